This design comes from an exercise in tuning for small area, a short achievable clock period and few clock cycles per item on the open sky130 flow, not from production work. RTL that was checked went through simulation tests only; none was proved equivalent to the original. The runs stand in the order in which they began. Some may have run side by side, so a run need not build on the results above it, and the first need not be the original design. The series may have gaps, and a smaller design here may also do less where the tests do not look. Only the layout flow was run in runs 11, 14, 15, 17, 18, 20, 21 and 24; the RTL was not checked for function there. No activity file was given, so power comes from the tool's default toggle rates.

`flow/config.mk`:
```
export PLATFORM = sky130hd
export DESIGN_NAME = divider
export DESIGN_NICKNAME = divider
export VERILOG_FILES = /design/flow/design.v
export SDC_FILE = /design/flow/constraint.sdc
export NUM_CORES = 4
export LEC_CHECK = 0
export CAP_MARGIN = 20
export CORE_MARGIN = 2
export CORE_UTILIZATION = 40
export SLEW_MARGIN = 20
```
`flow/constraint.sdc`:
```
create_clock -name core_clock -period 5.0 [get_ports {clk}]
set_input_delay 1.0000 -clock core_clock [delete_from_list [all_inputs] [get_ports {clk}]]
set_output_delay 1.0000 -clock core_clock [all_outputs]
set_load 0.01 [all_outputs]
```
`flow/design.v`:
```
module divider #(
    parameter WIDTH = 32
)(
    input  logic                   clk,
    input  logic                   rst_n,
    input  logic                   start,
    input  logic [WIDTH-1:0]       dividend,
    input  logic [WIDTH-1:0]       divisor,
    output logic [WIDTH-1:0]       quotient,
    output logic [WIDTH-1:0]       remainder,
    output logic                   done
);
    typedef enum logic [1:0] {
        IDLE = 2'd0,
        BUSY = 2'd1,
        DONE = 2'd2
    } state_e;
    state_e current_state, next_state;
    logic [WIDTH-1:0] dividend_reg, divisor_reg, quotient_reg, remainder_reg;
    logic [5:0] count;  
    logic [WIDTH:0] partial;
    assign partial = {remainder_reg, dividend_reg[WIDTH-1]} - {1'b0, divisor_reg};
    always_ff @(posedge clk or negedge rst_n) begin
        if (!rst_n)
            current_state <= IDLE;
        else
            current_state <= next_state;
    end
    always_comb begin
        next_state = current_state;
        case (current_state)
            IDLE: if (start) next_state = BUSY;
            BUSY: if (count == WIDTH) next_state = DONE;
            DONE: next_state = IDLE;
        endcase
    end
    always_ff @(posedge clk or negedge rst_n) begin
        if (!rst_n) begin
            dividend_reg <= '0;
            divisor_reg  <= '0;
            quotient_reg <= '0;
            remainder_reg<= '0;
            count        <= '0;
            done         <= 1'b0;
        end else begin
            case (current_state)
                IDLE: begin
                    done <= 1'b0;
                    if (start) begin
                        dividend_reg <= dividend;
                        divisor_reg  <= divisor;
                        quotient_reg <= '0;
                        remainder_reg<= '0;
                        count        <= '0;
                    end
                end
                BUSY: begin
                    if (count != WIDTH) begin
                        dividend_reg <= {dividend_reg[WIDTH-2:0], 1'b0};
                        if (partial[WIDTH]) begin
                            remainder_reg <= {remainder_reg[WIDTH-2:0], dividend_reg[WIDTH-1]};
                            quotient_reg  <= {quotient_reg[WIDTH-2:0], 1'b0};
                        end else begin
                            remainder_reg <= partial[WIDTH-1:0];
                            quotient_reg  <= {quotient_reg[WIDTH-2:0], 1'b1};
                        end
                    end
                    count <= count + 1;
                end
                DONE: begin
                    done <= 1'b1;
                end
            endcase
        end
    end
    assign quotient  = quotient_reg;
    assign remainder = remainder_reg;
endmodule
```
`flow/run.sh`:
```
#!/bin/bash
# synth_recipe.tcl (not shown) runs the flow's synth.tcl, then flattens the netlist and writes it again
# the make line also repeats each setting of config.mk as NAME=value (left out here)
make -C /OpenROAD-flow-scripts/flow DESIGN_CONFIG=/design/flow/config.mk WORK_HOME=/design/flow/orfs CLKGATE_MAP_FILE= SYNTH_SCRIPT=/design/flow/synth_recipe.tcl finish
```
==> results of run 1 <==
power breakdown:
part	total [mW]	switching, mW	internal [mW]
Sequential	1.71	0.242	1.47
Clock	1.38	0.487	0.897
Combinational	2.95	1.65	1.29
metrics by stage:
step	std cells	setup slack [ns]
after floorplan	746	2.225
final	1108	1.440
after CTS	1108	1.441
after global placement	1077	1.584
after global routing	1108	1.129
after detailed placement	1077	1.469
synth_stat cells, drive strengths merged, types with 3 or more instances:
library cell | n | area (sq um)
a21oi | 36 | 180.2
nor3 | 3 | 26.28
a21o | 14 | 105.1
nor2 | 22 | 82.58
o21bai | 3 | 22.52
a22o | 35 | 306.5
a31oi | 6 | 37.54
a32oi | 4 | 35.03
mux2 | 32 | 360.4
o21ai | 79 | 399.1
buf | 21 | 135.1
dfrtp | 137 | 3428
o221ai | 4 | 35.03
o21a | 9 | 67.56
mux2i | 58 | 580.6
nand2 | 91 | 354.1
inv | 46 | 172.7
o211ai | 5 | 42.54
xor2 | 10 | 87.58
ha | 38 | 475.5
a31o | 3 | 26.28
and3 | 4 | 30.03
nand3 | 11 | 55.05
nand2b | 3 | 18.77
xnor2 | 19 | 166.4
clkbuf | 18 | 68.81
cell usage in the layout (no fill, tap or decap), drive strengths merged, types with 5 or more instances in the layout:
master	count
dfrtp	137
clkdlybuf4s50	130
nand2	91
o21ai	79
mux2i	58
inv	48
ha	38
a21oi	36
a22o	35
mux2	32
nor2	22
clkbuf	20
xnor2	19
a21o	14
nand3	11
xor2	10
o21a	9
a31oi	6
buf	6
bufinv	5
o211ai	5
layer usage:
layer	GRT usage, %	part of all wire, %	vias up
met5	0	0	-
met4	6.421	1.5	0
met3	4.016	4.1	20
met2	29.56	47	141
met1	24.50	48	2838
li1	-	-	2888
tightest hold or removal path, delay by kind of cell (launching register included):
family	cells	cell delay [ns]
simple gates	1	0.05
compound gates	1	0.06
flops	1	0.34
cells by family after synthesis:
logic type / share of synthesized area [%]
and+or+nand+nor: 8.608
buffers and inverters: 4.954
adders and majority gates: 6.518
AOI/OAI and AO/OA: 19.11
muxes: 12.38
xor gates and xnor gates: 3.341
DFF: 45.10
worst paths after layout:
check | slack [ns] | endpoint | depth (start not counted) | startpoint
hold reg to reg | 0.48 | dividend_reg[21]$_DFFE_PN0P_ | 2 | dividend_reg[21]$_DFFE_PN0P_
setup reg to reg | 1.44 | remainder_reg[31]$_DFFE_PN0P_ | 13 | dividend_reg[31]$_DFFE_PN0P_
max in group asynchronous | 3.26 | quotient_reg[9]$_DFFE_PN0P_ | 2 | rst_n
min in group asynchronous | 0.66 | quotient_reg[30]$_DFFE_PN0P_ | 1 | rst_n
setup / recovery | 1.44 | remainder_reg[31]$_DFFE_PN0P_ | 13 | dividend_reg[31]$_DFFE_PN0P_
hold / removal | 0.48 | dividend_reg[21]$_DFFE_PN0P_ | 2 | dividend_reg[21]$_DFFE_PN0P_
final cells by class:
type / count / area, sq um
multi-input cells: 524 / 3810
repair buffers: 136 / 1350
flip-flops and latches: 137 / 3428
fillers: 1639 / 9011
well taps: 234 / 292.8
clock inverters: 11 / 193.9
clock buffers: 20 / 446.7
inverters: 46 / 172.7
==> flow_summary.yaml, run 1 <==
status:
  status: "finished clean"
synth:
  syn_area_sq_um: 7602
  synth-async-reset-ratio_pct: 100.0
  ys_ff_latch: 137
  synth_nets: 852
  netlist_instances: 746
  synth-edff-count: 0
  syn_avg_cell_area_sq_um: 10.19
  ys_warn_count: 1
  synth_ff_type: "dfrtp_1"
  ys_types: 65
  yosysSeqAreaShare_pct: 45.10
floorplan:
  fp-row-count: 50
  fp.dieW_um: 141.9
  initial_core_util_pct: 40.64
  core-area_sq_um: 18710
  die_h_um: 141.9
  die_area_sq_um: 20120
  io_pins: 132
critical_path:
  worstPathCellList: "inv_1 > ha_1 > inv_1 > fa_1 > a211oi_2 > o211a_1 > o21ai_1 > o311ai_2 > a22oi_2 > mux2i_1 > nand2_2 > o21ai_0 > a22oi_1"
  crit_buf_inv: 2
  worst_setup_path_end_kind: "register"
  critPathSlowestCell: "nand2_2"
  path_max_fanout: 30
  start_kind: "register"
  critPathMaxStageDelay_ns: 0.56
  cpMostUsedCell: "inv_1"
  critPathArrivalTime_ns: 3.82
  cp_data_required_time_ns: 5.26
  cp_top_family: "compound AO/OA/AOI/OAI gates"
  crit_type: "register to register"
timing:
  slew_violations: 0
  relSlewSlack_pct: 37.53
  fin_crit_sh_pct: 71.20
  rsz0062_at_grt: "no"
  tightest_slew_ns: 0.9371
  max_freq_mhz: 280.9
  setup_viol: 0
  finalHoldViolCount: 0
  skew_ns: 0.008502
  min_period_ns: 3.560
  finalSetupTns_ns: 0
  holdWs_ns: 0.4799
grt:
  grt_max_degree: 100
  grt_overflow: 0
  grt_pass1_wl_um: 29550
  grt_usage_pct: 18.34
  antenna_found_initial: 0
  grt_pass1_vias: 6008
detailed_routing:
  num_vias: 5887
  wl_per_cell_um: 16.10
  ant_nets: 0
  post-route-drc-count: 0
  wirelength_um: 17840
  via_per_inst: 5.313
  dr.pass1.iters: 5
  drt_iter0_markers: 289
final_layout:
  n_antenna_cell: 0
  syn_to_final_growth_pct: 27.52
  nNetsFinal: 968
  postLayoutCellArea_sq_um: 9694
  postLayoutCoreUtil_pct: 51.83
  drive_above_1_share_pct: 9.840
clock_network:
  cts_sinks: 137
  post_cts_resized: 0
  cts_buffer_depth: 2
  tritoncts: "built"
  postCtsSetupBuffers: 0
  h-tree-depth: 4
  cts_made_buffers: 17
  clock_latency_ns: 0.43
  clk_pin_slew_ns: 0.06
  cts_root_buf: "clkbuf_16"
  cts_hold_buf: 0
power_and_ir_drop:
  finalPower_mw: 6.044
  vdd_drop_max_v: 0.0002896
  power_leakage_nw: 4.438
  powerDensity_nw_per_um2: 623.4
placed_design:
  port_buffers: 131
  gp_congestion: 0.8742
  dpl.hpwl_um: 12380
  postPlaceCellArea_sq_um: 9054
min_path:
  holdCritPathClass: "register to register"
run:
  maxCapViolations: 0
Testbench counts, summed over its fixed seeds: cycles 44,800, items 1,280.
==> inputs of run 2 (changes only) <==
==> flow/design.v (replaced) <==
module divider #(
    parameter WIDTH = 32
)(
    input  logic                   clk,
    input  logic                   rst_n,
    input  logic                   start,
    input  logic [WIDTH-1:0]       dividend,
    input  logic [WIDTH-1:0]       divisor,
    output logic [WIDTH-1:0]       quotient,
    output logic [WIDTH-1:0]       remainder,
    output logic                   done
);
    logic        busy;
    logic [4:0]  cnt;           
    logic [31:0] rem_reg;       
    logic [31:0] dq_reg;        
    logic [31:0] dsr_reg;       
    logic [4:0] msb;
    always_comb begin
        msb = 5'd0;
        for (int i = 1; i < 32; i++)
            if (divisor[i]) msb = i[4:0];
    end
    logic [4:0]  skip;
    assign skip = {msb[4:2], 2'b00};
    logic [63:0] pre;
    assign pre = {32'd0, dividend} << skip;
    logic [32:0] partial;
    assign partial = {rem_reg, dq_reg[31]} - {1'b0, dsr_reg};
    always_ff @(posedge clk or negedge rst_n) begin
        if (!rst_n) begin
            busy <= 1'b0;
            done <= 1'b0;
        end else begin
            done <= busy && cnt == 5'd0;
            if (start)
                busy <= 1'b1;
            else if (cnt == 5'd0)
                busy <= 1'b0;
        end
    end
    always_ff @(posedge clk) begin
        if (start) begin
            rem_reg <= pre[63:32];
            dq_reg  <= pre[31:0];
            dsr_reg <= divisor;
            cnt     <= ~skip;
        end else if (busy) begin
            cnt    <= cnt - 5'd1;
            dq_reg <= {dq_reg[30:0], ~partial[32]};
            rem_reg <= partial[32] ? {rem_reg[30:0], dq_reg[31]} : partial[31:0];
        end
    end
    assign quotient  = dq_reg;
    assign remainder = rem_reg;
endmodule
==> run 2 against run 1 <==
Critical path type is now input pin to register. Final cell count is 6.5% lower. Combinational power fell by 25%. Largest cell class unchanged. Clock skew up 0.0023 ns. Utilization up 0.43 points. Register-to-register slack worse by 0.46 ns. Synthesized cell count is 8.2% lower. Global-route usage is 5.5 points higher. Critical path depth down 3.
==> flow_summary.yaml, run 2 <==
status:
  status: "finished clean"
floorplan:
  die_area_sq_um: 18140
  core-area_sq_um: 16640
  fp-row-count: 47
  fp.dieW_um: 134.7
  io_pins: 132
  initial_core_util_pct: 41.04
  die_h_um: 134.7
timing:
  setup_viol: 0
  min_period_ns: 4.064
  finalSetupTns_ns: 0
  skew_ns: 0.01077
  max_freq_mhz: 246.1
  rsz0062_at_grt: "no"
  slew_violations: 0
  relSlewSlack_pct: 33.95
  tightest_slew_ns: 0.9908
  fin_crit_sh_pct: 81.27
  finalHoldViolCount: 0
clock_network:
  tritoncts: "built"
  clock_latency_ns: 0.36
  cts_root_buf: "clkbuf_16"
  clk_pin_slew_ns: 0.08
  cts_buffer_depth: 2
  cts_made_buffers: 9
  h-tree-depth: 3
  post_cts_resized: 0
  postCtsSetupBuffers: 0
  cts_hold_buf: 0
  cts_sinks: 103
power_and_ir_drop:
  powerDensity_nw_per_um2: 491.9
  finalPower_mw: 4.278
  power_leakage_nw: 3.724
  vdd_drop_max_v: 0.0002237
synth:
  syn_avg_cell_area_sq_um: 9.971
  syn_area_sq_um: 6830
  yosysSeqAreaShare_pct: 45.14
  yosys.area.top_type_share_pct: 44.40
  synth-async-reset-ratio_pct: 1.942
  ys_ff_latch: 103
  yosys-top-cells-count: "edfxtp_1, nand2_1, a21oi_1, mux2i_1, nor2_1"
  synth.largest_area_cell: "edfxtp_1"
  synth_nets: 787
  synthTopCellsByArea: "edfxtp_1, mux2i_1, ha_1"
  yosys.cell_count.top_type: "edfxtp_1"
  synth_ff_type: "edfxtp_1"
  ys_types: 60
  ys_warn_count: 1
  netlist_instances: 685
  synth-edff-count: 101
critical_path:
  start_kind: "input pin"
  crit_type: "input pin to register"
  critPathMaxStageDelay_ns: 0.73
  worst_setup_path_end_kind: "register"
  r2r_setup_slack_ns: 0.98
  worstPathCellList: "clkdlybuf4s50_1 > nor4_1 > a21boi_0 > o21ai_4 > buf_12 > mux2i_1 > nor2_1 > a21oi_1 > o21ai_0 > mux2_2"
  cp_data_required_time_ns: 5.11
  critPathArrivalTime_ns: 4.18
  critPathSlowestCell: "nor4_1"
  path_max_fanout: 33
final_layout:
  nNetsFinal: 913
  nFillCells: 1531
  syn_to_final_growth_pct: 27.33
  regArea_sq_um: 3083
  mostFrequentLayoutCell: "clkdlybuf4s50_1"
  multi_input_comb_area_sq_um: 3453
  final_cell_mix: "clkdlybuf4s50_1, edfxtp_1, nand2_1"
  drive_above_1_share_pct: 5.637
  n_antenna_cell: 0
detailed_routing:
  ant_nets: 0
  dr.pass1.iters: 5
  drt_iter0_markers: 403
  via_per_inst: 5.808
  wirelength_um: 21660
  wl_per_cell_um: 20.91
  num_vias: 6017
  post-route-drc-count: 0
run:
  maxCapViolations: 0
placed_design:
  gp_congestion: 0.8852
  dpl.hpwl_um: 16260
  port_buffers: 131
min_path:
  holdCritPathClass: "register to register"
grt:
  grt_max_degree: 84
  grt_pass1_vias: 6028
  antenna_found_initial: 0
  grt_pass1_wl_um: 33360
  grt_usage_pct: 23.84
  grt_overflow: 0
==> run 2: cell types whose count changed after synthesis, sizes merged, moves of 26 or more <==
cell	before	now
dfrtp	137	2
edfxtp	0	101
o21ai	79	44
nor2	22	52
mux2	32	4
a22o	35	9
==> run 2: kinds of logic (layout without fill, tap and decap cells) <==
kind of cell	Yosys count	after routing	share of synthesized area [%]
DFF	103	103	45.14
AOI/OAI and AO/OA	201	201	19.49
adders and majority gates	35	35	6.521
buffers and inverters	76	207	4.506
muxes	57	57	8.426
and+or+nand+nor	185	185	12.33
xor gates and xnor gates	28	28	3.590
==> run 2: routing by layer <==
metal,routed length [um],track usage [%],vias up
met5,0,0,-
met4,324,5.731,0
met3,1292,4.617,27
met2,10190,38.44,233
met1,9854,33.21,2938
li1,-,-,2819
==> run 2: path summary, 6_finish.rpt <==
| check | from | end | depth (start not counted) |
|---|---|---|---|
| min in group asynchronous | rst_n | busy$_DFFE_PN0P_ | 1 |
| max | divisor[16] | dq_reg[27]$_DFFE_PP_ | 10 |
| min | busy$_DFFE_PN0P_ | busy$_DFFE_PN0P_ | 2 |
| max in group asynchronous | rst_n | done$_DFF_PN0_ | 1 |
| min reg2reg | busy$_DFFE_PN0P_ | busy$_DFFE_PN0P_ | 2 |
| max reg2reg | dq_reg[31]$_DFFE_PP_ | rem_reg[17]$_DFFE_PP_ | 13 |
==> run 2: report_power, final <==
| part | internal [mW] | switching [mW] | total, mW |
|---|---|---|---|
| combinational | 0.999 | 1.20 | 2.20 |
| sequential | 1.18 | 0.175 | 1.35 |
| clock | 0.353 | 0.367 | 0.720 |
| total | 2.53 | 1.75 | 4.28 |
==> run 2: area by class of cell <==
class	count	share of cell area (%)
timing repair buffer	145	16.37
inverter	46	2.000
clock inverter	7	0.7193
multi-input combinational	506	39.71
clock buffer	9	2.590
sequential	103	35.45
tap	220	3.165
==> run 2: through the flow <==
stage | cell area [sq um] | instances | hold WS [ns] | setup WS, ns | util (%)
after global placement | 8409 | 1020 | 0.4584 | 0.6778 | 50.53
after CTS | 8697 | 1036 | 0.4870 | 0.9152 | 52.26
after floorplan | 6830 | 685 | 0.4465 | 1.490 | -
final | 8697 | 1036 | 0.4827 | 0.9364 | 52.26
after global routing | 8697 | 1036 | 0.5277 | 0.7058 | 52.26
after detailed placement | 8409 | 1020 | 0.4686 | 0.6403 | 50.53
==> run 2: critical path: cells and delay by family <==
kind                   cells  cell delay (ns)
buffers and inverters      2             0.68
and+or+nand+nor            2             0.80
muxes                      2             0.62
AOI/OAI and AO/OA          4             1.05
Testbench counts for the RTL of run 2, summed over its fixed seeds: cycles 25,488, items 1,280.
==> inputs of run 3 (changes only) <==
--- a/flow/config.mk
+++ b/flow/config.mk
@@ -7,2 +7,3 @@
 export LEC_CHECK = 0
+export ABC_CLOCK_PERIOD_IN_PS = 3000
 export CAP_MARGIN = 20
==> run 3 against run 2 <==
Via count unchanged. Area after synthesis unchanged. Register-to-register slack about the same. Still clean. First-iteration DRC count unchanged. Critical path type unchanged. Setup slack unchanged. Die area unchanged. Cell area unchanged. Combinational power about the same. Final cell count unchanged.
==> flow_summary.yaml, run 3 <==
status:
  status: "finished clean"
synth:
  synth.largest_area_cell: "edfxtp_1"
  synth_ff_type: "edfxtp_1"
  synth_nets: 787
  syn_avg_cell_area_sq_um: 9.971
  ys_types: 60
  synthTopCellsByArea: "edfxtp_1, mux2i_1, ha_1"
  synth-edff-count: 101
  yosys.cell_count.top_type: "edfxtp_1"
  synth-adder-area-share_pct: 6.521
  yosys.area.top_type_share_pct: 44.40
  ys_warn_count: 1
  syn_area_sq_um: 6830
  synthSimpleGateAreaFrac_pct: 12.33
  synth-async-reset-ratio_pct: 1.942
  netlist_instances: 685
  synth_compound_area_share_pct: 19.49
  yosysSeqAreaShare_pct: 45.14
  yosys-top-cells-count: "edfxtp_1, nand2_1, a21oi_1, mux2i_1, nor2_1"
  synth_top_family_by_area: "compound AO/OA/AOI/OAI gates"
  muxShareOfSynthArea_pct: 8.426
  ys_ff_latch: 103
  synth_xor_area_share_pct: 3.590
timing:
  setup_viol: 0
  skew_ns: 0.01077
  slew_violations: 0
  finalHoldViolCount: 0
  tightest_slew_ns: 0.9908
  fin_crit_sh_pct: 81.27
  finalSetupTns_ns: 0
  min_period_ns: 4.064
  rsz0062_at_grt: "no"
  setup_slack_ns: 0.9364
  relSlewSlack_pct: 33.95
  max_freq_mhz: 246.1
critical_path:
  crit_type: "input pin to register"
  worstPathCellList: "clkdlybuf4s50_1 > nor4_1 > a21boi_0 > o21ai_4 > buf_12 > mux2i_1 > nor2_1 > a21oi_1 > o21ai_0 > mux2_2"
  critPathMaxStageDelay_ns: 0.73
  path_max_fanout: 33
  ff2ff_path_depth: 13
  cp_top_family: "compound AO/OA/AOI/OAI gates"
  critPathArrivalTime_ns: 4.18
  cp.depth: 10
  r2r_setup_slack_ns: 0.98
  start_kind: "input pin"
  critPathSlowestCell: "nor4_1"
  crit_buf_inv: 2
  reg2reg_to: "rem_reg[17]$_DFFE_PP_"
  worst_setup_path_end_kind: "register"
  r2r_start: "dq_reg[31]$_DFFE_PP_"
  cp_data_required_time_ns: 5.11
clock_network:
  postCtsSetupBuffers: 0
  cts_buffer_depth: 2
  cts_sinks: 103
  h-tree-depth: 3
  cts_hold_buf: 0
  cts_root_buf: "clkbuf_16"
  clock_latency_ns: 0.36
  cts_made_buffers: 9
  post_cts_resized: 0
  clk_pin_slew_ns: 0.08
  tritoncts: "built"
floorplan:
  die_area_sq_um: 18140
  fp-row-count: 47
  core-area_sq_um: 16640
  die_h_um: 134.7
  initial_core_util_pct: 41.04
  fp.dieW_um: 134.7
  io_pins: 132
placed_design:
  pre_cts_ws_ns: 0.6403
  gp_congestion: 0.8852
  port_buffers: 131
  dpl.hpwl_um: 16260
final_layout:
  nNetsFinal: 913
  mostFrequentLayoutCell: "clkdlybuf4s50_1"
  syn_to_final_growth_pct: 27.33
  final_cell_mix: "clkdlybuf4s50_1, edfxtp_1, nand2_1"
  drive_above_1_share_pct: 5.637
  n_antenna_cell: 0
detailed_routing:
  num_vias: 6017
  via_per_inst: 5.808
  ant_nets: 0
  post-route-drc-count: 0
  wirelength_um: 21660
  dr.pass1.iters: 5
  wl_per_cell_um: 20.91
  drt_iter0_markers: 403
grt:
  grt_max_degree: 84
  antenna_found_initial: 0
  grt_overflow: 0
  grt_usage_pct: 23.84
  grt_pass1_vias: 6028
  grt_pass1_wl_um: 33360
run:
  maxCapViolations: 0
power_and_ir_drop:
  power_leakage_nw: 3.724
  powerDensity_nw_per_um2: 491.9
  vdd_drop_max_v: 0.0002237
min_path:
  hold_start: "busy$_DFFE_PN0P_"
  holdCritPathClass: "register to register"
  min_path_cells: 2
  min_to: "busy$_DFFE_PN0P_"
[run 3: cell counts in the layout (fill, tap and decap cells not counted)]
Identical to the previous run, type by type.
[run 3: logic make-up (layout without fill, tap and decap cells)]
| group | count (synthesis) | count (layout) |
|---|---|---|
| AND/OR/NAND/NOR | 185 | 185 |
| AO/OA/AOI/OAI | 201 | 201 |
| XOR/XNOR | 28 | 28 |
| flip-flops | 103 | 103 |
| buffers and inverters | 76 | 207 |
| adder cells (fa/ha/maj) | 35 | 35 |
| multiplexers | 57 | 57 |
[run 3: through the flow]
stage	instances	total power, mW	instance area (sq um)	hold WS, ns	util (%)
finish	1036	4.278	8697	0.4827	52.26
CTS	1036	4.275	8697	0.4870	52.26
floorplan	685	2.776	6830	0.4465	-
global route	1036	4.546	8697	0.5277	52.26
detailed placement	1020	3.542	8409	0.4686	50.53
global placement	1020	3.509	8409	0.4584	50.53
[run 3: per-layer routing]
| layer | part of all wire [%] | routed length [um] | GRT usage, % |
|---|---|---|---|
| met5 | 0 | 0 | 0 |
| met4 | 1.5 | 324 | 5.731 |
| met2 | 47 | 10190 | 38.44 |
| met1 | 45 | 9854 | 33.21 |
| met3 | 6.0 | 1292 | 4.617 |
[run 3: worst max-delay path by stage]
stage	startpoint	endpoint	slack, ns
finish	divisor[16]	dq_reg[27]$_DFFE_PP_	0.94
global route	dq_reg[31]$_DFFE_PP_	rem_reg[17]$_DFFE_PP_	0.71
CTS	dq_reg[31]$_DFFE_PP_	rem_reg[17]$_DFFE_PP_	0.92
detailed placement	divisor[17]	dq_reg[27]$_DFFE_PP_	0.64
global placement	divisor[15]	dq_reg[27]$_DFFE_PP_	0.68
floorplan	start	cnt[0]$_SDFFCE_PP1P_	1.49
[run 3: worst reg2reg max path, cell delays in order, from the launching register on]
cell	delay, ns
edfxtp_1	0.39
inv_1	0.06
ha_1	0.21
fa_1	0.38
nor2b_1	0.19
o211ai_1	0.15
a211oi_1	0.42
o211ai_2	0.19
a21oi_1	0.37
o21a_1	0.24
o311a_4	0.40
clkinv_2	0.33
nand2_1	0.30
o21ai_0	0.14
[run 3: where the power goes]
group | leakage [nW] | internal, mW | switching (mW)
Clock | 0.145 | 0.353 | 0.367
Combinational | 2.46 | 0.999 | 1.20
Sequential | 1.12 | 1.18 | 0.175
[run 3: cell type report]
class                      count  area (sq um)
clock inverter                 7         62.56
clock buffer                   9         225.2
inverter                      46         173.9
fill                        1531          7945
sequential                   103          3083
timing repair buffer         145          1424
multi-input combinational    506          3453
tap                          220         275.3
==> inputs of run 4 (changes only) <==
--- a/flow/design.v
+++ b/flow/design.v
@@ -13,3 +13,3 @@
     logic        busy;
-    logic [4:0]  cnt;           
+    logic [3:0]  cnt;           
     logic [31:0] rem_reg;       
@@ -27,4 +27,22 @@
     assign pre = {32'd0, dividend} << skip;
-    logic [32:0] partial;
-    assign partial = {rem_reg, dq_reg[31]} - {1'b0, dsr_reg};
+    logic [33:0] w;
+    logic [34:0] d1, d2, d3;
+    assign w  = {rem_reg, dq_reg[31:30]};
+    assign d1 = {1'b0, w} - {3'b0, dsr_reg};
+    assign d2 = {1'b0, w} - {2'b0, dsr_reg, 1'b0};
+    logic [34:0] a3, nd, n2d, s3, cy3;
+    assign a3  = {1'b0, w};
+    assign nd  = ~{3'b0, dsr_reg};
+    assign n2d = ~{2'b0, dsr_reg, 1'b0};
+    assign s3  = a3 ^ nd ^ n2d;
+    assign cy3 = (a3 & nd) | (a3 & n2d) | (nd & n2d);
+    assign d3  = s3 - ~{cy3[33:0], 1'b1};
+    logic [1:0]  qd;
+    logic [31:0] rnext;
+    always_comb begin
+        if (!d3[34])      begin qd = 2'd3; rnext = d3[31:0]; end
+        else if (!d2[34]) begin qd = 2'd2; rnext = d2[31:0]; end
+        else if (!d1[34]) begin qd = 2'd1; rnext = d1[31:0]; end
+        else              begin qd = 2'd0; rnext = w[31:0];  end
+    end
     always_ff @(posedge clk or negedge rst_n) begin
@@ -34,6 +52,6 @@
         end else begin
-            done <= busy && cnt == 5'd0;
+            done <= busy && cnt == 4'd0;
             if (start)
                 busy <= 1'b1;
-            else if (cnt == 5'd0)
+            else if (cnt == 4'd0)
                 busy <= 1'b0;
@@ -43,10 +61,10 @@
         if (start) begin
-            rem_reg <= pre[63:32];
-            dq_reg  <= pre[31:0];
-            dsr_reg <= divisor;
-            cnt     <= ~skip;
+            rem_reg  <= pre[63:32];
+            dq_reg   <= pre[31:0];
+            dsr_reg  <= divisor;
+            cnt      <= {~msb[4:2], 1'b1};
         end else if (busy) begin
-            cnt    <= cnt - 5'd1;
-            dq_reg <= {dq_reg[30:0], ~partial[32]};
-            rem_reg <= partial[32] ? {rem_reg[30:0], dq_reg[31]} : partial[31:0];
+            cnt     <= cnt - 4'd1;
+            dq_reg  <= {dq_reg[29:0], qd};
+            rem_reg <= rnext;
         end
--- a/flow/config.mk
+++ b/flow/config.mk
@@ -7,3 +7,2 @@
 export LEC_CHECK = 0
-export ABC_CLOCK_PERIOD_IN_PS = 3000
 export CAP_MARGIN = 20
==> run 4 against run 3 <==
Clock skew grew 0.012 ns. Sequential power grew 25%. Utilization shrank 4.0 points. Worst hold slack gained 0.066 ns. Sequential cell count shrank 1. Die area grew 60%. Largest power group unchanged. Power grew 120%. Final cell count grew 63%. Non-clock buffer count grew 8.
==> flow_summary.yaml, run 4 <==
power_and_ir_drop:
  power_leakage_nw: 5.614
  vdd_drop_max_v: 0.0002436
  powerDensity_nw_per_um2: 727.1
  finalPower_mw: 9.512
synth:
  synth.largest_area_cell: "edfxtp_1"
  synth-edff-count: 99
  synth_ff_type: "edfxtp_1"
  yosys.area.top_type_share_pct: 26.84
  ys_ff_latch: 102
  ys_types: 93
  syn_avg_cell_area_sq_um: 9.260
  synth-async-reset-ratio_pct: 1.961
  ys_warn_count: 1
  synth_nets: 1397
  yosys-top-cells-count: "a21oi_1, ha_1, edfxtp_1, nand2_1, nor2_1"
  synthTopCellsByArea: "edfxtp_1, ha_1, fa_1"
  yosys.cell_count.top_type: "a21oi_1"
  syn_area_sq_um: 11070
  netlist_instances: 1196
  yosysSeqAreaShare_pct: 27.48
run:
  maxCapViolations: 0
clock_network:
  clock_latency_ns: 0.38
  h-tree-depth: 3
  postCtsSetupBuffers: 0
  cts_sinks: 102
  cts_buffer_depth: 2
  cts_hold_buf: 0
  cts_root_buf: "clkbuf_16"
  cts_made_buffers: 9
  post_cts_resized: 0
  clk_pin_slew_ns: 0.10
  tritoncts: "built"
floorplan:
  die_area_sq_um: 29030
  fp-row-count: 60
  io_pins: 132
  core-area_sq_um: 27100
  initial_core_util_pct: 40.86
  die_h_um: 170.4
  fp.dieW_um: 170.4
grt:
  grt_max_degree: 68
  grt_overflow: 0
  grt_usage_pct: 26.71
  grt_pass1_wl_um: 59100
  antenna_found_initial: 0
  grt_pass1_vias: 9964
timing:
  max_freq_mhz: 213.3
  relSlewSlack_pct: 32.16
  tightest_slew_ns: 1.018
  rsz0062_at_grt: "no"
  skew_ns: 0.02289
  setup_viol: 0
  finalSetupTns_ns: 0
  slew_violations: 0
  fin_crit_sh_pct: 93.75
  finalHoldViolCount: 0
  min_period_ns: 4.687
detailed_routing:
  drt_iter0_markers: 964
  wirelength_um: 38320
  num_vias: 10223
  ant_nets: 0
  dr.pass1.iters: 8
  post-route-drc-count: 0
  via_per_inst: 6.038
  wl_per_cell_um: 22.63
final_layout:
  syn_to_final_growth_pct: 18.13
  drive_above_1_share_pct: 5.753
  mostFrequentLayoutCell: "clkdlybuf4s50_1"
  nNetsFinal: 1517
  nFillCells: 2607
  final_cell_mix: "clkdlybuf4s50_1, a21oi_1, ha_1"
  postLayoutCellArea_sq_um: 13080
  n_antenna_cell: 0
min_path:
  holdCritPathClass: "register to register"
status:
  status: "finished clean"
critical_path:
  critPathSlowestCell: "o41ai_4"
  critPathArrivalTime_ns: 4.86
  critPathMaxStageDelay_ns: 0.67
  start_kind: "register"
  worst_setup_path_end_kind: "register"
  cp_data_required_time_ns: 5.18
  crit_type: "register to register"
  cp_top_family: "compound AO/OA/AOI/OAI gates"
  path_max_fanout: 12
  crit_buf_inv: 1
  worstPathCellList: "inv_1 > fa_1 > ha_1 > nand2b_1 > a211oi_2 > o211ai_2 > a2111oi_4 > a2111oi_4 > o41ai_4 > nor2_4 > nand2_1 > a211oi_1 > a211oi_1"
placed_design:
  gp_congestion: 0.9390
  postPlaceCellArea_sq_um: 12790
  dpl.hpwl_um: 29820
  port_buffers: 131
-- run 4: logic make-up (layout without fill, tap and decap cells) --
group	after synthesis	in the layout	synth area share [%]
flops	102	102	27.48
simple gates	304	304	13.34
mux	57	57	5.197
fa+ha+maj	134	134	17.44
xor+xnor	75	75	5.932
buf+inv	104	229	4.350
compound gates	420	420	26.26
-- run 4: final timing paths --
path	slack [ns]	start	cells after the start	end
setup / recovery	0.31	dsr_reg[1]$_DFFE_PP_	13	rem_reg[12]$_DFFE_PP_
hold / removal	0.55	cnt[0]$_SDFFE_PP1P_	2	cnt[0]$_SDFFE_PP1P_
setup reg to reg	0.31	dsr_reg[1]$_DFFE_PP_	13	rem_reg[12]$_DFFE_PP_
hold reg to reg	0.55	cnt[0]$_SDFFE_PP1P_	2	cnt[0]$_SDFFE_PP1P_
max in group asynchronous	4.11	rst_n	1	done$_DFF_PN0_
min in group asynchronous	0.78	rst_n	1	busy$_DFFE_PN0P_
-- run 4: cell type report --
cell class	count	area, sq um	share of cell area [%]
multi-input cells	990	7553	57.74
well taps	372	465.4	3.558
clock inverters	6	57.56	0.4399
flip-flops and latches	102	3043	23.26
repair buffers	153	1499	11.46
inverters	60	225.2	1.722
clock buffers	10	239.0	1.827
-- run 4: layer usage --
| layer | vias up | GRT usage [%] | part of all wire, % |
|---|---|---|---|
| met2 | 466 | 40.74 | 43 |
| li1 | 4802 | - | - |
| met1 | 4905 | 38.20 | 46 |
| met5 | - | 0 | 0 |
| met4 | 0 | 7.729 | 2.9 |
| met3 | 50 | 5.372 | 8.3 |
-- run 4: per-stage QoR --
stage	setup slack [ns]	hold slack (ns)	instances	util (%)
after floorplan	1.375	0.4878	1196	-
after global placement	0.4128	0.5243	1677	47.18
after detailed placement	0.4105	0.5289	1677	47.18
after CTS	0.4008	0.5495	1693	48.27
after global routing	0.08544	0.5901	1693	48.27
final	0.3126	0.5487	1693	48.27
-- run 4: power by group --
group	switching [mW]	total [mW]	internal [mW]
logic	4.13	7.04	2.91
registers	0.369	1.69	1.32
clock network	0.409	0.776	0.368
total	4.91	9.51	4.60
-- run 4: worst reg2reg max path: stages, from the launching register on --
cell	delay, ns
edfxtp_1	0.42
inv_1	0.22
fa_1	0.51
ha_1	0.30
nand2b_1	0.09
a211oi_2	0.30
o211ai_2	0.20
a2111oi_4	0.41
a2111oi_4	0.11
o41ai_4	0.67
nor2_4	0.21
nand2_1	0.57
a211oi_1	0.16
a211oi_1	0.30
Testbench counts for the RTL of run 4, summed over its fixed seeds: cycles 13,384, items 1,280.
==> inputs of run 5 (changes only) <==
==> flow/design.v (replaced) <==
module divider #(
    parameter WIDTH = 32
)(
    input  logic                   clk,
    input  logic                   rst_n,
    input  logic                   start,
    input  logic [WIDTH-1:0]       dividend,
    input  logic [WIDTH-1:0]       divisor,
    output logic [WIDTH-1:0]       quotient,
    output logic [WIDTH-1:0]       remainder,
    output logic                   done
);
    logic        busy;
    logic [4:0]  cnt;           
    logic [31:0] rem_reg;       
    logic [31:0] dq_reg;        
    logic [31:0] dsr_reg;       
    logic [4:0] msb;
    always_comb begin
        msb = 5'd0;
        for (int i = 1; i < 32; i++)
            if (divisor[i]) msb = i[4:0];
    end
    logic [4:0]  skip;
    assign skip = {msb[4:2], 2'b00};
    logic [63:0] pre;
    assign pre = {32'd0, dividend} << skip;
    logic [32:0] partial;
    assign partial = {rem_reg, dq_reg[31]} - {1'b0, dsr_reg};
    always_ff @(posedge clk or negedge rst_n) begin
        if (!rst_n) begin
            busy <= 1'b0;
            done <= 1'b0;
        end else begin
            done <= busy && cnt == 5'd0;
            if (start)
                busy <= 1'b1;
            else if (cnt == 5'd0)
                busy <= 1'b0;
        end
    end
    always_ff @(posedge clk) begin
        if (start) begin
            rem_reg <= pre[63:32];
            dq_reg  <= pre[31:0];
            dsr_reg <= divisor;
            cnt     <= ~skip;
        end else if (busy) begin
            cnt    <= cnt - 5'd1;
            dq_reg <= {dq_reg[30:0], ~partial[32]};
            rem_reg <= partial[32] ? {rem_reg[30:0], dq_reg[31]} : partial[31:0];
        end
    end
    assign quotient  = dq_reg;
    assign remainder = rem_reg;
endmodule
--- a/flow/config.mk
+++ b/flow/config.mk
@@ -7,2 +7,3 @@
 export LEC_CHECK = 0
+export ABC_AREA = 1
 export CAP_MARGIN = 20
==> run 5 against run 4 <==
Still clean. Fmax increased by 25%. Synthesized cell count decreased by 3.1%. Die area decreased by 26%. Sequential power decreased by 19%. First-iteration DRC count decreased by 22%. Clock power increased by 2%. Register-to-register slack improved by 1.6 ns. Utilization increased by 1.5 points. Critical path type is now input pin to register. Critical endpoint is now dq_reg[23]$_DFFE_PP_.
==> flow_summary.yaml, run 5 <==
floorplan:
  die_h_um: 146.4
  io_pins: 132
  initial_core_util_pct: 40.47
  die_area_sq_um: 21430
  fp-row-count: 52
  core-area_sq_um: 20040
  fp.dieW_um: 146.4
critical_path:
  start_kind: "input pin"
  path_max_fanout: 40
  worst_setup_path_end_kind: "register"
  critPathArrivalTime_ns: 3.98
  worstPathCellList: "clkdlybuf4s50_1 > nor2_1 > nor3b_1 > nand2_1 > nor3_1 > nand2_1 > inv_2 > nand3_1 > nand3_1"
  critPathSlowestCell: "nor3b_1"
  ff2ff_path_depth: 17
  critPathMaxStageDelay_ns: 0.66
  crit_type: "input pin to register"
  cp_data_required_time_ns: 5.23
synth:
  yosysSeqAreaShare_pct: 38.01
  synth_nets: 1261
  synth-async-reset-ratio_pct: 1.942
  syn_avg_cell_area_sq_um: 6.998
  syn_area_sq_um: 8110
  ys_ff_latch: 103
  netlist_instances: 1159
  synth.largest_area_cell: "edfxtp_1"
  synthTopCellsByArea: "edfxtp_1, nand3_1, nand2_1"
  ys_warn_count: 1
  synth-edff-count: 101
  synth_ff_type: "edfxtp_1"
  yosys.area.top_type_share_pct: 37.40
  yosys.cell_count.top_type: "nand2_1"
  yosys-top-cells-count: "nand2_1, nand3_1, inv_1, edfxtp_1, nor2_1"
  ys_types: 37
final_layout:
  nFillCells: 2142
  drive_above_1_share_pct: 4.784
  n_antenna_cell: 0
  mostFrequentLayoutCell: "nand2_1"
  syn_to_final_growth_pct: 22.86
  nNetsFinal: 1372
  final_cell_mix: "nand2_1, nand3_1, inv_1"
grt:
  antenna_found_initial: 0
  grt_overflow: 0
  grt_usage_pct: 24.91
  grt_pass1_wl_um: 41280
  grt_max_degree: 71
  grt_pass1_vias: 7625
clock_network:
  tritoncts: "built"
  cts_made_buffers: 9
  clk_pin_slew_ns: 0.09
  cts_buffer_depth: 2
  postCtsSetupBuffers: 0
  cts_hold_buf: 0
  h-tree-depth: 3
  cts_sinks: 103
  clock_latency_ns: 0.38
  post_cts_resized: 0
  cts_root_buf: "clkbuf_16"
placed_design:
  port_buffers: 131
  dpl.hpwl_um: 20970
  gp_congestion: 0.9107
timing:
  slew_violations: 0
  relSlewSlack_pct: 36.27
  rsz0062_at_grt: "no"
  setup_viol: 0
  min_period_ns: 3.747
  finalSetupTns_ns: 0
  tightest_slew_ns: 0.9559
  finalHoldViolCount: 0
  skew_ns: 0.02118
  fin_crit_sh_pct: 74.95
  max_freq_mhz: 266.9
detailed_routing:
  num_vias: 8190
  wirelength_um: 26930
  via_per_inst: 5.301
  post-route-drc-count: 0
  ant_nets: 0
  wl_per_cell_um: 17.43
  drt_iter0_markers: 754
  dr.pass1.iters: 5
min_path:
  holdCritPathClass: "register to register"
  min_path_cells: 2
status:
  status: "finished clean"
run:
  maxCapViolations: 0
power_and_ir_drop:
  vdd_drop_max_v: 0.0001973
  powerDensity_nw_per_um2: 483.5
  finalPower_mw: 4.818
  power_leakage_nw: 4.674
[run 5: area by class of cell]
type | count | area [sq um] | share of cell area (%)
timing repair buffer | 140 | 1374 | 13.79
tap | 270 | 337.8 | 3.390
clock buffer | 9 | 225.2 | 2.260
sequential | 103 | 3083 | 30.94
clock inverter | 7 | 98.84 | 0.9920
inverter | 168 | 630.6 | 6.328
multi-input combinational | 848 | 4215 | 42.30
[run 5: kinds of logic after synthesis]
| family | after synthesis | share of synthesized area (%) |
|---|---|---|
| AOI/OAI and AO/OA | 73 | 5.076 |
| DFF | 103 | 38.01 |
| and+or+nand+nor | 724 | 39.56 |
| xor gates and xnor gates | 16 | 1.728 |
| buffers and inverters | 208 | 10.14 |
| adders and majority gates | 35 | 5.492 |
[run 5: report_power, final]
group	internal (mW)	total [mW]	leakage [nW]	switching (mW)
sequential	1.18	1.37	1.12	0.191
clock	0.372	0.791	0.157	0.419
combinational	1.02	2.66	3.39	1.63
[run 5: routing by layer]
metal	up-vias	track usage, %	part of all wire [%]
li1	4053	-	-
met1	3767	34.09	44
met2	332	40.66	47
met3	38	4.344	7.1
met4	0	7.330	2.4
met5	-	0	0
[run 5: per-stage QoR]
| stage | std cells | hold slack [ns] | util (%) | setup WS, ns | instance area (sq um) |
|---|---|---|---|---|---|
| 5_1_grt | 1545 | 0.5918 | 49.73 | 1.067 | 9965 |
| 4_1_cts | 1545 | 0.5634 | 49.73 | 1.319 | 9965 |
| 2_1_floorplan | 1159 | 0.4599 | - | 1.748 | 8110 |
| 6_report | 1545 | 0.5496 | 49.73 | 1.253 | 9965 |
| 3_5_place_dp | 1529 | 0.5403 | 48.11 | 0.9512 | 9641 |
| 3_3_place_gp | 1529 | 0.5209 | 48.11 | 0.9766 | 9641 |
[run 5: path summary, 6_finish.rpt]
path | startpoint | end | slack [ns]
hold reg to reg | busy$_DFFE_PN0P_ | done$_DFF_PN0_ | 0.55
setup / recovery | divisor[18] | dq_reg[23]$_DFFE_PP_ | 1.25
max in group asynchronous | rst_n | busy$_DFFE_PN0P_ | 4.11
hold / removal | busy$_DFFE_PN0P_ | done$_DFF_PN0_ | 0.55
min in group asynchronous | rst_n | done$_DFF_PN0_ | 0.78
setup reg to reg | dq_reg[31]$_DFFE_PP_ | rem_reg[22]$_DFFE_PP_ | 1.88
[run 5: critical path, delay by kind of cell]
| family | cells | cell delay, ns |
|---|---|---|
| buffers and inverters | 2 | 1.02 |
| and+or+nand+nor | 7 | 1.91 |
Testbench counts for the RTL of run 5, summed over its fixed seeds: cycles 25,488, items 1,280.
==> inputs of run 6 (changes only) <==
==> flow/flow/run.sh (new file) <==
#!/bin/bash
# The standard layout, with each port buffered by a sky130 buf_1 instead of
# the buffer buffer_ports picks by default.
set -euo pipefail
export BUFFER_PORTS_ARGS="-buffer_cell sky130_fd_sc_hd__buf_1"
bash standard.sh > standard.log 2>&1
==> flow/standard.sh (new file) <==
#!/bin/bash
# synth_recipe.tcl (not shown) runs the flow's synth.tcl, then flattens the netlist and writes it again
# the make line also repeats each setting of config.mk as NAME=value (left out here)
make -C /OpenROAD-flow-scripts/flow DESIGN_CONFIG=/design/flow/config.mk WORK_HOME=/design/flow/orfs CLKGATE_MAP_FILE= SYNTH_SCRIPT=/design/flow/synth_recipe.tcl "${@:-finish}"
--- a/flow/config.mk
+++ b/flow/config.mk
@@ -7,3 +7,2 @@
 export LEC_CHECK = 0
-export ABC_AREA = 1
 export CAP_MARGIN = 20
removed: flow/run.sh
==> run 6 against run 5 <==
Still clean on timing, DRC and antenna. Via count down 28%. First-iteration DRC count is 42% lower. Area after synthesis is 16% lower. Combinational power is 26% lower. Routed wire length is 24% lower. Global-route usage down 2.3 points. Clock power shrank about 10%. Cell area fell by 21%. Non-clock buffer count grew 2. Sequential power about the same. Final cell count fell by 33%. Utilization is 2.6 points lower. Critical path type is now register to register. Largest power group unchanged. Highest routed layer unchanged.
==> flow_summary.yaml, run 6 <==
detailed_routing:
  drt_iter0_markers: 435
  wl_per_cell_um: 19.76
  ant_nets: 0
  post-route-drc-count: 0
  dr.pass1.iters: 7
  num_vias: 5936
  via_per_inst: 5.746
  wirelength_um: 20410
timing:
  fin_crit_sh_pct: 79.93
  relSlewSlack_pct: 25.83
  tightest_slew_ns: 1.108
  setup_viol: 0
  holdWs_ns: 0.4110
  min_period_ns: 3.996
  skew_ns: 0.01244
  max_freq_mhz: 250.2
  slew_violations: 0
  finalHoldViolCount: 0
  setup_slack_ns: 1.004
  rsz0062_at_grt: "no"
  finalSetupTns_ns: 0
synth:
  ys_types: 60
  synth.largest_area_cell: "edfxtp_1"
  synth_ff_type: "edfxtp_1"
  yosys.area.top_type_share_pct: 44.40
  syn_avg_cell_area_sq_um: 9.971
  synth-async-reset-ratio_pct: 1.942
  syn_area_sq_um: 6830
  ys_warn_count: 1
  synth_nets: 787
  netlist_instances: 685
  yosys-top-cells-count: "edfxtp_1, nand2_1, a21oi_1, mux2i_1, nor2_1"
  ys_ff_latch: 103
  synthTopCellsByArea: "edfxtp_1, mux2i_1, ha_1"
  synth-edff-count: 101
  yosysSeqAreaShare_pct: 45.14
  yosys.cell_count.top_type: "edfxtp_1"
clock_network:
  postCtsSetupBuffers: 0
  cts_hold_buf: 0
  cts_made_buffers: 9
  h-tree-depth: 3
  cts_sinks: 103
  tritoncts: "built"
  clock_latency_ns: 0.36
  clk_pin_slew_ns: 0.08
  cts_root_buf: "clkbuf_16"
  post_cts_resized: 0
  cts_buffer_depth: 2
final_layout:
  syn_to_final_growth_pct: 14.89
  multi_input_comb_area_sq_um: 3453
  nFillCells: 1580
  n_antenna_cell: 0
  mostFrequentLayoutCell: "buf_1"
  postLayoutCellArea_sq_um: 7848
  stdcell_count: 1033
  nNetsFinal: 910
  drive_above_1_share_pct: 5.166
  regArea_sq_um: 3083
  postLayoutCoreUtil_pct: 47.15
  final_cell_mix: "buf_1, edfxtp_1, nand2_1"
floorplan:
  initial_core_util_pct: 41.04
  core-area_sq_um: 16640
  fp-row-count: 47
  die_area_sq_um: 18140
  die_h_um: 134.7
  io_pins: 132
  fp.dieW_um: 134.7
power_and_ir_drop:
  pwr-share-comb_pct: 48.9
  swShare_pct: 42.51
  switchingPower_mw: 1.713
  vdd_drop_max_v: 0.0001867
  p_seq_share_pct: 33.5
  power_leakage_nw: 3.361
  internal-power_mw: 2.317
  powerDensity_nw_per_um2: 513.5
  p_clk_share_pct: 17.6
  finalPower_mw: 4.030
run:
  maxCapViolations: 0
critical_path:
  start_kind: "register"
  path_max_fanout: 26
  reg2reg_to: "rem_reg[7]$_DFFE_PP_"
  r2r_setup_slack_ns: 1.00
  crit_type: "register to register"
  ff2ff_path_depth: 13
  worst_setup_path_end_kind: "register"
  critPathArrivalTime_ns: 4.11
  r2r_start: "dq_reg[31]$_DFFE_PP_"
  cp_data_required_time_ns: 5.11
placed_design:
  dp_cells: 1017
  pre_cts_ws_ns: 0.7441
  gp_congestion: 0.8503
  postPlaceCellArea_sq_um: 7561
  dpl.hpwl_um: 15470
  port_buffers: 131
grt:
  antenna_found_initial: 0
  grt_max_degree: 84
  grt_usage_pct: 22.61
  grt_pass1_wl_um: 31750
  grt_overflow: 0
  grt_pass1_vias: 5860
status:
  status: "finished clean"
min_path:
  holdCritPathClass: "input pin to asynchronous set/reset pin"
[run 6: changes by cell type after synthesis, sizes merged, moves of 9 or more]
cell / before / now
nand4: 16 / 3
nand3: 259 / 12
nand2: 345 / 70
inv: 166 / 44
nor2: 82 / 52
mux2i: 0 / 53
buf: 24 / 8
o21ai: 28 / 44
xor2: 5 / 14
a21oi: 32 / 61
[run 6: worst max-delay path, cell delays in order (launching register included)]
cell	delay (ns)
edfxtp_1	0.38
inv_1	0.05
ha_1	0.22
fa_1	0.39
nor2b_1	0.19
o211ai_1	0.15
a211oi_1	0.45
o211ai_2	0.18
a21oi_1	0.36
o21a_1	0.24
o311a_4	0.33
buf_4	0.31
o21ai_1	0.11
a221o_1	0.36
[run 6: cell families (layout without fill, tap and decap cells)]
logic type	count (synthesis)	after routing	share of synthesized area, %
AND/OR/NAND/NOR	185	185	12.33
flip-flops	103	103	45.14
buffers and inverters	76	204	4.506
adder cells (fa/ha/maj)	35	35	6.521
multiplexers	57	57	8.426
XOR/XNOR	28	28	3.590
AO/OA/AOI/OAI	201	201	19.49
[run 6: power by group through the flow]
stage	registers, mW	logic (mW)	clock network (mW)
after floorplan	1.38	1.40	0
after global placement	1.37	1.90	0
after detailed placement	1.37	1.94	0
after CTS	1.35	1.96	0.725
after global routing	1.38	2.20	0.748
final	1.35	1.97	0.709
[run 6: metal layers]
layer | share of wire, % | global-route usage [%] | vias up
li1 | - | - | 2824
met5 | 0 | 0 | -
met1 | 45 | 31.17 | 2807
met2 | 45 | 35.42 | 261
met4 | 2.8 | 8.947 | 0
met3 | 7.0 | 4.017 | 44
[run 6: cell type report]
type	count	share of cell area [%]
sequential	103	39.29
inverter	46	2.216
tap	220	3.508
multi-input combinational	506	44.01
timing repair buffer	142	7.334
clock buffer	9	2.870
clock inverter	7	0.7812
[run 6: how the worst max path moves through the flow]
stage | end | slack (ns) | from
after global placement | dq_reg[24]$_DFFE_PP_ | 0.77 | divisor[9]
after CTS | rem_reg[5]$_DFFE_PP_ | 1.02 | dq_reg[31]$_DFFE_PP_
after floorplan | cnt[0]$_SDFFCE_PP1P_ | 1.49 | start
after detailed placement | rem_reg[3]$_DFFE_PP_ | 0.74 | divisor[9]
after global routing | rem_reg[2]$_DFFE_PP_ | 0.69 | dq_reg[31]$_DFFE_PP_
final | rem_reg[7]$_DFFE_PP_ | 1.00 | dq_reg[31]$_DFFE_PP_
==> inputs of run 7 (changes only) <==
--- a/flow/design.v
+++ b/flow/design.v
@@ -13,3 +13,3 @@
     logic        busy;
-    logic [4:0]  cnt;           
+    logic [3:0]  cnt;           
     logic [31:0] rem_reg;       
@@ -27,4 +27,22 @@
     assign pre = {32'd0, dividend} << skip;
-    logic [32:0] partial;
-    assign partial = {rem_reg, dq_reg[31]} - {1'b0, dsr_reg};
+    logic [33:0] w;
+    logic [34:0] d1, d2, d3;
+    assign w  = {rem_reg, dq_reg[31:30]};
+    assign d1 = {1'b0, w} - {3'b0, dsr_reg};
+    assign d2 = {1'b0, w} - {2'b0, dsr_reg, 1'b0};
+    logic [34:0] a3, nd, n2d, s3, cy3;
+    assign a3  = {1'b0, w};
+    assign nd  = ~{3'b0, dsr_reg};
+    assign n2d = ~{2'b0, dsr_reg, 1'b0};
+    assign s3  = a3 ^ nd ^ n2d;
+    assign cy3 = (a3 & nd) | (a3 & n2d) | (nd & n2d);
+    assign d3  = s3 - ~{cy3[33:0], 1'b1};
+    logic [1:0]  qd;
+    logic [31:0] rnext;
+    always_comb begin
+        if (!d3[34])      begin qd = 2'd3; rnext = d3[31:0]; end
+        else if (!d2[34]) begin qd = 2'd2; rnext = d2[31:0]; end
+        else if (!d1[34]) begin qd = 2'd1; rnext = d1[31:0]; end
+        else              begin qd = 2'd0; rnext = w[31:0];  end
+    end
     always_ff @(posedge clk or negedge rst_n) begin
@@ -34,6 +52,6 @@
         end else begin
-            done <= busy && cnt == 5'd0;
+            done <= busy && cnt == 4'd0;
             if (start)
                 busy <= 1'b1;
-            else if (cnt == 5'd0)
+            else if (cnt == 4'd0)
                 busy <= 1'b0;
@@ -43,10 +61,10 @@
         if (start) begin
-            rem_reg <= pre[63:32];
-            dq_reg  <= pre[31:0];
-            dsr_reg <= divisor;
-            cnt     <= ~skip;
+            rem_reg  <= pre[63:32];
+            dq_reg   <= pre[31:0];
+            dsr_reg  <= divisor;
+            cnt      <= {~msb[4:2], 1'b1};
         end else if (busy) begin
-            cnt    <= cnt - 5'd1;
-            dq_reg <= {dq_reg[30:0], ~partial[32]};
-            rem_reg <= partial[32] ? {rem_reg[30:0], dq_reg[31]} : partial[31:0];
+            cnt     <= cnt - 4'd1;
+            dq_reg  <= {dq_reg[29:0], qd};
+            rem_reg <= rnext;
         end
==> flow/run.sh (new file) <==
#!/bin/bash
# synth_recipe.tcl (not shown) runs the flow's synth.tcl, then flattens the netlist and writes it again
# the make line also repeats each setting of config.mk as NAME=value (left out here)
make -C /OpenROAD-flow-scripts/flow DESIGN_CONFIG=/design/flow/config.mk WORK_HOME=/design/flow/orfs CLKGATE_MAP_FILE= SYNTH_SCRIPT=/design/flow/synth_recipe.tcl finish
--- a/flow/config.mk
+++ b/flow/config.mk
@@ -10,2 +10,3 @@
 export CORE_UTILIZATION = 40
+export SETUP_SLACK_MARGIN = 1
 export SLEW_MARGIN = 20
removed: flow/flow/run.sh
removed: flow/standard.sh
==> run 7 against run 6 <==
Die area is 60% higher. Worst hold slack improved by 0.14 ns. Sequential share of layout area down 17 points. Setup slack better by 0.016 ns. Highest routed layer unchanged.
==> flow_summary.yaml, run 7 <==
synth:
  ys_ff_latch: 102
  synth_xor_area_share_pct: 5.932
  muxShareOfSynthArea_pct: 5.197
  yosys.cell_count.top_type: "a21oi_1"
  netlist_instances: 1196
  ys_warn_count: 1
  synth_compound_area_share_pct: 26.26
  yosys-top-cells-count: "a21oi_1, ha_1, edfxtp_1, nand2_1, nor2_1"
  synth_nets: 1397
  synthSimpleGateAreaFrac_pct: 13.34
  synthTopCellsByArea: "edfxtp_1, ha_1, fa_1"
  synth_ff_type: "edfxtp_1"
  synth-edff-count: 99
  synth.largest_area_cell: "edfxtp_1"
  synth-adder-area-share_pct: 17.44
  syn_area_sq_um: 11070
  syn_avg_cell_area_sq_um: 9.260
  yosys.area.top_type_share_pct: 26.84
  yosysSeqAreaShare_pct: 27.48
  synth-async-reset-ratio_pct: 1.961
  synth_top_family_by_area: "compound AO/OA/AOI/OAI gates"
  ys_types: 93
critical_path:
  cp_top_family: "simple AND/OR/NAND/NOR gates"
  crit_type: "input pin to register"
  worstPathCellList: "clkdlybuf4s50_1 > nor4_1 > nand2_1 > or2_2 > and3_1 > a222oi_1 > o21ai_1"
  critPathMaxStageDelay_ns: 0.71
  crit_buf_inv: 1
  worst_setup_path_end_kind: "register"
  cp_data_required_time_ns: 5.09
  start_kind: "input pin"
  critPathSlowestCell: "nor4_1"
  path_max_fanout: 29
  critPathArrivalTime_ns: 4.07
final_layout:
  regArea_sq_um: 3043
  syn_to_final_growth_pct: 21.55
  nNetsFinal: 1544
  n_antenna_cell: 0
  final_cell_mix: "clkdlybuf4s50_1, a21oi_1, edfxtp_1"
  nFillCells: 2586
  mostFrequentLayoutCell: "clkdlybuf4s50_1"
  drive_above_1_share_pct: 10.39
  multi_input_comb_area_sq_um: 7717
timing:
  tightest_slew_ns: 0.9560
  skew_ns: 0.02537
  slew_violations: 0
  holdWs_ns: 0.5465
  finalSetupTns_ns: 0
  relSlewSlack_pct: 36.03
  fin_crit_sh_pct: 79.61
  max_freq_mhz: 251.2
  setup_viol: 0
  finalHoldViolCount: 0
  min_period_ns: 3.981
  rsz0062_at_grt: "yes"
floorplan:
  io_pins: 132
  core-area_sq_um: 27100
  die_area_sq_um: 29030
  fp.dieW_um: 170.4
  die_h_um: 170.4
  fp-row-count: 60
  initial_core_util_pct: 40.86
power_and_ir_drop:
  powerDensity_nw_per_um2: 741.1
  pwr-share-comb_pct: 75.5
  power_leakage_nw: 5.778
  swShare_pct: 50.99
  p_seq_share_pct: 16.7
  p_clk_share_pct: 7.8
  switchingPower_mw: 5.086
  internal-power_mw: 4.889
  vdd_drop_max_v: 0.0002492
  finalPower_mw: 9.976
placed_design:
  gp_congestion: 0.9390
  dpl.hpwl_um: 29820
  port_buffers: 131
grt:
  grt_usage_pct: 26.77
  grt_pass1_vias: 10048
  grt_max_degree: 68
  grt_pass1_wl_um: 59260
  grt_overflow: 0
  antenna_found_initial: 0
detailed_routing:
  drt_iter0_markers: 946
  num_vias: 10436
  wirelength_um: 38660
  via_per_inst: 6.067
  dr.pass1.iters: 7
  ant_nets: 0
  post-route-drc-count: 0
  wl_per_cell_um: 22.48
run:
  maxCapViolations: 0
clock_network:
  cts_root_buf: "clkbuf_16"
  cts_made_buffers: 9
  tritoncts: "built"
  cts_sinks: 102
  cts_hold_buf: 0
  clk_pin_slew_ns: 0.09
  clock_latency_ns: 0.39
  cts_buffer_depth: 2
  h-tree-depth: 3
min_path:
  holdCritPathClass: "register to register"
status:
  status: "finished clean"
==> run 7: changes by cell type after synthesis, sizes merged, moves of 17 or more <==
cell / change
a21oi: +44
buf: +17
xor2: +22
o21ai: +44
fa: +33
a21o: +34
ha: +66
xnor2: +25
nor2: +34
nand2: +28
==> run 7: final timing paths <==
path | from | end | slack (ns) | cells past startpoint
setup / recovery | divisor[28] | rem_reg[11]$_DFFE_PP_ | 1.02 | 7
hold / removal | cnt[0]$_SDFFE_PP1P_ | cnt[0]$_SDFFE_PP1P_ | 0.55 | 2
setup reg to reg | dsr_reg[1]$_DFFE_PP_ | rem_reg[16]$_DFFE_PP_ | 1.10 | 15
hold reg to reg | cnt[0]$_SDFFE_PP1P_ | cnt[0]$_SDFFE_PP1P_ | 0.55 | 2
max in group asynchronous | rst_n | done$_DFF_PN0_ | 4.10 | 1
min in group asynchronous | rst_n | busy$_DFFE_PN0P_ | 0.78 | 1
==> run 7: cells by family after synthesis <==
group,count (synthesis)
DFF,102
buffers and inverters,104
AOI/OAI and AO/OA,420
adders and majority gates,134
xor gates and xnor gates,75
and+or+nand+nor,304
muxes,57
==> run 7: area by class of cell <==
class                   instances  share of cell area, %
inverters                      60                  1.673
multi-input cells             990                  57.33
clock inverters                 6                 0.4276
clock buffers                  10                  1.775
well taps                     372                  3.458
flip-flops and latches        102                  22.61
repair buffers                180                  12.73
==> run 7: per-layer routing <==
layer	global-route usage (%)	up-vias	share of wire (%)
met4	7.878	0	2.8
met2	40.93	507	43
met1	38.15	5030	45
met3	5.372	50	8.9
li1	-	4849	-
met5	0	-	0
==> run 7: stage by stage <==
stage	util (%)	instances	setup WS (ns)	area (sq um)
6_report	49.67	1720	1.019	13460
5_1_grt	49.67	1720	0.9147	13460
4_1_cts	48.69	1703	0.9524	13200
3_5_place_dp	47.18	1677	0.4105	12790
3_3_place_gp	47.18	1677	0.4128	12790
2_1_floorplan	-	1196	1.375	11070
==> run 7: repair_timing <==
item / CTS / global route
hold endpoints to repair: 0 / 0
gates resized for setup: 9 / 42
pin swaps: 5 / 6
endpoints found under the setup margin: 32 / 33
buffers inserted: 10 / 17
==> run 7: power by group through the flow <==
stage | clock network (mW) | logic (mW) | registers, mW
2_1_floorplan | 0 | 4.83 | 1.69
3_3_place_gp | 0 | 6.91 | 1.70
3_5_place_dp | 0 | 6.89 | 1.70
4_1_cts | 0.785 | 7.09 | 1.68
5_1_grt | 0.809 | 8.15 | 1.71
6_report | 0.778 | 7.53 | 1.67
==> run 7: worst min-delay path: cells and delay by family, from the launching register on <==
family / cells / cell delay, ns
DFF: 1 / 0.38
and+or+nand+nor: 1 / 0.05
xor gates and xnor gates: 1 / 0.09
Testbench counts for the RTL of run 7, summed over its fixed seeds: cycles 13,384, items 1,280.
==> inputs of run 8 (changes only) <==
--- a/flow/config.mk
+++ b/flow/config.mk
@@ -10,3 +10,3 @@
 export CORE_UTILIZATION = 40
-export SETUP_SLACK_MARGIN = 1
+export SETUP_SLACK_MARGIN = 2
 export SLEW_MARGIN = 20
==> run 8 against run 7 <==
Fmax up 1.5%. Power increased by 12%. Cell area rose by 14%. Non-clock buffer count increased by 94. Still clean. Clock power decreased by 2%. Global-route usage is 0.066 points lower. Utilization rose by 7.1 points. Combinational power is 16% higher. Critical path depth is 8 higher. Final cell count increased by 5.8%. Sequential share of layout area is 2.8 points lower. Sequential cell count did not move.
==> flow_summary.yaml, run 8 <==
placed_design:
  dpl.hpwl_um: 28820
  gp_congestion: 0.9141
  port_buffers: 131
  dp_cells: 1678
synth:
  yosys-top-cells-count: "a21oi_1, ha_1, edfxtp_1, nand2_1, nor2_1"
  syn_area_sq_um: 11070
  ys_ff_latch: 102
  synth-adder-area-share_pct: 17.44
  synth-edff-count: 99
  yosys.area.top_type_share_pct: 26.84
  synth_ff_type: "edfxtp_1"
  muxShareOfSynthArea_pct: 5.197
  yosysSeqAreaShare_pct: 27.48
  synthTopCellsByArea: "edfxtp_1, ha_1, fa_1"
  synth_xor_area_share_pct: 5.932
  netlist_instances: 1196
  synthSimpleGateAreaFrac_pct: 13.34
  synth-async-reset-ratio_pct: 1.961
  synth.largest_area_cell: "edfxtp_1"
  syn_avg_cell_area_sq_um: 9.260
  synth_nets: 1397
  ys_warn_count: 1
  synth_top_family_by_area: "compound AO/OA/AOI/OAI gates"
  synth_compound_area_share_pct: 26.26
  yosys.cell_count.top_type: "a21oi_1"
  ys_types: 93
timing:
  slew_violations: 0
  skew_ns: 0.01963
  max_freq_mhz: 254.9
  setup_viol: 0
  relSlewSlack_pct: 24.36
  min_period_ns: 3.923
  rsz0062_at_grt: "yes"
  finalHoldViolCount: 0
  tightest_slew_ns: 1.130
  fin_crit_sh_pct: 78.45
critical_path:
  cp.depth: 15
  path_max_fanout: 8
  reg2reg_to: "rem_reg[5]$_DFFE_PP_"
  critPathSlowestCell: "fa_2"
  worstPathCellList: "fa_2 > inv_2 > ha_4 > nand2b_4 > a211oi_4 > o211ai_4 > a2111oi_4 > a2111oi_4 > buf_4 > o41a_1 > buf_12 > nand2_8 > nor2_4 > a221oi_1 > o21ai_1"
  ff2ff_path_depth: 15
  cp_data_required_time_ns: 5.11
  cp_top_family: "compound AO/OA/AOI/OAI gates"
  crit_type: "register to register"
  critPathArrivalTime_ns: 4.03
  cpMostUsedCell: "a2111oi_4"
  crit_buf_inv: 3
  r2r_start: "dq_reg[31]$_DFFE_PP_"
  start_kind: "register"
  r2r_setup_slack_ns: 1.08
  critPathMaxStageDelay_ns: 0.57
  startpoint: "dq_reg[31]$_DFFE_PP_"
  worst_setup_path_end_kind: "register"
clock_network:
  cts_hold_buf: 0
  clk_pin_slew_ns: 0.09
  tritoncts: "built"
  clock_latency_ns: 0.38
  cts_sinks: 102
  cts_root_buf: "clkbuf_16"
  h-tree-depth: 3
  cts_made_buffers: 9
  cts_buffer_depth: 2
final_layout:
  stdcell_count: 1819
  multi_input_comb_area_sq_um: 8715
  final_cell_mix: "clkdlybuf4s50_1, buf_4, edfxtp_1"
  drive_above_1_share_pct: 25.98
  syn_to_final_growth_pct: 38.87
  n_antenna_cell: 0
  nNetsFinal: 1643
  mostFrequentLayoutCell: "clkdlybuf4s50_1"
  regArea_sq_um: 3043
  nFillCells: 2351
min_path:
  min_to: "cnt[0]$_SDFFE_PP1P_"
  hold_start: "cnt[0]$_SDFFE_PP1P_"
  min_path_cells: 2
  holdCritPathClass: "register to register"
run:
  maxCapViolations: 0
floorplan:
  initial_core_util_pct: 40.86
  fp-row-count: 60
  io_pins: 132
  die_h_um: 170.4
  die_area_sq_um: 29030
  fp.dieW_um: 170.4
  core-area_sq_um: 27100
detailed_routing:
  post-route-drc-count: 0
  dr.pass1.iters: 7
  wl_per_cell_um: 22.21
  num_vias: 10938
  ant_nets: 0
  via_per_inst: 6.013
  drt_iter0_markers: 1093
  wirelength_um: 40410
power_and_ir_drop:
  powerDensity_nw_per_um2: 723.9
  finalPower_mw: 11.13
  power_leakage_nw: 6.277
  vdd_drop_max_v: 0.0002997
grt:
  grt_pass1_wl_um: 59470
  grt_pass1_vias: 10455
  grt_max_degree: 68
  grt_overflow: 0
  antenna_found_initial: 1
  grt_usage_pct: 26.70
status:
  status: "finished clean"
## run 8: cell counts after synthesis
Identical to the previous run, type by type.
## run 8: logic make-up after synthesis
group | count (synthesis)
compound gates | 420
simple gates | 304
fa+ha+maj | 134
buf+inv | 104
flops | 102
xor+xnor | 75
mux | 57
## run 8: timing repair
action / in CTS / in global routing
pin swaps: 37 / 62
endpoints found under the setup margin: 66 / 63
setup buffers: 55 / 64
hold endpoints to repair: 0 / 0
cloned: 4 / 2
gates resized for setup: 178 / 125
## run 8: final cells by class
| class | count | area share, % |
|---|---|---|
| clock inverter | 7 | 0.4393 |
| tap | 372 | 3.027 |
| sequential | 102 | 19.79 |
| timing repair buffer | 274 | 17.13 |
| multi-input combinational | 995 | 56.67 |
| inverter | 60 | 1.481 |
| clock buffer | 9 | 1.464 |
## run 8: metal layers
metal / vias to the layer above / global-route usage, % / routed length (um)
met3: 103 / 5.233 / 3493
met1: 5223 / 36.98 / 17150
li1: 5038 / - / -
met2: 572 / 41.80 / 18230
met5: - / 0 / 13
met4: 2 / 8.844 / 1517
## run 8: worst max-delay path by stage
stage | to
finish | rem_reg[5]$_DFFE_PP_
global route | rem_reg[4]$_DFFE_PP_
CTS | rem_reg[4]$_DFFE_PP_
detailed placement | rem_reg[11]$_DFFE_PP_
global placement | rem_reg[11]$_DFFE_PP_
floorplan | rem_reg[5]$_DFFE_PP_
## run 8: power by group
part	internal (mW)	total (mW)	leakage [nW]	switching (mW)
sequential	1.32	1.61	1.09	0.289
combinational	3.94	8.76	5.05	4.81
clock	0.353	0.765	0.139	0.413
total	5.62	11.1	6.28	5.52
## run 8: per-stage QoR
stage	setup TNS (ns)	hold WS, ns	instance area (sq um)	worst slack [ns]	utilization, %
3_3_place_gp	-0.03269	0.5204	12850	-0.03269	47.41
2_1_floorplan	0	0.4878	11180	1.529	-
4_1_cts	0	0.5507	14310	0.9231	52.80
3_5_place_dp	-0.04557	0.5299	12850	-0.04557	47.41
5_1_grt	0	0.5809	15380	1.003	56.75
6_report	0	0.5446	15380	1.077	56.75
## run 8: worst min-delay path: cells and delay by family (launching register included)
| family | cells | cell delay (ns) |
|---|---|---|
| flops | 1 | 0.38 |
| xor+xnor | 1 | 0.08 |
| simple gates | 1 | 0.05 |
==> inputs of run 9 (changes only) <==
==> flow/flow/run.sh (new file) <==
#!/bin/bash
# The standard layout, with each port buffered by a sky130 buf_1 instead of
# the buffer buffer_ports picks by default.
set -euo pipefail
export BUFFER_PORTS_ARGS="-buffer_cell sky130_fd_sc_hd__buf_1"
bash standard.sh > standard.log 2>&1
==> flow/standard.sh (new file) <==
#!/bin/bash
# synth_recipe.tcl (not shown) runs the flow's synth.tcl, then flattens the netlist and writes it again
# the make line also repeats each setting of config.mk as NAME=value (left out here)
make -C /OpenROAD-flow-scripts/flow DESIGN_CONFIG=/design/flow/config.mk WORK_HOME=/design/flow/orfs CLKGATE_MAP_FILE= SYNTH_SCRIPT=/design/flow/synth_recipe.tcl "${@:-finish}"
--- a/flow/config.mk
+++ b/flow/config.mk
@@ -9,4 +9,4 @@
 export CORE_MARGIN = 2
-export CORE_UTILIZATION = 40
-export SETUP_SLACK_MARGIN = 2
+export CORE_UTILIZATION = 60
+export SETUP_SLACK_MARGIN = 1
 export SLEW_MARGIN = 20
removed: flow/run.sh
==> run 9 against run 8 <==
Still clean on timing, DRC and antenna. Area after synthesis unchanged. Clock power up 1%. Sequential cell count unchanged. First-iteration DRC count decreased by 5.8%. Fmax is 0.21% lower. Critical path type unchanged.
==> flow_summary.yaml, run 9 <==
final_layout:
  drive_above_1_share_pct: 8.806
  nNetsFinal: 1536
  final_cell_mix: "buf_1, a21oi_1, edfxtp_1"
  syn_to_final_growth_pct: 11.95
  postLayoutCoreUtil_pct: 68.78
  mostFrequentLayoutCell: "buf_1"
  nFillCells: 1529
clock_network:
  cts_sinks: 102
  cts_made_buffers: 9
  cts_buffer_depth: 2
  clock_latency_ns: 0.38
  clk_pin_slew_ns: 0.09
  h-tree-depth: 3
  cts_root_buf: "clkbuf_16"
  tritoncts: "built"
timing:
  tightest_slew_ns: 1.072
  setup_viol: 0
  skew_ns: 0.01217
  min_period_ns: 3.931
  max_freq_mhz: 254.4
  relSlewSlack_pct: 28.26
  finalHoldViolCount: 0
  fin_crit_sh_pct: 78.62
  slew_violations: 0
  rsz0062_at_grt: "yes"
  finalSetupTns_ns: 0
grt:
  grt_pass1_vias: 9888
  grt_pass1_wl_um: 53520
  grt_overflow: 0
  antenna_found_initial: 1
  grt_usage_pct: 35.09
  grt_max_degree: 44
critical_path:
  start_kind: "register"
  crit_type: "register to register"
  path_max_fanout: 7
  worst_setup_path_end_kind: "register"
  cp_data_required_time_ns: 5.12
  critPathArrivalTime_ns: 4.05
detailed_routing:
  drt_iter0_markers: 1030
  wirelength_um: 34840
  num_vias: 10239
  post-route-drc-count: 0
  via_per_inst: 6.522
  wl_per_cell_um: 22.19
  dr.pass1.iters: 6
  ant_nets: 0
synth:
  netlist_instances: 1196
  synth.largest_area_cell: "edfxtp_1"
  synthTopCellsByArea: "edfxtp_1, ha_1, fa_1"
  synth-edff-count: 99
  ys_types: 93
  syn_area_sq_um: 11070
  syn_avg_cell_area_sq_um: 9.260
  yosysSeqAreaShare_pct: 27.48
  ys_ff_latch: 102
  synth_nets: 1397
  yosys.cell_count.top_type: "a21oi_1"
  synth-async-reset-ratio_pct: 1.961
  synth_ff_type: "edfxtp_1"
  yosys-top-cells-count: "a21oi_1, ha_1, edfxtp_1, nand2_1, nor2_1"
  ys_warn_count: 1
  yosys.area.top_type_share_pct: 26.84
power_and_ir_drop:
  power_leakage_nw: 5.388
  powerDensity_nw_per_um2: 770.2
  vdd_drop_max_v: 0.0004077
floorplan:
  initial_core_util_pct: 61.44
  io_pins: 132
  die_area_sq_um: 19560
  fp-row-count: 49
  die_h_um: 139.9
  core-area_sq_um: 18020
  fp.dieW_um: 139.9
min_path:
  holdCritPathClass: "input pin to asynchronous set/reset pin"
run:
  maxCapViolations: 0
placed_design:
  gp_congestion: 0.9477
  port_buffers: 131
  dpl.hpwl_um: 27100
status:
  status: "finished clean"
-- run 9: area by class of cell --
| cell class | instances | area (sq um) | share of cell area (%) |
|---|---|---|---|
| Tap cell | 229 | 286.5 | 2.311 |
| Timing Repair Buffer | 172 | 832.0 | 6.711 |
| Clock buffer | 9 | 225.2 | 1.817 |
| Clock inverter | 7 | 92.59 | 0.7468 |
| Multi-Input combinational cell | 990 | 7691 | 62.03 |
| Inverter | 60 | 225.2 | 1.817 |
| Antenna cell | 1 | 2.502 | 0.02018 |
| Sequential cell | 102 | 3043 | 24.54 |
-- run 9: kinds of logic after synthesis --
| family | after synthesis | synth area share (%) |
|---|---|---|
| AO/OA/AOI/OAI | 420 | 26.26 |
| adder cells (fa/ha/maj) | 134 | 17.44 |
| XOR/XNOR | 75 | 5.932 |
| buffers and inverters | 104 | 4.350 |
| multiplexers | 57 | 5.197 |
| AND/OR/NAND/NOR | 304 | 13.34 |
| flip-flops | 102 | 27.48 |
-- run 9: routing by layer --
| layer | up-vias | GRT usage, % | share of wire (%) |
|---|---|---|---|
| met4 | 0 | 13.37 | 3.6 |
| met2 | 464 | 56.28 | 46 |
| met5 | - | 0 | 0 |
| li1 | 4845 | - | - |
| met3 | 81 | 7.192 | 8.4 |
| met1 | 4849 | 47.00 | 42 |
-- run 9: worst max-delay path: stages (launching register included) --
cell       delay (ns)
edfxtp_1         0.52
fa_1             0.52
ha_1             0.40
a211oi_1         0.46
o2111ai_2        0.25
nand3_1          0.13
o211ai_1         0.18
nor4b_1          0.24
o41ai_2          0.45
o21ai_0          0.19
xor2_1           0.17
nand2_1          0.08
o211ai_1         0.09
-- run 9: per-stage QoR --
stage	std cells	hold WS (ns)	total power [mW]	setup WS (ns)	cell area (sq um)
after floorplan	1196	0.4878	6.523	1.375	11070
after global placement	1534	0.5188	8.167	0.6217	11770
after detailed placement	1534	0.5286	8.183	0.6068	11770
after CTS	1555	0.3925	9.070	1.002	12150
after global routing	1569	0.4042	10.25	0.8954	12400
final	1570	0.3941	9.550	1.069	12400
-- run 9: repair_timing --
action,CTS,global route
gates resized for setup,8,28
endpoints found under the setup margin,30,32
hold buffers,0,0
buffers inserted,5,14
pin swaps,1,9
hold endpoints to repair,0,0
-- run 9: power breakdown --
group | leakage [nW] | total, mW | internal, mW | switching [mW]
Combinational | 4.15 | 7.13 | 2.90 | 4.23
Clock | 0.149 | 0.776 | 0.361 | 0.414
Sequential | 1.09 | 1.64 | 1.32 | 0.322
-- run 9: path summary, 6_finish.rpt --
check	start	end	slack, ns	cells past startpoint
worst max-delay path	rem_reg[8]$_DFFE_PP_	rem_reg[29]$_SDFFCE_PP0P_	1.07	12
worst min-delay path	rst_n	busy$_DFFE_PN0P_	0.39	1
worst max register to register	rem_reg[8]$_DFFE_PP_	rem_reg[29]$_SDFFCE_PP0P_	1.07	12
worst min register to register	cnt[0]$_SDFFE_PP1P_	cnt[0]$_SDFFE_PP1P_	0.55	2
max in group asynchronous	rst_n	done$_DFF_PN0_	4.49	1
min in group core_clock	cnt[0]$_SDFFE_PP1P_	cnt[0]$_SDFFE_PP1P_	0.55	2
==> inputs of run 10 (changes only) <==
--- a/flow/config.mk
+++ b/flow/config.mk
@@ -9,3 +9,3 @@
 export CORE_MARGIN = 2
-export CORE_UTILIZATION = 60
+export CORE_UTILIZATION = 40
 export SETUP_SLACK_MARGIN = 1
==> run 10 against run 9 <==
Still clean. Power up 3.0%. Count of clock-buffer cells in the layout up 1. Sequential cell count unchanged. Fmax up 0.69%. Global-route usage down 9.0 points. Sequential power about the same. Final cell count up 10%. Register-to-register slack better by 0.03 ns. Via count up 2.5%. Critical path type unchanged. Highest routed layer unchanged.
==> flow_summary.yaml, run 10 <==
floorplan:
  die_h_um: 170.4
  core-area_sq_um: 27100
  initial_core_util_pct: 40.86
  fp-row-count: 60
  die_area_sq_um: 29030
  fp.dieW_um: 170.4
  io_pins: 132
detailed_routing:
  wl_per_cell_um: 22.12
  dr.pass1.iters: 6
  ant_nets: 0
  num_vias: 10497
  wirelength_um: 38220
  via_per_inst: 6.075
  post-route-drc-count: 0
  drt_iter0_markers: 1049
clock_network:
  cts_root_buf: "clkbuf_16"
  cts_sinks: 102
  clock_latency_ns: 0.37
  tritoncts: "built"
  h-tree-depth: 3
  cts_buffer_depth: 2
  cts_made_buffers: 9
  clk_pin_slew_ns: 0.08
  cts_hold_buf: 0
grt:
  grt_pass1_wl_um: 58480
  grt_pass1_vias: 10135
  grt_overflow: 0
  grt_max_degree: 51
  grt_usage_pct: 26.11
  antenna_found_initial: 0
timing:
  fin_crit_sh_pct: 78.09
  finalSetupTns_ns: 0
  min_period_ns: 3.904
  finalHoldViolCount: 0
  tightest_slew_ns: 1.055
  max_freq_mhz: 256.1
  skew_ns: 0.01330
  setup_slack_ns: 1.096
  setup_viol: 0
  slew_violations: 0
  relSlewSlack_pct: 29.44
  holdWs_ns: 0.4018
  rsz0062_at_grt: "yes"
synth:
  yosys.cell_count.top_type: "a21oi_1"
  yosys.area.top_type_share_pct: 26.84
  syn_area_sq_um: 11070
  netlist_instances: 1196
  synth_xor_area_share_pct: 5.932
  synth-async-reset-ratio_pct: 1.961
  syn_avg_cell_area_sq_um: 9.260
  synth-edff-count: 99
  synth_top_family_by_area: "compound AO/OA/AOI/OAI gates"
  synthSimpleGateAreaFrac_pct: 13.34
  yosysSeqAreaShare_pct: 27.48
  synth_compound_area_share_pct: 26.26
  synthTopCellsByArea: "edfxtp_1, ha_1, fa_1"
  muxShareOfSynthArea_pct: 5.197
  yosys-top-cells-count: "a21oi_1, ha_1, edfxtp_1, nand2_1, nor2_1"
  synth_ff_type: "edfxtp_1"
  ys_types: 93
  synth-adder-area-share_pct: 17.44
  synth_nets: 1397
  synth.largest_area_cell: "edfxtp_1"
  ys_ff_latch: 102
  ys_warn_count: 1
power_and_ir_drop:
  finalPower_mw: 9.835
  vdd_drop_max_v: 0.0002655
  internal-power_mw: 4.695
  powerDensity_nw_per_um2: 771.8
  swShare_pct: 52.27
  p_seq_share_pct: 16.8
  power_leakage_nw: 5.464
  p_clk_share_pct: 8.0
  switchingPower_mw: 5.140
  pwr-share-comb_pct: 75.1
final_layout:
  nFillCells: 2639
  postLayoutCoreUtil_pct: 47.02
  n_antenna_cell: 0
  postLayoutCellArea_sq_um: 12740
  nNetsFinal: 1552
  final_cell_mix: "buf_1, edfxtp_1, a21oi_1"
  stdcell_count: 1728
  drive_above_1_share_pct: 10.99
  mostFrequentLayoutCell: "buf_1"
  syn_to_final_growth_pct: 15.07
placed_design:
  dp_cells: 1673
  gp_congestion: 0.9400
  postPlaceCellArea_sq_um: 11930
  dpl.hpwl_um: 29320
  pre_cts_ws_ns: 0.5609
  port_buffers: 131
critical_path:
  worst_setup_path_end_kind: "register"
  r2r_setup_slack_ns: 1.10
  cp_data_required_time_ns: 5.21
  crit_type: "register to register"
  path_max_fanout: 8
  critPathArrivalTime_ns: 4.11
  start_kind: "register"
run:
  maxCapViolations: 0
status:
  status: "finished clean"
min_path:
  holdCritPathClass: "input pin to asynchronous set/reset pin"
[run 10: cell counts after synthesis]
No cell type changed its count.
[run 10: final timing paths]
path	startpoint	to	cells after the start
worst max-delay path	rem_reg[3]$_DFFE_PP_	rem_reg[12]$_DFFE_PP_	12
worst min-delay path	rst_n	busy$_DFFE_PN0P_	1
worst max register to register	rem_reg[3]$_DFFE_PP_	rem_reg[12]$_DFFE_PP_	12
worst min register to register	cnt[0]$_SDFFE_PP1P_	cnt[0]$_SDFFE_PP1P_	2
max in group asynchronous	rst_n	done$_DFF_PN0_	1
min in group core_clock	cnt[0]$_SDFFE_PP1P_	cnt[0]$_SDFFE_PP1P_	2
[run 10: timing repair]
action | 4_1_cts | 5_1_grt
setup endpoints to repair | 31 | 32
buffers inserted | 2 | 35
gates resized for setup | 11 | 42
cloned | 0 | 2
hold endpoints to repair | 0 | 0
pin swaps | 5 | 21
[run 10: worst max-delay path, cell delays in order, from the launching register on]
cell and delay [ns]:
edfxtp_1 0.45, fa_1 0.54, ha_4 0.31, nand2_1 0.10, a211oi_2 0.31, o211ai_2 0.18
a2111oi_4 0.47, a2111oi_4 0.13, o41a_4 0.60, buf_6 0.18, a31oi_4 0.14, a31oi_2 0.08
a211oi_2 0.24
[run 10: logic make-up after synthesis]
| group | after synthesis |
|---|---|
| mux | 57 |
| xor+xnor | 75 |
| simple gates | 304 |
| buf+inv | 104 |
| flops | 102 |
| fa+ha+maj | 134 |
| compound gates | 420 |
[run 10: per-layer routing]
metal | track usage, % | routed length [um] | vias up
met5 | 0 | 0 | -
met2 | 39.47 | 16570 | 527
met4 | 7.729 | 922 | 0
met1 | 37.68 | 17090 | 5035
li1 | - | - | 4871
met3 | 5.116 | 3632 | 64
[run 10: power groups by stage]
stage / sequential [mW] / clock [mW] / combinational (mW)
3_3_place_gp: 1.69 / 0 / 6.62
4_1_cts: 1.68 / 0.797 / 6.72
6_report: 1.66 / 0.791 / 7.39
5_1_grt: 1.69 / 0.822 / 8.05
2_1_floorplan: 1.69 / 0 / 4.83
3_5_place_dp: 1.69 / 0 / 6.60
[run 10: cell type report]
class                   count  area, sq um  area share, %
well taps                 372        465.4          3.652
repair buffers            186        932.1          7.315
multi-input cells         992         7764          60.92
clock buffers              10        239.0          1.875
inverters                  60        225.2          1.767
flip-flops and latches    102         3043          23.88
clock inverters             6        75.07         0.5891
==> inputs of run 11 (changes only) <==
--- a/flow/design.v
+++ b/flow/design.v
@@ -17,12 +17,35 @@
     logic [31:0] dsr_reg;       
-    logic [4:0] msb;
+    logic [7:0] nib_a, nib_d;
+    logic [2:0] na, nd;
     always_comb begin
-        msb = 5'd0;
-        for (int i = 1; i < 32; i++)
-            if (divisor[i]) msb = i[4:0];
+        for (int i = 0; i < 8; i++) begin
+            nib_a[i] = |dividend[4*i +: 4];
+            nib_d[i] = |divisor[4*i +: 4];
+        end
+        na[2] = |nib_a[7:4];
+        na[1] = na[2] ? |nib_a[7:6] : |nib_a[3:2];
+        na[0] = na[2] ? (na[1] ? nib_a[7] : nib_a[5]) : (na[1] ? nib_a[3] : nib_a[1]);
+        nd[2] = |nib_d[7:4];
+        nd[1] = nd[2] ? |nib_d[7:6] : |nib_d[3:2];
+        nd[0] = nd[2] ? (nd[1] ? nib_d[7] : nib_d[5]) : (nd[1] ? nib_d[3] : nib_d[1]);
     end
-    logic [4:0]  skip;
-    assign skip = {msb[4:2], 2'b00};
-    logic [63:0] pre;
-    assign pre = {32'd0, dividend} << skip;
+    logic [3:0] nsum;
+    logic       dz;
+    assign nsum = {1'b0, ~na} + {1'b0, nd};
+    assign dz   = ~|divisor;
+    logic [63:0] pre_sh, pre;
+    logic [3:0]  cnt_init;
+    assign pre_sh = {32'd0, dividend} << {nsum[2:0], 2'b00};
+    always_comb begin
+        if (dz) begin
+            pre      = {32'd0, dividend};
+            cnt_init = 4'd15;
+        end else if (nsum[3]) begin
+            pre      = {2'd0, dividend, 30'd0};
+            cnt_init = 4'd0;
+        end else begin
+            pre      = pre_sh;
+            cnt_init = {~nsum[2:0], 1'b1};    
+        end
+    end
     logic [33:0] w;
@@ -32,8 +55,8 @@
     assign d2 = {1'b0, w} - {2'b0, dsr_reg, 1'b0};
-    logic [34:0] a3, nd, n2d, s3, cy3;
+    logic [34:0] a3, nd3, n2d, s3, cy3;
     assign a3  = {1'b0, w};
-    assign nd  = ~{3'b0, dsr_reg};
+    assign nd3 = ~{3'b0, dsr_reg};
     assign n2d = ~{2'b0, dsr_reg, 1'b0};
-    assign s3  = a3 ^ nd ^ n2d;
-    assign cy3 = (a3 & nd) | (a3 & n2d) | (nd & n2d);
+    assign s3  = a3 ^ nd3 ^ n2d;
+    assign cy3 = (a3 & nd3) | (a3 & n2d) | (nd3 & n2d);
     assign d3  = s3 - ~{cy3[33:0], 1'b1};
@@ -61,8 +84,6 @@
         if (start) begin
-            rem_reg  <= pre[63:32];
-            dq_reg   <= pre[31:0];
-            dsr_reg  <= divisor;
-            cnt      <= {~msb[4:2], 1'b1};
+            rem_reg <= pre[63:32];
+            dq_reg  <= pre[31:0];
+            dsr_reg <= divisor;
         end else if (busy) begin
-            cnt     <= cnt - 4'd1;
             dq_reg  <= {dq_reg[29:0], qd};
@@ -71,2 +92,8 @@
     end
+    always_ff @(posedge clk) begin
+        if (start)
+            cnt <= cnt_init;
+        else
+            cnt <= cnt - 4'd1;
+    end
     assign quotient  = dq_reg;
==> run 11 against run 10 <==
Sequential share of layout area down 4.4 points. Global-route usage up 3.8 points. First-iteration DRC count up 8.5%. Count of clock-buffer cells in the layout up 1. Register-to-register slack worse by 0.03 ns. Sequential power down 8%. Non-clock buffer count up 90. Largest cell class unchanged. Critical endpoint is now dq_reg[28]$_DFFE_PP_. Highest routed layer unchanged. Still clean on timing, DRC and antenna. Routed wire length up 26%.
==> flow_summary.yaml, run 11 <==
status:
  status: "finished clean"
floorplan:
  die_h_um: 178.6
  fp.dieW_um: 178.6
  io_pins: 132
  initial_core_util_pct: 40.94
  core-area_sq_um: 29800
  die_area_sq_um: 31910
  fp-row-count: 63
timing:
  rsz0062_at_grt: "yes"
  slew_violations: 0
  relSlewSlack_pct: 27.34
  finalSetupTns_ns: 0
  tightest_slew_ns: 1.086
  setup_viol: 0
  skew_ns: 0.01296
  holdWs_ns: 0.3898
  max_freq_mhz: 232.8
  min_period_ns: 4.295
  finalHoldViolCount: 0
  setup_slack_ns: 0.7046
  fin_crit_sh_pct: 85.91
synth:
  netlist_instances: 1456
  ys_types: 82
  synth.largest_area_cell: "edfxtp_1"
  yosys.cell_count.top_type: "nand2_1"
  yosys-top-cells-count: "nand2_1, nor2_1, a21oi_1, ha_1, edfxtp_1"
  syn_avg_cell_area_sq_um: 8.379
  ys_ff_latch: 102
  yosysSeqAreaShare_pct: 24.70
  synth-edff-count: 96
  yosys.area.top_type_share_pct: 23.63
  ys_warn_count: 1
  synth-async-reset-ratio_pct: 1.961
  synthTopCellsByArea: "edfxtp_1, ha_1, fa_1"
  synth_ff_type: "edfxtp_1"
  synth_nets: 1660
  syn_area_sq_um: 12200
detailed_routing:
  ant_nets: 0
  wl_per_cell_um: 23.30
  dr.pass1.iters: 6
  post-route-drc-count: 0
  wirelength_um: 48170
  via_per_inst: 6.153
  num_vias: 12719
  drt_iter0_markers: 1138
critical_path:
  r2r_start: "rem_reg[9]$_DFFE_PP_"
  startpoint: "dividend[28]"
  worstPathCellList: "buf_8 > nor4_4 > nand2_2 > a21oi_4 > o41ai_2 > a32o_2 > ha_4 > fa_2 > buf_4 > buf_6 > buf_16 > buf_4 > mux2i_4 > mux2i_2 > mux2_4 > a221oi_2 > nor2_1"
  r2r_setup_slack_ns: 1.07
  crit_type: "input pin to register"
  cp_data_required_time_ns: 5.14
  critPathArrivalTime_ns: 4.44
  ff2ff_path_depth: 13
  critPathMaxStageDelay_ns: 0.59
  path_max_fanout: 5
  critPathCapture: "dq_reg[28]$_DFFE_PP_"
  start_kind: "input pin"
  worst_setup_path_end_kind: "register"
  critPathSlowestCell: "fa_2"
  reg2reg_to: "rem_reg[0]$_DFFE_PP_"
  cpMostUsedCell: "buf_4"
placed_design:
  gp_congestion: 1.017
  pre_cts_ws_ns: 0.07803
  dpl.hpwl_um: 36760
  port_buffers: 131
power_and_ir_drop:
  switchingPower_mw: 5.217
  vdd_drop_max_v: 0.0002653
  p_clk_share_pct: 7.4
  p_seq_share_pct: 15.4
  internal-power_mw: 4.677
  powerDensity_nw_per_um2: 639.8
  pwr-share-comb_pct: 77.2
  swShare_pct: 52.73
  power_leakage_nw: 6.412
clock_network:
  cts_made_buffers: 9
  cts_buffer_depth: 2
  clk_pin_slew_ns: 0.08
  cts_hold_buf: 0
  clock_latency_ns: 0.39
  cts_sinks: 102
  h-tree-depth: 3
  tritoncts: "built"
  cts_root_buf: "clkbuf_16"
run:
  maxCapViolations: 0
grt:
  grt_usage_pct: 29.96
  grt_pass1_wl_um: 71570
  antenna_found_initial: 0
  grt_max_degree: 40
  grt_overflow: 0
  grt_pass1_vias: 12224
final_layout:
  postLayoutCoreUtil_pct: 51.90
  nFillCells: 2830
  final_cell_mix: "nand2_1, nor2_1, buf_4"
  regArea_sq_um: 3013
  syn_to_final_growth_pct: 26.77
  mostFrequentLayoutCell: "nand2_1"
  nNetsFinal: 1876
  n_antenna_cell: 0
  multi_input_comb_area_sq_um: 9529
  drive_above_1_share_pct: 21.35
min_path:
  holdCritPathClass: "input pin to asynchronous set/reset pin"
run 11: changes by cell type in the layout (fill, tap and decap cells not counted), sizes merged, moves of 15 or more:
cell,change
a21oi,+28
a221oi,+21
buf,+86
inv,+15
mux2,+16
mux2i,-17
nand2,+41
nor2,+52
nor3,+20
o211ai,+16
run 11: kinds of logic (layout without fill, tap and decap cells):
kind of cell             Yosys count  count (layout)  share of synthesized area (%)
AO/OA/AOI/OAI                    509             509                          27.94
AND/OR/NAND/NOR                  435             435                          16.44
buffers and inverters            146             367                          4.820
flip-flops                       102             102                          24.70
adder cells (fa/ha/maj)          137             137                          16.21
XOR/XNOR                          71              71                          5.097
multiplexers                      56              56                          4.800
run 11: worst min-delay path by stage:
stage | from | endpoint | slack (ns) | depth (start not counted)
after global placement | cnt[0]$_DFF_P_ | cnt[0]$_DFF_P_ | 0.46 | 1
after floorplan | cnt[0]$_DFF_P_ | cnt[0]$_DFF_P_ | 0.43 | 1
after CTS | rst_n | done$_DFF_PN0_ | 0.38 | 1
after global routing | rst_n | done$_DFF_PN0_ | 0.38 | 1
final | rst_n | done$_DFF_PN0_ | 0.39 | 1
after detailed placement | cnt[0]$_DFF_P_ | cnt[0]$_DFF_P_ | 0.45 | 1
run 11: area by class of cell:
class	instances	share of cell area [%]
Multi-Input combinational cell	1208	61.62
Clock buffer	11	1.570
Timing Repair Buffer	276	12.09
Inverter	75	1.820
Clock inverter	5	0.2670
Tap cell	390	3.155
Sequential cell	102	19.48
run 11: critical path, delay by kind of cell:
| family | cells | cell delay (ns) |
|---|---|---|
| buf+inv | 5 | 0.63 |
| simple gates | 3 | 0.61 |
| compound gates | 4 | 0.76 |
| fa+ha+maj | 2 | 0.77 |
| mux | 3 | 0.66 |
run 11: stage by stage:
stage / power, mW / cells / cell area (sq um)
4_1_cts: 9.451 / 2033 / 14670
3_3_place_gp: 8.396 / 1984 / 13590
2_1_floorplan: 6.434 / 1456 / 12340
3_5_place_dp: 8.420 / 1984 / 13590
5_1_grt: 10.65 / 2067 / 15460
6_report: 9.894 / 2067 / 15460
run 11: per-layer routing:
| layer | track usage [%] | part of all wire [%] |
|---|---|---|
| met1 | 39.65 | 42 |
| met2 | 47.86 | 45 |
| met3 | 5.328 | 7.6 |
| met4 | 13.04 | 4.8 |
| met5 | 0 | 0 |
run 11: repair_timing:
action	4_1_cts	5_1_grt
pin swaps	59	65
endpoints found under the setup margin	61	64
gates cloned	3	1
setup buffers	30	33
resized for setup	116	136
run 11: power groups by stage:
| stage | clock network [mW] | logic (mW) | registers [mW] |
|---|---|---|---|
| 2_1_floorplan | 0 | 4.89 | 1.54 |
| 3_3_place_gp | 0 | 6.84 | 1.56 |
| 3_5_place_dp | 0 | 6.87 | 1.55 |
| 4_1_cts | 0.755 | 7.17 | 1.53 |
| 5_1_grt | 0.778 | 8.31 | 1.55 |
| 6_report | 0.735 | 7.64 | 1.52 |
==> inputs of run 12 (changes only) <==
==> flow/design.v (replaced) <==
module divider #(
    parameter WIDTH = 32
)(
    input  logic                   clk,
    input  logic                   rst_n,
    input  logic                   start,
    input  logic [WIDTH-1:0]       dividend,
    input  logic [WIDTH-1:0]       divisor,
    output logic [WIDTH-1:0]       quotient,
    output logic [WIDTH-1:0]       remainder,
    output logic                   done
);
    logic        busy;
    logic [3:0]  cnt;           
    logic [31:0] rem_reg;       
    logic [31:0] dq_reg;        
    logic [31:0] dsr_reg;       
    logic [4:0] msb;
    always_comb begin
        msb = 5'd0;
        for (int i = 1; i < 32; i++)
            if (divisor[i]) msb = i[4:0];
    end
    logic [4:0]  skip;
    assign skip = {msb[4:2], 2'b00};
    logic [63:0] pre;
    assign pre = {32'd0, dividend} << skip;
    logic [33:0] w;
    logic [34:0] d1, d2, d3;
    assign w  = {rem_reg, dq_reg[31:30]};
    assign d1 = {1'b0, w} - {3'b0, dsr_reg};
    assign d2 = {1'b0, w} - {2'b0, dsr_reg, 1'b0};
    logic [34:0] a3, nd, n2d, s3, cy3;
    assign a3  = {1'b0, w};
    assign nd  = ~{3'b0, dsr_reg};
    assign n2d = ~{2'b0, dsr_reg, 1'b0};
    assign s3  = a3 ^ nd ^ n2d;
    assign cy3 = (a3 & nd) | (a3 & n2d) | (nd & n2d);
    assign d3  = s3 - ~{cy3[33:0], 1'b1};
    logic [1:0]  qd;
    logic [31:0] rnext;
    always_comb begin
        if (!d3[34])      begin qd = 2'd3; rnext = d3[31:0]; end
        else if (!d2[34]) begin qd = 2'd2; rnext = d2[31:0]; end
        else if (!d1[34]) begin qd = 2'd1; rnext = d1[31:0]; end
        else              begin qd = 2'd0; rnext = w[31:0];  end
    end
    always_ff @(posedge clk or negedge rst_n) begin
        if (!rst_n) begin
            busy <= 1'b0;
            done <= 1'b0;
        end else begin
            done <= busy && cnt == 4'd0;
            if (start)
                busy <= 1'b1;
            else if (cnt == 4'd0)
                busy <= 1'b0;
        end
    end
    always_ff @(posedge clk) begin
        if (start) begin
            rem_reg  <= pre[63:32];
            dq_reg   <= pre[31:0];
            dsr_reg  <= divisor;
            cnt      <= {~msb[4:2], 1'b1};
        end else if (busy) begin
            cnt     <= cnt - 4'd1;
            dq_reg  <= {dq_reg[29:0], qd};
            rem_reg <= rnext;
        end
    end
    assign quotient  = dq_reg;
    assign remainder = rem_reg;
endmodule
--- a/flow/config.mk
+++ b/flow/config.mk
@@ -7,3 +7,3 @@
 export LEC_CHECK = 0
-export CAP_MARGIN = 20
+export CAP_MARGIN = 0
 export CORE_MARGIN = 2
@@ -11,2 +11,2 @@
 export SETUP_SLACK_MARGIN = 1
-export SLEW_MARGIN = 20
+export SLEW_MARGIN = 0
==> run 12 against run 11 <==
Area after synthesis down 9.2%. Critical path type is now register to register. Final cell count down 16%. Combinational power down 3.3%. Cell area down 18%. Setup slack better by 0.39 ns. Register-to-register slack better by 0.03 ns. Largest power group unchanged.
==> flow_summary.yaml, run 12 <==
status:
  status: "finished clean"
synth:
  syn_avg_cell_area_sq_um: 9.260
  synthTopCellsByArea: "edfxtp_1, ha_1, fa_1"
  yosys.area.top_type_share_pct: 26.84
  ys_ff_latch: 102
  synth-async-reset-ratio_pct: 1.961
  syn_area_sq_um: 11070
  ys_warn_count: 1
  yosys-top-cells-count: "a21oi_1, ha_1, edfxtp_1, nand2_1, nor2_1"
  netlist_instances: 1196
  yosys.cell_count.top_type: "a21oi_1"
  synth_ff_type: "edfxtp_1"
  synth-edff-count: 99
  synth.largest_area_cell: "edfxtp_1"
  synth_nets: 1397
  ys_types: 93
  yosysSeqAreaShare_pct: 27.48
detailed_routing:
  wl_per_cell_um: 22.12
  ant_nets: 0
  via_per_inst: 6.075
  drt_iter0_markers: 1049
  dr.pass1.iters: 6
  num_vias: 10497
  post-route-drc-count: 0
  wirelength_um: 38220
timing:
  finalHoldViolCount: 0
  relSlewSlack_pct: 29.44
  fin_crit_sh_pct: 78.09
  rsz0062_at_grt: "yes"
  finalSetupTns_ns: 0
  tightest_slew_ns: 1.055
  skew_ns: 0.01330
  min_period_ns: 3.904
  slew_violations: 0
  setup_viol: 0
  max_freq_mhz: 256.1
clock_network:
  tritoncts: "built"
  cts_root_buf: "clkbuf_16"
  cts_made_buffers: 9
  cts_buffer_depth: 2
  cts_hold_buf: 0
  clk_pin_slew_ns: 0.08
  cts_sinks: 102
  h-tree-depth: 3
  clock_latency_ns: 0.37
run:
  maxCapViolations: 0
placed_design:
  postPlaceCellArea_sq_um: 11930
  port_buffers: 131
  gp_congestion: 0.9400
  dpl.hpwl_um: 29320
grt:
  grt_overflow: 0
  grt_usage_pct: 26.11
  grt_pass1_vias: 10135
  antenna_found_initial: 0
  grt_pass1_wl_um: 58480
  grt_max_degree: 51
final_layout:
  postLayoutCellArea_sq_um: 12740
  drive_above_1_share_pct: 10.99
  mostFrequentLayoutCell: "buf_1"
  final_cell_mix: "buf_1, edfxtp_1, a21oi_1"
  nNetsFinal: 1552
  syn_to_final_growth_pct: 15.07
  nFillCells: 2639
  postLayoutCoreUtil_pct: 47.02
  n_antenna_cell: 0
floorplan:
  core-area_sq_um: 27100
  initial_core_util_pct: 40.86
  die_h_um: 170.4
  fp.dieW_um: 170.4
  fp-row-count: 60
  io_pins: 132
  die_area_sq_um: 29030
critical_path:
  reg2reg_to: "rem_reg[12]$_DFFE_PP_"
  crit_type: "register to register"
  r2r_start: "rem_reg[3]$_DFFE_PP_"
  critPathArrivalTime_ns: 4.11
  ff2ff_path_depth: 12
  start_kind: "register"
  critPathSlowestCell: "o41a_4"
  r2r_setup_slack_ns: 1.10
  worstPathCellList: "fa_1 > ha_4 > nand2_1 > a211oi_2 > o211ai_2 > a2111oi_4 > a2111oi_4 > o41a_4 > buf_6 > a31oi_4 > a31oi_2 > a211oi_2"
  cp_top_family: "compound AO/OA/AOI/OAI gates"
  path_max_fanout: 8
  worst_setup_path_end_kind: "register"
  crit_buf_inv: 1
  cp_data_required_time_ns: 5.21
  critPathMaxStageDelay_ns: 0.60
power_and_ir_drop:
  power_leakage_nw: 5.464
  vdd_drop_max_v: 0.0002655
  powerDensity_nw_per_um2: 771.8
min_path:
  holdCritPathClass: "input pin to asynchronous set/reset pin"
==> run 12: cell count changes in the layout (fill, tap and decap cells not counted), moves of 21 or more <==
cell     previous run  this run
mux2i_1            21        53
buf_4             122        51
nor2_1            127        83
a21oi_1           118        97
nand2_1           132        95
==> run 12: power breakdown <==
part	total (mW)	switching [mW]	internal, mW
clock	0.791	0.379	0.412
combinational	7.39	4.43	2.96
sequential	1.66	0.335	1.32
total	9.83	5.14	4.69
==> run 12: cell families (layout without fill, tap and decap cells) <==
kind of cell,after synthesis,after routing,share of synthesized area [%]
adder cells (fa/ha/maj),134,134,17.44
multiplexers,57,57,5.197
flip-flops,102,102,27.48
AND/OR/NAND/NOR,304,305,13.34
buffers and inverters,104,262,4.350
XOR/XNOR,75,75,5.932
AO/OA/AOI/OAI,420,421,26.26
==> run 12: cell type report <==
cell class	count	area, sq um	area share (%)
Clock inverter	6	75.07	0.5891
Sequential cell	102	3043	23.88
Multi-Input combinational cell	992	7764	60.92
Inverter	60	225.2	1.767
Timing Repair Buffer	186	932.1	7.315
Tap cell	372	465.4	3.652
Clock buffer	10	239.0	1.875
==> run 12: layer usage <==
layer | routed length [um] | up-vias | track usage, %
met1 | 17090 | 5035 | 37.68
met5 | 0 | - | 0
li1 | - | 4871 | -
met3 | 3632 | 64 | 5.116
met4 | 922 | 0 | 7.729
met2 | 16570 | 527 | 39.47
==> run 12: timing repair <==
action                                  in CTS  in global routing
buffers inserted                             2                 35
endpoints found under the setup margin      31                 32
gates resized for setup                     11                 42
pin swaps                                    5                 21
cloned                                       0                  2
==> run 12: worst max path at each step <==
stage                           endpoint                  start  cells past startpoint
2_1_floorplan      rem_reg[16]$_DFFE_PP_  rem_reg[13]$_DFFE_PP_                     12
3_3_place_gp   rem_reg[30]$_SDFFCE_PP0P_   dsr_reg[0]$_DFFE_PP_                     13
3_5_place_dp   rem_reg[30]$_SDFFCE_PP0P_   dsr_reg[0]$_DFFE_PP_                     13
4_1_cts            rem_reg[13]$_DFFE_PP_  dsr_reg[24]$_DFFE_PP_                     13
5_1_grt        rem_reg[29]$_SDFFCE_PP0P_   rem_reg[8]$_DFFE_PP_                     12
6_report           rem_reg[12]$_DFFE_PP_   rem_reg[3]$_DFFE_PP_                     12
==> run 12: through the flow <==
step / total power [mW] / worst slack (ns) / hold slack (ns) / std cells
2_1_floorplan: 6.523 / 1.375 / 0.4878 / 1196
3_3_place_gp: 8.319 / 0.5881 / 0.5241 / 1673
3_5_place_dp: 8.296 / 0.5609 / 0.5188 / 1673
4_1_cts: 9.203 / 1.003 / 0.3958 / 1691
5_1_grt: 10.56 / 0.8475 / 0.4046 / 1728
6_report: 9.835 / 1.096 / 0.4018 / 1728
==> run 12: worst register-to-register path, delay by kind of cell, from the launching register on <==
kind	cells	cell delay, ns
adder cells (fa/ha/maj)	2	0.86
AO/OA/AOI/OAI	8	2.15
flip-flops	1	0.45
buffers and inverters	1	0.18
AND/OR/NAND/NOR	1	0.10
Testbench counts for the RTL of run 12, summed over its fixed seeds: cycles 13,384, items 1,280.
==> inputs of run 13 (changes only) <==
==> flow/design.v (replaced) <==
module divider #(
    parameter WIDTH = 32
)(
    input  logic                   clk,
    input  logic                   rst_n,
    input  logic                   start,
    input  logic [WIDTH-1:0]       dividend,
    input  logic [WIDTH-1:0]       divisor,
    output logic [WIDTH-1:0]       quotient,
    output logic [WIDTH-1:0]       remainder,
    output logic                   done
);
    logic        busy;
    logic [4:0]  cnt;           
    logic [31:0] rem_reg;       
    logic [31:0] dq_reg;        
    logic [31:0] dsr_reg;       
    logic [4:0] msb;
    always_comb begin
        msb = 5'd0;
        for (int i = 1; i < 32; i++)
            if (divisor[i]) msb = i[4:0];
    end
    logic [4:0]  skip;
    assign skip = {msb[4:2], 2'b00};
    logic [63:0] pre;
    assign pre = {32'd0, dividend} << skip;
    logic [32:0] partial;
    assign partial = {rem_reg, dq_reg[31]} - {1'b0, dsr_reg};
    always_ff @(posedge clk or negedge rst_n) begin
        if (!rst_n) begin
            busy <= 1'b0;
            done <= 1'b0;
        end else begin
            done <= busy && cnt == 5'd0;
            if (start)
                busy <= 1'b1;
            else if (cnt == 5'd0)
                busy <= 1'b0;
        end
    end
    always_ff @(posedge clk) begin
        if (start) begin
            rem_reg <= pre[63:32];
            dq_reg  <= pre[31:0];
            dsr_reg <= divisor;
            cnt     <= ~skip;
        end else if (busy) begin
            cnt    <= cnt - 5'd1;
            dq_reg <= {dq_reg[30:0], ~partial[32]};
            rem_reg <= partial[32] ? {rem_reg[30:0], dq_reg[31]} : partial[31:0];
        end
    end
    assign quotient  = dq_reg;
    assign remainder = rem_reg;
endmodule
--- a/flow/config.mk
+++ b/flow/config.mk
@@ -7,3 +7,3 @@
 export LEC_CHECK = 0
-export CAP_MARGIN = 0
+export CAP_MARGIN = 20
 export CORE_MARGIN = 2
@@ -11,2 +11,2 @@
 export SETUP_SLACK_MARGIN = 1
-export SLEW_MARGIN = 0
+export SLEW_MARGIN = 20
==> run 13 against run 12 <==
Non-clock buffer count is 44 lower. Die area is 38% lower. Count of clock-buffer cells in the layout is 1 lower. Sequential power is 19% lower.
==> flow_summary.yaml, run 13 <==
floorplan:
  fp.dieW_um: 134.7
  fp-row-count: 47
  die_area_sq_um: 18140
  die_h_um: 134.7
  io_pins: 132
  initial_core_util_pct: 41.04
  core-area_sq_um: 16640
synth:
  syn_area_sq_um: 6830
  synth.largest_area_cell: "edfxtp_1"
  netlist_instances: 685
  synth_nets: 787
  synth-async-reset-ratio_pct: 1.942
  ys_types: 60
  yosys-top-cells-count: "edfxtp_1, nand2_1, a21oi_1, mux2i_1, nor2_1"
  yosysSeqAreaShare_pct: 45.14
  synthTopCellsByArea: "edfxtp_1, mux2i_1, ha_1"
  ys_ff_latch: 103
  syn_avg_cell_area_sq_um: 9.971
  synth-edff-count: 101
  synth_ff_type: "edfxtp_1"
  yosys.area.top_type_share_pct: 44.40
  yosys.cell_count.top_type: "edfxtp_1"
  ys_warn_count: 1
grt:
  grt_max_degree: 84
  grt_pass1_wl_um: 31750
  antenna_found_initial: 0
  grt_usage_pct: 22.61
  grt_overflow: 0
  grt_pass1_vias: 5860
critical_path:
  critPathArrivalTime_ns: 3.89
  crit_type: "input pin to register"
  path_max_fanout: 33
  worst_setup_path_end_kind: "register"
  start_kind: "input pin"
  cp_data_required_time_ns: 5.07
detailed_routing:
  dr.pass1.iters: 5
  wl_per_cell_um: 19.75
  num_vias: 5964
  post-route-drc-count: 0
  ant_nets: 0
  drt_iter0_markers: 419
  wirelength_um: 20400
  via_per_inst: 5.773
power_and_ir_drop:
  vdd_drop_max_v: 0.0001878
  powerDensity_nw_per_um2: 513.4
  power_leakage_nw: 3.363
final_layout:
  final_cell_mix: "buf_1, edfxtp_1, nand2_1"
  nFillCells: 1582
  mostFrequentLayoutCell: "buf_1"
  drive_above_1_share_pct: 5.658
  syn_to_final_growth_pct: 15.26
  nNetsFinal: 910
  n_antenna_cell: 0
clock_network:
  clock_latency_ns: 0.36
  clk_pin_slew_ns: 0.08
  h-tree-depth: 3
  postCtsSetupBuffers: 0
  tritoncts: "built"
  cts_root_buf: "clkbuf_16"
  cts_hold_buf: 0
  cts_sinks: 103
  cts_made_buffers: 9
  cts_buffer_depth: 2
placed_design:
  dpl.hpwl_um: 15470
  gp_congestion: 0.8503
  port_buffers: 131
timing:
  holdWs_ns: 0.4121
  max_freq_mhz: 261.9
  skew_ns: 0.01008
  fin_crit_sh_pct: 76.37
  setup_viol: 0
  tightest_slew_ns: 1.106
  rsz0062_at_grt: "yes"
  min_period_ns: 3.818
  finalSetupTns_ns: 0
  relSlewSlack_pct: 26.01
  finalHoldViolCount: 0
  slew_violations: 0
run:
  maxCapViolations: 0
min_path:
  holdCritPathClass: "input pin to asynchronous set/reset pin"
status:
  status: "finished clean"
## run 13: final timing paths
kind / slack [ns] / start / depth (start not counted) / to
worst max register to register: 1.25 / rem_reg[10]$_DFFE_PP_ / 12 / rem_reg[7]$_DFFE_PP_
worst max-delay path: 1.18 / divisor[12] / 10 / rem_reg[3]$_DFFE_PP_
worst min register to register: 0.49 / busy$_DFFE_PN0P_ / 2 / busy$_DFFE_PN0P_
min in group core_clock: 0.49 / busy$_DFFE_PN0P_ / 2 / busy$_DFFE_PN0P_
worst min-delay path: 0.41 / rst_n / 1 / done$_DFF_PN0_
max in group asynchronous: 4.46 / rst_n / 1 / busy$_DFFE_PN0P_
## run 13: kinds of logic after synthesis
kind of cell	Yosys count	share of synthesized area (%)
mux	57	8.426
xor+xnor	28	3.590
simple gates	185	12.33
compound gates	201	19.49
fa+ha+maj	35	6.521
buf+inv	76	4.506
flops	103	45.14
## run 13: layout make-up
class,count,area [sq um],area share [%]
Inverter,46,173.9,2.209
Sequential cell,103,3083,39.16
Tap cell,220,275.3,3.497
Clock inverter,7,61.31,0.7788
Clock buffer,9,225.2,2.861
Multi-Input combinational cell,506,3475,44.14
Timing Repair Buffer,142,579.3,7.359
## run 13: per-stage QoR
| step | total power, mW | util, % | std cells | setup slack [ns] | area, sq um |
|---|---|---|---|---|---|
| floorplan | 2.776 | - | 685 | 1.490 | 6830 |
| global placement | 3.268 | 45.43 | 1017 | 0.7716 | 7561 |
| detailed placement | 3.304 | 45.43 | 1017 | 0.7441 | 7561 |
| CTS | 4.029 | 47.15 | 1033 | 1.024 | 7848 |
| global route | 4.337 | 47.30 | 1033 | 0.9880 | 7873 |
| finish | 4.042 | 47.30 | 1033 | 1.182 | 7873 |
## run 13: power by group
part	internal (mW)	total [mW]	leakage (nW)	switching, mW
sequential	1.18	1.35	1.12	0.171
combinational	0.794	1.98	2.10	1.19
clock	0.349	0.708	0.142	0.358
## run 13: routing by layer
layer | GRT usage [%] | vias up | share of wire (%) | wire (um)
met2 | 35.42 | 258 | 46 | 9340
met5 | 0 | - | 0 | 0
met4 | 8.947 | 0 | 2.4 | 492
met3 | 4.017 | 40 | 7.1 | 1452
li1 | - | 2829 | - | -
met1 | 31.17 | 2837 | 45 | 9118
## run 13: worst max-delay path, stage by stage
cell      delay [ns]
buf_1           0.10
nor4_1          0.65
a21bo_2         0.30
a21boi_0        0.42
o21ai_4         0.06
buf_4           0.28
mux2i_1         0.31
mux2i_1         0.20
o21ai_0         0.41
a21oi_1         0.12
## run 13: what timing repair did
action	in CTS	in global routing
resized for setup	0	5
endpoints found under the setup margin	0	25
hold endpoints to repair	0	0
Testbench counts for the RTL of run 13, summed over its fixed seeds: cycles 25,488, items 1,280.
==> inputs of run 14 (changes only) <==
--- a/flow/design.v
+++ b/flow/design.v
@@ -13,3 +13,3 @@
     logic        busy;
-    logic [4:0]  cnt;           
+    logic [3:0]  cnt;           
     logic [31:0] rem_reg;       
@@ -24,7 +24,25 @@
     logic [4:0]  skip;
-    assign skip = {msb[4:2], 2'b00};
+    assign skip = {msb[4:1], 1'b0};
     logic [63:0] pre;
     assign pre = {32'd0, dividend} << skip;
-    logic [32:0] partial;
-    assign partial = {rem_reg, dq_reg[31]} - {1'b0, dsr_reg};
+    logic [33:0] w;
+    logic [34:0] d1, d2, d3;
+    assign w  = {rem_reg, dq_reg[31:30]};
+    assign d1 = {1'b0, w} - {3'b0, dsr_reg};
+    assign d2 = {1'b0, w} - {2'b0, dsr_reg, 1'b0};
+    logic [34:0] a3, nd, n2d, s3, cy3;
+    assign a3  = {1'b0, w};
+    assign nd  = ~{3'b0, dsr_reg};
+    assign n2d = ~{2'b0, dsr_reg, 1'b0};
+    assign s3  = a3 ^ nd ^ n2d;
+    assign cy3 = (a3 & nd) | (a3 & n2d) | (nd & n2d);
+    assign d3  = s3 - ~{cy3[33:0], 1'b1};
+    logic [1:0]  qd;
+    logic [31:0] rnext;
+    always_comb begin
+        if (!d3[34])      begin qd = 2'd3; rnext = d3[31:0]; end
+        else if (!d2[34]) begin qd = 2'd2; rnext = d2[31:0]; end
+        else if (!d1[34]) begin qd = 2'd1; rnext = d1[31:0]; end
+        else              begin qd = 2'd0; rnext = w[31:0];  end
+    end
     always_ff @(posedge clk or negedge rst_n) begin
@@ -34,6 +52,6 @@
         end else begin
-            done <= busy && cnt == 5'd0;
+            done <= busy && cnt == 4'd0;
             if (start)
                 busy <= 1'b1;
-            else if (cnt == 5'd0)
+            else if (cnt == 4'd0)
                 busy <= 1'b0;
@@ -43,10 +61,10 @@
         if (start) begin
-            rem_reg <= pre[63:32];
-            dq_reg  <= pre[31:0];
-            dsr_reg <= divisor;
-            cnt     <= ~skip;
+            rem_reg  <= pre[63:32];
+            dq_reg   <= pre[31:0];
+            dsr_reg  <= divisor;
+            cnt      <= ~msb[4:1];
         end else if (busy) begin
-            cnt    <= cnt - 5'd1;
-            dq_reg <= {dq_reg[30:0], ~partial[32]};
-            rem_reg <= partial[32] ? {rem_reg[30:0], dq_reg[31]} : partial[31:0];
+            cnt     <= cnt - 4'd1;
+            dq_reg  <= {dq_reg[29:0], qd};
+            rem_reg <= rnext;
         end
==> run 14 against run 13 <==
Area after synthesis rose by 76%. Final cell count rose by 78%. Die area grew 73%. Clock skew rose by 0.0012 ns. Routed wire length is 100% higher. Synthesized cell count grew 90%. Critical endpoint is now rem_reg[29]$_DFFE_PP_. Clock power about the same. Largest power group unchanged. Still clean. Critical path type is now register to register.
==> flow_summary.yaml, run 14 <==
floorplan:
  fp-row-count: 63
  die_h_um: 177.2
  die_area_sq_um: 31420
  initial_core_util_pct: 40.61
  fp.dieW_um: 177.2
  io_pins: 132
  core-area_sq_um: 29560
clock_network:
  h-tree-depth: 3
  cts_buffer_depth: 2
  clk_pin_slew_ns: 0.08
  tritoncts: "built"
  cts_sinks: 102
  cts_made_buffers: 9
  cts_root_buf: "clkbuf_16"
  clock_latency_ns: 0.37
final_layout:
  drive_above_1_share_pct: 10.23
  postLayoutCellArea_sq_um: 13580
  postLayoutCoreUtil_pct: 45.95
  n_antenna_cell: 0
  final_cell_mix: "buf_1, nand2_1, edfxtp_1"
  stdcell_count: 1837
  mostFrequentLayoutCell: "buf_1"
  nNetsFinal: 1642
  syn_to_final_growth_pct: 13.14
grt:
  grt_max_degree: 46
  grt_pass1_wl_um: 61350
  antenna_found_initial: 0
  grt_usage_pct: 25.54
  grt_overflow: 0
  grt_pass1_vias: 10645
power_and_ir_drop:
  powerDensity_nw_per_um2: 740.3
  vdd_drop_max_v: 0.0002871
  power_leakage_nw: 5.687
placed_design:
  dp_cells: 1801
  postPlaceCellArea_sq_um: 12950
  port_buffers: 131
  gp_congestion: 0.9430
  dpl.hpwl_um: 32380
  pre_cts_ws_ns: 0.5107
synth:
  yosysSeqAreaShare_pct: 25.43
  ys_ff_latch: 102
  synth_ff_type: "edfxtp_1"
  synth_nets: 1504
  yosys.area.top_type_share_pct: 25.01
  yosys.cell_count.top_type: "nand2_1"
  yosys-top-cells-count: "nand2_1, edfxtp_1, ha_1, nor2_1, a21oi_1"
  ys_warn_count: 1
  synth-async-reset-ratio_pct: 1.961
  netlist_instances: 1304
  synth.largest_area_cell: "edfxtp_1"
  synth-edff-count: 100
  synthTopCellsByArea: "edfxtp_1, ha_1, fa_1"
  ys_types: 99
  syn_area_sq_um: 12010
  syn_avg_cell_area_sq_um: 9.206
detailed_routing:
  num_vias: 11500
  wirelength_um: 41680
  post-route-drc-count: 0
  wl_per_cell_um: 22.69
  drt_iter0_markers: 1211
  via_per_inst: 6.260
  ant_nets: 0
  dr.pass1.iters: 6
status:
  status: "finished clean"
min_path:
  holdCritPathClass: "input pin to asynchronous set/reset pin"
timing:
  tightest_slew_ns: 1.098
  rsz0062_at_grt: "yes"
  relSlewSlack_pct: 26.05
  setup_slack_ns: 1.012
  setup_viol: 0
  finalSetupTns_ns: 0
  fin_crit_sh_pct: 79.75
  slew_violations: 0
  min_period_ns: 3.988
  skew_ns: 0.01132
  finalHoldViolCount: 0
  max_freq_mhz: 250.8
critical_path:
  ff2ff_path_depth: 17
  path_max_fanout: 3
  worst_setup_path_end_kind: "register"
  critPathArrivalTime_ns: 4.09
  cp_data_required_time_ns: 5.10
  crit_type: "register to register"
  start_kind: "register"
run:
  maxCapViolations: 0
-- run 14: cell types whose count changed in the layout (fill, tap and decap cells not counted), moves of 21 or more --
cell	delta
xnor2_1	+24
nor2_1	+47
a21oi_1	+37
ha_1	+64
buf_4	+29
a21o_1	+33
inv_1	+21
fa_1	+31
nand2_1	+35
o21ai_0	+24
-- run 14: metal layers --
layer | GRT usage (%) | share of wire (%) | vias to the layer above
met5 | 0 | 0 | -
met4 | 7.231 | 2.8 | 0
met3 | 4.038 | 8.9 | 68
met2 | 40.11 | 45 | 585
met1 | 36.27 | 43 | 5551
li1 | - | - | 5296
-- run 14: where the power goes --
part           switching (mW)  internal (mW)  total (mW)
logic                    4.56           3.10        7.66
clock network           0.364          0.345       0.710
registers               0.368           1.32        1.69
-- run 14: path summary, 6_finish.rpt --
path                       slack (ns)            startpoint                     to
max in group asynchronous        4.47                 rst_n       busy$_DFFE_PN0P_
hold reg to reg                  0.49      busy$_DFFE_PN0P_       busy$_DFFE_PN0P_
setup / recovery                 1.01  dsr_reg[0]$_DFFE_PP_  rem_reg[29]$_DFFE_PP_
min in group core_clock          0.49      busy$_DFFE_PN0P_       busy$_DFFE_PN0P_
setup reg to reg                 1.01  dsr_reg[0]$_DFFE_PP_  rem_reg[29]$_DFFE_PP_
hold / removal                   0.40                 rst_n         done$_DFF_PN0_
-- run 14: logic make-up (layout without fill, tap and decap cells) --
logic type                 after synthesis  after routing  synth area share, %
AOI/OAI and AO/OA                      467            468                26.94
and+or+nand+nor                        345            345                13.73
adders and majority gates              133            133                15.99
DFF                                    102            102                25.43
buffers and inverters                  121            263                4.700
xor gates and xnor gates                65             65                4.742
muxes                                   71             71                8.473
-- run 14: layout make-up --
| class | instances | area (sq um) |
|---|---|---|
| fill | 2849 | 15980 |
| multi-input combinational | 1082 | 8571 |
| sequential | 102 | 3053 |
| timing repair buffer | 177 | 924.6 |
| tap | 390 | 488.0 |
| inverter | 70 | 262.8 |
| clock buffer | 9 | 225.2 |
| clock inverter | 7 | 58.81 |
-- run 14: per-stage QoR --
step | hold WS (ns) | total power [mW]
finish | 0.4046 | 10.06
global route | 0.4013 | 10.81
CTS | 0.3946 | 9.557
detailed placement | 0.4750 | 8.665
global placement | 0.4805 | 8.694
floorplan | 0.4507 | 6.747
-- run 14: critical path, cell delays in order (launching register included) --
cell and delay, ns:
edfxtp_1 0.47, inv_2 0.09, fa_1 0.41, inv_1 0.09, ha_2 0.20, inv_2 0.04, fa_2 0.34, a21o_1 0.20
a221oi_2 0.21, buf_4 0.16, a31o_1 0.18, o21ai_4 0.08, a31oi_4 0.25, o211ai_2 0.13, a31oi_2 0.20, mux2i_1 0.11
a221oi_2 0.39, o311ai_1 0.16
-- run 14: what timing repair did --
action / CTS / global route
gates cloned: 0 / 3
pin swaps: 4 / 11
endpoints found under the setup margin: 29 / 32
hold buffers: 0 / 0
setup buffers: 6 / 11
gates resized for setup: 13 / 31
==> inputs of run 15 (changes only) <==
--- a/flow/design.v
+++ b/flow/design.v
@@ -24,3 +24,3 @@
     logic [4:0]  skip;
-    assign skip = {msb[4:1], 1'b0};
+    assign skip = {msb[4:2], 2'b00};
     logic [63:0] pre;
@@ -39,10 +39,13 @@
     assign d3  = s3 - ~{cy3[33:0], 1'b1};
+    logic        ge1, ge2, ge3;
     logic [1:0]  qd;
     logic [31:0] rnext;
-    always_comb begin
-        if (!d3[34])      begin qd = 2'd3; rnext = d3[31:0]; end
-        else if (!d2[34]) begin qd = 2'd2; rnext = d2[31:0]; end
-        else if (!d1[34]) begin qd = 2'd1; rnext = d1[31:0]; end
-        else              begin qd = 2'd0; rnext = w[31:0];  end
-    end
+    assign ge1 = ~d1[34];
+    assign ge2 = ~d2[34];
+    assign ge3 = ~d3[34];
+    assign qd  = {ge2, ge3 | (ge1 & ~ge2)};
+    assign rnext = ({32{ge3}}        & d3[31:0])
+                 | ({32{ge2 & ~ge3}} & d2[31:0])
+                 | ({32{ge1 & ~ge2}} & d1[31:0])
+                 | ({32{~ge1}}       & w[31:0]);
     always_ff @(posedge clk or negedge rst_n) begin
@@ -64,5 +67,3 @@
             dsr_reg  <= divisor;
-            cnt      <= ~msb[4:1];
         end else if (busy) begin
-            cnt     <= cnt - 4'd1;
             dq_reg  <= {dq_reg[29:0], qd};
@@ -71,2 +72,8 @@
     end
+    always_ff @(posedge clk) begin
+        if (start)
+            cnt <= {~msb[4:2], 1'b1};
+        else
+            cnt <= cnt - 4'd1;
+    end
     assign quotient  = dq_reg;
==> run 15 against run 14 <==
Still clean. Cell area shrank 7.1%. Critical path depth shrank 4. Power shrank 5.8%. Fmax grew 1.2%. Critical endpoint is now rem_reg[16]$_DFFE_PP_.
==> flow_summary.yaml, run 15 <==
timing:
  min_period_ns: 3.941
  slew_violations: 0
  skew_ns: 0.01355
  max_freq_mhz: 253.7
  finalHoldViolCount: 0
  fin_crit_sh_pct: 78.83
  rsz0062_at_grt: "yes"
  relSlewSlack_pct: 53.67
  setup_viol: 0
  finalSetupTns_ns: 0
  tightest_slew_ns: 0.6949
critical_path:
  path_max_fanout: 10
  r2r_start: "rem_reg[12]$_DFFE_PP_"
  cp_data_required_time_ns: 5.08
  ff2ff_path_depth: 13
  crit_type: "register to register"
  worst_setup_path_end_kind: "register"
  critPathArrivalTime_ns: 4.03
  start_kind: "register"
  r2r_setup_slack_ns: 1.06
  reg2reg_to: "rem_reg[16]$_DFFE_PP_"
clock_network:
  cts_made_buffers: 9
  cts_sinks: 102
  cts_buffer_depth: 2
  h-tree-depth: 3
  cts_root_buf: "clkbuf_16"
  clock_latency_ns: 0.37
  tritoncts: "built"
  clk_pin_slew_ns: 0.09
synth:
  ys_ff_latch: 102
  netlist_instances: 1194
  yosysSeqAreaShare_pct: 27.68
  synth_nets: 1394
  synth_ff_type: "edfxtp_1"
  ys_warn_count: 1
  yosys-top-cells-count: "a21oi_1, nand2_1, ha_1, edfxtp_1, nor2_1"
  synth-async-reset-ratio_pct: 1.961
  yosys.area.top_type_share_pct: 26.49
  synthTopCellsByArea: "edfxtp_1, ha_1, a21oi_1"
  synth-edff-count: 96
  ys_types: 78
  yosys.cell_count.top_type: "a21oi_1"
  synth.largest_area_cell: "edfxtp_1"
  syn_area_sq_um: 10880
  syn_avg_cell_area_sq_um: 9.115
power_and_ir_drop:
  power_leakage_nw: 5.199
  p_clk_share_pct: 8.0
  switchingPower_mw: 4.878
  vdd_drop_max_v: 0.0003246
  swShare_pct: 51.47
  pwr-share-comb_pct: 76.4
  powerDensity_nw_per_um2: 751.1
  internal-power_mw: 4.599
  p_seq_share_pct: 15.7
grt:
  grt_pass1_vias: 9886
  grt_pass1_wl_um: 57530
  grt_max_degree: 48
  grt_usage_pct: 26.07
  antenna_found_initial: 0
  grt_overflow: 0
final_layout:
  postLayoutCoreUtil_pct: 47.08
  n_antenna_cell: 0
  nNetsFinal: 1549
  mostFrequentLayoutCell: "a21oi_1"
  drive_above_1_share_pct: 11.82
  final_cell_mix: "a21oi_1, buf_1, nand2_1"
  syn_to_final_growth_pct: 15.93
  stdcell_count: 1695
placed_design:
  gp_congestion: 0.9269
  dp_cells: 1642
  dpl.hpwl_um: 29010
  port_buffers: 131
detailed_routing:
  via_per_inst: 6.063
  ant_nets: 0
  drt_iter0_markers: 1007
  num_vias: 10277
  wl_per_cell_um: 22.25
  wirelength_um: 37710
  dr.pass1.iters: 5
  post-route-drc-count: 0
floorplan:
  fp.dieW_um: 168.9
  io_pins: 132
  fp-row-count: 60
  die_h_um: 168.9
  die_area_sq_um: 28540
  core-area_sq_um: 26800
  initial_core_util_pct: 40.61
min_path:
  holdCritPathClass: "input pin to asynchronous set/reset pin"
status:
  status: "finished clean"
run:
  maxCapViolations: 0
==> run 15: cell count changes after synthesis, sizes merged, moves of 15 or more <==
cell and change:
o21ai -31, a211oi -15, a21oi +39, mux4 -18, nor2 -17
==> run 15: metal layers <==
layer | GRT usage [%] | part of all wire [%] | vias to the layer above
li1 | - | - | 4818
met2 | 40.98 | 46 | 439
met4 | 7.571 | 2.2 | 0
met3 | 2.829 | 6.9 | 55
met5 | 0 | 0 | -
met1 | 37.88 | 45 | 4965
==> run 15: power groups by stage <==
stage	Sequential [mW]	Clock, mW	Combinational, mW
after floorplan	1.54	0	4.69
after global placement	1.56	0	6.37
after detailed placement	1.56	0	6.36
after CTS	1.50	0.766	6.60
after global routing	1.52	0.785	7.88
final	1.49	0.753	7.24
==> run 15: worst max-delay path, stage by stage, from the launching register on <==
cell,delay [ns]
edfxtp_1,0.49
fa_1,0.51
ha_4,0.32
and3_4,0.21
nand2_1,0.07
or3_4,0.41
a211oi_4,0.32
o311ai_4,0.16
a31oi_4,0.26
nor2b_1,0.13
buf_6,0.18
a221o_1,0.33
a221oi_2,0.19
a21oi_1,0.08
==> run 15: what timing repair did <==
item | in CTS | in global routing
hold buffers | 0 | 0
pin swaps | 1 | 12
resized for setup | 21 | 52
endpoints found under the setup margin | 25 | 27
setup buffers | 13 | 24
==> run 15: worst max path at each step <==
stage	from	endpoint	slack, ns	cells after the start
2_1_floorplan	rem_reg[9]$_DFFE_PP_	rem_reg[1]$_DFFE_PP_	1.43	13
3_3_place_gp	dsr_reg[21]$_DFFE_PP_	rem_reg[11]$_DFFE_PP_	0.53	14
3_5_place_dp	dsr_reg[20]$_DFFE_PP_	rem_reg[11]$_DFFE_PP_	0.56	14
4_1_cts	dq_reg[30]$_DFFE_PP_	rem_reg[4]$_DFFE_PP_	0.96	14
5_1_grt	dq_reg[31]$_DFFE_PP_	rem_reg[27]$_DFFE_PP_	0.85	15
6_report	rem_reg[12]$_DFFE_PP_	rem_reg[16]$_DFFE_PP_	1.06	13
==> run 15: cell type report <==
class | count | area (sq um)
clock buffers | 10 | 250.2
flip-flops and latches | 102 | 3013
fillers | 2615 | 14180
inverters | 62 | 240.2
repair buffers | 187 | 960.9
well taps | 341 | 426.7
multi-input cells | 987 | 7677
clock inverters | 6 | 48.80
==> run 15: per-stage QoR <==
step	setup WS, ns	hold slack, ns	power [mW]	cell area [sq um]
2_1_floorplan	1.428	0.3717	6.230	10880
3_3_place_gp	0.5336	0.3879	7.925	11760
3_5_place_dp	0.5640	0.3869	7.925	11760
4_1_cts	0.9599	0.3948	8.866	12220
5_1_grt	0.8474	0.3994	10.18	12620
6_report	1.059	0.4013	9.476	12620
==> run 15: logic make-up after synthesis <==
family	after synthesis	share of synthesized area [%]
muxes	47	4.771
DFF	102	27.68
buffers and inverters	105	4.196
xor gates and xnor gates	78	6.277
adders and majority gates	133	17.64
and+or+nand+nor	311	13.43
AOI/OAI and AO/OA	418	26.01
==> inputs of run 16 (changes only) <==
==> flow/design.v (replaced) <==
module divider #(
    parameter WIDTH = 32
)(
    input  logic                   clk,
    input  logic                   rst_n,
    input  logic                   start,
    input  logic [WIDTH-1:0]       dividend,
    input  logic [WIDTH-1:0]       divisor,
    output logic [WIDTH-1:0]       quotient,
    output logic [WIDTH-1:0]       remainder,
    output logic                   done
);
    logic        busy;
    logic [4:0]  cnt;           
    logic [31:0] rem_reg;       
    logic [31:0] dq_reg;        
    logic [31:0] dsr_reg;       
    logic [4:0] msb;
    always_comb begin
        msb = 5'd0;
        for (int i = 1; i < 32; i++)
            if (divisor[i]) msb = i[4:0];
    end
    logic [4:0]  skip;
    assign skip = {msb[4:2], 2'b00};
    logic [63:0] pre;
    assign pre = {32'd0, dividend} << skip;
    logic [32:0] partial;
    assign partial = {rem_reg, dq_reg[31]} - {1'b0, dsr_reg};
    always_ff @(posedge clk or negedge rst_n) begin
        if (!rst_n) begin
            busy <= 1'b0;
            done <= 1'b0;
        end else begin
            done <= busy && cnt == 5'd0;
            if (start)
                busy <= 1'b1;
            else if (cnt == 5'd0)
                busy <= 1'b0;
        end
    end
    always_ff @(posedge clk) begin
        if (start) begin
            rem_reg <= pre[63:32];
            dq_reg  <= pre[31:0];
            dsr_reg <= divisor;
            cnt     <= ~skip;
        end else if (busy) begin
            cnt    <= cnt - 5'd1;
            dq_reg <= {dq_reg[30:0], ~partial[32]};
            rem_reg <= partial[32] ? {rem_reg[30:0], dq_reg[31]} : partial[31:0];
        end
    end
    assign quotient  = dq_reg;
    assign remainder = rem_reg;
endmodule
--- a/flow/config.mk
+++ b/flow/config.mk
@@ -10,3 +10,3 @@
 export CORE_UTILIZATION = 40
-export SETUP_SLACK_MARGIN = 1
+export SETUP_SLACK_MARGIN = 2
 export SLEW_MARGIN = 20
==> run 16 against run 15 <==
Cell area is 22% lower. Die area is 36% lower. Critical path depth unchanged. Register-to-register slack gained 0.57 ns. Final cell count fell by 35%. Largest cell class unchanged. Sequential power decreased by 8%. Worst hold slack worse by 0.0034 ns. Sequential share of layout area is 7.6 points higher.
==> flow_summary.yaml, run 16 <==
power_and_ir_drop:
  powerDensity_nw_per_um2: 549.8
  p_seq_share_pct: 25.5
  internal-power_mw: 3.104
  pwr-share-comb_pct: 59.6
  vdd_drop_max_v: 0.0002720
  power_leakage_nw: 3.754
  finalPower_mw: 5.388
  switchingPower_mw: 2.284
  p_clk_share_pct: 14.9
  swShare_pct: 42.39
synth:
  synthTopCellsByArea: "edfxtp_1, mux2i_1, ha_1"
  syn_area_sq_um: 6830
  ys_types: 60
  yosysSeqAreaShare_pct: 45.14
  syn_avg_cell_area_sq_um: 9.971
  ys_ff_latch: 103
  yosys-top-cells-count: "edfxtp_1, nand2_1, a21oi_1, mux2i_1, nor2_1"
  synth_nets: 787
  netlist_instances: 685
  yosys.area.top_type_share_pct: 44.40
  synth-edff-count: 101
  yosys.cell_count.top_type: "edfxtp_1"
  ys_warn_count: 1
  synth_ff_type: "edfxtp_1"
  synth.largest_area_cell: "edfxtp_1"
  synth-async-reset-ratio_pct: 1.942
critical_path:
  path_max_fanout: 7
  worst_setup_path_end_kind: "register"
  critPathMaxStageDelay_ns: 0.45
  start_kind: "register"
  crit_buf_inv: 3
  critPathSlowestCell: "edfxtp_1"
  critPathArrivalTime_ns: 3.47
  cp_data_required_time_ns: 5.10
  cp_top_family: "compound AO/OA/AOI/OAI gates"
  worstPathCellList: "ha_4 > a211o_1 > a21oi_2 > or3b_4 > o211ai_4 > a21oi_4 > o211ai_1 > buf_4 > o311a_4 > clkinv_8 > buf_12 > mux2i_1 > a21oi_1"
  crit_type: "register to register"
final_layout:
  postLayoutCellArea_sq_um: 9801
  drive_above_1_share_pct: 28.83
  regArea_sq_um: 3083
  final_cell_mix: "buf_1, edfxtp_1, nand2_1"
  syn_to_final_growth_pct: 43.49
  stdcell_count: 1108
  multi_input_comb_area_sq_um: 4641
  n_antenna_cell: 0
  nNetsFinal: 985
  mostFrequentLayoutCell: "buf_1"
  postLayoutCoreUtil_pct: 58.89
  nFillCells: 1371
timing:
  relSlewSlack_pct: 26.03
  setup_viol: 0
  fin_crit_sh_pct: 67.39
  tightest_slew_ns: 1.106
  max_freq_mhz: 296.8
  slew_violations: 0
  finalSetupTns_ns: 0
  min_period_ns: 3.370
  rsz0062_at_grt: "yes"
  skew_ns: 0.01224
  finalHoldViolCount: 0
clock_network:
  cts_buffer_depth: 2
  cts_hold_buf: 0
  cts_root_buf: "clkbuf_16"
  clock_latency_ns: 0.37
  h-tree-depth: 3
  cts_sinks: 103
  tritoncts: "built"
  clk_pin_slew_ns: 0.08
  cts_made_buffers: 9
grt:
  grt_pass1_vias: 6589
  grt_usage_pct: 26.96
  grt_max_degree: 57
  grt_pass1_wl_um: 37090
  grt_overflow: 0
  antenna_found_initial: 0
detailed_routing:
  post-route-drc-count: 0
  drt_iter0_markers: 578
  num_vias: 6730
  dr.pass1.iters: 8
  ant_nets: 0
  via_per_inst: 6.074
  wirelength_um: 25420
  wl_per_cell_um: 22.94
placed_design:
  dp_cells: 1015
  dpl.hpwl_um: 16280
  port_buffers: 131
  gp_congestion: 0.9357
  postPlaceCellArea_sq_um: 7582
floorplan:
  fp.dieW_um: 134.7
  die_h_um: 134.7
  initial_core_util_pct: 41.04
  core-area_sq_um: 16640
  fp-row-count: 47
  die_area_sq_um: 18140
  io_pins: 132
status:
  status: "finished clean"
min_path:
  holdCritPathClass: "input pin to asynchronous set/reset pin"
run:
  maxCapViolations: 0
==> run 16: cell count changes after synthesis, sizes merged, moves of 15 or more <==
cell    before  now
a21o        35    6
a21oi      138   61
a221oi      23    3
a31oi       24    9
buf         24    8
fa          34    1
ha          99   34
inv         61   44
mux2i       35   53
nand2      101   70
nor2        85   52
o21ai       62   44
xnor2       50   14
==> run 16: area by class of cell <==
type | count | area share [%]
Timing Repair Buffer | 209 | 13.14
Inverter | 46 | 1.889
Clock buffer | 11 | 2.477
Tap cell | 220 | 2.809
Sequential cell | 103 | 31.46
Multi-Input combinational cell | 514 | 47.35
Clock inverter | 5 | 0.8809
==> run 16: routing by layer <==
metal | GRT usage [%] | vias up | part of all wire, %
li1 | - | 3002 | -
met4 | 9.942 | 0 | 3.1
met3 | 6.644 | 75 | 9.7
met1 | 34.33 | 3231 | 39
met2 | 44.56 | 422 | 48
met5 | 0 | - | 0
==> run 16: path summary, 6_finish.rpt <==
path | start | end | slack, ns | depth (start not counted)
max | rem_reg[10]$_DFFE_PP_ | rem_reg[13]$_DFFE_PP_ | 1.63 | 13
min | rst_n | done$_DFF_PN0_ | 0.40 | 1
max reg2reg | rem_reg[10]$_DFFE_PP_ | rem_reg[13]$_DFFE_PP_ | 1.63 | 13
min reg2reg | busy$_DFFE_PN0P_ | busy$_DFFE_PN0P_ | 0.48 | 2
max in group asynchronous | rst_n | busy$_DFFE_PN0P_ | 4.48 | 1
min in group core_clock | busy$_DFFE_PN0P_ | busy$_DFFE_PN0P_ | 0.48 | 2
==> run 16: cell families after synthesis <==
| kind of cell | after synthesis | synth area share (%) |
|---|---|---|
| and+or+nand+nor | 185 | 12.33 |
| DFF | 103 | 45.14 |
| adders and majority gates | 35 | 6.521 |
| xor gates and xnor gates | 28 | 3.590 |
| buffers and inverters | 76 | 4.506 |
| muxes | 57 | 8.426 |
| AOI/OAI and AO/OA | 201 | 19.49 |
==> run 16: per-stage QoR <==
step	setup WS (ns)	hold WS, ns
after floorplan	1.753	0.4465
after global placement	0.9730	0.4631
after detailed placement	0.9453	0.4637
after CTS	1.760	0.3913
after global routing	1.476	0.3846
final	1.630	0.3979
==> run 16: power by group through the flow <==
stage	logic, mW	clock network, mW	registers (mW)
after CTS	2.71	0.807	1.36
after global routing	3.41	0.838	1.39
final	3.21	0.801	1.37
after global placement	1.91	0	1.36
after detailed placement	1.95	0	1.37
after floorplan	1.41	0	1.38
==> run 16: timing repair <==
action,4_1_cts,5_1_grt
buffers inserted,47,18
pin swaps,38,44
gates cloned,11,1
setup endpoints to repair,62,56
resized for setup,153,81
Testbench counts for the RTL of run 16, summed over its fixed seeds: cycles 25,488, items 1,280.
==> inputs of run 17 (changes only) <==
--- a/flow/design.v
+++ b/flow/design.v
@@ -13,3 +13,3 @@
     logic        busy;
-    logic [4:0]  cnt;           
+    logic [3:0]  cnt;           
     logic [31:0] rem_reg;       
@@ -27,4 +27,25 @@
     assign pre = {32'd0, dividend} << skip;
-    logic [32:0] partial;
-    assign partial = {rem_reg, dq_reg[31]} - {1'b0, dsr_reg};
+    logic [33:0] w;
+    logic [34:0] d1, d2, d3;
+    assign w  = {rem_reg, dq_reg[31:30]};
+    assign d1 = {1'b0, w} - {3'b0, dsr_reg};
+    assign d2 = {1'b0, w} - {2'b0, dsr_reg, 1'b0};
+    logic [34:0] a3, nd, n2d, s3, cy3;
+    assign a3  = {1'b0, w};
+    assign nd  = ~{3'b0, dsr_reg};
+    assign n2d = ~{2'b0, dsr_reg, 1'b0};
+    assign s3  = a3 ^ nd ^ n2d;
+    assign cy3 = (a3 & nd) | (a3 & n2d) | (nd & n2d);
+    assign d3  = s3 - ~{cy3[33:0], 1'b1};
+    logic        ge1, ge2, ge3;
+    logic [1:0]  qd;
+    logic [31:0] rnext;
+    assign ge1 = ~d1[34];
+    assign ge2 = ~d2[34];
+    assign ge3 = ~d3[34];
+    assign qd  = {ge2, ge3 | (ge1 & ~ge2)};
+    assign rnext = ({32{ge3}}        & d3[31:0])
+                 | ({32{ge2 & ~ge3}} & d2[31:0])
+                 | ({32{ge1 & ~ge2}} & d1[31:0])
+                 | ({32{~ge1}}       & w[31:0]);
     always_ff @(posedge clk or negedge rst_n) begin
@@ -34,6 +55,6 @@
         end else begin
-            done <= busy && cnt == 5'd0;
+            done <= busy && cnt == 4'd0;
             if (start)
                 busy <= 1'b1;
-            else if (cnt == 5'd0)
+            else if (cnt == 4'd0)
                 busy <= 1'b0;
@@ -43,11 +64,15 @@
         if (start) begin
-            rem_reg <= pre[63:32];
-            dq_reg  <= pre[31:0];
-            dsr_reg <= divisor;
-            cnt     <= ~skip;
+            rem_reg  <= pre[63:32];
+            dq_reg   <= pre[31:0];
+            dsr_reg  <= divisor;
         end else if (busy) begin
-            cnt    <= cnt - 5'd1;
-            dq_reg <= {dq_reg[30:0], ~partial[32]};
-            rem_reg <= partial[32] ? {rem_reg[30:0], dq_reg[31]} : partial[31:0];
+            dq_reg  <= {dq_reg[29:0], qd};
+            rem_reg <= rnext;
         end
+    end
+    always_ff @(posedge clk) begin
+        if (start)
+            cnt <= {~msb[4:2], 1'b1};
+        else
+            cnt <= cnt - 4'd1;
     end
--- a/flow/config.mk
+++ b/flow/config.mk
@@ -10,3 +10,3 @@
 export CORE_UTILIZATION = 40
-export SETUP_SLACK_MARGIN = 2
+export SETUP_SLACK_MARGIN = 1.3
 export SLEW_MARGIN = 20
==> run 17 against run 16 <==
Final cell count rose by 56%. Sequential share of layout area is 8.9 points lower. Power up 93%. Utilization decreased by 9.0 points. Count of clock-buffer cells in the layout shrank 1. Cell area rose by 36%. Non-clock buffer count increased by 15. Synthesized cell count grew 74%. Clock skew grew 0.0017 ns. Global-route usage down 0.33 points. Clock power decreased by 6.5%. Area after synthesis is 59% higher. Largest power group unchanged. Highest routed layer unchanged.
==> flow_summary.yaml, run 17 <==
min_path:
  holdCritPathClass: "input pin to asynchronous set/reset pin"
placed_design:
  dpl.hpwl_um: 29010
  gp_congestion: 0.9269
  port_buffers: 131
synth:
  yosys-top-cells-count: "a21oi_1, nand2_1, ha_1, edfxtp_1, nor2_1"
  yosys.area.top_type_share_pct: 26.49
  synthTopCellsByArea: "edfxtp_1, ha_1, a21oi_1"
  synth_ff_type: "edfxtp_1"
  synth_nets: 1394
  syn_avg_cell_area_sq_um: 9.115
  synth.largest_area_cell: "edfxtp_1"
  ys_ff_latch: 102
  yosys.cell_count.top_type: "a21oi_1"
  synth-edff-count: 96
  ys_types: 78
  yosysSeqAreaShare_pct: 27.68
  netlist_instances: 1194
  ys_warn_count: 1
  synth-async-reset-ratio_pct: 1.961
  syn_area_sq_um: 10880
clock_network:
  clk_pin_slew_ns: 0.08
  clock_latency_ns: 0.37
  h-tree-depth: 3
  cts_hold_buf: 0
  cts_made_buffers: 9
  cts_root_buf: "clkbuf_16"
  cts_sinks: 102
  tritoncts: "built"
  cts_buffer_depth: 2
critical_path:
  start_kind: "register"
  critPathSlowestCell: "fa_1"
  cp_top_family: "compound AO/OA/AOI/OAI gates"
  worstPathCellList: "inv_2 > fa_1 > ha_4 > and3_4 > nand2_2 > or3_4 > a211oi_4 > o311ai_4 > a31oi_4 > nand2b_4 > buf_12 > o21ai_2 > a221o_1 > mux2_4"
  cp_data_required_time_ns: 5.11
  crit_buf_inv: 2
  crit_type: "register to register"
  critPathMaxStageDelay_ns: 0.47
  critPathArrivalTime_ns: 3.94
  worst_setup_path_end_kind: "register"
  path_max_fanout: 5
status:
  status: "finished clean"
grt:
  grt_pass1_wl_um: 58450
  grt_max_degree: 48
  top_usage_layer: "met2"
  use_met3_pct: 4.746
  grt_overflow: 0
  gr-usage-met2_pct: 41.09
  antenna_found_initial: 0
  use_met1_pct: 37.15
  grt_pass1_vias: 10132
  grt_usage_pct: 26.64
detailed_routing:
  num_vias: 10609
  ant_nets: 0
  post-route-drc-count: 0
  dr.pass1.iters: 5
  drt_iter0_markers: 1019
  wl_per_cell_um: 22.52
  via_per_inst: 6.125
  wirelength_um: 39010
timing:
  skew_ns: 0.01390
  fin_crit_sh_pct: 76.57
  rsz0062_at_grt: "yes"
  min_period_ns: 3.829
  holdWs_ns: 0.4013
  setup_viol: 0
  relSlewSlack_pct: 52.51
  finalSetupTns_ns: 0
  max_freq_mhz: 261.2
  slew_violations: 0
  finalHoldViolCount: 0
  tightest_slew_ns: 0.7123
final_layout:
  multi_input_comb_area_sq_um: 8075
  regArea_sq_um: 3013
  syn_to_final_growth_pct: 22.74
  n_antenna_cell: 0
  final_cell_mix: "buf_1, a21oi_1, nand2_1"
  drive_above_1_share_pct: 18.04
  mostFrequentLayoutCell: "buf_1"
  nFillCells: 2516
  nNetsFinal: 1586
floorplan:
  core-area_sq_um: 26800
  fp.dieW_um: 168.9
  fp-row-count: 60
  die_h_um: 168.9
  die_area_sq_um: 28540
  io_pins: 132
  initial_core_util_pct: 40.61
power_and_ir_drop:
  power_leakage_nw: 5.439
  vdd_drop_max_v: 0.0003303
  powerDensity_nw_per_um2: 778.4
run:
  maxCapViolations: 0
run 17: cell count changes after synthesis, moves of 29 or more:
cell | previous run | this run
a21oi_1 | 60 | 136
ha_1 | 34 | 99
xnor2_1 | 14 | 50
fa_1 | 1 | 34
nand2_1 | 70 | 101
nor2_1 | 52 | 82
a21o_1 | 6 | 35
run 17: power breakdown:
group,internal [mW],switching [mW],leakage [nW]
combinational,3.54,4.66,4.21
sequential,1.22,0.223,1.08
clock,0.377,0.371,0.151
total,5.14,5.26,5.44
run 17: area by class of cell:
cell class | count | share of cell area, %
clock inverter | 6 | 0.3653
clock buffer | 10 | 1.873
inverter | 62 | 1.798
sequential | 102 | 22.56
multi-input combinational | 987 | 60.45
timing repair buffer | 224 | 9.760
tap | 341 | 3.194
run 17: cell families after synthesis:
group | Yosys count | share of synthesized area [%]
and+or+nand+nor | 311 | 13.43
muxes | 47 | 4.771
DFF | 102 | 27.68
adders and majority gates | 133 | 17.64
xor gates and xnor gates | 78 | 6.277
AOI/OAI and AO/OA | 418 | 26.01
buffers and inverters | 105 | 4.196
run 17: stage by stage:
step | cell area (sq um) | utilization [%] | setup WS (ns) | total power, mW | std cells
6_report | 13360 | 49.84 | 1.171 | 10.40 | 1732
5_1_grt | 13360 | 49.84 | 1.084 | 11.10 | 1732
4_1_cts | 12720 | 47.48 | 1.207 | 9.519 | 1697
3_5_place_dp | 11760 | 43.89 | 0.5640 | 7.925 | 1642
3_3_place_gp | 11760 | 43.89 | 0.5336 | 7.925 | 1642
2_1_floorplan | 10880 | - | 1.428 | 6.230 | 1194
run 17: worst paths after layout:
check | depth (start not counted) | slack [ns] | from | end
worst max-delay path | 14 | 1.17 | dsr_reg[15]$_DFFE_PP_ | rem_reg[1]$_DFFE_PP_
worst min-delay path | 1 | 0.40 | rst_n | busy$_DFFE_PN0P_
worst max register to register | 14 | 1.17 | dsr_reg[15]$_DFFE_PP_ | rem_reg[1]$_DFFE_PP_
worst min register to register | 1 | 0.41 | cnt[0]$_SDFF_PP1_ | cnt[0]$_SDFF_PP1_
max in group asynchronous | 1 | 4.48 | rst_n | done$_DFF_PN0_
min in group core_clock | 1 | 0.41 | cnt[0]$_SDFF_PP1_ | cnt[0]$_SDFF_PP1_
run 17: what timing repair did:
action / in CTS / in global routing
cloned: 1 / 2
endpoints found under the setup margin: 35 / 36
pin swaps: 15 / 39
setup buffers: 38 / 33
gates resized for setup: 82 / 67
run 17: worst reg2reg max path, cell delays in order, from the launching register on:
cell and delay (ns):
edfxtp_1 0.39, inv_2 0.14, fa_1 0.47, ha_4 0.31, and3_4 0.19, nand2_2 0.06
or3_4 0.35, a211oi_4 0.32, o311ai_4 0.15, a31oi_4 0.30, nand2b_4 0.21, buf_12 0.13
o21ai_2 0.05, a221o_1 0.26, mux2_4 0.25
run 17: per-layer routing:
metal  part of all wire, %  routed length (um)
met1                    43               16740
met5                     0                   0
met3                   8.9                3454
met2                    44               17340
met4                   3.8                1478
==> inputs of run 18 (changes only) <==
--- a/flow/config.mk
+++ b/flow/config.mk
@@ -9,4 +9,5 @@
 export CORE_MARGIN = 2
-export CORE_UTILIZATION = 40
-export SETUP_SLACK_MARGIN = 1.3
+export CORE_UTILIZATION = 55
+export PLACE_DENSITY = 0.8
+export SETUP_SLACK_MARGIN = 1
 export SLEW_MARGIN = 20
==> run 18 against run 17 <==
First-iteration DRC count increased by 36%. Synthesized cell count unchanged. Non-clock buffer count decreased by 8. Combinational power decreased by 4.3%. Largest cell class unchanged.
==> flow_summary.yaml, run 18 <==
floorplan:
  fp-row-count: 51
  io_pins: 132
  fp.dieW_um: 144.7
  core-area_sq_um: 19460
  die_h_um: 144.7
  die_area_sq_um: 20930
  initial_core_util_pct: 55.92
timing:
  rsz0062_at_grt: "yes"
  setup_viol: 0
  min_period_ns: 4.045
  slew_violations: 0
  skew_ns: 0.01051
  relSlewSlack_pct: 40.51
  max_freq_mhz: 247.2
  fin_crit_sh_pct: 80.90
  finalSetupTns_ns: 0
  tightest_slew_ns: 0.8923
  finalHoldViolCount: 0
critical_path:
  crit_buf_inv: 2
  path_max_fanout: 7
  crit_type: "register to register"
  worst_setup_path_end_kind: "register"
  start_kind: "register"
  worstPathCellList: "fa_1 > ha_4 > a21oi_2 > o21ai_1 > a311o_1 > nor2b_2 > o311ai_4 > a31oi_4 > nand2b_4 > buf_8 > buf_4 > o221ai_2 > a21oi_1 > o22ai_1"
  cp_top_family: "compound AO/OA/AOI/OAI gates"
  critPathSlowestCell: "fa_1"
  cp_data_required_time_ns: 5.19
  critPathArrivalTime_ns: 4.23
  critPathMaxStageDelay_ns: 0.52
final_layout:
  drive_above_1_share_pct: 15.68
  n_antenna_cell: 0
  final_cell_mix: "buf_1, a21oi_1, nand2_1"
  postLayoutCoreUtil_pct: 67.03
  stdcell_count: 1649
  nNetsFinal: 1579
  syn_to_final_growth_pct: 19.87
  mostFrequentLayoutCell: "buf_1"
detailed_routing:
  post-route-drc-count: 0
  wl_per_cell_um: 22.92
  via_per_inst: 6.659
  num_vias: 10980
  ant_nets: 0
  dr.pass1.iters: 6
  drt_iter0_markers: 1389
  wirelength_um: 37790
power_and_ir_drop:
  power_leakage_nw: 5.404
  powerDensity_nw_per_um2: 779.1
  vdd_drop_max_v: 0.0002681
clock_network:
  clk_pin_slew_ns: 0.08
  cts_sinks: 102
  clock_latency_ns: 0.37
  cts_buffer_depth: 2
  tritoncts: "built"
  cts_hold_buf: 0
  cts_root_buf: "clkbuf_16"
  cts_made_buffers: 9
  h-tree-depth: 3
synth:
  synth-edff-count: 96
  yosys.area.top_type_share_pct: 26.49
  synth.largest_area_cell: "edfxtp_1"
  ys_types: 78
  yosys.cell_count.top_type: "a21oi_1"
  netlist_instances: 1194
  syn_area_sq_um: 10880
  synth-async-reset-ratio_pct: 1.961
  yosys-top-cells-count: "a21oi_1, nand2_1, ha_1, edfxtp_1, nor2_1"
  ys_warn_count: 1
  synthTopCellsByArea: "edfxtp_1, ha_1, a21oi_1"
  ys_ff_latch: 102
  syn_avg_cell_area_sq_um: 9.115
  yosysSeqAreaShare_pct: 27.68
  synth_ff_type: "edfxtp_1"
  synth_nets: 1394
grt:
  antenna_found_initial: 1
  grt_pass1_vias: 10095
  grt_pass1_wl_um: 55610
  grt_overflow: 0
  grt_usage_pct: 34.95
  grt_max_degree: 45
placed_design:
  port_buffers: 131
  gp_congestion: 0.9898
  dpl.hpwl_um: 27260
  dp_cells: 1570
status:
  status: "finished clean"
min_path:
  holdCritPathClass: "register to register"
run:
  maxCapViolations: 0
-- run 18: area by class of cell --
class                           count  area, sq um
Clock buffer                       12        289.0
Clock inverter                      4        37.54
Fill cell                        1541         6417
Inverter                           62        235.2
Multi-Input combinational cell    988         7876
Sequential cell                   102         3013
Tap cell                          265        331.6
Timing Repair Buffer              216         1262
-- run 18: timing repair --
action                     4_1_cts  5_1_grt
gates cloned                     0        3
pin swaps                        6       27
setup endpoints to repair       33       34
setup buffers                   20       40
resized for setup               33       65
-- run 18: logic make-up after synthesis --
family / after synthesis / share of synthesized area [%]
AOI/OAI and AO/OA: 418 / 26.01
xor gates and xnor gates: 78 / 6.277
adders and majority gates: 133 / 17.64
buffers and inverters: 105 / 4.196
DFF: 102 / 27.68
muxes: 47 / 4.771
and+or+nand+nor: 311 / 13.43
-- run 18: final timing paths --
kind / start / to / slack (ns) / cells after the start
worst max register to register: rem_reg[8]$_DFFE_PP_ / rem_reg[12]$_DFFE_PP_ / 0.96 / 14
worst min-delay path: cnt[0]$_SDFF_PP1_ / cnt[0]$_SDFF_PP1_ / 0.40 / 1
max in group asynchronous: rst_n / busy$_DFFE_PN0P_ / 4.46 / 1
min in group asynchronous: rst_n / done$_DFF_PN0_ / 0.41 / 1
worst max-delay path: rem_reg[8]$_DFFE_PP_ / rem_reg[12]$_DFFE_PP_ / 0.96 / 14
worst min register to register: cnt[0]$_SDFF_PP1_ / cnt[0]$_SDFF_PP1_ / 0.40 / 1
-- run 18: power breakdown --
group	switching (mW)	internal [mW]
Sequential	0.294	1.22
Combinational	4.49	3.37
Clock	0.366	0.422
-- run 18: layer usage --
layer | track usage [%] | vias up | wire length [um]
met4 | 18.09 | 0 | 2082
met3 | 7.371 | 146 | 4503
li1 | - | 4886 | -
met5 | 0 | - | 0
met2 | 53.35 | 784 | 16650
met1 | 47.01 | 5164 | 14560
-- run 18: stage by stage --
step / instance area, sq um / setup WS (ns) / total power, mW / hold slack, ns
6_report: 13050 / 0.9551 / 10.16 / 0.4008
3_3_place_gp: 11710 / 0.3157 / 7.774 / 0.3838
2_1_floorplan: 10880 / 1.428 / 6.230 / 0.3717
5_1_grt: 13050 / 0.9049 / 10.75 / 0.4063
4_1_cts: 12350 / 0.9819 / 9.082 / 0.4018
3_5_place_dp: 11710 / 0.3259 / 7.855 / 0.3844
==> inputs of run 19 (changes only) <==
==> flow/design.v (replaced) <==
module divider #(
    parameter WIDTH = 32
)(
    input  logic                   clk,
    input  logic                   rst_n,
    input  logic                   start,
    input  logic [WIDTH-1:0]       dividend,
    input  logic [WIDTH-1:0]       divisor,
    output logic [WIDTH-1:0]       quotient,
    output logic [WIDTH-1:0]       remainder,
    output logic                   done
);
    logic        busy;
    logic [3:0]  cnt;           
    logic [31:0] rem_reg;       
    logic [31:0] quo_reg;       
    logic [31:0] dsr_reg;       
    logic [15:0] pair;
    logic [3:0]  mpos;
    always_comb begin
        for (int i = 0; i < 16; i++)
            pair[i] = divisor[2*i+1] | divisor[2*i];
        mpos[3] = |pair[15:8];
        mpos[2] = mpos[3] ? |pair[15:12] : |pair[7:4];
        mpos[1] = mpos[3] ? (mpos[2] ? |pair[15:14] : |pair[11:10])
                          : (mpos[2] ? |pair[7:6]   : |pair[3:2]);
        mpos[0] = mpos[3] ? (mpos[2] ? (mpos[1] ? pair[15] : pair[13]) : (mpos[1] ? pair[11] : pair[9]))
                          : (mpos[2] ? (mpos[1] ? pair[7]  : pair[5])  : (mpos[1] ? pair[3]  : pair[1]));
    end
    logic [31:0] dsr_init;
    assign dsr_init = divisor << {~mpos, 1'b0};
    logic [34:0] r, d1, d2, d3;
    assign r  = {3'b0, rem_reg};
    assign d1 = r - {3'b0, dsr_reg};
    assign d2 = r - {2'b0, dsr_reg, 1'b0};
    logic [34:0] nd, n2d, s3, cy3;
    assign nd  = ~{3'b0, dsr_reg};
    assign n2d = ~{2'b0, dsr_reg, 1'b0};
    assign s3  = r ^ nd ^ n2d;
    assign cy3 = (r & nd) | (r & n2d) | (nd & n2d);
    assign d3  = s3 - ~{cy3[33:0], 1'b1};
    logic        ge1, ge2, ge3;
    logic [1:0]  qd;
    logic [31:0] rnext;
    assign ge1 = ~d1[34];
    assign ge2 = ~d2[34];
    assign ge3 = ~d3[34];
    assign qd  = {ge2, ge3 | (ge1 & ~ge2)};
    assign rnext = ({32{ge3}}        & d3[31:0])
                 | ({32{ge2 & ~ge3}} & d2[31:0])
                 | ({32{ge1 & ~ge2}} & d1[31:0])
                 | ({32{~ge1}}       & rem_reg);
    always_ff @(posedge clk or negedge rst_n) begin
        if (!rst_n) begin
            busy <= 1'b0;
            done <= 1'b0;
        end else begin
            done <= busy && cnt == 4'd0;
            if (start)
                busy <= 1'b1;
            else if (cnt == 4'd0)
                busy <= 1'b0;
        end
    end
    always_ff @(posedge clk) begin
        if (start) begin
            rem_reg <= dividend;
            quo_reg <= 32'd0;
        end else if (busy) begin
            rem_reg <= rnext;
            quo_reg <= {quo_reg[29:0], qd};
        end
    end
    always_ff @(posedge clk) begin
        if (start) begin
            dsr_reg <= dsr_init;
            cnt     <= ~mpos;
        end else begin
            dsr_reg <= {2'b00, dsr_reg[31:2]};
            cnt     <= cnt - 4'd1;
        end
    end
    assign quotient  = quo_reg;
    assign remainder = rem_reg;
endmodule
--- a/flow/config.mk
+++ b/flow/config.mk
@@ -9,4 +9,3 @@
 export CORE_MARGIN = 2
-export CORE_UTILIZATION = 55
-export PLACE_DENSITY = 0.8
+export CORE_UTILIZATION = 40
 export SETUP_SLACK_MARGIN = 1
==> run 19 against run 18 <==
Combinational power fell by about 10%. Still clean on timing, DRC and antenna. Die area grew 39%. Register-to-register slack better by 0.15 ns.
==> flow_summary.yaml, run 19 <==
timing:
  slew_violations: 0
  relSlewSlack_pct: 29.58
  setup_viol: 0
  setup_slack_ns: 1.104
  max_freq_mhz: 256.7
  holdWs_ns: 0.3932
  finalHoldViolCount: 0
  rsz0062_at_grt: "yes"
  min_period_ns: 3.896
  skew_ns: 0.01356
  tightest_slew_ns: 1.056
  finalSetupTns_ns: 0
  fin_crit_sh_pct: 77.92
synth:
  synth_ff_type: "dfxtp_1"
  synth.largest_area_cell: "dfxtp_1"
  yosysSeqAreaShare_pct: 21.31
  yosys.cell_count.top_type: "nor2_1"
  synth-edff-count: 32
  yosys.area.top_type_share_pct: 12.23
  ys_types: 82
  syn_area_sq_um: 11130
  syn_avg_cell_area_sq_um: 8.353
  synth-async-reset-ratio_pct: 1.961
  synth_nets: 1529
  ys_ff_latch: 102
  synthTopCellsByArea: "dfxtp_1, ha_1, edfxtp_1"
  netlist_instances: 1333
  ys_warn_count: 1
  yosys-top-cells-count: "nor2_1, a21oi_1, nand2_1, ha_1, mux2i_1"
final_layout:
  postLayoutCellArea_sq_um: 12670
  drive_above_1_share_pct: 8.612
  nFillCells: 2818
  multi_input_comb_area_sq_um: 8413
  final_cell_mix: "buf_1, nor2_1, a21oi_1"
  stdcell_count: 1841
  postLayoutCoreUtil_pct: 45.87
  regArea_sq_um: 2374
  nNetsFinal: 1654
  n_antenna_cell: 0
  syn_to_final_growth_pct: 13.81
  mostFrequentLayoutCell: "buf_1"
critical_path:
  critPathSlowestCell: "fa_1"
  critPathMaxStageDelay_ns: 0.55
  worst_setup_path_end_kind: "register"
  crit_type: "register to register"
  critPathCapture: "rem_reg[27]$_DFFE_PP_"
  reg2reg_to: "rem_reg[27]$_DFFE_PP_"
  r2r_start: "rem_reg[3]$_DFFE_PP_"
  startpoint: "rem_reg[3]$_DFFE_PP_"
  critPathArrivalTime_ns: 4.01
  worstPathCellList: "fa_1 > ha_1 > o21a_1 > o31ai_2 > a21oi_2 > a221o_1 > a22oi_2 > o31ai_4 > nor2_2 > buf_4 > a221oi_1 > a2bb2oi_1"
  start_kind: "register"
  cp_data_required_time_ns: 5.12
  path_max_fanout: 31
  crit_buf_inv: 1
  cp_top_family: "compound AO/OA/AOI/OAI gates"
  ff2ff_path_depth: 12
  r2r_setup_slack_ns: 1.10
  cp.depth: 12
clock_network:
  cts_made_buffers: 9
  clock_latency_ns: 0.37
  cts_sinks: 102
  clk_pin_slew_ns: 0.09
  cts_root_buf: "clkbuf_16"
  cts_buffer_depth: 2
  tritoncts: "built"
  h-tree-depth: 3
detailed_routing:
  via_per_inst: 5.992
  num_vias: 11031
  drt_iter0_markers: 963
  post-route-drc-count: 0
  dr.pass1.iters: 5
  wl_per_cell_um: 19.54
  ant_nets: 0
  wirelength_um: 35980
power_and_ir_drop:
  vdd_drop_max_v: 0.0002765
  powerDensity_nw_per_um2: 729.1
  power_leakage_nw: 5.175
  finalPower_mw: 9.239
floorplan:
  die_h_um: 170.8
  fp-row-count: 61
  io_pins: 132
  initial_core_util_pct: 40.30
  die_area_sq_um: 29190
  fp.dieW_um: 170.8
  core-area_sq_um: 27630
placed_design:
  port_buffers: 131
  dpl.hpwl_um: 27880
  dp_cells: 1804
  postPlaceCellArea_sq_um: 12070
  gp_congestion: 0.9765
  pre_cts_ws_ns: 0.5897
run:
  maxCapViolations: 0
grt:
  grt_usage_pct: 24.24
  antenna_found_initial: 0
  grt_overflow: 0
  grt_max_degree: 56
  grt_pass1_wl_um: 55670
  grt_pass1_vias: 10024
min_path:
  holdCritPathClass: "input pin to asynchronous set/reset pin"
status:
  status: "finished clean"
==> run 19: cells by family after synthesis <==
family | after synthesis | synth area share, %
AO/OA/AOI/OAI | 466 | 28.79
AND/OR/NAND/NOR | 340 | 14.28
buffers and inverters | 130 | 4.686
adder cells (fa/ha/maj) | 129 | 16.79
flip-flops | 102 | 21.31
XOR/XNOR | 84 | 6.608
multiplexers | 82 | 7.540
==> run 19: what timing repair did <==
item	CTS	global route
resized for setup	10	24
endpoints found under the setup margin	32	41
hold buffers	0	0
pin swaps	4	9
buffers inserted	7	14
==> run 19: layout make-up <==
cell class | count | area share [%]
multi-input cells | 1101 | 66.39
flip-flops and latches | 102 | 18.73
repair buffers | 178 | 6.694
well taps | 378 | 3.732
inverters | 66 | 1.955
clock buffers | 9 | 1.777
clock inverters | 7 | 0.7208
==> run 19: layer usage <==
layer  vias up  share of wire (%)  GRT usage (%)
met4         0                2.8          7.885
met3        56                7.3          4.164
met1      5239                 46          34.19
li1       5287                  -              -
met5         -                  0              0
met2       449                 44          37.55
==> run 19: how the worst min path moves through the flow <==
stage | end | slack, ns | from
2_1_floorplan | cnt[0]$_DFF_P_ | 0.43 | cnt[0]$_DFF_P_
3_3_place_gp | cnt[0]$_DFF_P_ | 0.45 | cnt[0]$_DFF_P_
3_5_place_dp | cnt[0]$_DFF_P_ | 0.45 | cnt[0]$_DFF_P_
4_1_cts | done$_DFF_PN0_ | 0.38 | rst_n
5_1_grt | done$_DFF_PN0_ | 0.40 | rst_n
6_report | done$_DFF_PN0_ | 0.39 | rst_n
==> run 19: power by group <==
part	switching, mW	total, mW	internal, mW	leakage (nW)
logic	4.05	7.06	3.00	4.11
clock network	0.416	0.783	0.367	0.153
registers	0.290	1.40	1.11	0.910
Testbench counts for the RTL of run 19, summed over its fixed seeds: cycles 12,769, items 1,280.
==> inputs of run 20 (changes only) <==
--- a/flow/design.v
+++ b/flow/design.v
@@ -17,16 +17,31 @@
     logic [31:0] dsr_reg;       
-    logic [15:0] pair;
-    logic [3:0]  mpos;
+    logic [15:0] pair_a, pair_d;
+    logic [3:0]  pa, pd;
     always_comb begin
-        for (int i = 0; i < 16; i++)
-            pair[i] = divisor[2*i+1] | divisor[2*i];
-        mpos[3] = |pair[15:8];
-        mpos[2] = mpos[3] ? |pair[15:12] : |pair[7:4];
-        mpos[1] = mpos[3] ? (mpos[2] ? |pair[15:14] : |pair[11:10])
-                          : (mpos[2] ? |pair[7:6]   : |pair[3:2]);
-        mpos[0] = mpos[3] ? (mpos[2] ? (mpos[1] ? pair[15] : pair[13]) : (mpos[1] ? pair[11] : pair[9]))
-                          : (mpos[2] ? (mpos[1] ? pair[7]  : pair[5])  : (mpos[1] ? pair[3]  : pair[1]));
+        for (int i = 0; i < 16; i++) begin
+            pair_a[i] = dividend[2*i+1] | dividend[2*i];
+            pair_d[i] = divisor[2*i+1]  | divisor[2*i];
+        end
+        pa[3] = |pair_a[15:8];
+        pa[2] = pa[3] ? |pair_a[15:12] : |pair_a[7:4];
+        pa[1] = pa[3] ? (pa[2] ? |pair_a[15:14] : |pair_a[11:10])
+                      : (pa[2] ? |pair_a[7:6]   : |pair_a[3:2]);
+        pa[0] = pa[3] ? (pa[2] ? (pa[1] ? pair_a[15] : pair_a[13]) : (pa[1] ? pair_a[11] : pair_a[9]))
+                      : (pa[2] ? (pa[1] ? pair_a[7]  : pair_a[5])  : (pa[1] ? pair_a[3]  : pair_a[1]));
+        pd[3] = |pair_d[15:8];
+        pd[2] = pd[3] ? |pair_d[15:12] : |pair_d[7:4];
+        pd[1] = pd[3] ? (pd[2] ? |pair_d[15:14] : |pair_d[11:10])
+                      : (pd[2] ? |pair_d[7:6]   : |pair_d[3:2]);
+        pd[0] = pd[3] ? (pd[2] ? (pd[1] ? pair_d[15] : pair_d[13]) : (pd[1] ? pair_d[11] : pair_d[9]))
+                      : (pd[2] ? (pd[1] ? pair_d[7]  : pair_d[5])  : (pd[1] ? pair_d[3]  : pair_d[1]));
     end
-    logic [31:0] dsr_init;
-    assign dsr_init = divisor << {~mpos, 1'b0};
+    logic [4:0]  pdiff;
+    logic [31:0] dsr_sh, dsr_init;
+    logic [3:0]  cnt_init;
+    logic        dz;
+    assign pdiff    = {1'b0, pa} - {1'b0, pd};
+    assign dz       = ~|divisor;
+    assign dsr_sh   = divisor << {pdiff[3:0], 1'b0};
+    assign dsr_init = pdiff[4] ? divisor : dsr_sh;
+    assign cnt_init = dz ? 4'd15 : (pdiff[4] ? 4'd0 : pdiff[3:0]);
     logic [34:0] r, d1, d2, d3;
@@ -76,3 +91,3 @@
             dsr_reg <= dsr_init;
-            cnt     <= ~mpos;
+            cnt     <= cnt_init;
         end else begin
==> run 20 against run 19 <==
Still clean. Power grew 21%. Combinational power rose by 27%. Critical path depth rose by 10. Clock power is 0.6% higher. First-iteration DRC count increased by 23%. Critical endpoint is now dsr_reg[17]$_DFF_P_. Largest cell class unchanged.
==> flow_summary.yaml, run 20 <==
status:
  status: "finished clean"
grt:
  antenna_found_initial: 1
  grt_pass1_vias: 11176
  grt_pass1_wl_um: 63560
  grt_usage_pct: 26.96
  grt_overflow: 0
  grt_max_degree: 78
clock_network:
  cts_root_buf: "clkbuf_16"
  clk_pin_slew_ns: 0.09
  cts_buffer_depth: 2
  tritoncts: "built"
  clock_latency_ns: 0.38
  cts_made_buffers: 9
  cts_sinks: 102
  h-tree-depth: 3
synth:
  synth-async-reset-ratio_pct: 1.961
  ys_ff_latch: 102
  synthTopCellsByArea: "dfxtp_1, ha_1, edfxtp_1"
  syn_area_sq_um: 11490
  ys_types: 89
  netlist_instances: 1376
  synth.largest_area_cell: "dfxtp_1"
  syn_avg_cell_area_sq_um: 8.350
  synth-edff-count: 32
  yosys-top-cells-count: "nor2_1, a21oi_1, nand2_1, ha_1, dfxtp_1"
  yosysSeqAreaShare_pct: 20.65
  ys_warn_count: 1
  yosys.cell_count.top_type: "nor2_1"
  yosys.area.top_type_share_pct: 11.85
  synth_ff_type: "dfxtp_1"
  synth_nets: 1576
placed_design:
  dpl.hpwl_um: 31330
  port_buffers: 131
  gp_congestion: 0.9547
  pre_cts_ws_ns: 0.2028
final_layout:
  n_antenna_cell: 0
  nFillCells: 2787
  drive_above_1_share_pct: 18.53
  postLayoutCoreUtil_pct: 50.00
  final_cell_mix: "nor2_1, buf_1, a21oi_1"
  syn_to_final_growth_pct: 23.88
  nNetsFinal: 1792
floorplan:
  fp.dieW_um: 173.5
  die_h_um: 173.5
  initial_core_util_pct: 40.36
  core-area_sq_um: 28470
  fp-row-count: 62
  die_area_sq_um: 30100
  io_pins: 132
critical_path:
  critPathArrivalTime_ns: 4.62
  worst_setup_path_end_kind: "register"
  cp_data_required_time_ns: 5.24
  crit_type: "input pin to register"
  start_kind: "input pin"
  path_max_fanout: 6
timing:
  rsz0062_at_grt: "yes"
  holdWs_ns: 0.3855
  slew_violations: 0
  fin_crit_sh_pct: 87.61
  skew_ns: 0.01537
  relSlewSlack_pct: 32.45
  finalHoldViolCount: 0
  min_period_ns: 4.381
  setup_viol: 0
  max_freq_mhz: 228.3
  tightest_slew_ns: 1.013
  setup_slack_ns: 0.6195
  finalSetupTns_ns: 0
power_and_ir_drop:
  finalPower_mw: 11.20
  vdd_drop_max_v: 0.0003319
  power_leakage_nw: 5.894
  powerDensity_nw_per_um2: 787.1
detailed_routing:
  ant_nets: 0
  wirelength_um: 41610
  dr.pass1.iters: 5
  drt_iter0_markers: 1184
  wl_per_cell_um: 21.00
  via_per_inst: 5.976
  num_vias: 11838
  post-route-drc-count: 0
min_path:
  holdCritPathClass: "input pin to asynchronous set/reset pin"
run:
  maxCapViolations: 0
## run 20: critical path: stages
cell and delay [ns]:
buf_6 0.09, or4_4 0.55, nor4b_4 0.32, a21oi_2 0.10
nor2_1 0.14, nor2_2 0.09, nor3_2 0.16, a21oi_1 0.06
mux2i_1 0.15, nor2_1 0.07, a211oi_2 0.14, buf_4 0.18
ha_4 0.15, inv_4 0.04, maj3_2 0.33, a21oi_4 0.25
xor2_4 0.25, buf_6 0.14, buf_6 0.13, nor3_1 0.06
nor3_2 0.17, a211oi_2 0.05
## run 20: final timing paths
check,from,endpoint,slack (ns),depth (start not counted)
worst min-delay path,rst_n,done$_DFF_PN0_,0.39,1
worst max-delay path,dividend[23],dsr_reg[17]$_DFF_P_,0.62,22
max in group asynchronous,rst_n,busy$_DFFE_PN0P_,4.48,1
worst max register to register,dsr_reg[1]$_DFF_P_,rem_reg[17]$_DFFE_PP_,1.08,17
worst min register to register,cnt[0]$_DFF_P_,cnt[0]$_DFF_P_,0.47,1
min in group core_clock,cnt[0]$_DFF_P_,cnt[0]$_DFF_P_,0.47,1
## run 20: cells by family (layout without fill, tap and decap cells)
logic type      count (synthesis)  count (layout)  share of synthesized area, %
compound gates                458             458                         27.55
fa+ha+maj                     134             134                         16.80
simple gates                  406             406                         16.53
flops                         102             102                         20.65
xor+xnor                       82              83                         6.610
mux                            65              65                         6.795
buf+inv                       129             349                         5.064
## run 20: repair_timing
| item | 4_1_cts | 5_1_grt |
|---|---|---|
| setup endpoints to repair | 68 | 66 |
| buffers inserted | 23 | 12 |
| resized for setup | 74 | 68 |
| pin swaps | 22 | 31 |
| hold buffers | 0 | 0 |
| cloned | 2 | 2 |
## run 20: per-stage QoR
step | std cells | area, sq um
5_1_grt | 1981 | 14230
6_report | 1981 | 14230
2_1_floorplan | 1376 | 11610
3_3_place_gp | 1926 | 13000
3_5_place_dp | 1926 | 13000
4_1_cts | 1967 | 13830
## run 20: per-layer routing
metal | routed length [um] | part of all wire, % | up-vias | GRT usage, %
met5 | 13 | 0.031 | - | 0
met1 | 18320 | 44 | 5680 | 36.95
li1 | - | - | 5594 | -
met3 | 2970 | 7.1 | 87 | 3.969
met2 | 18830 | 45 | 475 | 42.93
met4 | 1474 | 3.5 | 2 | 10.38
## run 20: cell type report
type                    instances  area [sq um]  area share (%)
multi-input cells            1146          9070           63.72
flip-flops and latches        102          2379           16.71
repair buffers                268          1742           12.24
well taps                     384         480.5           3.376
inverters                      65         249.0           1.749
clock buffers                   9         225.2           1.582
clock inverters                 7         88.84          0.6241
## run 20: where the power goes
group          internal (mW)  switching, mW  leakage (nW)
registers               1.15          0.324         0.909
clock network          0.368          0.420         0.154
logic                   3.82           5.12          4.83
==> inputs of run 21 (changes only) <==
--- a/flow/design.v
+++ b/flow/design.v
@@ -17,22 +17,5 @@
     logic [31:0] dsr_reg;       
-    logic [15:0] pair_a, pair_d;
-    logic [3:0]  pa, pd;
-    always_comb begin
-        for (int i = 0; i < 16; i++) begin
-            pair_a[i] = dividend[2*i+1] | dividend[2*i];
-            pair_d[i] = divisor[2*i+1]  | divisor[2*i];
-        end
-        pa[3] = |pair_a[15:8];
-        pa[2] = pa[3] ? |pair_a[15:12] : |pair_a[7:4];
-        pa[1] = pa[3] ? (pa[2] ? |pair_a[15:14] : |pair_a[11:10])
-                      : (pa[2] ? |pair_a[7:6]   : |pair_a[3:2]);
-        pa[0] = pa[3] ? (pa[2] ? (pa[1] ? pair_a[15] : pair_a[13]) : (pa[1] ? pair_a[11] : pair_a[9]))
-                      : (pa[2] ? (pa[1] ? pair_a[7]  : pair_a[5])  : (pa[1] ? pair_a[3]  : pair_a[1]));
-        pd[3] = |pair_d[15:8];
-        pd[2] = pd[3] ? |pair_d[15:12] : |pair_d[7:4];
-        pd[1] = pd[3] ? (pd[2] ? |pair_d[15:14] : |pair_d[11:10])
-                      : (pd[2] ? |pair_d[7:6]   : |pair_d[3:2]);
-        pd[0] = pd[3] ? (pd[2] ? (pd[1] ? pair_d[15] : pair_d[13]) : (pd[1] ? pair_d[11] : pair_d[9]))
-                      : (pd[2] ? (pd[1] ? pair_d[7]  : pair_d[5])  : (pd[1] ? pair_d[3]  : pair_d[1]));
-    end
+    logic [3:0] pa, pd;
+    lead_pair u_lead_a (.x(dividend), .p(pa));
+    lead_pair u_lead_d (.x(divisor),  .p(pd));
     logic [4:0]  pdiff;
@@ -100 +83,18 @@
 endmodule
+module lead_pair (
+    input  logic [31:0] x,
+    output logic [3:0]  p
+);
+    logic [32:0] none;
+    always_comb begin
+        none[32] = 1'b1;
+        for (int i = 31; i >= 0; i--)
+            none[i] = ~|(x >> i);
+        for (int k = 0; k < 4; k++) begin
+            p[k] = 1'b0;
+            for (int b = 0; b < (32 >> (k + 2)); b++)
+                p[k] = p[k] | (none[(b + 1) << (k + 2)]
+                               & ~none[(b << (k + 2)) + (1 << (k + 1))]);
+        end
+    end
+endmodule
==> run 21 against run 20 <==
Still clean on timing, DRC and antenna. Count of clock-buffer cells in the layout unchanged. Clock power decreased by 2%. Synthesized cell count increased by 4.4%. Routed wire length decreased by 2.9%. Worst hold slack improved by 0.0073 ns. Register-to-register slack got worse by 0.09 ns. Sequential cell count unchanged. Combinational power about the same. Largest cell class unchanged.
==> flow_summary.yaml, run 21 <==
synth:
  yosys.cell_count.top_type: "a21oi_1"
  ys_types: 85
  yosys-top-cells-count: "a21oi_1, nor2_1, nand2_1, ha_1, o21ai_0"
  syn_area_sq_um: 11720
  synth-edff-count: 32
  synth-async-reset-ratio_pct: 1.961
  synthTopCellsByArea: "dfxtp_1, ha_1, edfxtp_1"
  ys_warn_count: 2
  yosys.area.top_type_share_pct: 11.62
  syn_avg_cell_area_sq_um: 8.162
  yosysSeqAreaShare_pct: 20.24
  netlist_instances: 1436
  synth_ff_type: "dfxtp_1"
  synth_nets: 1637
  ys_ff_latch: 102
  synth.largest_area_cell: "dfxtp_1"
clock_network:
  tritoncts: "built"
  cts_root_buf: "clkbuf_16"
  clk_pin_slew_ns: 0.08
  clock_latency_ns: 0.38
  cts_sinks: 102
  cts_buffer_depth: 2
  h-tree-depth: 3
  cts_made_buffers: 9
timing:
  tightest_slew_ns: 0.9447
  rsz0062_at_grt: "yes"
  min_period_ns: 4.188
  fin_crit_sh_pct: 83.77
  skew_ns: 0.01651
  slew_violations: 0
  max_freq_mhz: 238.8
  setup_viol: 0
  relSlewSlack_pct: 36.02
  finalHoldViolCount: 0
  finalSetupTns_ns: 0
final_layout:
  drive_above_1_share_pct: 10.33
  n_antenna_cell: 0
  mostFrequentLayoutCell: "a21oi_1"
  final_cell_mix: "a21oi_1, buf_1, nor2_1"
  nNetsFinal: 1764
  syn_to_final_growth_pct: 14.98
  postLayoutCellArea_sq_um: 13480
placed_design:
  gp_congestion: 1.006
  dpl.hpwl_um: 31320
  port_buffers: 131
  postPlaceCellArea_sq_um: 12660
power_and_ir_drop:
  vdd_drop_max_v: 0.0003479
  power_leakage_nw: 5.455
  pwr-share-comb_pct: 79.6
  swShare_pct: 54.72
  internal-power_mw: 5.078
  powerDensity_nw_per_um2: 832.3
  p_clk_share_pct: 6.9
  switchingPower_mw: 6.138
  p_seq_share_pct: 13.5
detailed_routing:
  post-route-drc-count: 0
  ant_nets: 0
  via_per_inst: 6.094
  wl_per_cell_um: 20.71
  wirelength_um: 40420
  num_vias: 11895
  drt_iter0_markers: 1232
  dr.pass1.iters: 5
grt:
  grt_max_degree: 75
  grt_pass1_wl_um: 62290
  grt_pass1_vias: 11048
  grt_overflow: 0
  antenna_found_initial: 0
  grt_usage_pct: 25.71
floorplan:
  initial_core_util_pct: 40.72
  fp-row-count: 62
  io_pins: 132
  fp.dieW_um: 175.2
  die_h_um: 175.2
  core-area_sq_um: 28780
  die_area_sq_um: 30680
critical_path:
  r2r_start: "rem_reg[4]$_DFFE_PP_"
  worstPathCellList: "buf_1 > nor4_4 > buf_4 > o21ai_0 > nor4b_2 > o2111ai_2 > ha_2 > fa_2 > buf_6 > mux4_2 > a211oi_1 > o21ai_0 > o211ai_1 > o21ai_0"
  critPathSlowestCell: "fa_2"
  startpoint: "divisor[31]"
  path_max_fanout: 13
  crit_type: "input pin to register"
  critPathArrivalTime_ns: 4.44
  cp_data_required_time_ns: 5.26
  worst_setup_path_end_kind: "register"
  cpMostUsedCell: "o21ai_0"
  start_kind: "input pin"
  critPathMaxStageDelay_ns: 0.67
run:
  maxCapViolations: 0
min_path:
  holdCritPathClass: "input pin to asynchronous set/reset pin"
status:
  status: "finished clean"
-- run 21: kinds of logic after synthesis --
group,Yosys count,share of synthesized area (%)
AO/OA/AOI/OAI,485,27.30
AND/OR/NAND/NOR,404,16.24
buffers and inverters,140,4.815
adder cells (fa/ha/maj),134,16.55
flip-flops,102,20.24
XOR/XNOR,88,6.576
multiplexers,83,8.284
-- run 21: final timing paths --
check                                              to  slack (ns)  depth (start not counted)
worst max-delay path              dsr_reg[21]$_DFF_P_        0.81                         14
worst min-delay path                   done$_DFF_PN0_        0.39                          1
worst max register to register  rem_reg[29]$_DFFE_PP_        0.99                         12
worst min register to register         cnt[0]$_DFF_P_        0.47                          1
max in group asynchronous            busy$_DFFE_PN0P_        4.47                          1
min in group core_clock                cnt[0]$_DFF_P_        0.47                          1
-- run 21: metrics by stage --
stage	cells	hold slack (ns)	util, %	total power [mW]	setup WS, ns
2_1_floorplan	1436	0.4294	-	7.692	1.018
3_3_place_gp	1908	0.4521	44.00	9.748	0.1927
3_5_place_dp	1908	0.4575	44.00	9.781	0.1111
4_1_cts	1928	0.3844	45.63	10.73	0.7574
5_1_grt	1952	0.3961	46.82	12.10	0.5903
6_report	1952	0.3928	46.82	11.22	0.8116
-- run 21: worst max-delay path: cells and delay by family --
kind / cells / cell delay (ns)
compound gates: 6 / 0.83
fa+ha+maj: 2 / 0.93
buf+inv: 3 / 0.68
mux: 1 / 0.53
simple gates: 2 / 0.46
-- run 21: timing repair --
item                       CTS  global route
hold buffers                 0             0
resized for setup           29            35
setup endpoints to repair   61            47
pin swaps                    9            13
gates cloned                 0             1
buffers inserted             4            23
-- run 21: routing by layer --
metal	GRT usage, %	share of wire, %
met1	37.51	45
met2	40.60	45
met3	2.241	7.2
met4	6.910	2.4
met5	0	0
-- run 21: final cells by class --
cell class              count  area [sq um]
fillers                  2869         15300
multi-input cells        1195          9086
flip-flops and latches    102          2375
repair buffers            186         949.7
well taps                 384         480.5
inverters                  69         265.3
clock buffers               9         225.2
clock inverters             7         93.84
-- run 21: power groups by stage --
stage | Sequential, mW | Clock, mW | Combinational [mW]
6_report | 1.51 | 0.776 | 8.93
5_1_grt | 1.54 | 0.811 | 9.75
4_1_cts | 1.52 | 0.784 | 8.42
3_5_place_dp | 1.55 | 0 | 8.23
3_3_place_gp | 1.55 | 0 | 8.20
2_1_floorplan | 1.46 | 0 | 6.23
==> inputs of run 22 (changes only) <==
--- a/flow/design.v
+++ b/flow/design.v
@@ -17,14 +17,16 @@
     logic [31:0] dsr_reg;       
-    logic [3:0] pa, pd;
-    lead_pair u_lead_a (.x(dividend), .p(pa));
-    lead_pair u_lead_d (.x(divisor),  .p(pd));
-    logic [4:0]  pdiff;
-    logic [31:0] dsr_sh, dsr_init;
-    logic [3:0]  cnt_init;
-    logic        dz;
-    assign pdiff    = {1'b0, pa} - {1'b0, pd};
-    assign dz       = ~|divisor;
-    assign dsr_sh   = divisor << {pdiff[3:0], 1'b0};
-    assign dsr_init = pdiff[4] ? divisor : dsr_sh;
-    assign cnt_init = dz ? 4'd15 : (pdiff[4] ? 4'd0 : pdiff[3:0]);
+    logic [15:0] pair;
+    logic [3:0]  mpos;
+    always_comb begin
+        for (int i = 0; i < 16; i++)
+            pair[i] = divisor[2*i+1] | divisor[2*i];
+        mpos[3] = |pair[15:8];
+        mpos[2] = mpos[3] ? |pair[15:12] : |pair[7:4];
+        mpos[1] = mpos[3] ? (mpos[2] ? |pair[15:14] : |pair[11:10])
+                          : (mpos[2] ? |pair[7:6]   : |pair[3:2]);
+        mpos[0] = mpos[3] ? (mpos[2] ? (mpos[1] ? pair[15] : pair[13]) : (mpos[1] ? pair[11] : pair[9]))
+                          : (mpos[2] ? (mpos[1] ? pair[7]  : pair[5])  : (mpos[1] ? pair[3]  : pair[1]));
+    end
+    logic [31:0] dsr_init;
+    assign dsr_init = divisor << {~mpos, 1'b0};
     logic [34:0] r, d1, d2, d3;
@@ -63,8 +65,14 @@
     always_ff @(posedge clk) begin
+        if (start)
+            quo_reg <= 32'd0;
+        else if (busy)
+            quo_reg <= {quo_reg[29:0], qd};
+    end
+    always_ff @(posedge clk) begin
         if (start) begin
             rem_reg <= dividend;
-            quo_reg <= 32'd0;
-        end else if (busy) begin
+            dsr_reg <= dsr_init;
+        end else begin
             rem_reg <= rnext;
-            quo_reg <= {quo_reg[29:0], qd};
+            dsr_reg <= (busy && cnt != 4'd0) ? {2'b00, dsr_reg[31:2]} : 32'd0;
         end
@@ -72,9 +80,6 @@
     always_ff @(posedge clk) begin
-        if (start) begin
-            dsr_reg <= dsr_init;
-            cnt     <= cnt_init;
-        end else begin
-            dsr_reg <= {2'b00, dsr_reg[31:2]};
-            cnt     <= cnt - 4'd1;
-        end
+        if (start)
+            cnt <= ~mpos;
+        else
+            cnt <= cnt - 4'd1;
     end
@@ -83,18 +88 @@
 endmodule
-module lead_pair (
-    input  logic [31:0] x,
-    output logic [3:0]  p
-);
-    logic [32:0] none;
-    always_comb begin
-        none[32] = 1'b1;
-        for (int i = 31; i >= 0; i--)
-            none[i] = ~|(x >> i);
-        for (int k = 0; k < 4; k++) begin
-            p[k] = 1'b0;
-            for (int b = 0; b < (32 >> (k + 2)); b++)
-                p[k] = p[k] | (none[(b + 1) << (k + 2)]
-                               & ~none[(b << (k + 2)) + (1 << (k + 1))]);
-        end
-    end
-endmodule
==> run 22 against run 21 <==
Still clean. Clock skew fell by 0.0028 ns. Cell area fell by 12%. Non-clock buffer count fell by 39. Register-to-register slack improved by 0.14 ns. Worst hold slack improved by 0.0035 ns. Global-route usage fell by 1.2 points. Combinational power fell by 21%. Sequential cell count did not move. Synthesized cell count fell by 8.8%. Count of clock-buffer cells in the layout did not move. Die area fell by 9.1%. Final cell count fell by 10%. Largest cell class unchanged.
==> flow_summary.yaml, run 22 <==
status:
  status: "finished clean"
clock_network:
  h-tree-depth: 3
  cts_sinks: 102
  cts_hold_buf: 0
  tritoncts: "built"
  cts_made_buffers: 9
  cts_buffer_depth: 2
  clk_pin_slew_ns: 0.09
  clock_latency_ns: 0.37
  cts_root_buf: "clkbuf_16"
power_and_ir_drop:
  swShare_pct: 53.25
  pwr-share-comb_pct: 76.8
  switchingPower_mw: 4.914
  internal-power_mw: 4.315
  vdd_drop_max_v: 0.0003896
  power_leakage_nw: 4.860
  p_seq_share_pct: 14.8
  powerDensity_nw_per_um2: 779.2
  p_clk_share_pct: 8.4
floorplan:
  die_h_um: 167.0
  fp.dieW_um: 167.0
  die_area_sq_um: 27880
  core-area_sq_um: 26060
  io_pins: 132
  fp-row-count: 59
  initial_core_util_pct: 40.77
grt:
  grt_pass1_wl_um: 55520
  antenna_found_initial: 0
  grt_max_degree: 37
  grt_overflow: 0
  grt_usage_pct: 24.50
  grt_pass1_vias: 10141
critical_path:
  critPathMaxStageDelay_ns: 0.55
  start_kind: "register"
  critPathSlowestCell: "or4_1"
  worst_setup_path_end_kind: "register"
  crit_buf_inv: 3
  path_max_fanout: 34
  worstPathCellList: "inv_1 > ha_1 > a21oi_1 > o21ai_0 > o211ai_1 > buf_4 > a211oi_4 > o21ai_2 > o211a_1 > or2_1 > buf_4 > or4_1 > a41oi_1"
  crit_type: "register to register"
  cp_data_required_time_ns: 5.30
  cpMostUsedCell: "buf_4"
  cp_top_family: "compound AO/OA/AOI/OAI gates"
  critPathArrivalTime_ns: 4.17
synth:
  yosysSeqAreaShare_pct: 19.31
  synth_nets: 1506
  ys_ff_latch: 102
  yosys-top-cells-count: "nor2_1, a21oi_1, dfxtp_1, nand2_1, ha_1"
  synth.largest_area_cell: "dfxtp_1"
  netlist_instances: 1310
  yosys.area.top_type_share_pct: 18.84
  synthTopCellsByArea: "dfxtp_1, ha_1, fa_1"
  yosys.cell_count.top_type: "nor2_1"
  synth-async-reset-ratio_pct: 1.961
  ys_warn_count: 1
  ys_types: 85
  synth_ff_type: "dfxtp_1"
  syn_avg_cell_area_sq_um: 8.110
  synth-edff-count: 0
  syn_area_sq_um: 10620
timing:
  rsz0062_at_grt: "no"
  tightest_slew_ns: 0.9413
  finalSetupTns_ns: 0
  relSlewSlack_pct: 37.24
  finalHoldViolCount: 0
  skew_ns: 0.01372
  slew_violations: 0
  setup_viol: 0
  max_freq_mhz: 258.5
  min_period_ns: 3.869
  setup_slack_ns: 1.131
  fin_crit_sh_pct: 77.38
detailed_routing:
  dr.pass1.iters: 6
  wl_per_cell_um: 19.87
  drt_iter0_markers: 943
  wirelength_um: 34910
  num_vias: 10678
  via_per_inst: 6.077
  ant_nets: 0
  post-route-drc-count: 0
final_layout:
  regArea_sq_um: 2054
  syn_to_final_growth_pct: 11.48
  drive_above_1_share_pct: 5.696
  nNetsFinal: 1613
  nFillCells: 2705
  mostFrequentLayoutCell: "buf_1"
  multi_input_comb_area_sq_um: 8158
  n_antenna_cell: 0
  final_cell_mix: "buf_1, nor2_1, a21oi_1"
min_path:
  holdCritPathClass: "input pin to asynchronous set/reset pin"
placed_design:
  pre_cts_ws_ns: 0.5792
  gp_congestion: 0.9311
  dpl.hpwl_um: 27240
  port_buffers: 131
run:
  maxCapViolations: 0
run 22: cell types whose count changed in the layout (fill, tap and decap cells not counted), moves of 11 or more:
cell / before / now
nand2_1: 113 / 100
a31oi_1: 10 / 25
dfxtp_1: 67 / 99
o21ai_0: 83 / 63
edfxtp_1: 32 / 0
a21oi_1: 156 / 102
nor2b_1: 18 / 7
mux4_2: 11 / 0
a22oi_1: 15 / 28
a211o_1: 2 / 13
nand4_1: 18 / 7
buf_4: 51 / 14
run 22: what timing repair did:
item / 4_1_cts / 5_1_grt
pin swaps: 3 / 6
cloned: 0 / 0
setup endpoints to repair: 33 / 59
gates resized for setup: 10 / 13
buffers inserted: 4 / 2
run 22: path summary, 6_finish.rpt:
kind	cells after the start	slack, ns	endpoint	start
max in group asynchronous	1	4.47	busy$_DFFE_PN0P_	rst_n
min in group core_clock	2	0.47	dsr_reg[7]$_DFF_P_	dsr_reg[9]$_DFF_P_
setup reg to reg	13	1.13	rem_reg[21]$_DFF_P_	dsr_reg[4]$_DFF_P_
hold reg to reg	2	0.47	dsr_reg[7]$_DFF_P_	dsr_reg[9]$_DFF_P_
hold / removal	1	0.40	done$_DFF_PN0_	rst_n
setup / recovery	13	1.13	rem_reg[21]$_DFF_P_	dsr_reg[4]$_DFF_P_
run 22: per-layer routing:
metal | GRT usage [%] | part of all wire, %
met4 | 7.871 | 3.1
met1 | 34.64 | 46
met5 | 0 | 0
met2 | 38.79 | 45
met3 | 3.018 | 6.2
run 22: kinds of logic after synthesis:
logic type | synth area share, %
buf+inv | 4.734
fa+ha+maj | 17.60
xor+xnor | 5.771
mux | 6.736
flops | 19.31
compound gates | 28.97
simple gates | 16.88
run 22: power by group through the flow:
stage / logic (mW) / clock network, mW / registers [mW]
after floorplan: 5.13 / 0 / 1.32
after global placement: 6.72 / 0 / 1.38
after detailed placement: 6.75 / 0 / 1.39
after CTS: 6.88 / 0.796 / 1.37
after global routing: 7.84 / 0.821 / 1.40
final: 7.09 / 0.772 / 1.37
run 22: through the flow:
stage	power, mW	hold slack, ns	util, %	std cells	instance area (sq um)
4_1_cts	9.043	0.3819	45.20	1755	11780
3_5_place_dp	8.131	0.4499	43.74	1735	11400
5_1_grt	10.06	0.3919	45.45	1757	11840
6_report	9.229	0.3963	45.45	1757	11840
3_3_place_gp	8.104	0.4403	43.74	1735	11400
2_1_floorplan	6.452	0.4250	-	1310	10620
run 22: area by class of cell:
type	instances	area share [%]
clock buffer	9	1.902
clock inverter	7	0.7501
inverter	74	2.345
multi-input combinational	1083	68.88
sequential	102	17.35
tap	335	3.539
timing repair buffer	147	5.240
Testbench counts for the RTL of run 22, summed over its fixed seeds: cycles 12,769, items 1,280.
==> inputs of run 23 (changes only) <==
--- a/flow/config.mk
+++ b/flow/config.mk
@@ -10,3 +10,3 @@
 export CORE_UTILIZATION = 40
-export SETUP_SLACK_MARGIN = 1
+export SETUP_SLACK_MARGIN = 0.8
 export SLEW_MARGIN = 20
==> run 23 against run 22 <==
Via count is 0.51% higher. Fmax shrank 4.9%. First-iteration DRC count up 5.3%. Clock power about the same. Critical endpoint unchanged.
==> flow_summary.yaml, run 23 <==
status:
  status: "finished clean"
synth:
  ys_warn_count: 1
  ys_ff_latch: 102
  syn_avg_cell_area_sq_um: 8.110
  synth_nets: 1506
  synth-edff-count: 0
  netlist_instances: 1310
  synth.largest_area_cell: "dfxtp_1"
  yosys.area.top_type_share_pct: 18.84
  yosysSeqAreaShare_pct: 19.31
  synthTopCellsByArea: "dfxtp_1, ha_1, fa_1"
  yosys.cell_count.top_type: "nor2_1"
  yosys-top-cells-count: "nor2_1, a21oi_1, dfxtp_1, nand2_1, ha_1"
  synth_ff_type: "dfxtp_1"
  syn_area_sq_um: 10620
  ys_types: 85
  synth-async-reset-ratio_pct: 1.961
clock_network:
  cts_sinks: 102
  clk_pin_slew_ns: 0.09
  clock_latency_ns: 0.37
  cts_root_buf: "clkbuf_16"
  cts_made_buffers: 9
  cts_hold_buf: 0
  cts_buffer_depth: 2
  h-tree-depth: 3
  tritoncts: "built"
timing:
  rsz0062_at_grt: "no"
  fin_crit_sh_pct: 81.39
  skew_ns: 0.01476
  finalHoldViolCount: 0
  setup_viol: 0
  slew_violations: 0
  tightest_slew_ns: 0.9515
  max_freq_mhz: 245.7
  finalSetupTns_ns: 0
  min_period_ns: 4.070
  relSlewSlack_pct: 36.57
final_layout:
  n_antenna_cell: 0
  stdcell_count: 1754
  mostFrequentLayoutCell: "buf_1"
  nNetsFinal: 1610
  final_cell_mix: "buf_1, nor2_1, a21oi_1"
  drive_above_1_share_pct: 5.144
  syn_to_final_growth_pct: 10.82
min_path:
  holdCritPathClass: "input pin to asynchronous set/reset pin"
critical_path:
  path_max_fanout: 34
  critPathArrivalTime_ns: 4.37
  reg2reg_to: "rem_reg[21]$_DFF_P_"
  r2r_start: "dsr_reg[4]$_DFF_P_"
  ff2ff_path_depth: 12
  cp_data_required_time_ns: 5.30
  crit_type: "register to register"
  worst_setup_path_end_kind: "register"
  r2r_setup_slack_ns: 0.93
  start_kind: "register"
run:
  maxCapViolations: 0
grt:
  grt_pass1_wl_um: 55270
  grt_pass1_vias: 10060
  grt_overflow: 0
  grt_usage_pct: 24.40
  grt_max_degree: 37
  antenna_found_initial: 0
detailed_routing:
  post-route-drc-count: 0
  drt_iter0_markers: 993
  ant_nets: 0
  wl_per_cell_um: 19.85
  wirelength_um: 34820
  dr.pass1.iters: 7
  via_per_inst: 6.119
  num_vias: 10732
placed_design:
  dpl.hpwl_um: 27240
  dp_cells: 1735
  port_buffers: 131
  gp_congestion: 0.9311
power_and_ir_drop:
  vdd_drop_max_v: 0.0003930
  power_leakage_nw: 4.839
  powerDensity_nw_per_um2: 776.2
  finalPower_mw: 9.139
floorplan:
  core-area_sq_um: 26060
  initial_core_util_pct: 40.77
  fp-row-count: 59
  fp.dieW_um: 167.0
  io_pins: 132
  die_area_sq_um: 27880
  die_h_um: 167.0
[run 23: cell families (layout without fill, tap and decap cells)]
kind of cell,after synthesis,after routing,share of synthesized area (%)
AO/OA/AOI/OAI,443,443,28.97
XOR/XNOR,70,70,5.771
multiplexers,69,69,6.736
buffers and inverters,125,234,4.734
adder cells (fa/ha/maj),129,129,17.60
AND/OR/NAND/NOR,372,372,16.88
flip-flops,102,102,19.31
[run 23: where the power goes]
group | internal [mW] | leakage, nW | switching [mW]
combinational | 2.89 | 3.83 | 4.12
sequential | 1.01 | 0.853 | 0.350
clock | 0.366 | 0.153 | 0.409
total | 4.27 | 4.84 | 4.87
[run 23: area by class of cell]
| type | instances | area [sq um] |
|---|---|---|
| clock inverters | 7 | 88.84 |
| fillers | 2715 | 14290 |
| repair buffers | 144 | 594.3 |
| well taps | 335 | 419.2 |
| inverters | 74 | 277.8 |
| flip-flops and latches | 102 | 2054 |
| multi-input cells | 1083 | 8114 |
| clock buffers | 9 | 225.2 |
[run 23: routing by layer]
layer  part of all wire (%)  global-route usage [%]  vias to the layer above
met2                     45                   38.74                      431
met4                    2.9                   7.496                        0
met3                    6.1                   2.899                       63
met5                      0                       0                        -
met1                     46                   34.62                     5113
li1                       -                       -                     5125
[run 23: worst max-delay path by stage]
stage,start,to,slack [ns]
floorplan,rem_reg[1]$_DFF_P_,rem_reg[31]$_DFF_P_,1.43
global placement,dsr_reg[1]$_DFF_P_,rem_reg[6]$_DFF_P_,0.60
detailed placement,divisor[20],dsr_reg[28]$_DFF_P_,0.58
global route,divisor[20],dsr_reg[28]$_DFF_P_,0.81
CTS,dsr_reg[2]$_DFF_P_,rem_reg[6]$_DFF_P_,0.81
finish,dsr_reg[4]$_DFF_P_,rem_reg[21]$_DFF_P_,0.93
[run 23: critical path, cell delays in order, from the launching register on]
cell and delay (ns):
dfxtp_1 0.40, inv_1 0.15, ha_1 0.41, a21oi_1 0.15
o21ai_0 0.31, o211ai_1 0.28, a211oi_2 0.49, o21ai_1 0.25
o211a_1 0.30, or2_1 0.22, buf_4 0.28, or4_1 0.55
a41oi_1 0.20
[run 23: repair_timing]
action / 4_1_cts / 5_1_grt
setup endpoints to repair: 28 / 43
pin swaps: 2 / 3
resized for setup: 4 / 8
buffers inserted: 0 / 3
[run 23: per-stage QoR]
| stage | area (sq um) | hold WS, ns | worst slack (ns) | utilization (%) |
|---|---|---|---|---|
| 2_1_floorplan | 10620 | 0.4250 | 1.432 | - |
| 3_3_place_gp | 11400 | 0.4403 | 0.5963 | 43.74 |
| 3_5_place_dp | 11400 | 0.4499 | 0.5792 | 43.74 |
| 4_1_cts | 11720 | 0.3819 | 0.8097 | 44.98 |
| 5_1_grt | 11770 | 0.3919 | 0.8128 | 45.18 |
| 6_report | 11770 | 0.3902 | 0.9303 | 45.18 |
==> inputs of run 24 (changes only) <==
--- a/flow/design.v
+++ b/flow/design.v
@@ -29,4 +29,36 @@
     end
+    logic [3:0] byte_nz;
+    logic [1:0] na, sh_hi;
+    logic       zq, dz;
+    logic [3:0] sh;
+    always_comb begin
+        for (int i = 0; i < 4; i++)
+            byte_nz[i] = |dividend[8*i +: 8];
+        na[1] = |byte_nz[3:2];
+        na[0] = byte_nz[3] | (~byte_nz[2] & byte_nz[1]);
+        case ({na, mpos[3:2]})
+            4'b00_00: {zq, sh_hi} = 3'b0_00;
+            4'b00_01: {zq, sh_hi} = 3'b1_10;
+            4'b00_10: {zq, sh_hi} = 3'b1_01;
+            4'b00_11: {zq, sh_hi} = 3'b1_00;
+            4'b01_00: {zq, sh_hi} = 3'b0_01;
+            4'b01_01: {zq, sh_hi} = 3'b0_00;
+            4'b01_10: {zq, sh_hi} = 3'b1_01;
+            4'b01_11: {zq, sh_hi} = 3'b1_00;
+            4'b10_00: {zq, sh_hi} = 3'b0_10;
+            4'b10_01: {zq, sh_hi} = 3'b0_01;
+            4'b10_10: {zq, sh_hi} = 3'b0_00;
+            4'b10_11: {zq, sh_hi} = 3'b1_00;
+            4'b11_00: {zq, sh_hi} = 3'b0_11;
+            4'b11_01: {zq, sh_hi} = 3'b0_10;
+            4'b11_10: {zq, sh_hi} = 3'b0_01;
+            default:  {zq, sh_hi} = 3'b0_00;
+        endcase
+        sh    = {sh_hi, ~mpos[1:0]};
+    end
+    assign dz = ~|divisor;
     logic [31:0] dsr_init;
-    assign dsr_init = divisor << {~mpos, 1'b0};
+    logic [3:0]  cnt_init;
+    assign dsr_init = divisor << {sh, 1'b0};
+    assign cnt_init = dz ? 4'd15 : (zq ? 4'd0 : sh);
     logic [34:0] r, d1, d2, d3;
@@ -81,3 +113,3 @@
         if (start)
-            cnt <= ~mpos;
+            cnt <= cnt_init;
         else
--- a/flow/config.mk
+++ b/flow/config.mk
@@ -10,3 +10,3 @@
 export CORE_UTILIZATION = 40
-export SETUP_SLACK_MARGIN = 0.8
+export SETUP_SLACK_MARGIN = 1
 export SLEW_MARGIN = 20
==> run 24 against run 23 <==
Combinational power up 4.1%. Utilization up 1.7 points. Still clean on timing, DRC and antenna. Sequential share of layout area down 0.61 points.
==> flow_summary.yaml, run 24 <==
final_layout:
  final_cell_mix: "buf_1, nor2_1, a21oi_1"
  drive_above_1_share_pct: 8.222
  syn_to_final_growth_pct: 15.19
  mostFrequentLayoutCell: "buf_1"
  nNetsFinal: 1614
  postLayoutCoreUtil_pct: 46.85
grt:
  grt_max_degree: 67
  grt_pass1_vias: 10085
  use_met1_pct: 34.38
  antenna_found_initial: 0
  top_usage_layer: "met2"
  grt_overflow: 0
  grt_pass1_wl_um: 55900
  gr-usage-met2_pct: 41.29
  use_met3_pct: 2.495
  grt_usage_pct: 25.06
placed_design:
  port_buffers: 131
  pre_cts_ws_ns: 0.5144
  dpl.hpwl_um: 27670
  gp_congestion: 0.9392
critical_path:
  crit_type: "input pin to register"
  worst_setup_path_end_kind: "register"
  reg2reg_to: "rem_reg[31]$_DFF_P_"
  r2r_start: "dsr_reg[1]$_DFF_P_"
  r2r_setup_slack_ns: 1.07
  start_kind: "input pin"
  path_max_fanout: 9
  cp_data_required_time_ns: 5.27
  critPathArrivalTime_ns: 4.28
  ff2ff_path_depth: 16
timing:
  setup_slack_ns: 0.9889
  holdWs_ns: 0.3996
  skew_ns: 0.01403
  min_period_ns: 4.011
  setup_viol: 0
  max_freq_mhz: 249.3
  tightest_slew_ns: 0.9069
  fin_crit_sh_pct: 80.22
  slew_violations: 0
  finalSetupTns_ns: 0
  relSlewSlack_pct: 39.54
  finalHoldViolCount: 0
  rsz0062_at_grt: "yes"
power_and_ir_drop:
  finalPower_mw: 9.415
  vdd_drop_max_v: 0.0003640
  power_leakage_nw: 5.095
  powerDensity_nw_per_um2: 771.1
status:
  status: "finished clean"
clock_network:
  cts_buffer_depth: 2
  cts_sinks: 102
  cts_root_buf: "clkbuf_16"
  tritoncts: "built"
  clock_latency_ns: 0.37
  clk_pin_slew_ns: 0.08
  cts_made_buffers: 9
  cts_hold_buf: 0
  h-tree-depth: 3
synth:
  syn_avg_cell_area_sq_um: 8.191
  ys_types: 68
  yosys.cell_count.top_type: "nor2_1"
  synth_ff_type: "dfxtp_1"
  synthTopCellsByArea: "dfxtp_1, ha_1, mux2i_1"
  ys_ff_latch: 102
  synth.largest_area_cell: "dfxtp_1"
  synth_nets: 1490
  yosys-top-cells-count: "nor2_1, a21oi_1, dfxtp_1, ha_1, nand2_1"
  synth-async-reset-ratio_pct: 1.961
  netlist_instances: 1294
  syn_area_sq_um: 10600
  ys_warn_count: 1
  yosysSeqAreaShare_pct: 19.36
  synth-edff-count: 0
  yosys.area.top_type_share_pct: 18.89
floorplan:
  fp-row-count: 59
  initial_core_util_pct: 40.67
  die_h_um: 166.8
  io_pins: 132
  die_area_sq_um: 27820
  core-area_sq_um: 26060
  fp.dieW_um: 166.8
detailed_routing:
  ant_nets: 0
  wl_per_cell_um: 20.30
  via_per_inst: 6.034
  dr.pass1.iters: 6
  post-route-drc-count: 0
  num_vias: 10613
  drt_iter0_markers: 984
  wirelength_um: 35710
min_path:
  holdCritPathClass: "input pin to asynchronous set/reset pin"
run:
  maxCapViolations: 0
[run 24: worst max path at each step]
stage	startpoint	endpoint
floorplan	divisor[28]	dsr_reg[28]$_DFF_P_
global placement	divisor[16]	dsr_reg[31]$_SDFF_PN0_
detailed placement	dsr_reg[1]$_DFF_P_	rem_reg[31]$_DFF_P_
CTS	dsr_reg[1]$_DFF_P_	rem_reg[31]$_DFF_P_
global route	divisor[9]	dsr_reg[24]$_DFF_P_
finish	divisor[16]	dsr_reg[22]$_DFF_P_
[run 24: worst max-delay path, cell delays in order]
cell and delay (ns):
buf_1 0.13, or4_4 0.56, or4_4 0.56, nand4b_4 0.21, o21ai_4 0.11, a2111oi_4 0.11, a311oi_4 0.32, buf_4 0.18
clkbuf_16 0.17, mux2i_1 0.33, mux2_2 0.25, o22ai_1 0.07, a221o_1 0.27
[run 24: metal layers]
metal	vias up	part of all wire, %	wire, um
met1	5080	45	16010
met4	0	2.9	1032
met2	386	46	16600
met3	63	5.8	2064
li1	5084	-	-
met5	-	0	0
[run 24: cells by family (layout without fill, tap and decap cells)]
kind of cell / after synthesis / in the layout / share of synthesized area, %
AO/OA/AOI/OAI: 436 / 436 / 28.41
AND/OR/NAND/NOR: 345 / 345 / 15.64
adder cells (fa/ha/maj): 129 / 129 / 17.64
buffers and inverters: 123 / 252 / 4.698
flip-flops: 102 / 102 / 19.36
multiplexers: 83 / 83 / 7.968
XOR/XNOR: 76 / 76 / 6.280
other: 0 / 1 / 0
[run 24: power breakdown]
group | switching [mW] | leakage [nW] | total (mW) | internal (mW)
Sequential | 0.353 | 0.853 | 1.36 | 1.01
Combinational | 4.22 | 4.09 | 7.29 | 3.07
Clock | 0.401 | 0.152 | 0.765 | 0.364
Total | 4.97 | 5.10 | 9.41 | 4.44
[run 24: layout make-up]
class | instances | area, sq um
repair buffers | 170 | 852.1
clock inverters | 7 | 91.34
clock buffers | 9 | 225.2
well taps | 335 | 419.2
diodes | 1 | 2.502
fillers | 2608 | 13850
multi-input cells | 1069 | 8313
inverters | 66 | 250.2
flip-flops and latches | 102 | 2056
[run 24: what timing repair did]
item | CTS | global route
pin swaps | 1 | 12
setup endpoints to repair | 42 | 48
cloned | 1 | 1
resized for setup | 17 | 32
buffers inserted | 1 | 12
[run 24: metrics by stage]
step	std cells	cell area, sq um
6_report	1759	12210
3_3_place_gp	1727	11510
4_1_cts	1745	11940
5_1_grt	1758	12210
3_5_place_dp	1727	11510
2_1_floorplan	1294	10640
==> inputs of run 25 (changes only) <==
--- a/flow/design.v
+++ b/flow/design.v
@@ -29,31 +29,7 @@
     end
-    logic [3:0] byte_nz;
-    logic [1:0] na, sh_hi;
-    logic       zq, dz;
+    logic       hi, zq, dz;
     logic [3:0] sh;
-    always_comb begin
-        for (int i = 0; i < 4; i++)
-            byte_nz[i] = |dividend[8*i +: 8];
-        na[1] = |byte_nz[3:2];
-        na[0] = byte_nz[3] | (~byte_nz[2] & byte_nz[1]);
-        case ({na, mpos[3:2]})
-            4'b00_00: {zq, sh_hi} = 3'b0_00;
-            4'b00_01: {zq, sh_hi} = 3'b1_10;
-            4'b00_10: {zq, sh_hi} = 3'b1_01;
-            4'b00_11: {zq, sh_hi} = 3'b1_00;
-            4'b01_00: {zq, sh_hi} = 3'b0_01;
-            4'b01_01: {zq, sh_hi} = 3'b0_00;
-            4'b01_10: {zq, sh_hi} = 3'b1_01;
-            4'b01_11: {zq, sh_hi} = 3'b1_00;
-            4'b10_00: {zq, sh_hi} = 3'b0_10;
-            4'b10_01: {zq, sh_hi} = 3'b0_01;
-            4'b10_10: {zq, sh_hi} = 3'b0_00;
-            4'b10_11: {zq, sh_hi} = 3'b1_00;
-            4'b11_00: {zq, sh_hi} = 3'b0_11;
-            4'b11_01: {zq, sh_hi} = 3'b0_10;
-            4'b11_10: {zq, sh_hi} = 3'b0_01;
-            default:  {zq, sh_hi} = 3'b0_00;
-        endcase
-        sh    = {sh_hi, ~mpos[1:0]};
-    end
+    assign hi = |dividend[31:16];
+    assign zq = ~hi & mpos[3];
+    assign sh = {hi & ~mpos[3], ~mpos[2:0]};
     assign dz = ~|divisor;
==> run 25 against run 24 <==
Die area decreased by 2.6%. Clock skew fell by 0.0013 ns. Utilization rose by 0.18 points. Final cell count is 3.2% lower. Still clean. Combinational power is 2% higher. Via count shrank 5.9%. Highest routed layer unchanged.
==> flow_summary.yaml, run 25 <==
detailed_routing:
  num_vias: 9987
  via_per_inst: 5.864
  wl_per_cell_um: 18.91
  post-route-drc-count: 0
  drt_iter0_markers: 776
  ant_nets: 0
  dr.pass1.iters: 6
  wirelength_um: 32200
critical_path:
  start_kind: "register"
  worst_setup_path_end_kind: "register"
  critPathArrivalTime_ns: 4.12
  path_max_fanout: 16
  cp_data_required_time_ns: 5.26
  crit_type: "register to register"
synth:
  synthTopCellsByArea: "dfxtp_1, ha_1, mux2i_1"
  ys_types: 85
  syn_area_sq_um: 10310
  synth_compound_area_share_pct: 28.29
  muxShareOfSynthArea_pct: 7.836
  yosys.area.top_type_share_pct: 19.41
  synth-adder-area-share_pct: 18.12
  yosys-top-cells-count: "nor2_1, dfxtp_1, ha_1, a21oi_1, nand2_1"
  synth_xor_area_share_pct: 6.198
  netlist_instances: 1235
  synth.largest_area_cell: "dfxtp_1"
  ys_warn_count: 1
  synth_ff_type: "dfxtp_1"
  yosysSeqAreaShare_pct: 19.89
  synth-async-reset-ratio_pct: 1.961
  synthSimpleGateAreaFrac_pct: 15.43
  ys_ff_latch: 102
  synth_nets: 1431
  yosys.cell_count.top_type: "nor2_1"
  synth_top_family_by_area: "compound AO/OA/AOI/OAI gates"
  syn_avg_cell_area_sq_um: 8.352
  synth-edff-count: 0
final_layout:
  nFillCells: 2527
  final_cell_mix: "buf_1, nor2_1, dfxtp_1"
  postLayoutCoreUtil_pct: 47.03
  postLayoutCellArea_sq_um: 11880
  n_antenna_cell: 0
  mostFrequentLayoutCell: "buf_1"
  nNetsFinal: 1564
  drive_above_1_share_pct: 8.594
  syn_to_final_growth_pct: 15.15
placed_design:
  gp_congestion: 0.9344
  postPlaceCellArea_sq_um: 11220
  dpl.hpwl_um: 24730
  port_buffers: 131
grt:
  grt_usage_pct: 23.43
  antenna_found_initial: 0
  grt_max_degree: 46
  grt_pass1_wl_um: 50290
  grt_overflow: 0
  grt_pass1_vias: 9263
floorplan:
  io_pins: 132
  core-area_sq_um: 25250
  fp-row-count: 58
  fp.dieW_um: 164.6
  die_h_um: 164.6
  die_area_sq_um: 27090
  initial_core_util_pct: 40.84
clock_network:
  clock_latency_ns: 0.37
  cts_buffer_depth: 2
  cts_sinks: 102
  clk_pin_slew_ns: 0.09
  cts_hold_buf: 0
  cts_root_buf: "clkbuf_16"
  h-tree-depth: 3
  cts_made_buffers: 9
  tritoncts: "built"
status:
  status: "finished clean"
run:
  maxCapViolations: 0
timing:
  max_freq_mhz: 259.4
  skew_ns: 0.01276
  finalHoldViolCount: 0
  min_period_ns: 3.855
  tightest_slew_ns: 0.9616
  holdWs_ns: 0.3957
  fin_crit_sh_pct: 77.10
  relSlewSlack_pct: 35.90
  finalSetupTns_ns: 0
  slew_violations: 0
  setup_viol: 0
  rsz0062_at_grt: "no"
power_and_ir_drop:
  swShare_pct: 52.14
  p_seq_share_pct: 14.2
  internal-power_mw: 4.569
  finalPower_mw: 9.546
  power_leakage_nw: 4.873
  vdd_drop_max_v: 0.0003263
  pwr-share-comb_pct: 77.5
  switchingPower_mw: 4.977
  p_clk_share_pct: 8.3
  powerDensity_nw_per_um2: 803.7
min_path:
  holdCritPathClass: "input pin to asynchronous set/reset pin"
[run 25: area by class of cell]
cell class / count / area [sq um] / share of cell area, %
multi-input combinational: 1027 / 8066 / 67.91
sequential: 102 / 2056 / 17.31
timing repair buffer: 163 / 770.7 / 6.489
tap: 330 / 412.9 / 3.476
inverter: 65 / 250.2 / 2.107
clock buffer: 9 / 225.2 / 1.896
clock inverter: 7 / 96.34 / 0.8111
[run 25: worst max-delay path, cell delays in order (launching register included)]
cell	delay (ns)
dfxtp_1	0.32
inv_1	0.16
fa_1	0.50
ha_1	0.29
nor2b_1	0.14
o311ai_1	0.31
nand3_1	0.22
o221ai_2	0.24
a21oi_1	0.16
o21ai_2	0.26
o21ai_4	0.12
buf_4	0.17
buf_4	0.22
a221o_1	0.36
a21oi_1	0.18
a2bb2oi_1	0.09
[run 25: cells by family (layout without fill, tap and decap cells)]
| kind of cell | Yosys count | after routing |
|---|---|---|
| compound gates | 418 | 419 |
| simple gates | 326 | 327 |
| fa+ha+maj | 129 | 129 |
| buf+inv | 108 | 244 |
| flops | 102 | 102 |
| mux | 79 | 79 |
| xor+xnor | 73 | 73 |
[run 25: per-stage QoR]
stage / setup slack [ns] / std cells
after floorplan: 1.217 / 1235
after global placement: -0.03174 / 1674
after detailed placement: 0.009576 / 1674
after CTS: 1.006 / 1696
after global routing: 0.9478 / 1703
final: 1.145 / 1703
[run 25: worst paths after layout]
kind                                           from             endpoint  slack, ns  depth (start not counted)
worst min register to register  dsr_reg[13]$_DFF_P_  dsr_reg[11]$_DFF_P_       0.48                          2
max in group asynchronous                     rst_n     busy$_DFFE_PN0P_       4.47                          1
min in group core_clock         dsr_reg[13]$_DFF_P_  dsr_reg[11]$_DFF_P_       0.48                          2
worst min-delay path                          rst_n       done$_DFF_PN0_       0.40                          1
worst max register to register   dsr_reg[2]$_DFF_P_  rem_reg[30]$_DFF_P_       1.14                         15
worst max-delay path             dsr_reg[2]$_DFF_P_  rem_reg[30]$_DFF_P_       1.14                         15
[run 25: what timing repair did]
item	4_1_cts	5_1_grt
gates resized for setup	19	28
cloned	0	2
setup endpoints to repair	33	52
pin swaps	5	9
setup buffers	6	5
[run 25: power groups by stage]
stage	Combinational, mW	Sequential [mW]	Clock [mW]
floorplan	5.13	1.33	0
global placement	6.86	1.37	0
detailed placement	6.86	1.38	0
CTS	7.15	1.36	0.810
global route	8.14	1.41	0.832
finish	7.40	1.36	0.790
[run 25: per-layer routing]
| layer | routed length [um] | track usage, % | vias up |
|---|---|---|---|
| li1 | - | - | 4892 |
| met1 | 15030 | 33.43 | 4722 |
| met2 | 14320 | 36.82 | 344 |
| met3 | 2303 | 3.918 | 29 |
| met4 | 546 | 5.692 | 0 |
| met5 | 0 | 0 | - |
Testbench counts for the RTL of run 25, summed over its fixed seeds: cycles 12,204, items 1,280.
==> inputs of run 26 (changes only) <==
--- a/flow/config.mk
+++ b/flow/config.mk
@@ -9,3 +9,3 @@
 export CORE_MARGIN = 2
-export CORE_UTILIZATION = 40
+export CORE_UTILIZATION = 50
 export SETUP_SLACK_MARGIN = 1
==> run 26 against run 25 <==
Sequential cell count did not move. Final cell count fell by 3.4%. Worst hold slack improved by 0.0092 ns.
==> flow_summary.yaml, run 26 <==
status:
  status: "finished clean"
critical_path:
  worst_setup_path_end_kind: "register"
  crit_type: "input pin to register"
  path_max_fanout: 11
  cp_data_required_time_ns: 5.25
  critPathArrivalTime_ns: 4.08
  start_kind: "input pin"
grt:
  grt_usage_pct: 30.01
  antenna_found_initial: 0
  grt_pass1_vias: 9622
  grt_max_degree: 42
  grt_overflow: 0
  grt_pass1_wl_um: 52470
synth:
  synth-edff-count: 0
  syn_area_sq_um: 10310
  synthTopCellsByArea: "dfxtp_1, ha_1, mux2i_1"
  synth-async-reset-ratio_pct: 1.961
  netlist_instances: 1235
  ys_warn_count: 1
  yosys-top-cells-count: "nor2_1, dfxtp_1, ha_1, a21oi_1, nand2_1"
  syn_avg_cell_area_sq_um: 8.352
  yosys.cell_count.top_type: "nor2_1"
  ys_ff_latch: 102
  yosys.area.top_type_share_pct: 19.41
  synth_ff_type: "dfxtp_1"
  ys_types: 85
  synth.largest_area_cell: "dfxtp_1"
  synth_nets: 1431
  yosysSeqAreaShare_pct: 19.89
power_and_ir_drop:
  finalPower_mw: 9.630
  vdd_drop_max_v: 0.0003165
  power_leakage_nw: 4.876
  powerDensity_nw_per_um2: 814.6
detailed_routing:
  routed.top_layer: "met4"
  ant_nets: 0
  wl_per_cell_um: 20.17
  met3_length_um: 1848
  via_per_inst: 6.174
  met1_length_um: 15620
  wl_met2_um: 14860
  wirelength_um: 33180
  dr.pass1.iters: 5
  num_vias: 10157
  drt_iter0_markers: 784
  post-route-drc-count: 0
timing:
  skew_ns: 0.02779
  finalHoldViolCount: 0
  slew_violations: 0
  relSlewSlack_pct: 35.60
  rsz0062_at_grt: "yes"
  max_freq_mhz: 261.1
  tightest_slew_ns: 0.9660
  setup_viol: 0
  min_period_ns: 3.830
  fin_crit_sh_pct: 76.60
  finalSetupTns_ns: 0
clock_network:
  clk_pin_slew_ns: 0.08
  cts_sinks: 102
  cts_made_buffers: 9
  h-tree-depth: 3
  tritoncts: "built"
  cts_buffer_depth: 2
  cts_hold_buf: 0
  cts_root_buf: "clkbuf_16"
  clock_latency_ns: 0.38
placed_design:
  gp_congestion: 0.9584
  dpl.hpwl_um: 25300
  dp_cells: 1609
  port_buffers: 131
final_layout:
  postLayoutCoreUtil_pct: 58.42
  nNetsFinal: 1566
  syn_to_final_growth_pct: 14.60
  n_antenna_cell: 0
  final_cell_mix: "buf_1, nor2_1, dfxtp_1"
  mostFrequentLayoutCell: "buf_1"
  stdcell_count: 1645
  drive_above_1_share_pct: 8.655
floorplan:
  fp-row-count: 52
  initial_core_util_pct: 50.98
  core-area_sq_um: 20230
  fp.dieW_um: 147.6
  die_h_um: 147.6
  io_pins: 132
  die_area_sq_um: 21790
min_path:
  holdCritPathClass: "input pin to asynchronous set/reset pin"
run:
  maxCapViolations: 0
==> run 26: cell counts after synthesis <==
Identical to the previous run, type by type.
==> run 26: power breakdown <==
group          internal, mW  switching (mW)
sequential             1.02           0.353
combinational          3.18            4.28
clock                 0.367           0.422
total                  4.57            5.06
==> run 26: critical path, cell delays in order <==
cell,delay [ns]
buf_1,0.13
nor4_4,0.47
nand2_2,0.15
o311a_2,0.45
or2_1,0.26
o21ai_2,0.09
o2111ai_4,0.21
a21oi_4,0.19
buf_12,0.16
mux2i_1,0.23
o21ai_0,0.29
a222oi_1,0.40
inv_1,0.06
==> run 26: layer usage <==
layer / GRT usage (%) / vias up
met4: 7.885 / 0
li1: - / 4910
met1: 42.57 / 4817
met3: 3.765 / 61
met2: 48.33 / 369
met5: 0 / -
==> run 26: cell type report <==
cell class	instances	area [sq um]
clock inverters	7	93.84
multi-input cells	1027	8079
inverters	65	250.2
clock buffers	9	225.2
well taps	270	337.8
fillers	1964	8413
flip-flops and latches	102	2058
repair buffers	165	777.0
==> run 26: cell families after synthesis <==
| family | after synthesis | synth area share (%) |
|---|---|---|
| buffers and inverters | 108 | 4.233 |
| adders and majority gates | 129 | 18.12 |
| AOI/OAI and AO/OA | 418 | 28.29 |
| DFF | 102 | 19.89 |
| xor gates and xnor gates | 73 | 6.198 |
| muxes | 79 | 7.836 |
| and+or+nand+nor | 326 | 15.43 |
==> run 26: timing repair <==
action / in CTS / in global routing
endpoints found under the setup margin: 34 / 50
pin swaps: 9 / 18
setup buffers: 8 / 10
cloned: 0 / 2
resized for setup: 16 / 31
==> run 26: metrics by stage <==
stage / setup WS (ns) / hold WS [ns] / area, sq um
detailed placement: 0.2930 / 0.4511 / 11100
floorplan: 1.217 / 0.4250 / 10310
global route: 0.9551 / 0.4092 / 11820
CTS: 1.005 / 0.4019 / 11560
finish: 1.170 / 0.4049 / 11820
global placement: 0.2772 / 0.4551 / 11100
==> run 26: final timing paths <==
| kind | startpoint | endpoint | slack [ns] | depth (start not counted) |
|---|---|---|---|---|
| worst max-delay path | divisor[28] | dsr_reg[13]$_DFF_P_ | 1.17 | 13 |
| worst min-delay path | rst_n | done$_DFF_PN0_ | 0.40 | 1 |
| worst max register to register | dsr_reg[7]$_DFF_P_ | rem_reg[7]$_DFF_P_ | 1.18 | 16 |
| worst min register to register | dsr_reg[13]$_DFF_P_ | dsr_reg[11]$_DFF_P_ | 0.46 | 2 |
| max in group asynchronous | rst_n | busy$_DFFE_PN0P_ | 4.46 | 1 |
| min in group core_clock | dsr_reg[13]$_DFF_P_ | dsr_reg[11]$_DFF_P_ | 0.46 | 2 |
==> inputs of run 27 (changes only) <==
--- a/flow/config.mk
+++ b/flow/config.mk
@@ -9,4 +9,4 @@
 export CORE_MARGIN = 2
-export CORE_UTILIZATION = 50
-export SETUP_SLACK_MARGIN = 1
+export CORE_UTILIZATION = 40
+export SETUP_SLACK_MARGIN = 0.9
 export SLEW_MARGIN = 20
==> run 27 against run 26 <==
Power down 2.0%. Critical path depth up 2. Sequential power about the same. Critical endpoint is now rem_reg[30]$_DFF_P_. Largest power group unchanged.
==> flow_summary.yaml, run 27 <==
power_and_ir_drop:
  vdd_drop_max_v: 0.0003095
  power_leakage_nw: 4.838
  powerDensity_nw_per_um2: 802.5
floorplan:
  fp.dieW_um: 164.6
  initial_core_util_pct: 40.84
  die_h_um: 164.6
  die_area_sq_um: 27090
  fp-row-count: 58
  io_pins: 132
  core-area_sq_um: 25250
clock_network:
  cts_hold_buf: 0
  clock_latency_ns: 0.37
  h-tree-depth: 3
  cts_made_buffers: 9
  cts_root_buf: "clkbuf_16"
  cts_buffer_depth: 2
  cts_sinks: 102
  tritoncts: "built"
  clk_pin_slew_ns: 0.09
placed_design:
  dp_cells: 1674
  port_buffers: 131
  dpl.hpwl_um: 24730
  gp_congestion: 0.9344
synth:
  syn_avg_cell_area_sq_um: 8.352
  ys_ff_latch: 102
  ys_warn_count: 1
  yosysSeqAreaShare_pct: 19.89
  syn_area_sq_um: 10310
  synthTopCellsByArea: "dfxtp_1, ha_1, mux2i_1"
  yosys.area.top_type_share_pct: 19.41
  yosys.cell_count.top_type: "nor2_1"
  synth.largest_area_cell: "dfxtp_1"
  synth_nets: 1431
  synth_ff_type: "dfxtp_1"
  netlist_instances: 1235
  synth-async-reset-ratio_pct: 1.961
  yosys-top-cells-count: "nor2_1, dfxtp_1, ha_1, a21oi_1, nand2_1"
  ys_types: 85
  synth-edff-count: 0
timing:
  skew_ns: 0.01266
  min_period_ns: 3.915
  rsz0062_at_grt: "yes"
  relSlewSlack_pct: 36.20
  finalHoldViolCount: 0
  tightest_slew_ns: 0.9570
  holdWs_ns: 0.3922
  slew_violations: 0
  max_freq_mhz: 255.4
  fin_crit_sh_pct: 78.30
  setup_viol: 0
final_layout:
  drive_above_1_share_pct: 7.529
  stdcell_count: 1698
  nFillCells: 2538
  regArea_sq_um: 2056
  nNetsFinal: 1559
  syn_to_final_growth_pct: 14.01
  n_antenna_cell: 0
  multi_input_comb_area_sq_um: 7991
  final_cell_mix: "buf_1, nor2_1, dfxtp_1"
  mostFrequentLayoutCell: "buf_1"
detailed_routing:
  num_vias: 9956
  met1_length_um: 15120
  routed.top_layer: "met4"
  via_per_inst: 5.863
  met3_length_um: 2126
  post-route-drc-count: 0
  drt_iter0_markers: 797
  wirelength_um: 31900
  dr.pass1.iters: 6
  wl_met2_um: 14120
  ant_nets: 0
  wl_per_cell_um: 18.79
critical_path:
  critPathArrivalTime_ns: 4.18
  worst_setup_path_end_kind: "register"
  start_kind: "register"
  cp_data_required_time_ns: 5.27
  path_max_fanout: 16
  r2r_setup_slack_ns: 1.09
  crit_type: "register to register"
run:
  maxCapViolations: 0
grt:
  antenna_found_initial: 0
  grt_usage_pct: 23.41
  grt_pass1_vias: 9248
  grt_pass1_wl_um: 50270
  grt_max_degree: 46
  grt_overflow: 0
min_path:
  holdCritPathClass: "input pin to asynchronous set/reset pin"
status:
  status: "finished clean"
-- run 27: cell counts after synthesis --
Identical to the previous run, type by type.
-- run 27: final timing paths --
path	startpoint	to	depth (start not counted)
setup / recovery	dsr_reg[2]$_DFF_P_	rem_reg[30]$_DFF_P_	15
hold / removal	rst_n	done$_DFF_PN0_	1
setup reg to reg	dsr_reg[2]$_DFF_P_	rem_reg[30]$_DFF_P_	15
hold reg to reg	dsr_reg[13]$_DFF_P_	dsr_reg[11]$_DFF_P_	2
max in group asynchronous	rst_n	busy$_DFFE_PN0P_	1
min in group core_clock	dsr_reg[13]$_DFF_P_	dsr_reg[11]$_DFF_P_	2
-- run 27: where the power goes --
part           total, mW  switching [mW]  leakage (nW)  internal [mW]
combinational       7.29            4.16          3.83           3.13
clock              0.791           0.422         0.156          0.368
sequential          1.35           0.334         0.852           1.02
total               9.44            4.92          4.84           4.52
-- run 27: cell type report --
cell class                 count  share of cell area (%)
clock inverter                 7                  0.8192
multi-input combinational   1026                   67.95
sequential                   102                   17.48
clock buffer                   9                   1.915
tap                          330                   3.511
timing repair buffer         159                   6.192
inverter                      65                   2.128
-- run 27: cell families after synthesis --
| family | count (synthesis) | share of synthesized area [%] |
|---|---|---|
| buffers and inverters | 108 | 4.233 |
| xor gates and xnor gates | 73 | 6.198 |
| muxes | 79 | 7.836 |
| and+or+nand+nor | 326 | 15.43 |
| DFF | 102 | 19.89 |
| adders and majority gates | 129 | 18.12 |
| AOI/OAI and AO/OA | 418 | 28.29 |
-- run 27: timing repair --
action                                  4_1_cts  5_1_grt
buffers inserted                              5        2
resized for setup                            12       20
endpoints found under the setup margin       33       45
pin swaps                                     5        4
gates cloned                                  0        1
-- run 27: metal layers --
layer	GRT usage [%]	vias up
met5	0	-
met4	6.285	0
met3	4.043	31
met2	36.48	312
met1	33.34	4724
li1	-	4889
-- run 27: critical path, cell delays in order (launching register included) --
cell and delay [ns]:
dfxtp_1 0.32, inv_1 0.16, fa_1 0.50, ha_1 0.29, nor2b_1 0.14, o311ai_1 0.30, nand3_1 0.22, o221ai_2 0.25
a21oi_1 0.16, o21ai_2 0.33, o21ai_4 0.12, buf_4 0.17, buf_4 0.21, a221o_1 0.35, a21oi_1 0.18, a2bb2oi_1 0.09
-- run 27: stage by stage --
step | util (%) | cell area, sq um | total power, mW | setup TNS, ns | worst slack [ns]
2_1_floorplan | - | 10310 | 6.466 | 0 | 1.217
3_3_place_gp | 44.44 | 11220 | 8.235 | -0.03174 | -0.03174
3_5_place_dp | 44.44 | 11220 | 8.240 | 0 | 0.009576
4_1_cts | 46.08 | 11640 | 9.226 | 0 | 0.8998
5_1_grt | 46.57 | 11760 | 10.27 | 0 | 0.8889
6_report | 46.57 | 11760 | 9.438 | 0 | 1.085
==> inputs of run 28 (changes only) <==
--- a/flow/config.mk
+++ b/flow/config.mk
@@ -10,3 +10,3 @@
 export CORE_UTILIZATION = 40
-export SETUP_SLACK_MARGIN = 0.9
+export SETUP_SLACK_MARGIN = 1.15
 export SLEW_MARGIN = 20
==> run 28 against run 27 <==
First-iteration DRC count rose by 6.0%. Final cell count rose by 1.9%. Still clean. Cell area rose by 5.7%.
==> flow_summary.yaml, run 28 <==
synth:
  muxShareOfSynthArea_pct: 7.836
  synth.largest_area_cell: "dfxtp_1"
  synth_compound_area_share_pct: 28.29
  yosys.area.top_type_share_pct: 19.41
  ys_ff_latch: 102
  synth_ff_type: "dfxtp_1"
  ys_types: 85
  synth-edff-count: 0
  syn_area_sq_um: 10310
  yosysSeqAreaShare_pct: 19.89
  synth-adder-area-share_pct: 18.12
  syn_avg_cell_area_sq_um: 8.352
  ys_warn_count: 1
  yosys.cell_count.top_type: "nor2_1"
  synthTopCellsByArea: "dfxtp_1, ha_1, mux2i_1"
  synth-async-reset-ratio_pct: 1.961
  netlist_instances: 1235
  synth_xor_area_share_pct: 6.198
  synth_nets: 1431
  yosys-top-cells-count: "nor2_1, dfxtp_1, ha_1, a21oi_1, nand2_1"
  synth_top_family_by_area: "compound AO/OA/AOI/OAI gates"
  synthSimpleGateAreaFrac_pct: 15.43
timing:
  setup_viol: 0
  tightest_slew_ns: 0.9692
  relSlewSlack_pct: 35.39
  skew_ns: 0.01166
  max_freq_mhz: 261.3
  holdWs_ns: 0.3937
  slew_violations: 0
  fin_crit_sh_pct: 76.55
  min_period_ns: 3.828
  rsz0062_at_grt: "yes"
  finalHoldViolCount: 0
critical_path:
  critPathArrivalTime_ns: 4.08
  ff2ff_path_depth: 17
  path_max_fanout: 5
  worst_setup_path_end_kind: "register"
  cp_data_required_time_ns: 5.25
  crit_type: "input pin to register"
  start_kind: "input pin"
detailed_routing:
  wirelength_um: 33140
  drt_iter0_markers: 845
  num_vias: 10205
  via_per_inst: 5.899
  ant_nets: 0
  wl_per_cell_um: 19.16
  post-route-drc-count: 0
  dr.pass1.iters: 5
grt:
  grt_pass1_wl_um: 50560
  grt_max_degree: 46
  antenna_found_initial: 0
  grt_usage_pct: 23.55
  grt_overflow: 0
  grt_pass1_vias: 9330
min_path:
  holdCritPathClass: "input pin to asynchronous set/reset pin"
floorplan:
  initial_core_util_pct: 40.84
  io_pins: 132
  core-area_sq_um: 25250
  die_area_sq_um: 27090
  fp-row-count: 58
  die_h_um: 164.6
  fp.dieW_um: 164.6
clock_network:
  h-tree-depth: 3
  cts_made_buffers: 9
  cts_root_buf: "clkbuf_16"
  clk_pin_slew_ns: 0.09
  clock_latency_ns: 0.37
  cts_sinks: 102
  tritoncts: "built"
  cts_buffer_depth: 2
final_layout:
  syn_to_final_growth_pct: 20.54
  mostFrequentLayoutCell: "buf_1"
  postLayoutCoreUtil_pct: 49.23
  drive_above_1_share_pct: 13.43
  nNetsFinal: 1591
  multi_input_comb_area_sq_um: 8310
  regArea_sq_um: 2063
  n_antenna_cell: 0
  final_cell_mix: "buf_1, nor2_1, dfxtp_1"
  nFillCells: 2449
placed_design:
  gp_congestion: 0.9344
  dpl.hpwl_um: 24730
  port_buffers: 131
run:
  maxCapViolations: 0
power_and_ir_drop:
  powerDensity_nw_per_um2: 802.4
  power_leakage_nw: 5.083
  vdd_drop_max_v: 0.0003064
status:
  status: "finished clean"
## run 28: cell counts after synthesis
No cell type changed its count.
## run 28: final cells by class
type / count / share of cell area [%]
repair buffers: 191 / 8.644
multi-input cells: 1026 / 66.84
clock inverters: 7 / 0.7749
flip-flops and latches: 102 / 16.59
clock buffers: 9 / 1.811
inverters: 65 / 2.013
well taps: 330 / 3.321
## run 28: metal layers
metal  track usage [%]  share of wire (%)  vias up
li1                  -                  -     4952
met3             3.692                7.1       30
met2             37.26                 45      383
met1             33.58                 46     4840
met4             5.652                1.4        0
met5                 0                  0        -
## run 28: per-stage QoR
step / TNS [ns] / worst slack [ns] / instance area, sq um / std cells / total power [mW]
2_1_floorplan: 0 / 1.217 / 10310 / 1235 / 6.466
3_3_place_gp: -0.03174 / -0.03174 / 11220 / 1674 / 8.235
3_5_place_dp: 0 / 0.009576 / 11220 / 1674 / 8.240
4_1_cts: 0 / 1.162 / 11760 / 1699 / 9.378
5_1_grt: 0 / 1.054 / 12430 / 1730 / 10.80
6_report: 0 / 1.172 / 12430 / 1730 / 9.976
## run 28: worst max-delay path: stages
cell       delay [ns]
buf_1            0.16
nor4_4           0.44
o21ai_2          0.13
and2_4           0.20
o41a_1           0.38
a21oi_2          0.22
o2111ai_4        0.21
a21oi_4          0.24
clkbuf_16        0.20
mux2i_2          0.31
mux2i_1          0.21
a221oi_1         0.27
o21ai_1          0.09
## run 28: worst paths after layout
| check | start | endpoint | slack (ns) |
|---|---|---|---|
| worst min-delay path | rst_n | done$_DFF_PN0_ | 0.39 |
| max in group asynchronous | rst_n | busy$_DFFE_PN0P_ | 4.47 |
| worst max-delay path | divisor[27] | dsr_reg[25]$_DFF_P_ | 1.17 |
| min in group core_clock | dsr_reg[13]$_DFF_P_ | dsr_reg[11]$_DFF_P_ | 0.48 |
| worst max register to register | rem_reg[0]$_DFF_P_ | rem_reg[16]$_DFF_P_ | 1.24 |
| worst min register to register | dsr_reg[13]$_DFF_P_ | dsr_reg[11]$_DFF_P_ | 0.48 |
## run 28: cells by family after synthesis
kind of cell | count (synthesis)
compound gates | 418
xor+xnor | 73
fa+ha+maj | 129
buf+inv | 108
flops | 102
mux | 79
simple gates | 326
## run 28: report_power, final
| part | switching (mW) | leakage, nW | internal [mW] |
|---|---|---|---|
| clock | 0.424 | 0.156 | 0.368 |
| sequential | 0.341 | 0.853 | 1.02 |
| combinational | 4.41 | 4.07 | 3.41 |
## run 28: timing repair
item / in CTS / in global routing
hold buffers: 0 / 0
setup buffers: 9 / 28
pin swaps: 7 / 35
endpoints found under the setup margin: 41 / 55
gates cloned: 0 / 3
gates resized for setup: 30 / 89

==> afterwards: timing with drivers on the ports <==
In the flow no input, the clock included, has a driving cell. The finished layouts below were timed again as built, in two steps. Step 1: set_driving_cell puts a clkbuf_16 on clk and a buf_2 on each other input, an assumption about the parent block. Step 2 adds t to the input delays and takes it off the output delays; t is the mean of the earliest and latest rising clock arrival at the registers after step 1. Input paths then give back, and output paths get back, about the clock's delay inside the block. Three values: ideal, step 1, step 2; two values: the first two.
run | t (ns) | setup slack, ns | cell pins on the clock port's net
run 1 | 0.463 | 1.440 / 1.440 / 1.440 | 1
run 2 | 0.401 | 0.936 / 0.961 / 0.560 | 1
run 3 | 0.401 | 0.936 / 0.961 / 0.560 | 1
run 4 | 0.421 | 0.313 / 0.313 / 0.313 | 1
run 5 | 0.412 | 1.253 / 1.275 / 0.863 | 1
run 6 | 0.400 | 1.004 / 1.004 / 0.712 | 1
run 7 | 0.422 | 1.019 / 1.047 / 0.625 | 1
run 8 | 0.414 | 1.077 / 1.077 / 1.077 | 1
run 9 | 0.416 | 1.069 / 1.069 / 0.838 | 1
run 10 | 0.416 | 1.096 / 1.096 / 0.969 | 1
run 11 | 0.433 | 0.705 / 0.705 / 0.272 | 1
run 12 | 0.416 | 1.096 / 1.096 / 0.969 | 1
run 13 | 0.398 | 1.182 / 1.202 / 0.804 | 1
run 14 | 0.414 | 1.012 / 1.012 / 0.676 | 1
run 15 | 0.406 | 1.059 / 1.059 / 0.807 | 1
run 16 | 0.407 | 1.630 / 1.630 / 1.436 | 1
run 17 | 0.406 | 1.171 / 1.171 / 0.969 | 1
run 18 | 0.406 | 0.955 / 0.955 / 0.805 | 1
run 19 | 0.409 | 1.104 / 1.104 / 0.863 | 1
run 20 | 0.422 | 0.619 / 0.638 / 0.216 | 1
run 21 | 0.409 | 0.812 / 0.831 / 0.421 | 1
run 22 | 0.407 | 1.131 / 1.131 / 0.811 | 1
run 23 | 0.412 | 0.930 / 0.930 / 0.570 | 1
run 24 | 0.415 | 0.989 / 1.018 / 0.603 | 1
run 25 | 0.414 | 1.145 / 1.145 / 0.766 | 1
run 26 | 0.420 | 1.170 / 1.177 / 0.781 | 1
run 27 | 0.416 | 1.085 / 1.085 / 0.709 | 1
run 28 | 0.416 | 1.172 / 1.190 / 0.774 | 1
After both steps setup and hold are still met in every run listed. The setup slack of run 11, which loses most, moves by 0.000 ns with the drivers and by -0.433 ns with both steps.
